This design comes from an exercise in tuning for small area on the open sky130 flow, not from production work.
Only simulation tests tie the RTL to the original design; equivalence was not proved.
Runs are listed by start time; runs that overlapped did not see each other's results, and the first one shown may already differ from the original design.
Some runs may be left out. An edit can pass the tests and still lose a function that they never use.
No activity file was given, so power comes from the tool's default toggle rates.

**design/flow/run.sh**
```bash
#!/bin/bash
# synth_recipe.tcl (not shown) runs the flow's synth.tcl, then flattens the netlist and writes it again
# the make line also repeats each setting of config.mk as NAME=value (left out here)
make -C /OpenROAD-flow-scripts/flow DESIGN_CONFIG=/design/flow/config.mk WORK_HOME=/design/flow/orfs CLKGATE_MAP_FILE= SYNTH_SCRIPT=/design/flow/synth_recipe.tcl finish
```
**design/flow/config.mk**
```make
export PLATFORM = sky130hd
export DESIGN_NAME = fdc1772
export DESIGN_NICKNAME = fdc1772
export VERILOG_FILES = /design/flow/design.v
export SDC_FILE = /design/flow/constraint.sdc
export NUM_CORES = 4
export LEC_CHECK = 0
export CAP_MARGIN = 20
export CORE_MARGIN = 2
export CORE_UTILIZATION = 40
export PLACE_DENSITY = 0.6
export SLEW_MARGIN = 20
```
**design/flow/constraint.sdc**
```tcl
create_clock -name core_clock -period 13.0 [get_ports {clkcpu}]
set_input_delay 2.6000 -clock core_clock [delete_from_list [all_inputs] [get_ports {clkcpu}]]
set_output_delay 2.6000 -clock core_clock [all_outputs]
set_load 0.01 [all_outputs]
```
**design/flow/design.v**
```verilog
module floppy (
	input        clk,
	input        clk8m_en,
	input        reset,           
	input        select,
	input        motor_on,
	input        step_in,
	input        step_out,
	input        inserted,
	input  [1:0] sector_size_code,
	input        sector_base,     
	input  [5:0] spt,             
	input  [9:0] sector_gap_len,  
	input        hd,
	input        ed,
	input        fm,
	output 	     dclk_en,       
	output [6:0] track,         
	output [5:0] sector,        
	output       sector_hdr,    
	output       sector_data,   
	output       ready,         
	output reg   index
);
parameter CLK_EN = 8000;
assign sector_hdr = (sec_state == SECTOR_STATE_HDR);
assign sector_data = (sec_state == SECTOR_STATE_DATA);
localparam RATESD          = 125000;
localparam RATEDD          = 250000;
localparam RATEHD          = 500000;
localparam RATEED          = 1000000;
localparam RPM             = 300;
localparam STEPBUSY        = 18;     
localparam SPINUP          = 500;    
localparam SPINDOWN        = 300;    
localparam INDEX_PULSE_LEN = 5;      
localparam SECTOR_HDR_LEN  = 6;      
localparam TRACKS          = 85;     
localparam BPTSD = RATESD*60/(8*RPM);
localparam BPTDD = RATEDD*60/(8*RPM);
localparam BPTHD = RATEHD*60/(8*RPM);
localparam BPTED = RATEED*60/(8*RPM);
wire [31:0] DISK_RATE = fm ? RATESD : ed ? RATEED : hd ? RATEHD : RATEDD;
wire [31:0] DISK_BPT  = fm ? BPTSD : ed ? BPTED : hd ? BPTHD : BPTDD;
assign ready = select && (rate == DISK_RATE);
localparam INDEX_PULSE_CYCLES = INDEX_PULSE_LEN * CLK_EN;
reg [19:0] index_pulse_cnt;
always @(posedge clk) if(clk8m_en) begin
	if(index_pulse_start && (index_pulse_cnt == INDEX_PULSE_CYCLES-1)) begin
		index <= 1'b0;
		index_pulse_cnt <= 19'd0;
	end else if(index_pulse_cnt == INDEX_PULSE_CYCLES-1)
		index <= 1'b1;
	else
		index_pulse_cnt <= index_pulse_cnt + 1'd1;
	if(reset) begin
		index <= 1'b0;
		index_pulse_cnt <= 20'd0;
	end
end
localparam STEP_BUSY_CLKS = CLK_EN*STEPBUSY;   
assign track = current_track;
reg [6:0] current_track;
reg step_inD;
reg step_outD;
reg [19:0] step_busy;
always @(posedge clk) begin
	step_inD <= step_in;
	step_outD <= step_out;
	if(clk8m_en && step_busy != 0)
		step_busy <= step_busy - 18'd1;
	if(select) begin
		if(step_in && !step_inD) begin
			if(current_track != 0) current_track <= current_track - 7'd1;
				step_busy <= STEP_BUSY_CLKS[19:0];
		end
		if(step_out && !step_outD) begin
			if(current_track != TRACKS-1) current_track <= current_track + 7'd1;
				step_busy <= STEP_BUSY_CLKS[19:0];
		end
	end
	if(reset) begin
		step_inD <= 1'b0;
		step_outD <= 1'b0;
		step_busy <= 20'd0;
		current_track <= 7'd0;
	end
end
assign sector = current_sector;
localparam SECTOR_STATE_GAP  = 2'd0;
localparam SECTOR_STATE_HDR  = 2'd1;
localparam SECTOR_STATE_DATA = 2'd2;
wire [5:0] start_sector = 6'd1;
reg [1:0] sec_state;
reg [9:0] sec_byte_cnt;   
reg [5:0] current_sector;
always @(posedge clk) begin
	if (byte_clk_en) begin
		if(index_pulse_start) begin
			sec_byte_cnt <= sector_gap_len-1'd1;
			sec_state <= SECTOR_STATE_GAP;      
			current_sector <= start_sector;     
		end else begin
			if(sec_byte_cnt == 0) begin
				case(sec_state)
				SECTOR_STATE_GAP: begin
					sec_state <= SECTOR_STATE_HDR;
					sec_byte_cnt <= SECTOR_HDR_LEN[9:0]-1'd1;
				end
				SECTOR_STATE_HDR: begin
					sec_state <= SECTOR_STATE_DATA;
					sec_byte_cnt <= (10'd128 << sector_size_code) - 1'd1;
				end
				SECTOR_STATE_DATA: begin
					sec_state <= SECTOR_STATE_GAP;
					sec_byte_cnt <= sector_gap_len-1'd1;
					if(current_sector == sector_base+spt-1) 
						current_sector <= sector_base;
					else
						current_sector <= sector + 1'd1;
					end
				default:
					sec_state <= SECTOR_STATE_GAP;
				endcase
			end else
				sec_byte_cnt <= sec_byte_cnt - 10'd1;
		end
	end
	if(reset) begin
		sec_state <= SECTOR_STATE_GAP;
		sec_byte_cnt <= 10'd0;
		current_sector <= 6'd1;
	end
end
reg [14:0] byte_cnt;
reg 	   index_pulse_start;
always @(posedge clk) begin
	if (byte_clk_en) begin
		index_pulse_start <= 1'b0;
		if(byte_cnt == (DISK_BPT - 1'd1)) begin
			byte_cnt <= 0;
			index_pulse_start <= 1'b1;
		end else
			byte_cnt <= byte_cnt + 1'd1;
	end
	if(reset) begin
		byte_cnt <= 15'd0;
		index_pulse_start <= 1'b0;
	end
end
assign dclk_en = byte_clk_en;
reg byte_clk_en;
reg [2:0] clk_cnt2;
always @(posedge clk) begin
	byte_clk_en <= 0;
	if (data_clk_en) begin
		clk_cnt2 <= clk_cnt2 + 1'd1;
		if (clk_cnt2 == 3'b011) byte_clk_en <= 1;
	end
	if(reset) begin
		byte_clk_en <= 1'b0;
		clk_cnt2 <= 3'd0;
	end
end
localparam SPIN_UP_CLKS = CLK_EN*SPINUP;
localparam SPIN_DOWN_CLKS = CLK_EN*SPINDOWN;
reg [31:0] spin_up_counter;
wire motor_on_sel = motor_on && select;
reg [31:0] rate;
reg motor_onD;
always @(posedge clk) begin
	motor_onD <= motor_on_sel;
	if(motor_onD != motor_on_sel)
		spin_up_counter <= 32'd0;
	else if(clk8m_en) begin
		spin_up_counter <= spin_up_counter + DISK_RATE;
		if(motor_on_sel) begin
			if(spin_up_counter > SPIN_UP_CLKS) begin
				if(rate < DISK_RATE)
					rate <= rate + 32'd1;
				spin_up_counter <= spin_up_counter - (SPIN_UP_CLKS - DISK_RATE);
			end
		end else begin
			if(spin_up_counter > SPIN_DOWN_CLKS) begin
				if(rate > 0)
					rate <= rate - 32'd1;
				spin_up_counter <= spin_up_counter - (SPIN_DOWN_CLKS - DISK_RATE);
			end
		end  
	end  
	if(reset) begin
		motor_onD <= 1'b0;
		spin_up_counter <= 32'd0;
		rate <= 32'd0;
	end
end
reg data_clk;
reg data_clk_en;
reg [31:0] clk_cnt;
always @(posedge clk) begin
	data_clk_en <= 0;
	if(clk8m_en) begin
		if(clk_cnt + rate > CLK_EN*1000/2) begin
			clk_cnt <= clk_cnt - (CLK_EN*1000/2 - rate);
			data_clk <= !data_clk;
			if (~data_clk) data_clk_en <= 1;
		end else
			clk_cnt <= clk_cnt + rate;
	end
	if(reset) begin
		data_clk <= 1'b0;
		data_clk_en <= 1'b0;
		clk_cnt <= 32'd0;
	end
end
endmodule
module fdc1772 #(
	parameter CLK_EN           = 16'd2000,  
	parameter FD_NUM           = 2,     
	parameter MODEL            = 2,     
	parameter EXT_MOTOR        = 1'b0,  
	parameter INVERT_HEAD_RA   = 1'b0   
) (
	input            clkcpu,  
	input            clk8m_en,
	input      [FD_NUM-1:0] floppy_drive,
	input            floppy_side, 
	input            floppy_reset,
	output           floppy_step,
	input            floppy_motor,
	output           floppy_ready,
	output reg       irq,
	output reg       drq,  
	input      [1:0] cpu_addr,
	input            cpu_sel,
	input            cpu_rw,
	input      [7:0] cpu_din,
	output reg [7:0] cpu_dout,
	input      [2:0] img_type,
	input      [FD_NUM-1:0] img_mounted,  
	input      [FD_NUM-1:0] img_wp,       
	input            img_ds,       
	input     [31:0] img_size,     
	output reg[31:0] sd_lba,
	output reg [FD_NUM-1:0] sd_rd,
	output reg [FD_NUM-1:0] sd_wr,
	input            sd_ack,
	input      [8:0] sd_buff_addr,
	input      [7:0] sd_dout,
	output     [7:0] sd_din,
	input            sd_dout_strobe,
	output     [9:0] fifo_a_addr,   
	output           fifo_a_we,
	input      [7:0] fifo_a_q,
	output     [9:0] fifo_b_addr,   
	output     [7:0] fifo_b_data,
	output           fifo_b_we,
	input      [7:0] fifo_b_q
);
localparam IMG_ARCHIE      = 0;
localparam IMG_ST          = 1;
localparam IMG_BBC         = 2;  
localparam IMG_TI99        = 3;  
localparam IMG_BETA        = 4;  
localparam IMG_PLUSD_IMG   = 5;  
localparam IMG_COCO        = 6;  
localparam W    = FD_NUM - 1;
localparam WIDX = $clog2(FD_NUM);
reg   [5:0] fdn_spt[FD_NUM];      
reg   [9:0] fdn_gap_len[FD_NUM];  
reg         fdn_doubleside[FD_NUM];
reg         fdn_hd[FD_NUM];
reg         fdn_ed[FD_NUM];
reg         fdn_fm[FD_NUM];
reg         fdn_present[FD_NUM];
reg   [1:0] fdn_sector_size_code[FD_NUM];  
reg         fdn_sector_base[FD_NUM];
reg   [2:0] fdn_type[FD_NUM];
reg  [12:0] image_sectors;
reg  [12:0] image_sps;  
reg   [5:0] image_spt;  
reg   [9:0] image_gap_len;
reg         image_doubleside;
wire        image_hd = img_size[20];  
wire        image_ed = img_size[21];  
reg         image_fm;
reg   [1:0] image_sector_size_code;  
reg         image_sector_base;  
always @(*) begin
	image_sps = 0;
	case (img_type)
	IMG_ARCHIE: begin
		image_sector_size_code = 2'd3;
		image_sector_base = 0;
		image_fm = 0;
		image_sectors = img_size[22:10];
		image_doubleside = 1'b1;
		image_spt = image_hd ? 6'd10 : 6'd5;
		image_gap_len = 10'd220;
	end
	IMG_ST, IMG_PLUSD_IMG: begin
		image_sector_size_code = 2'd2;
		image_sector_base = 1;
		image_fm = 0;
		image_sectors = img_size[21:9];
		image_doubleside = 1'b0;
		image_sps = image_sectors;
		if (image_sectors > (85*12)) begin
			image_doubleside = 1'b1;
			image_sps = image_sectors >> 1'b1;
		end
		if (image_ed) image_sps = image_sps >> 2'd2; else
		if (image_hd) image_sps = image_sps >> 1'd1;
		case (image_sps)
			711,720,729,738,747,756,765   : image_spt = 6'd9;
			790,800,810,820,830,840,850   : image_spt = 6'd10;
			948,960,972,984,996,1008,1020 : image_spt = 6'd12;
			default : image_spt = 6'd11;
		endcase;
		if (image_ed) image_spt = image_spt << 2'd2; else
		if (image_hd) image_spt = image_spt << 2'd1;
		case (image_spt)
			6'd9, 6'd18, 6'd36: image_gap_len = 10'd176;
			6'd10,6'd20, 6'd40: image_gap_len = 10'd107;
			6'd11,6'd22, 6'd44: image_gap_len = 10'd50;
			default : image_gap_len = 10'd2;
		endcase;
	end
	IMG_BBC, IMG_TI99, IMG_BETA, IMG_COCO: begin
		image_sector_size_code = 2'd1;
		image_sector_base = 0;
		image_fm = 1;
		if (img_type == IMG_COCO) begin
			image_spt = 18;
			image_sector_base = 1;
			image_fm = 0;
		end else if (img_type == IMG_BBC) begin
			image_spt = 10;
		end else if (img_type == IMG_TI99) begin
			image_spt = 9;
		end else begin
			image_sector_base = 1;
			image_spt = 16;
			image_fm = 0;
		end
		image_sectors = img_size[19:8];
		image_doubleside = img_ds;
		image_gap_len = 10'd50;
	end
	default: begin
		image_sector_size_code = 2'd0;
		image_sector_base = 0;
		image_fm = 0;
		image_sectors = 0;
		image_doubleside = 0;
		image_spt = 0;
		image_gap_len = 0;
	end
	endcase
end
always @(*) begin
	case (fd_type)
	IMG_ARCHIE:    sd_lba = {(16'd0 + (fd_spt*track[6:0]) << fd_doubleside) + (floppy_side ? 5'd0 : fd_spt) + sector[5:0], s_odd };
	IMG_ST:        sd_lba = ((fd_spt*track[6:0]) << fd_doubleside) + (floppy_side ? 6'd0 : fd_spt) + sector[5:0] - 1'd1;
	IMG_PLUSD_IMG: sd_lba = (floppy_side ? 16'd0 : 16'd800) + fd_spt*track[6:0] + sector[5:0] - 1'd1;
	IMG_BBC:       sd_lba = (((fd_spt*track[6:0]) << fd_doubleside) + (floppy_side ? 5'd0 : fd_spt) + sector[5:0]) >> 1;
	IMG_TI99:      sd_lba = (fd_spt*(floppy_side ? track[5:0] : 79-track[5:0]) + sector[5:0]) >> 1;
	IMG_BETA,
	IMG_COCO:      sd_lba = (((fd_spt*track[6:0]) << fd_doubleside) + (floppy_side ? 5'd0 : fd_spt) + sector[5:0] - 1'd1) >> 1;
	default:       sd_lba = 0;
	endcase
end
always @(posedge clkcpu) begin
	reg [W:0] img_mountedD;
	integer i;
	img_mountedD <= img_mounted;
	for(i = 0; i < FD_NUM; i = i+1'd1) begin
		if (~img_mountedD[i] && img_mounted[i]) begin
			fdn_present[i] <= |img_size;
			fdn_sector_size_code[i] <= image_sector_size_code;
			fdn_spt[i] <= image_spt;
			fdn_gap_len[i] <= image_gap_len;
			fdn_doubleside[i] <= image_doubleside;
			fdn_hd[i] <= image_hd;
			fdn_ed[i] <= image_ed;
			fdn_fm[i] <= image_fm;
			fdn_sector_base[i] <= image_sector_base;
			fdn_type[i] <= img_type;
		end
	end
end
reg cpu_selD;
reg cpu_rwD;
always @(posedge clkcpu) begin
	cpu_rwD <= cpu_sel & ~cpu_rw;
	cpu_selD <= cpu_sel;
	if(!floppy_reset) begin
		cpu_rwD <= 1'b0;
		cpu_selD <= 1'b0;
	end
end
wire cpu_we = cpu_sel & ~cpu_rw & ~cpu_rwD;
reg irq_set;
reg cpu_rw_cmdstatus;
always @(posedge clkcpu)
  cpu_rw_cmdstatus <= floppy_reset && ~cpu_selD && cpu_sel && cpu_addr == FDC_REG_CMDSTATUS;
wire irq_clr = !floppy_reset || cpu_rw_cmdstatus;
always @(posedge clkcpu) begin
	if(irq_clr) irq <= 1'b0;
	else if(irq_set) irq <= 1'b1;
end
reg drq_set;
reg cpu_rw_data;
always @(posedge clkcpu)
	cpu_rw_data <= floppy_reset && ~cpu_selD && cpu_sel && cpu_addr == FDC_REG_DATA;
wire drq_clr = !floppy_reset || cpu_rw_data;
always @(posedge clkcpu) begin
	if(drq_clr) drq <= 1'b0;
	else if(drq_set) drq <= 1'b1;
end
wire       fdn_index[FD_NUM];
wire       fdn_ready[FD_NUM];
wire [6:0] fdn_track[FD_NUM];
wire [5:0] fdn_sector[FD_NUM];
wire       fdn_sector_hdr[FD_NUM];
wire       fdn_sector_data[FD_NUM];
wire       fdn_dclk[FD_NUM];
generate
	genvar i;
	for(i=0; i < FD_NUM; i = i+1) begin :fdd
		floppy #(.CLK_EN(CLK_EN)) floppy
		(
			.clk         ( clkcpu             ),
			.clk8m_en    ( clk8m_en           ),
			.reset       ( !floppy_reset      ),
			.select      ( fd_any && fdn == i ),
			.motor_on    ( fd_motor           ),
			.step_in     ( step_in            ),
			.step_out    ( step_out           ),
			.inserted    ( fdn_present[i]     ),
			.sector_size_code ( fdn_sector_size_code[i]  ),
			.spt         ( fdn_spt[i]         ),
			.sector_gap_len ( fdn_gap_len[i]  ),
			.sector_base ( fdn_sector_base[i] ),
			.hd          ( fdn_hd[i]          ),
			.ed          ( fdn_ed[i]          ),
			.fm          ( fdn_fm[i]          ),
			.dclk_en     ( fdn_dclk[i]        ),
			.track       ( fdn_track[i]       ),
			.sector      ( fdn_sector[i]      ),
			.sector_hdr  ( fdn_sector_hdr[i]  ),
			.sector_data ( fdn_sector_data[i] ),
			.ready       ( fdn_ready[i]       ),
			.index       ( fdn_index[i]       )
		);
	end
endgenerate
reg [WIDX:0] fdn;
always @(*) begin
	integer i;
	fdn = 0;
	for(i = FD_NUM-1; i >= 0; i = i - 1) if(!floppy_drive[i]) fdn = i[WIDX:0];
end
wire        fd_any         = ~&floppy_drive;
wire        fd_index       = fd_any ? fdn_index[fdn]       : 1'b0;
wire        fd_ready       = fd_any ? fdn_ready[fdn]       : 1'b0;
wire  [6:0] fd_track       = fd_any ? fdn_track[fdn]       : 7'd0;
wire  [5:0] fd_sector      = fd_any ? fdn_sector[fdn]      : 5'd0;
wire        fd_sector_hdr  = fd_any ? fdn_sector_hdr[fdn]  : 1'b0;
wire        fd_dclk_en     = fd_any ? fdn_dclk[fdn]        : 1'b0;
wire        fd_present     = fd_any ? fdn_present[fdn]     : 1'b0;
wire        fd_writeprot   = fd_any ? img_wp[fdn]          : 1'b1;
wire        fd_doubleside  = fdn_doubleside[fdn];
wire  [5:0] fd_spt         = fdn_spt[fdn];
wire  [1:0] fd_sector_size_code = fdn_sector_size_code[fdn];
wire [10:0] fd_sector_size = 11'd128 << fdn_sector_size_code[fdn];
wire        fd_sector_base = fdn_sector_base[fdn];
wire  [2:0] fd_type        = fdn_type[fdn];
assign floppy_ready = fd_ready && fd_present;
localparam MOTOR_IDLE_COUNTER = 4'd10;
reg [3:0] motor_timeout_index;
reg indexD;
reg busy;
reg step_in, step_out;
reg [3:0] motor_spin_up_sequence;
wire fd_motor = EXT_MOTOR ? floppy_motor : motor_on;
wire motor_spin_up_done = (!motor_on) || (motor_on && (motor_spin_up_sequence == 0));
localparam STEP_PULSE_LEN = 16'd1;
localparam STEP_PULSE_CLKS = STEP_PULSE_LEN * CLK_EN;
reg [15:0] step_pulse_cnt;
wire [19:0] step_rate_clk = 
           (cmd[1:0]==2'b00)               ? (16'd6 *CLK_EN-1'd1):    
           (cmd[1:0]==2'b01)               ? (16'd12*CLK_EN-1'd1):    
           (MODEL == 2 && cmd[1:0]==2'b10) ? (16'd2 *CLK_EN-1'd1):    
           (cmd[1:0]==2'b10)               ? (16'd20*CLK_EN-1'd1):    
           (MODEL == 2)                    ? (16'd3 *CLK_EN-1'd1):    
                                             (16'd30*CLK_EN-1'd1);    
reg [19:0] step_rate_cnt;
reg [23:0] delay_cnt;
assign floppy_step = step_in | step_out;
wire step_busy = (step_rate_cnt != 0);
wire delaying = (delay_cnt != 0);
wire fd_track0 = (fd_track == 0);
reg [7:0] step_to;
reg RNF;
reg sector_inc_strobe;
reg track_inc_strobe;
reg track_dec_strobe;
reg track_clear_strobe;
always @(posedge clkcpu) begin
	reg [1:0] seek_state;
	reg notready_wait;
	reg sector_not_found;
	reg irq_at_index;
	reg [1:0] data_transfer_state;
	sector_inc_strobe <= 1'b0;
	track_inc_strobe <= 1'b0;
	track_dec_strobe <= 1'b0;
	track_clear_strobe <= 1'b0;
	irq_set <= 1'b0;
	if(!floppy_reset) begin
		motor_on <= 1'b0;
		busy <= 1'b0;
		step_in <= 1'b0;
		step_out <= 1'b0;
		sd_card_read <= 0;
		sd_card_write <= 0;
		data_transfer_start <= 1'b0;
		seek_state <= 0;
		notready_wait <= 1'b0;
		sector_not_found <= 1'b0;
		irq_at_index <= 1'b0;
		data_transfer_state <= 2'b00;
		RNF <= 1'b0;
		motor_spin_up_sequence <= 4'd0;
		motor_timeout_index <= 4'd0;
		step_pulse_cnt <= 16'd0;
		step_rate_cnt <= 20'd0;
		delay_cnt <= 24'd0;
		step_dir <= 1'b0;
		indexD <= 1'b0;
	end else if (clk8m_en) begin
		sd_card_read <= 0;
		sd_card_write <= 0;
		data_transfer_start <= 1'b0;
		if(step_pulse_cnt != 0) 
			step_pulse_cnt <= step_pulse_cnt - 16'd1;
		else begin
			step_in <= 1'b0;
			step_out <= 1'b0;
		end
		if(step_rate_cnt != 0) 
			step_rate_cnt <= step_rate_cnt - 16'd1;
		if(delay_cnt != 0) 
			delay_cnt <= delay_cnt - 1'd1;
		if(cmd_rx) begin
			busy <= 1'b1;
			notready_wait <= 1'b0;
			sector_not_found <= 1'b0;
			data_transfer_state <= 2'b00;
			if(cmd_type_1 || cmd_type_2 || cmd_type_3) begin
				RNF <= 1'b0;
				motor_on <= 1'b1;
				if (!motor_on && !cmd[3]) motor_spin_up_sequence <= 6;    
			end
			if(cmd_type_4) begin
				busy <= 1'b0;
				if(cmd[3]) irq_set <= 1'b1;
				if(cmd[3:2] == 2'b01) irq_at_index <= 1'b1;
				if (!busy) motor_on <= 1'b1;
			end
		end
		if(busy && motor_spin_up_done && !step_busy && !delaying) begin
			if(cmd_type_1) begin
				if(!fd_present) begin
					if (!notready_wait) begin
						delay_cnt <= 16'd6*CLK_EN;
						notready_wait <= 1'b1;
					end else begin
						RNF <= 1'b1;
						busy <= 1'b0;
						irq_set <= 1'b1;  
					end
				end else
				case (seek_state)
				0: begin
					if(cmd[7:4] == 4'b0000) begin
						if (fd_track0) begin
							track_clear_strobe <= 1'b1;
							seek_state <= 2;
						end else begin
							step_dir <= 1'b1;
							seek_state <= 1;
						end
					end
					if(cmd[7:4] == 4'b0001) begin
						if (track == step_to) seek_state <= 2;
						else begin
							step_dir <= (step_to < track);
							seek_state <= 1;
						end
					end
					if(cmd[7:5] == 3'b001) seek_state <= 1;
					if(cmd[7:5] == 3'b010) begin
						step_dir <= 1'b0;
						seek_state <= 1;
					end
					if(cmd[7:5] == 3'b011) begin
						step_dir <= 1'b1;
						seek_state <= 1;
					end
				   end
				1: begin
					if (step_dir)
						step_in <= 1'b1;
					else
						step_out <= 1'b1;
					if( (!cmd[6] && !cmd[5]) || ((cmd[6] || cmd[5]) && cmd[4]))
						if (step_dir)
							track_dec_strobe <= 1'b1;
						else
							track_inc_strobe <= 1'b1;
					step_pulse_cnt <= STEP_PULSE_CLKS - 1'd1;
					step_rate_cnt <= step_rate_clk;
					seek_state <= (!cmd[6] && !cmd[5]) ? 0 : 2;  
				   end
				2: begin
					if (cmd[2]) begin
						delay_cnt <= 16'd3*CLK_EN;  
					end
					seek_state <= 3;
				   end
				3: begin
					busy <= 1'b0;
					irq_set <= 1'b1;  
					seek_state <= 0;
				   end
				endcase
			end  
			if(cmd_type_2) begin
				if(!fd_present) begin
					if (!notready_wait) begin
						delay_cnt <= 16'd6*CLK_EN;
						notready_wait <= 1'b1;
					end else begin
						RNF <= 1'b1;
						busy <= 1'b0;
						irq_set <= 1'b1;  
					end
				end else if (sector_not_found) begin
					busy <= 1'b0;
					irq_set <= 1'b1;  
					RNF <= 1'b1;
				end else if (cmd[2] && !notready_wait) begin
					delay_cnt <= 16'd15*CLK_EN;
					notready_wait <= 1'b1;
				end else begin
					if(cmd[7:5] == 3'b100) begin
						if ((sector - fd_sector_base) >= fd_spt) begin
							sector_not_found <= 1'b1;
							delay_cnt <= 24'd1000 * CLK_EN;
						end else if (sd_state == SD_IDLE) begin
							case (data_transfer_state)
							2'b00: if (fifo_cpuptr == 0) begin
								sd_card_read <= 1;
								data_transfer_state <= 2'b01;
							end
							2'b01: begin
								if(fd_ready && fd_sector_hdr && (fd_sector == sector)) data_transfer_start <= 1'b1;
								if(data_transfer_done) begin
									data_transfer_state <= 2'b00;
									if (cmd[4]) sector_inc_strobe <= 1'b1;  
									else begin
										busy <= 1'b0;
										irq_set <= 1'b1;  
									end
								end
							end
							default :;
							endcase
						end
					end
					if(cmd[7:5] == 3'b101) begin
						if ((sector - fd_sector_base) >= fd_spt) begin
							sector_not_found <= 1'b1;
							delay_cnt <= 24'd1000 * CLK_EN;
						end else if (sd_state == SD_IDLE) begin
							case (data_transfer_state)
							2'b00: begin
									if (fd_sector_size_code < 2) sd_card_read <= 1;
									data_transfer_state <= 2'b10;
								end
							2'b10: begin
								if (fifo_cpuptr == 0 && fd_ready && fd_sector_hdr && (fd_sector == sector)) data_transfer_start <= 1'b1;
								if (data_transfer_done) begin
									sd_card_write <= 1;
									data_transfer_state <= 2'b11;
								end
							end
							2'b11: begin
								data_transfer_state <= 2'b00;
								if (cmd[4]) sector_inc_strobe <= 1'b1;  
								else begin
									busy <= 1'b0;
									irq_set <= 1'b1;  
								end
							end
							default: ;
							endcase
						end
					end
				end
			end
			if(cmd_type_3) begin
				if(!fd_present) begin
					RNF <= 1'b1;
					busy <= 1'b0; 
					irq_set <= 1'b1;  
				end else begin
					if(cmd[7:4] == 4'b1110) begin
						busy <= 1'b0;
						irq_set <= 1'b1;  
					end
					if(cmd[7:4] == 4'b1111) begin
						busy <= 1'b0;
						irq_set <= 1'b1;  
					end
					if(cmd[7:4] == 4'b1100) begin
						if(fd_ready && fd_sector_hdr)
							data_transfer_start <= 1'b1;
						if(data_transfer_done) begin
							busy <= 1'b0;
							irq_set <= 1'b1;  
						end
					end
				end
			end
		end
		indexD <= fd_index;
		if(indexD && !fd_index) begin
			irq_at_index <= 1'b0;
			if (irq_at_index) irq_set <= 1'b1;
			if(!busy && motor_spin_up_done) begin
				if(motor_timeout_index != 0)
					motor_timeout_index <= motor_timeout_index - 4'd1;
				else if(motor_on)
					motor_timeout_index <= MOTOR_IDLE_COUNTER;
				if(motor_timeout_index == 1)
					motor_on <= 1'b0;
			end
			if(motor_spin_up_sequence != 0)
				motor_spin_up_sequence <= motor_spin_up_sequence - 4'd1;
		end
		if(busy) motor_timeout_index <= 0;
	end
end
reg data_transfer_start;
reg data_transfer_done;
reg  [10:0] fifo_cpuptr;
reg  [9:0] fifo_cpuptr_adj;
wire [7:0] fifo_q;
reg        s_odd;  
reg  [9:0] fifo_sdptr;
always @(*) begin
	if (fd_sector_size_code == 3)
		fifo_sdptr = { s_odd, sd_buff_addr };
	else
		fifo_sdptr = { 1'b0, sd_buff_addr };
	if (fd_sector_size_code == 1)
		fifo_cpuptr_adj = { 1'b0, (fd_spt[0] & (track[0] ^ !floppy_side)) ^ sector[0] ^ fd_sector_base, fifo_cpuptr[7:0] };
	else
		fifo_cpuptr_adj = fifo_cpuptr[9:0];
end
assign fifo_a_addr = fifo_sdptr;
assign fifo_a_we   = sd_dout_strobe & sd_ack;
assign sd_din      = fifo_a_q;
assign fifo_b_addr = fifo_cpuptr_adj;
assign fifo_b_data = data_in;
assign fifo_b_we   = data_in_strobe;
assign fifo_q      = fifo_b_q;
localparam SD_IDLE = 0;
localparam SD_READ = 1;
localparam SD_WRITE = 2;
reg [1:0] sd_state;
reg       sd_card_write;
reg       sd_card_read;
always @(posedge clkcpu) begin
	reg sd_ackD;
	reg sd_card_readD;
	reg sd_card_writeD;
	sd_card_readD <= sd_card_read;
	sd_card_writeD <= sd_card_write;
	sd_ackD <= sd_ack;
	if (sd_ack) {sd_rd, sd_wr} <= 0;
	case (sd_state)
	SD_IDLE:
	begin
		s_odd <= 1'b0;
		if (~sd_card_readD & sd_card_read) begin
			sd_rd[fdn] <= 1;
			sd_state <= SD_READ;
		end
		else if (~sd_card_writeD & sd_card_write) begin
			sd_wr[fdn] <= 1;
			sd_state <= SD_WRITE;
		end
	end
	SD_READ:
	if (sd_ackD & ~sd_ack) begin
		if (s_odd || fd_sector_size_code != 3) begin
			sd_state <= SD_IDLE;
		end else begin
			s_odd <= 1;
			sd_rd[fdn] <= 1;
		end
	end
	SD_WRITE:
	if (sd_ackD & ~sd_ack) begin
		if (s_odd || fd_sector_size_code != 3) begin
			sd_state <= SD_IDLE;
		end else begin
			s_odd <= 1;
			sd_wr[fdn] <= 1;
		end
	end
	default: ;
	endcase
	if(!floppy_reset) begin
		sd_ackD <= 1'b0;
		sd_card_readD <= 1'b0;
		sd_card_writeD <= 1'b0;
		sd_rd <= 0;
		sd_wr <= 0;
		sd_state <= SD_IDLE;
		s_odd <= 1'b0;
	end
end
reg data_in_strobe;
reg data_in_valid;
function [15:0] crc;
	input [15:0] curcrc;
	input  [7:0] val;
	reg    [3:0] i;
	begin
		crc = {curcrc[15:8] ^ val, 8'h00};
		for (i = 0; i < 8; i=i+1'd1) begin
			if(crc[15]) begin
				crc = crc << 1;
				crc = crc ^ 16'h1021;
			end
			else crc = crc << 1;
		end
		crc = {curcrc[7:0] ^ crc[15:8], crc[7:0]};
	end
endfunction
always @(posedge clkcpu) begin
	reg        data_transfer_startD;
	reg [10:0] data_transfer_cnt;
	reg [15:0] crcval;
	reg        crc_en;
	crc_en <= 0;
	if(crc_en) crcval <= crc(crcval, data_out);
	if (cpu_we && cpu_addr == FDC_REG_DATA) begin
		data_out <= data_in;
		data_in_valid <= 1;
	end
	if(cmd_rx || sector_inc_strobe) begin
		data_in_valid <= 0;
		data_transfer_cnt <= 0;
		fifo_cpuptr <= 0;
	end
	drq_set <= 1'b0;
	if (clk8m_en) data_transfer_done <= 0;
	data_transfer_startD <= data_transfer_start;
	if(~data_transfer_startD & data_transfer_start) begin
		if(cmd[7:4] == 4'b1100) begin
			crcval <= 16'hB230;
			data_transfer_cnt <= 11'd6+11'd1;
		end
		if(cmd[7:6] == 2'b10)
			data_transfer_cnt <= fd_sector_size + 1'd1;
		if(cmd[7:5] == 3'b101) drq_set <= !data_in_valid;
	end
	data_in_strobe <= 1'b0;
	if(cmd[7:5] == 3'b101 && data_in_strobe) fifo_cpuptr <= fifo_cpuptr + 1'd1;
	if(fd_dclk_en) begin
		if(data_transfer_cnt != 0) begin
			if(data_transfer_cnt != 1) begin
				data_lost <= 1'b0;
				if (drq) data_lost <= 1'b1;
				if (cmd[7:5] != 3'b101 || data_transfer_cnt != 2) drq_set <= 1'b1;
				if(cmd[7:4] == 4'b1100) begin
					case(data_transfer_cnt)
						7: begin data_out <= fd_track; crc_en <= 1; end
						6: begin data_out <= { 7'b0000000, (INVERT_HEAD_RA != 0) ^ floppy_side }; crc_en <= 1; end
						5: begin data_out <= fd_sector; crc_en <= 1; end
						4: begin data_out <= fd_sector_size_code[1:0]; crc_en <= 1; end  
						3: data_out <= crcval[15:8];
						2: data_out <= crcval[7:0];
					endcase  
				end
				if(cmd[7:5] == 3'b100 && fifo_cpuptr != fd_sector_size) begin
					data_out <= fifo_q;
					fifo_cpuptr <= fifo_cpuptr + 1'd1;
				end
				if(cmd[7:5] == 3'b101 && fifo_cpuptr != fd_sector_size) begin
					data_in_strobe <= 1;
					data_in_valid <= 0;
				end
			end
			data_transfer_cnt <= data_transfer_cnt - 11'd1;
			if(data_transfer_cnt == 1)
				data_transfer_done <= 1'b1;
		end
	end
	if(!floppy_reset) begin
		crc_en <= 1'b0;
		crcval <= 16'd0;
		data_out <= 8'd0;
		data_in_valid <= 1'b0;
		data_transfer_cnt <= 11'd0;
		fifo_cpuptr <= 11'd0;
		drq_set <= 1'b0;
		data_transfer_done <= 1'b0;
		data_transfer_startD <= 1'b0;
		data_in_strobe <= 1'b0;
		data_lost <= 1'b0;
	end
end
wire [7:0] status = { (MODEL == 1 || MODEL == 3) ? !floppy_ready : motor_on,
		      (cmd[7:5] == 3'b101 || cmd[7:4] == 4'b1111 || cmd_type_1) && fd_writeprot,  
		      cmd_type_1?motor_spin_up_done:1'b0,   
		      RNF,                                  
		      1'b0,                                 
		      (cmd_type_1 | cmd_type_4)?fd_track0:data_lost,  
		      (cmd_type_1 | cmd_type_4)?~fd_index:drq,        
		      busy }  ;
reg [7:0] track;
reg [7:0] sector;
reg [7:0] data_in;
reg [7:0] data_out;
reg step_dir;
reg motor_on;
reg data_lost;
reg [7:0] cmd;
wire cmd_type_1 = (cmd[7] == 1'b0);
wire cmd_type_2 = (cmd[7:6] == 2'b10);
wire cmd_type_3 = (cmd[7:5] == 3'b111) || (cmd[7:4] == 4'b1100);
wire cmd_type_4 = (cmd[7:4] == 4'b1101);
localparam FDC_REG_CMDSTATUS    = 0;
localparam FDC_REG_TRACK        = 1;
localparam FDC_REG_SECTOR       = 2;
localparam FDC_REG_DATA         = 3;
always @(*) begin
	cpu_dout = 8'h00;
	if(cpu_sel && cpu_rw) begin
		case(cpu_addr)
			FDC_REG_CMDSTATUS: cpu_dout = status;
			FDC_REG_TRACK:     cpu_dout = track;
			FDC_REG_SECTOR:    cpu_dout = sector;
			FDC_REG_DATA:      cpu_dout = data_out;
		endcase
	end
end
reg cmd_rx;
reg cmd_rx_i;
always @(posedge clkcpu) begin
	if(!floppy_reset) begin
		cmd <= 8'h00;
		track <= 8'h00;
		sector <= 8'h00;
		step_to <= 8'h00;
		data_in <= 8'h00;
		cmd_rx_i <= 1'b0;
		cmd_rx <= 1'b0;
	end else begin
		cmd_rx <= cmd_rx_i;
		if((!cmd_type_4 && busy) || (clk8m_en && cmd_type_4 && !busy)) cmd_rx_i <= 1'b0;
		if(cpu_we) begin
			if(cpu_addr == FDC_REG_CMDSTATUS) begin        
				cmd <= cpu_din;
				cmd_rx_i <= 1'b1;
				if(cpu_din[7:4] == 4'b0000) begin                
					step_to <= 8'd0;
					track <= 8'hff;
				end
				if(cpu_din[7:4] == 4'b0001) begin                
					step_to <= data_in;
				end
				if(cpu_din[7:5] == 3'b001) begin                 
				end
				if(cpu_din[7:5] == 3'b010) begin                 
				end
				if(cpu_din[7:5] == 3'b011) begin                 
				end
				if(cpu_din[7:5] == 3'b100) begin                 
				end
				if(cpu_din[7:5] == 3'b101) begin                 
				end
				if(cpu_din[7:4] == 4'b1100) begin                
				end
				if(cpu_din[7:4] == 4'b1110) begin                
				end
				if(cpu_din[7:4] == 4'b1111) begin                
				end
				if(cpu_din[7:4] == 4'b1101) begin                
				end
			end
			if(cpu_addr == FDC_REG_TRACK)                     
				track <= cpu_din;
			if(cpu_addr == FDC_REG_SECTOR)                    
				sector <= cpu_din;
			if(cpu_addr == FDC_REG_DATA) begin                
				data_in <= cpu_din;
			end
		end
		if (sector_inc_strobe) sector <= sector + 1'd1;
		if (track_inc_strobe) track <= track + 1'd1;
		if (track_dec_strobe) track <= track - 1'd1;
		if (track_clear_strobe) track <= 8'd0;
	end
end
endmodule
```
==> results of run 1 <==
[worst max-delay path: cells and delay by family]
family                     cells  cell delay, ns
AOI/OAI and AO/OA              8            1.21
xor gates and xnor gates       1            0.18
adders and majority gates      6            2.61
buffers and inverters          8            1.87
muxes                          1            0.29
and+or+nand+nor                7            1.29
[placed cells by master (no fill, tap or decap), types with 74 or more instances in the layout]
| cell type | n |
|---|---|
| nand4_1 | 84 |
| inv_1 | 562 |
| buf_4 | 96 |
| nor2b_1 | 74 |
| a31oi_1 | 81 |
| nor3_1 | 162 |
| nand3_1 | 192 |
| a21oi_1 | 537 |
| nand2b_1 | 82 |
| nor2_1 | 787 |
| xor2_1 | 189 |
| a211oi_1 | 99 |
| and3_1 | 83 |
| o21ai_0 | 421 |
| a21o_1 | 119 |
| clkdlybuf4s50_1 | 132 |
| fa_1 | 105 |
| dfxtp_1 | 487 |
| xnor2_1 | 304 |
| mux2i_1 | 111 |
| edfxtp_1 | 90 |
| nand2_1 | 614 |
| ha_1 | 607 |
| clkbuf_16 | 78 |
[state kept, by name, indices dropped and copies added, names as in the netlist, 11 cells and up, named ones only]
name / cells
fdd.floppy.byte_cnt: 30
fdd.floppy.index_pulse_cnt: 40
step_rate_cnt: 20
fdd.floppy.current_track: 14
fifo_cpuptr: 11
fdd.floppy.spin_up_counter: 58
fdd.floppy.current_sector: 12
fdn_spt: 12
fdd.floppy.clk_cnt: 64
step_pulse_cnt: 16
fdd.floppy.rate: 64
delay_cnt: 24
fdd.floppy.sec_byte_cnt: 20
fdn_gap_len: 14
[routing by layer]
metal / part of all wire [%] / global-route usage [%] / vias to the layer above
li1: - / - / 25400
met1: 48 / 33.6 / 24600
met2: 43 / 36.3 / 1571
met3: 6.6 / 3.27 / 255
met4: 2.5 / 6.75 / 2
met5: 0.0047 / 0 / -
[how the worst max path moves through the flow]
stage	slack [ns]	cells after the start	end	startpoint
detailed placement	0.1	30	sd_lba[13]	floppy_drive[1]
global placement	0.19	31	sd_lba[13]	floppy_drive[1]
floorplan	0.94	30	sd_lba[13]	floppy_drive[0]
finish	0.36	31	sd_lba[15]	floppy_drive[1]
global route	-0.02	31	sd_lba[15]	floppy_drive[1]
CTS	0.06	30	sd_lba[13]	floppy_drive[1]
[power by group through the flow]
stage | registers, W | logic [W] | clock network, W
3_3_place_gp | 0.00257 | 0.00749 | 0
2_1_floorplan | 0.00242 | 0.00596 | 0
6_report | 0.00254 | 0.00772 | 0.00227
4_1_cts | 0.00254 | 0.00763 | 0.00233
5_1_grt | 0.00259 | 0.00860 | 0.00239
3_5_place_dp | 0.00257 | 0.00756 | 0
[cell families (layout without fill, tap and decap cells)]
kind of cell / after synthesis / in the layout / synth area share (%)
and+or+nand+nor: 2443 / 2443 / 21.2
AOI/OAI and AO/OA: 1910 / 1910 / 22.3
buffers and inverters: 842 / 942 / 5.96
adders and majority gates: 712 / 712 / 17.7
DFF: 577 / 577 / 22.7
xor gates and xnor gates: 495 / 495 / 7.91
muxes: 122 / 122 / 2.31
other: 0 / 2 / 0
[cell type report]
type	count	area (um2)	share of cell area, %
multi-input cells	5682	39300	64.5
clock buffers	93	2080	3.41
well taps	1781	2230	3.66
flip-flops and latches	577	12500	20.4
inverters	575	2170	3.56
clock inverters	42	588	0.965
repair buffers	232	2090	3.43
diodes	2	5.00	0.00821
[repair_timing]
| item | 4_1_cts | 5_1_grt |
|---|---|---|
| hold buffers | 0 | 0 |
| resized for setup | 0 | 17 |
| endpoints found under the setup margin | 0 | 21 |
| buffers inserted | 0 | 4 |
[through the flow]
stage               hold WS (ns)  instances  TNS [ns]  instance area (um2)  setup slack (ns)
finish                     0.388       8984         0                60900             0.360
global route               0.404       8984   -0.0228                60900           -0.0215
CTS                        0.391       8978         0                60800            0.0609
detailed placement         0.383       8843         0                58200            0.0999
global placement           0.379       8842         0                58200             0.194
floorplan                  0.373       7101         0                54900             0.938
==> out/metrics.yaml, run 1 <==
run_status:
  status: "timing/DRC/antenna clean"
power:
  power_density_nw_per_um2: 206
  intPower_w: 0.00670
  p_clk_share_pct: 18.1
  p_sw_w: 0.00583
  seqPwrFrac_pct: 20.3
  p_leak_nw: 25.6
  peakVddDrop_uv: 105
  p_sw_share_pct: 46.5
  power_frac_comb_pct: 61.6
  total_power_w: 0.0125
synthesis:
  synth_common_cells: "790 x nor2_1, 615 x nand2_1, 607 x ha_1"
  synth_edf_count: 90
  avgSynthCellArea_um2: 7.74
  synth-main-ff-cell: "dfxtp_1"
  ys_types: 102
  yosysMostFrequentCell: "nor2_1"
  async_reset_ff_share_pct: 0
  netlist_instances: 7101
  syn_area_um2: 54900
  synth_seq_cells: 577
  synth.area.top_cells: "dfxtp_1 18%, ha_1 14%, nor2_1 5.4%"
  seq_area_frac_synth_pct: 22.7
  synth_largest_area_cell: "dfxtp_1"
  syn_nets: 7907
  synthDominantCellAreaShare_pct: 17.7
  yosysWarnings: 22
sta:
  fin_crit_sh_pct: 97.2
  worst_slew_pin_slew_ns: 1.11
  maxSlewHeadroom_pct: 26.0
  layout_min_cycle_time_ns: 12.64
  hold_viol: 0
  drv_slew: 0
  setup_viol: 0
  fin_skew_ns: 0.0403
  fmax_mhz: 79.1
worst_hold_path:
  hp-start: "cpu_rw_data"
  hold_depth: 1
  hold_path_class: "flop to flop"
  min_to: "drq"
setup_path:
  worstSetupPathType: "input port to output pin"
  regToRegSetupSlack_ns: 6.80
  critPathRequiredTime_ns: 10.40
  r2r_cells: 17
  cpMaxStageDelayCell: "clkdlybuf4s50_1"
  rr_startpoint: "fdn_fm[0]"
  arrival_ns: 10.04
  cp_max_fo: 7
  crit_path_max_incr_delay_ns: 0.58
  worst_setup_path_end_kind: "output pin"
  worst_path_most_repeated_cell: "fa_1"
  r2r-end: "fdd[0].floppy.spin_up_counter[24]"
  startpoint_type: "input port"
clock_network:
  clk_latency_ns: 0.70
  htreeDepth: 3
  clock_path_buffers: 3
  cts_tree: "yes"
  clk_pin_slew_ns: 0.06
  numCtsBuffers: 76
  clock-sinks: 577
  root_buffer: "clkbuf_16"
grt:
  grt_pass1_wl_um: 269000
  grt_max_degree: 87
  antenna_found_initial: 3
  track_usage_pct: 23.4
  grt_pass1_vias: 48500
  grt_overflow_total: 0
cells_and_area:
  drive_gt1_share_pct: 4.53
  final_nets: 7950
  fill_cells: 13600
  finish.utilization_pct: 44.9
  syn2layout_area_growth_pct: 10.9
place:
  hpwlAfterDp_um: 128000
  portBuffers: 136
  gp_congestion: 0.924
route:
  drt-initial-drc-count: 4731
  drt_wl_total_um: 170000
  avgRoutedWirePerCell_um: 19.0
  dr_total_vias: 51900
  first_pass_iters: 8
  postRouteAntennaNets: 0
  viasPerCell: 5.77
  drc: 0
die:
  die_h_um: 375
  die_area_um2: 140000
  die_w_um: 375
  pin_count: 180
  num_rows: 135
  start_util_pct: 40.4
  core_um2: 136000
flow_run:
  max-cap-violations: 0
==> run 2, diff against run 1 <==
--- a/design/flow/config.mk
+++ b/design/flow/config.mk
@@ -7,2 +7,3 @@
 export LEC_CHECK = 0
+export ABC_AREA = 1
 export CAP_MARGIN = 20
==> run 2 against run 1 <==
Still clean on timing, DRC and antenna. Area after synthesis is 7.6% higher. Hold slack lost 0.0031 ns. Critical path depth rose by 6. Largest power group unchanged. Sequential cell count did not move. Via count rose by 17%. Core utilization down 0.54 points. Sequential share of layout area fell by 1.4 points. Count of clock-buffer cells in the layout up 16. Largest cell class unchanged. Wire length is 19% higher. Die area is 7.5% higher. First-iteration DRC count rose by 7.4%.
==> out/metrics.yaml, run 2 <==
setup_path:
  startpoint_type: "input port"
  critPathRequiredTime_ns: 10.40
  arrival_ns: 9.88
  worst_setup_path_end_kind: "output pin"
  cpMaxStageDelayCell: "fa_1"
  worst_path_most_repeated_cell: "inv_1"
  worstSetupPathType: "input port to output pin"
  regToRegSetupSlack_ns: 6.61
  cp_max_fo: 7
  crit_path_max_incr_delay_ns: 0.56
die:
  core_um2: 147000
  die_w_um: 388
  die_area_um2: 151000
  start_util_pct: 40.1
  die_h_um: 388
  pin_count: 180
  num_rows: 141
sta:
  drv_slew: 0
  layout_min_cycle_time_ns: 12.48
  setup_viol: 0
  setup_tns_ns: 0
  fmax_mhz: 80.1
  setup_slack_ns: 0.523
  fin_skew_ns: 0.0468
  rsz0062_at_grt: "no"
  fin_crit_sh_pct: 96.0
  maxSlewHeadroom_pct: 32.6
  worst_slew_pin_slew_ns: 1.00
  hold_viol: 0
cells_and_area:
  final_nets: 9963
  final_cells: 11200
  layout_common_cells: "1835 x nand2_1, 1403 x inv_1, 899 x nor2_1, 818 x a21oi_1, 607 x ha_1"
  reg.largest.list: "fdd.floppy.clk_cnt x64, fdd.floppy.rate x64, fdd.floppy.spin_up_counter x58"
  syn2layout_area_growth_pct: 10.5
  drive_gt1_share_pct: 3.55
  layout_commonest_cell: "nand2_1"
clock_network:
  cts_hold_buf: 0
  htreeDepth: 3
  numCtsBuffers: 78
  root_buffer: "clkbuf_16"
  clock-sinks: 577
  clk_latency_ns: 0.71
  cts_tree: "yes"
  clock_path_buffers: 3
  clk_pin_slew_ns: 0.05
grt:
  antenna_found_initial: 6
  track_usage_pct: 26.1
  grt_max_degree: 110
  grt_pass1_wl_um: 318000
  grt_pass1_vias: 57300
  grt_overflow_total: 0
synthesis:
  synth.area.top_cells: "dfxtp_1 16%, ha_1 13%, nand2_1 12%"
  ys_types: 79
  synth_edf_count: 90
  yosysMostFrequentCell: "nand2_1"
  syn_area_um2: 59100
  avgSynthCellArea_um2: 6.52
  synth_largest_area_cell: "dfxtp_1"
  netlist_instances: 9071
  synthDominantCellAreaShare_pct: 16.5
  synth_common_cells: "1835 x nand2_1, 1404 x inv_1, 901 x nor2_1"
  seq_area_frac_synth_pct: 21.1
  async_reset_ff_share_pct: 0
  yosysWarnings: 22
  synth-main-ff-cell: "dfxtp_1"
  synth_seq_cells: 577
  syn_nets: 9877
place:
  gp_congestion: 0.990
  post-place-ws_ns: 0.0586
  portBuffers: 136
  place_inst: 11000
  hpwlAfterDp_um: 159000
power:
  p_leak_nw: 30.9
  peakVddDrop_uv: 170
  power_density_nw_per_um2: 209
route:
  postRouteAntennaNets: 0
  viasPerCell: 5.46
  first_pass_iters: 8
  drc: 0
  drt-initial-drc-count: 5080
  avgRoutedWirePerCell_um: 18.2
  drt_wl_total_um: 203000
  dr_total_vias: 60900
run_status:
  status: "timing/DRC/antenna clean"
worst_hold_path:
  hold_path_class: "flop to flop"
flow_run:
  max-cap-violations: 0
[run 2: cell families (layout without fill, tap and decap cells)]
kind of cell / after synthesis / after routing / synth area share, %
buffers and inverters: 1643 / 1792 / 10.7
xor gates and xnor gates: 415 / 415 / 6.15
other: 0 / 1 / 0
and+or+nand+nor: 3845 / 3845 / 27.8
DFF: 577 / 577 / 21.1
muxes: 1 / 1 / 0.0169
AOI/OAI and AO/OA: 1878 / 1878 / 17.8
adders and majority gates: 712 / 712 / 16.4
[run 2: through the flow]
step / instance area (um2) / total power (W) / hold slack, ns / util [%]
after CTS: 65300 / 0.0136 / 0.387 / 44.3
after floorplan: 59100 / 0.00882 / 0.373 / -
after global routing: 65300 / 0.0149 / 0.407 / 44.3
after global placement: 62500 / 0.0111 / 0.379 / 42.4
after detailed placement: 62500 / 0.0112 / 0.380 / 42.4
final: 65300 / 0.0137 / 0.385 / 44.3
[run 2: cell type report]
cell class                      count  area, um2
Inverter                         1444       5430
Sequential cell                   577      12500
Multi-Input combinational cell   6851      40400
Timing Repair Buffer              205       1900
Antenna cell                        1       2.50
Clock inverter                     34        518
Tap cell                         1930       2410
Fill cell                       15500      82000
Clock buffer                      109       2230
[run 2: worst paths after layout]
check              startpoint                           endpoint  depth (start not counted)
max           floppy_drive[1]                         sd_lba[19]                         37
min          cpu_rw_cmdstatus                                irq                          1
max reg2reg         fdn_fm[0]  fdd[0].floppy.spin_up_counter[23]                         21
min reg2reg  cpu_rw_cmdstatus                                irq                          1
[run 2: power by group]
| group | leakage [nW] | switching, W | internal (W) | total [W] |
|---|---|---|---|---|
| Clock | 1.33 | 0.000942 | 0.00140 | 0.00234 |
| Sequential | 4.87 | 0.000417 | 0.00211 | 0.00253 |
| Combinational | 24.7 | 0.00573 | 0.00308 | 0.00880 |
| Total | 30.9 | 0.00708 | 0.00658 | 0.0137 |
[run 2: critical path, delay by kind of cell]
kind                       cells  cell delay, ns
adders and majority gates      6            2.79
buffers and inverters         11            1.78
AOI/OAI and AO/OA              6            0.76
and+or+nand+nor               12            1.46
xor gates and xnor gates       2            0.46
[run 2: timing repair]
action                     in CTS  in global routing
setup endpoints to repair       0                 22
setup buffers                   0                  2
resized for setup               0                  8
[run 2: routing by layer]
metal | global-route usage (%) | share of wire (%)
met1 | 35.7 | 46
met2 | 42.7 | 45
met3 | 3.16 | 6.6
met4 | 7.72 | 2.8
met5 | 0 | 0.017
==> run 3, diff against run 2 <==
--- a/design/flow/design.v
+++ b/design/flow/design.v
@@ -44,5 +44,5 @@
 wire [31:0] DISK_BPT  = fm ? BPTSD : ed ? BPTED : hd ? BPTHD : BPTDD;
-assign ready = select && (rate == DISK_RATE);
+assign ready = select && (rate == DISK_RATE[19:0]);
 localparam INDEX_PULSE_CYCLES = INDEX_PULSE_LEN * CLK_EN;
-reg [19:0] index_pulse_cnt;
+reg [13:0] index_pulse_cnt;
 always @(posedge clk) if(clk8m_en) begin
@@ -50,3 +50,3 @@
 		index <= 1'b0;
-		index_pulse_cnt <= 19'd0;
+		index_pulse_cnt <= 14'd0;
 	end else if(index_pulse_cnt == INDEX_PULSE_CYCLES-1)
@@ -57,3 +57,3 @@
 		index <= 1'b0;
-		index_pulse_cnt <= 20'd0;
+		index_pulse_cnt <= 14'd0;
 	end
@@ -65,3 +65,2 @@
 reg step_outD;
-reg [19:0] step_busy;
 always @(posedge clk) begin
@@ -69,4 +68,2 @@
 	step_outD <= step_out;
-	if(clk8m_en && step_busy != 0)
-		step_busy <= step_busy - 18'd1;
 	if(select) begin
@@ -74,3 +71,2 @@
 			if(current_track != 0) current_track <= current_track - 7'd1;
-				step_busy <= STEP_BUSY_CLKS[19:0];
 		end
@@ -78,3 +74,2 @@
 			if(current_track != TRACKS-1) current_track <= current_track + 7'd1;
-				step_busy <= STEP_BUSY_CLKS[19:0];
 		end
@@ -84,3 +79,2 @@
 		step_outD <= 1'b0;
-		step_busy <= 20'd0;
 		current_track <= 7'd0;
@@ -166,6 +160,16 @@
 localparam SPIN_DOWN_CLKS = CLK_EN*SPINDOWN;
-reg [31:0] spin_up_counter;
+reg [28:0] spin_up_counter;
 wire motor_on_sel = motor_on && select;
-reg [31:0] rate;
+reg [19:0] rate;
 reg motor_onD;
+wire [19:0] DISK_RATE20 = DISK_RATE[19:0];
+wire spin_over = motor_on_sel ? (spin_up_counter > SPIN_UP_CLKS/8) : (spin_up_counter > SPIN_DOWN_CLKS/8);
+reg [28:0] spin_add;
+always @(*) begin
+	case ({spin_over, motor_on_sel})
+	2'b10:   spin_add = (DISK_RATE[28:0] >> 3) - SPIN_DOWN_CLKS/8;
+	2'b11:   spin_add = (DISK_RATE[28:0] >> 3) - SPIN_UP_CLKS/8;
+	default: spin_add = DISK_RATE[28:0] >> 3;
+	endcase
+end
 always @(posedge clk) begin
@@ -173,23 +177,19 @@
 	if(motor_onD != motor_on_sel)
-		spin_up_counter <= 32'd0;
+		spin_up_counter <= 29'd0;
 	else if(clk8m_en) begin
-		spin_up_counter <= spin_up_counter + DISK_RATE;
-		if(motor_on_sel) begin
-			if(spin_up_counter > SPIN_UP_CLKS) begin
-				if(rate < DISK_RATE)
-					rate <= rate + 32'd1;
-				spin_up_counter <= spin_up_counter - (SPIN_UP_CLKS - DISK_RATE);
-			end
-		end else begin
-			if(spin_up_counter > SPIN_DOWN_CLKS) begin
-				if(rate > 0)
-					rate <= rate - 32'd1;
-				spin_up_counter <= spin_up_counter - (SPIN_DOWN_CLKS - DISK_RATE);
+		spin_up_counter <= spin_up_counter + spin_add;
+		if(spin_over) begin
+			if(motor_on_sel) begin
+				if(rate < DISK_RATE20)
+					rate <= rate + 20'd1;
+			end else begin
+				if(rate != 0)
+					rate <= rate - 20'd1;
 			end
-		end  
-	end  
+		end
+	end
 	if(reset) begin
 		motor_onD <= 1'b0;
-		spin_up_counter <= 32'd0;
-		rate <= 32'd0;
+		spin_up_counter <= 29'd0;
+		rate <= 20'd0;
 	end
@@ -198,3 +198,4 @@
 reg data_clk_en;
-reg [31:0] clk_cnt;
+reg [19:0] clk_cnt;
+wire [20:0] clk_sum = clk_cnt + rate;
 always @(posedge clk) begin
@@ -202,4 +203,4 @@
 	if(clk8m_en) begin
-		if(clk_cnt + rate > CLK_EN*1000/2) begin
-			clk_cnt <= clk_cnt - (CLK_EN*1000/2 - rate);
+		if(clk_sum > CLK_EN*1000/2) begin
+			clk_cnt <= clk_sum - CLK_EN*1000/2;
 			data_clk <= !data_clk;
@@ -207,3 +208,3 @@
 		end else
-			clk_cnt <= clk_cnt + rate;
+			clk_cnt <= clk_sum[19:0];
 	end
@@ -212,3 +213,3 @@
 		data_clk_en <= 1'b0;
-		clk_cnt <= 32'd0;
+		clk_cnt <= 20'd0;
 	end
@@ -268,4 +269,2 @@
 localparam WIDX = $clog2(FD_NUM);
-reg   [5:0] fdn_spt[FD_NUM];      
-reg   [9:0] fdn_gap_len[FD_NUM];  
 reg         fdn_doubleside[FD_NUM];
@@ -273,11 +272,51 @@
 reg         fdn_ed[FD_NUM];
-reg         fdn_fm[FD_NUM];
 reg         fdn_present[FD_NUM];
-reg   [1:0] fdn_sector_size_code[FD_NUM];  
-reg         fdn_sector_base[FD_NUM];
+reg   [1:0] fdn_cls[FD_NUM];   
 reg   [2:0] fdn_type[FD_NUM];
+function [5:0] spt_of(input [2:0] t, input hd, input ed, input [1:0] cls);
+	reg [5:0] b;
+	begin
+		b = 6'd9 + {4'd0, cls};
+		case (t)
+		IMG_ARCHIE:              spt_of = hd ? 6'd10 : 6'd5;
+		IMG_ST, IMG_PLUSD_IMG:   spt_of = ed ? (b << 2) : hd ? (b << 1) : b;
+		IMG_BBC:                 spt_of = 6'd10;
+		IMG_TI99:                spt_of = 6'd9;
+		IMG_BETA:                spt_of = 6'd16;
+		IMG_COCO:                spt_of = 6'd18;
+		default:                 spt_of = 6'd0;
+		endcase
+	end
+endfunction
+function [9:0] gap_of(input [2:0] t, input [1:0] cls);
+	begin
+		case (t)
+		IMG_ARCHIE:              gap_of = 10'd220;
+		IMG_ST, IMG_PLUSD_IMG:   gap_of = cls == 0 ? 10'd176 : cls == 1 ? 10'd107 : cls == 2 ? 10'd50 : 10'd2;
+		IMG_BBC, IMG_TI99,
+		IMG_BETA, IMG_COCO:      gap_of = 10'd50;
+		default:                 gap_of = 10'd0;
+		endcase
+	end
+endfunction
+function [1:0] ssc_of(input [2:0] t);
+	begin
+		case (t)
+		IMG_ARCHIE:              ssc_of = 2'd3;
+		IMG_ST, IMG_PLUSD_IMG:   ssc_of = 2'd2;
+		IMG_BBC, IMG_TI99,
+		IMG_BETA, IMG_COCO:      ssc_of = 2'd1;
+		default:                 ssc_of = 2'd0;
+		endcase
+	end
+endfunction
+function base_of(input [2:0] t);
+	base_of = (t == IMG_ST) || (t == IMG_PLUSD_IMG) || (t == IMG_BETA) || (t == IMG_COCO);
+endfunction
+function fm_of(input [2:0] t);
+	fm_of = (t == IMG_BBC) || (t == IMG_TI99);
+endfunction
 reg  [12:0] image_sectors;
 reg  [12:0] image_sps;  
-reg   [5:0] image_spt;  
-reg   [9:0] image_gap_len;
+reg   [1:0] image_cls;  
 reg         image_doubleside;
@@ -285,22 +324,11 @@
 wire        image_ed = img_size[21];  
-reg         image_fm;
-reg   [1:0] image_sector_size_code;  
-reg         image_sector_base;  
 always @(*) begin
 	image_sps = 0;
+	image_cls = 2'd0;
+	image_sectors = img_size[21:9];
 	case (img_type)
 	IMG_ARCHIE: begin
-		image_sector_size_code = 2'd3;
-		image_sector_base = 0;
-		image_fm = 0;
-		image_sectors = img_size[22:10];
 		image_doubleside = 1'b1;
-		image_spt = image_hd ? 6'd10 : 6'd5;
-		image_gap_len = 10'd220;
 	end
 	IMG_ST, IMG_PLUSD_IMG: begin
-		image_sector_size_code = 2'd2;
-		image_sector_base = 1;
-		image_fm = 0;
-		image_sectors = img_size[21:9];
 		image_doubleside = 1'b0;
@@ -314,14 +342,6 @@
 		case (image_sps)
-			711,720,729,738,747,756,765   : image_spt = 6'd9;
-			790,800,810,820,830,840,850   : image_spt = 6'd10;
-			948,960,972,984,996,1008,1020 : image_spt = 6'd12;
-			default : image_spt = 6'd11;
-		endcase;
-		if (image_ed) image_spt = image_spt << 2'd2; else
-		if (image_hd) image_spt = image_spt << 2'd1;
-		case (image_spt)
-			6'd9, 6'd18, 6'd36: image_gap_len = 10'd176;
-			6'd10,6'd20, 6'd40: image_gap_len = 10'd107;
-			6'd11,6'd22, 6'd44: image_gap_len = 10'd50;
-			default : image_gap_len = 10'd2;
+			711,720,729,738,747,756,765   : image_cls = 2'd0;
+			790,800,810,820,830,840,850   : image_cls = 2'd1;
+			948,960,972,984,996,1008,1020 : image_cls = 2'd3;
+			default : image_cls = 2'd2;
 		endcase;
@@ -329,30 +349,6 @@
 	IMG_BBC, IMG_TI99, IMG_BETA, IMG_COCO: begin
-		image_sector_size_code = 2'd1;
-		image_sector_base = 0;
-		image_fm = 1;
-		if (img_type == IMG_COCO) begin
-			image_spt = 18;
-			image_sector_base = 1;
-			image_fm = 0;
-		end else if (img_type == IMG_BBC) begin
-			image_spt = 10;
-		end else if (img_type == IMG_TI99) begin
-			image_spt = 9;
-		end else begin
-			image_sector_base = 1;
-			image_spt = 16;
-			image_fm = 0;
-		end
-		image_sectors = img_size[19:8];
 		image_doubleside = img_ds;
-		image_gap_len = 10'd50;
 	end
 	default: begin
-		image_sector_size_code = 2'd0;
-		image_sector_base = 0;
-		image_fm = 0;
-		image_sectors = 0;
 		image_doubleside = 0;
-		image_spt = 0;
-		image_gap_len = 0;
 	end
@@ -360,11 +356,51 @@
 end
+reg   [3:0] lba_o;
+reg   [2:0] lba_sh;
+wire  [1:0] fd_cls = fdn_cls[fdn];
+wire        fd_hd  = fdn_hd[fdn];
+wire        fd_ed  = fdn_ed[fdn];
+always @(*) begin
+	lba_o = 4'd1;
+	lba_sh = 3'd0;
+	case (fd_type)
+	IMG_ARCHIE: begin lba_o = 4'd5; lba_sh = {2'b00, fd_hd}; end
+	IMG_ST, IMG_PLUSD_IMG: begin
+		case (fd_cls)
+		2'd0: begin lba_o = 4'd9;  lba_sh = 3'd0; end
+		2'd1: begin lba_o = 4'd5;  lba_sh = 3'd1; end
+		2'd2: begin lba_o = 4'd11; lba_sh = 3'd0; end
+		2'd3: begin lba_o = 4'd3;  lba_sh = 3'd2; end
+		endcase
+		if (fd_ed) lba_sh = lba_sh + 3'd2; else
+		if (fd_hd) lba_sh = lba_sh + 3'd1;
+	end
+	IMG_BBC:  begin lba_o = 4'd5; lba_sh = 3'd1; end
+	IMG_TI99: begin lba_o = 4'd9; lba_sh = 3'd0; end
+	IMG_BETA: begin lba_o = 4'd1; lba_sh = 3'd4; end
+	IMG_COCO: begin lba_o = 4'd9; lba_sh = 3'd1; end
+	default:  begin lba_o = 4'd1; lba_sh = 3'd0; end
+	endcase
+end
+wire        lba_plusd = (fd_type == IMG_PLUSD_IMG);
+wire        lba_ti99  = (fd_type == IMG_TI99);
+wire  [6:0] lba_trk   = lba_ti99 ? (floppy_side ? {1'b0, track[5:0]} : 7'd79 - {1'b0, track[5:0]}) : track[6:0];
+wire [10:0] lba_mo    = {4'd0, lba_trk} + (lba_o[1] ? {3'd0, lba_trk, 1'b0} : 11'd0) +
+                        (lba_o[2] ? {2'd0, lba_trk, 2'b00} : lba_o[3] ? {1'd0, lba_trk, 3'b000} : 11'd0);
+wire  [2:0] lba_shift = lba_sh + {2'b00, fd_doubleside & !lba_plusd & !lba_ti99};
+wire [13:0] lba_prod  = {3'd0, lba_mo} << lba_shift;
+wire  [9:0] lba_add   = lba_plusd ? (floppy_side ? 10'd0 : 10'd800) :
+                        (lba_ti99 || floppy_side) ? 10'd0 : {4'd0, fd_spt};
+wire        lba_dec   = (fd_type == IMG_ST) || lba_plusd || (fd_type == IMG_BETA) || (fd_type == IMG_COCO);
+wire [13:0] lba_sum   = lba_prod + {4'd0, lba_add} + {8'd0, sector[5:0]};
+wire [14:0] lba_q     = {1'b0, lba_sum} - {14'd0, lba_dec};
+wire [31:0] lba_q32   = {{17{lba_q[14]}}, lba_q};
 always @(*) begin
 	case (fd_type)
-	IMG_ARCHIE:    sd_lba = {(16'd0 + (fd_spt*track[6:0]) << fd_doubleside) + (floppy_side ? 5'd0 : fd_spt) + sector[5:0], s_odd };
-	IMG_ST:        sd_lba = ((fd_spt*track[6:0]) << fd_doubleside) + (floppy_side ? 6'd0 : fd_spt) + sector[5:0] - 1'd1;
-	IMG_PLUSD_IMG: sd_lba = (floppy_side ? 16'd0 : 16'd800) + fd_spt*track[6:0] + sector[5:0] - 1'd1;
-	IMG_BBC:       sd_lba = (((fd_spt*track[6:0]) << fd_doubleside) + (floppy_side ? 5'd0 : fd_spt) + sector[5:0]) >> 1;
-	IMG_TI99:      sd_lba = (fd_spt*(floppy_side ? track[5:0] : 79-track[5:0]) + sector[5:0]) >> 1;
+	IMG_ARCHIE:    sd_lba = {lba_q32[30:0], s_odd};
+	IMG_ST,
+	IMG_PLUSD_IMG: sd_lba = lba_q32;
+	IMG_BBC,
+	IMG_TI99,
 	IMG_BETA,
-	IMG_COCO:      sd_lba = (((fd_spt*track[6:0]) << fd_doubleside) + (floppy_side ? 5'd0 : fd_spt) + sector[5:0] - 1'd1) >> 1;
+	IMG_COCO:      sd_lba = {1'b0, lba_q32[31:1]};
 	default:       sd_lba = 0;
@@ -379,5 +415,3 @@
 			fdn_present[i] <= |img_size;
-			fdn_sector_size_code[i] <= image_sector_size_code;
-			fdn_spt[i] <= image_spt;
-			fdn_gap_len[i] <= image_gap_len;
+			fdn_cls[i] <= image_cls;
 			fdn_doubleside[i] <= image_doubleside;
@@ -385,4 +419,2 @@
 			fdn_ed[i] <= image_ed;
-			fdn_fm[i] <= image_fm;
-			fdn_sector_base[i] <= image_sector_base;
 			fdn_type[i] <= img_type;
@@ -440,9 +472,9 @@
 			.inserted    ( fdn_present[i]     ),
-			.sector_size_code ( fdn_sector_size_code[i]  ),
-			.spt         ( fdn_spt[i]         ),
-			.sector_gap_len ( fdn_gap_len[i]  ),
-			.sector_base ( fdn_sector_base[i] ),
+			.sector_size_code ( ssc_of(fdn_type[i]) ),
+			.spt         ( spt_of(fdn_type[i], fdn_hd[i], fdn_ed[i], fdn_cls[i]) ),
+			.sector_gap_len ( gap_of(fdn_type[i], fdn_cls[i]) ),
+			.sector_base ( base_of(fdn_type[i]) ),
 			.hd          ( fdn_hd[i]          ),
 			.ed          ( fdn_ed[i]          ),
-			.fm          ( fdn_fm[i]          ),
+			.fm          ( fm_of(fdn_type[i]) ),
 			.dclk_en     ( fdn_dclk[i]        ),
@@ -473,7 +505,7 @@
 wire        fd_doubleside  = fdn_doubleside[fdn];
-wire  [5:0] fd_spt         = fdn_spt[fdn];
-wire  [1:0] fd_sector_size_code = fdn_sector_size_code[fdn];
-wire [10:0] fd_sector_size = 11'd128 << fdn_sector_size_code[fdn];
-wire        fd_sector_base = fdn_sector_base[fdn];
 wire  [2:0] fd_type        = fdn_type[fdn];
+wire  [5:0] fd_spt         = spt_of(fd_type, fdn_hd[fdn], fdn_ed[fdn], fdn_cls[fdn]);
+wire  [1:0] fd_sector_size_code = ssc_of(fd_type);
+wire [10:0] fd_sector_size = 11'd128 << fd_sector_size_code;
+wire        fd_sector_base = base_of(fd_type);
 assign floppy_ready = fd_ready && fd_present;
@@ -484,3 +516,3 @@
 reg step_in, step_out;
-reg [3:0] motor_spin_up_sequence;
+reg [2:0] motor_spin_up_sequence;
 wire fd_motor = EXT_MOTOR ? floppy_motor : motor_on;
@@ -489,15 +521,16 @@
 localparam STEP_PULSE_CLKS = STEP_PULSE_LEN * CLK_EN;
-reg [15:0] step_pulse_cnt;
-wire [19:0] step_rate_clk = 
-           (cmd[1:0]==2'b00)               ? (16'd6 *CLK_EN-1'd1):    
-           (cmd[1:0]==2'b01)               ? (16'd12*CLK_EN-1'd1):    
-           (MODEL == 2 && cmd[1:0]==2'b10) ? (16'd2 *CLK_EN-1'd1):    
-           (cmd[1:0]==2'b10)               ? (16'd20*CLK_EN-1'd1):    
-           (MODEL == 2)                    ? (16'd3 *CLK_EN-1'd1):    
-                                             (16'd30*CLK_EN-1'd1);    
-reg [19:0] step_rate_cnt;
-reg [23:0] delay_cnt;
+reg [20:0] tmr;
+reg        tmr_pulse;
+reg  [1:0] tmr_rs;
+wire [20:0] step_rest_clk =
+           (tmr_rs==2'b00)               ? (16'd6 *CLK_EN-16'd1-STEP_PULSE_CLKS):    
+           (tmr_rs==2'b01)               ? (16'd12*CLK_EN-16'd1-STEP_PULSE_CLKS):    
+           (MODEL == 2 && tmr_rs==2'b10) ? (16'd2 *CLK_EN-16'd1-STEP_PULSE_CLKS):    
+           (tmr_rs==2'b10)               ? (16'd20*CLK_EN-16'd1-STEP_PULSE_CLKS):    
+           (MODEL == 2)                  ? (16'd3 *CLK_EN-16'd1-STEP_PULSE_CLKS):    
+                                           (16'd30*CLK_EN-16'd1-STEP_PULSE_CLKS);    
 assign floppy_step = step_in | step_out;
-wire step_busy = (step_rate_cnt != 0);
-wire delaying = (delay_cnt != 0);
+wire tmr_zero = (tmr == 0);
+wire step_pulse_done = !tmr_pulse || tmr_zero;
+wire tmr_idle = !tmr_pulse && tmr_zero;
 wire fd_track0 = (fd_track == 0);
@@ -534,7 +567,7 @@
 		RNF <= 1'b0;
-		motor_spin_up_sequence <= 4'd0;
+		motor_spin_up_sequence <= 3'd0;
 		motor_timeout_index <= 4'd0;
-		step_pulse_cnt <= 16'd0;
-		step_rate_cnt <= 20'd0;
-		delay_cnt <= 24'd0;
+		tmr <= 21'd0;
+		tmr_pulse <= 1'b0;
+		tmr_rs <= 2'd0;
 		step_dir <= 1'b0;
@@ -545,5 +578,3 @@
 		data_transfer_start <= 1'b0;
-		if(step_pulse_cnt != 0) 
-			step_pulse_cnt <= step_pulse_cnt - 16'd1;
-		else begin
+		if(step_pulse_done) begin
 			step_in <= 1'b0;
@@ -551,6 +582,7 @@
 		end
-		if(step_rate_cnt != 0) 
-			step_rate_cnt <= step_rate_cnt - 16'd1;
-		if(delay_cnt != 0) 
-			delay_cnt <= delay_cnt - 1'd1;
+		if(tmr_pulse && tmr_zero) begin
+			tmr_pulse <= 1'b0;
+			tmr <= step_rest_clk;
+		end else if(!tmr_zero)
+			tmr <= tmr - 21'd1;
 		if(cmd_rx) begin
@@ -572,3 +604,3 @@
 		end
-		if(busy && motor_spin_up_done && !step_busy && !delaying) begin
+		if(busy && motor_spin_up_done && tmr_idle) begin
 			if(cmd_type_1) begin
@@ -576,3 +608,3 @@
 					if (!notready_wait) begin
-						delay_cnt <= 16'd6*CLK_EN;
+						tmr <= 16'd6*CLK_EN;
 						notready_wait <= 1'b1;
@@ -622,4 +654,5 @@
 							track_inc_strobe <= 1'b1;
-					step_pulse_cnt <= STEP_PULSE_CLKS - 1'd1;
-					step_rate_cnt <= step_rate_clk;
+					tmr <= STEP_PULSE_CLKS - 1'd1;
+					tmr_pulse <= 1'b1;
+					tmr_rs <= cmd[1:0];
 					seek_state <= (!cmd[6] && !cmd[5]) ? 0 : 2;  
@@ -628,3 +661,3 @@
 					if (cmd[2]) begin
-						delay_cnt <= 16'd3*CLK_EN;  
+						tmr <= 16'd3*CLK_EN;  
 					end
@@ -642,3 +675,3 @@
 					if (!notready_wait) begin
-						delay_cnt <= 16'd6*CLK_EN;
+						tmr <= 16'd6*CLK_EN;
 						notready_wait <= 1'b1;
@@ -654,3 +687,3 @@
 				end else if (cmd[2] && !notready_wait) begin
-					delay_cnt <= 16'd15*CLK_EN;
+					tmr <= 16'd15*CLK_EN;
 					notready_wait <= 1'b1;
@@ -660,3 +693,3 @@
 							sector_not_found <= 1'b1;
-							delay_cnt <= 24'd1000 * CLK_EN;
+							tmr <= 24'd1000 * CLK_EN;
 						end else if (sd_state == SD_IDLE) begin
@@ -685,3 +718,3 @@
 							sector_not_found <= 1'b1;
-							delay_cnt <= 24'd1000 * CLK_EN;
+							tmr <= 24'd1000 * CLK_EN;
 						end else if (sd_state == SD_IDLE) begin
@@ -751,3 +784,3 @@
 			if(motor_spin_up_sequence != 0)
-				motor_spin_up_sequence <= motor_spin_up_sequence - 4'd1;
+				motor_spin_up_sequence <= motor_spin_up_sequence - 3'd1;
 		end
--- a/design/flow/config.mk
+++ b/design/flow/config.mk
@@ -7,3 +7,2 @@
 export LEC_CHECK = 0
-export ABC_AREA = 1
 export CAP_MARGIN = 20
==> run 3 against run 2 <==
Clock skew shrank 0.0074 ns. Cell count shrank 44%. Sequential cell count shrank 127. Hold slack is essentially flat. Count of clock-buffer cells in the layout shrank 33. Design area shrank 36%. Largest power group unchanged.
==> out/metrics.yaml, run 3 <==
run_status:
  status: "timing/DRC/antenna clean"
synthesis:
  seq_area_frac_synth_pct: 25.6
  netlist_instances: 4864
  synth_edf_count: 48
  async_reset_ff_share_pct: 0
  avgSynthCellArea_um2: 7.63
  synth.area.top_cells: "dfxtp_1 22%, ha_1 10%, nor2_1 6.2%"
  synth_seq_cells: 450
  syn_nets: 5275
  synth_common_cells: "617 x nor2_1, 447 x nand2_1, 415 x a21oi_1"
  synth-main-ff-cell: "dfxtp_1"
  synthDominantCellAreaShare_pct: 21.7
  yosysWarnings: 14
  syn_area_um2: 37100
  synth_largest_area_cell: "dfxtp_1"
  yosysMostFrequentCell: "nor2_1"
  ys_types: 112
clock_network:
  cts_hold_buf: 0
  htreeDepth: 2
  clock-sinks: 450
  cts_tree: "yes"
  clock_path_buffers: 3
  root_buffer: "clkbuf_16"
  clk_latency_ns: 0.64
  clk_pin_slew_ns: 0.06
  numCtsBuffers: 54
setup_path:
  worst_setup_path_end_kind: "output pin"
  crit_path_max_incr_delay_ns: 0.59
  startpoint_type: "input port"
  cpMaxStageDelayCell: "clkdlybuf4s50_1"
  critPathRequiredTime_ns: 10.40
  arrival_ns: 9.78
  worstSetupPathType: "input port to output pin"
  cp_max_fo: 5
sta:
  rsz0062_at_grt: "no"
  hold_viol: 0
  fmax_mhz: 80.8
  worst_slew_pin_slew_ns: 1.13
  drv_slew: 0
  setup_slack_ns: 0.621
  fin_crit_sh_pct: 95.2
  fin_skew_ns: 0.0394
  hold_ws_ns: 0.385
  setup_tns_ns: 0
  setup_viol: 0
  layout_min_cycle_time_ns: 12.38
  maxSlewHeadroom_pct: 24.1
place:
  hpwlAfterDp_um: 81400
  post-place-ws_ns: -0.0827
  portBuffers: 136
  gp_congestion: 0.914
  place_inst: 6095
cells_and_area:
  diodes: 0
  largest_register_ffs: 58
  final_nets: 5321
  final_cells: 6198
  reg.largest.list: "fdd.floppy.spin_up_counter x58, fdd.floppy.clk_cnt x40, fdd.floppy.rate x40"
  fill_cells: 9234
  largest_register: "fdd.floppy.spin_up_counter"
  layout_commonest_cell: "nor2_1"
  syn2layout_area_growth_pct: 12.6
  drive_gt1_share_pct: 6.62
  layout_common_cells: "616 x nor2_1, 446 x nand2_1, 415 x a21oi_1, 402 x dfxtp_1, 294 x ha_1"
worst_hold_path:
  hold_path_class: "flop to flop"
route:
  drt_wl_total_um: 110000
  drt-initial-drc-count: 2630
  drc: 0
  postRouteAntennaNets: 0
  dr_total_vias: 35500
  avgRoutedWirePerCell_um: 17.7
  viasPerCell: 5.72
  first_pass_iters: 6
die:
  die_w_um: 309
  die_area_um2: 95200
  pin_count: 180
  core_um2: 91800
  start_util_pct: 40.4
  die_h_um: 309
  num_rows: 111
grt:
  grt_max_degree: 82
  track_usage_pct: 22.4
  grt_pass1_wl_um: 177000
  grt_overflow_total: 0
  grt_pass1_vias: 33100
  antenna_found_initial: 2
power:
  p_leak_nw: 16.7
  peakVddDrop_uv: 112
  power_density_nw_per_um2: 154
flow_run:
  max-cap-violations: 0
==> run 3: cell count changes after synthesis, moves of 168 or more <==
| cell | before | now |
|---|---|---|
| ha_1 | 607 | 296 |
| xor2_1 | 289 | 121 |
| nand3_1 | 535 | 134 |
| inv_1 | 1404 | 202 |
| nand2_1 | 1835 | 447 |
| o21ai_0 | 606 | 287 |
| nor2_1 | 901 | 617 |
| a21oi_1 | 818 | 415 |
==> run 3: layer usage <==
layer,global-route usage (%),routed length (um)
met5,0,26
met1,30.2,51300
met2,37.5,50400
met4,7.07,3310
met3,2.44,4880
==> run 3: kinds of logic after synthesis <==
kind of cell	after synthesis	share of synthesized area, %
AO/OA/AOI/OAI	1333	22.8
XOR/XNOR	296	7.08
adder cells (fa/ha/maj)	317	11.1
buffers and inverters	458	5.14
flip-flops	450	25.6
multiplexers	143	4.11
AND/OR/NAND/NOR	1867	24.2
==> run 3: final timing paths <==
check	startpoint	slack [ns]	cells after the start	end
worst max-delay path	floppy_drive[0]	0.62	33	sd_lba[12]
worst min-delay path	cpu_rw_cmdstatus	0.39	1	irq
worst max register to register	fdn_type[1][1]	6.15	27	fdd[1].floppy.spin_up_counter[27]
worst min register to register	cpu_rw_cmdstatus	0.39	1	irq
==> run 3: report_power, final <==
part	internal [W]	switching (W)	total, W
registers	0.00157	0.000203	0.00178
clock network	0.000937	0.000658	0.00160
logic	0.00136	0.00172	0.00308
total	0.00387	0.00258	0.00645
==> run 3: worst max-delay path: cells and delay by family <==
kind / cells / cell delay, ns
xor gates and xnor gates: 3 / 0.54
adders and majority gates: 5 / 1.60
muxes: 2 / 0.64
buffers and inverters: 6 / 1.15
AOI/OAI and AO/OA: 10 / 2.08
and+or+nand+nor: 7 / 1.17
==> run 3: area by class of cell <==
class                           instances  area, um2  area share, %
Inverter                              207        783           1.88
Clock inverter                         25        280          0.671
Clock buffer                           76       1590           3.82
Tap cell                             1243       1560           3.72
Multi-Input combinational cell       3956      25900           62.0
Sequential cell                       450       9490           22.7
Timing Repair Buffer                  241       2170           5.20
==> run 3: timing repair <==
| item | CTS | global route |
|---|---|---|
| resized for setup | 2 | 33 |
| pin swaps | 0 | 3 |
| setup endpoints to repair | 20 | 25 |
| buffers inserted | 0 | 2 |
==> run 3: stage by stage <==
stage / cell area, um2 / utilization, % / total power, W
4_1_cts: 41600 / 45.3 / 0.00648
3_5_place_dp: 39700 / 43.3 / 0.00485
2_1_floorplan: 37100 / - / 0.00418
5_1_grt: 41800 / 45.5 / 0.00698
6_report: 41800 / 45.5 / 0.00645
3_3_place_gp: 39700 / 43.3 / 0.00481
==> run 4, diff against run 3 <==
--- a/design/flow/design.v
+++ b/design/flow/design.v
@@ -8,7 +8,6 @@
 	input        step_out,
-	input        inserted,
 	input  [1:0] sector_size_code,
 	input        sector_base,     
-	input  [5:0] spt,             
-	input  [9:0] sector_gap_len,  
+	input  [6:0] sector_last,     
+	input  [9:0] sector_gap_m1,   
 	input        hd,
@@ -20,3 +19,2 @@
 	output       sector_hdr,    
-	output       sector_data,   
 	output       ready,         
@@ -25,4 +23,2 @@
 parameter CLK_EN = 8000;
-assign sector_hdr = (sec_state == SECTOR_STATE_HDR);
-assign sector_data = (sec_state == SECTOR_STATE_DATA);
 localparam RATESD          = 125000;
@@ -32,3 +28,2 @@
 localparam RPM             = 300;
-localparam STEPBUSY        = 18;     
 localparam SPINUP          = 500;    
@@ -42,15 +37,16 @@
 localparam BPTED = RATEED*60/(8*RPM);
-wire [31:0] DISK_RATE = fm ? RATESD : ed ? RATEED : hd ? RATEHD : RATEDD;
-wire [31:0] DISK_BPT  = fm ? BPTSD : ed ? BPTED : hd ? BPTHD : BPTDD;
-assign ready = select && (rate == DISK_RATE[19:0]);
+wire [19:0] rate_max = fm ? RATESD : ed ? RATEED : hd ? RATEHD : RATEDD;
+wire [14:0] bpt_m1   = fm ? BPTSD-1 : ed ? BPTED-1 : hd ? BPTHD-1 : BPTDD-1;
+assign ready = select && (rate == rate_max);
 localparam INDEX_PULSE_CYCLES = INDEX_PULSE_LEN * CLK_EN;
-reg [13:0] index_pulse_cnt;
+reg [13:0] index_pulse_cnt;   
+wire index_pulse_end = (index_pulse_cnt == INDEX_PULSE_CYCLES-1);
 always @(posedge clk) if(clk8m_en) begin
-	if(index_pulse_start && (index_pulse_cnt == INDEX_PULSE_CYCLES-1)) begin
+	if(index_pulse_start && index_pulse_end) begin
 		index <= 1'b0;
 		index_pulse_cnt <= 14'd0;
-	end else if(index_pulse_cnt == INDEX_PULSE_CYCLES-1)
+	end else if(index_pulse_end)
 		index <= 1'b1;
 	else
-		index_pulse_cnt <= index_pulse_cnt + 1'd1;
+		index_pulse_cnt <= index_pulse_cnt + 14'd1;
 	if(reset) begin
@@ -60,3 +56,2 @@
 end
-localparam STEP_BUSY_CLKS = CLK_EN*STEPBUSY;   
 assign track = current_track;
@@ -90,2 +85,12 @@
 reg [5:0] current_sector;
+assign sector_hdr = (sec_state == SECTOR_STATE_HDR);
+reg [9:0] sec_len_m1;
+always @(*) begin
+	case (sector_size_code)
+	2'd0: sec_len_m1 = 10'd127;
+	2'd1: sec_len_m1 = 10'd255;
+	2'd2: sec_len_m1 = 10'd511;
+	2'd3: sec_len_m1 = 10'd1023;
+	endcase
+end
 always @(posedge clk) begin
@@ -93,3 +98,3 @@
 		if(index_pulse_start) begin
-			sec_byte_cnt <= sector_gap_len-1'd1;
+			sec_byte_cnt <= sector_gap_m1;
 			sec_state <= SECTOR_STATE_GAP;      
@@ -101,3 +106,3 @@
 					sec_state <= SECTOR_STATE_HDR;
-					sec_byte_cnt <= SECTOR_HDR_LEN[9:0]-1'd1;
+					sec_byte_cnt <= SECTOR_HDR_LEN[9:0]-10'd1;
 				end
@@ -105,3 +110,3 @@
 					sec_state <= SECTOR_STATE_DATA;
-					sec_byte_cnt <= (10'd128 << sector_size_code) - 1'd1;
+					sec_byte_cnt <= sec_len_m1;
 				end
@@ -109,7 +114,7 @@
 					sec_state <= SECTOR_STATE_GAP;
-					sec_byte_cnt <= sector_gap_len-1'd1;
-					if(current_sector == sector_base+spt-1) 
-						current_sector <= sector_base;
+					sec_byte_cnt <= sector_gap_m1;
+					if({1'b0, current_sector} == sector_last)
+						current_sector <= {5'd0, sector_base};
 					else
-						current_sector <= sector + 1'd1;
+						current_sector <= current_sector + 6'd1;
 					end
@@ -133,3 +138,3 @@
 		index_pulse_start <= 1'b0;
-		if(byte_cnt == (DISK_BPT - 1'd1)) begin
+		if(byte_cnt == bpt_m1) begin
 			byte_cnt <= 0;
@@ -137,3 +142,3 @@
 		end else
-			byte_cnt <= byte_cnt + 1'd1;
+			byte_cnt <= byte_cnt + 15'd1;
 	end
@@ -160,3 +165,10 @@
 localparam SPIN_DOWN_CLKS = CLK_EN*SPINDOWN;
-reg [28:0] spin_up_counter;
+localparam SPIN_UNIT = 25000;
+localparam [5:0] SPIN_UP_Q   = SPIN_UP_CLKS/SPIN_UNIT;     
+localparam [5:0] SPIN_DOWN_Q = SPIN_DOWN_CLKS/SPIN_UNIT;   
+localparam [17:0] WRAP_Q = (33'd1 << 32) / SPIN_UNIT;     
+localparam [11:0] WRAP_R = ((33'd1 << 32) % SPIN_UNIT) / 8;  
+localparam [11:0] UNIT_R = SPIN_UNIT / 8;                  
+reg [17:0] spin_q;
+reg [11:0] spin_r;
 wire motor_on_sel = motor_on && select;
@@ -164,27 +176,33 @@
 reg motor_onD;
-wire [19:0] DISK_RATE20 = DISK_RATE[19:0];
-wire spin_over = motor_on_sel ? (spin_up_counter > SPIN_UP_CLKS/8) : (spin_up_counter > SPIN_DOWN_CLKS/8);
-reg [28:0] spin_add;
-always @(*) begin
-	case ({spin_over, motor_on_sel})
-	2'b10:   spin_add = (DISK_RATE[28:0] >> 3) - SPIN_DOWN_CLKS/8;
-	2'b11:   spin_add = (DISK_RATE[28:0] >> 3) - SPIN_UP_CLKS/8;
-	default: spin_add = DISK_RATE[28:0] >> 3;
-	endcase
-end
+wire [5:0] rate_q = fm ? RATESD/SPIN_UNIT : ed ? RATEED/SPIN_UNIT : hd ? RATEHD/SPIN_UNIT : RATEDD/SPIN_UNIT;
+wire [5:0] spin_lim = motor_on_sel ? SPIN_UP_Q : SPIN_DOWN_Q;
+wire spin_q_hi = |spin_q[17:6];
+wire spin_over = spin_q_hi || (spin_q[5:0] > spin_lim) || ((spin_q[5:0] == spin_lim) && (spin_r != 0));
+wire [6:0] spin_step = {1'b0, rate_q} - (spin_over ? {1'b0, spin_lim} : 7'd0);
+wire [17:0] spin_qn;
+floppy_rca #(18) spin_add (.a(spin_q), .b({{11{spin_step[6]}}, spin_step}), .ci(1'b0), .s(spin_qn), .co());
+wire spin_r_hi = (spin_r >= WRAP_R);
+wire spin_wrap = (spin_qn > WRAP_Q) || ((spin_qn == WRAP_Q) && spin_r_hi);
+wire [11:0] spin_rn;
+floppy_rca #(12) spin_radd (.a(spin_r), .b(spin_r_hi ? -WRAP_R : UNIT_R - WRAP_R), .ci(1'b0), .s(spin_rn), .co());
+wire [5:0] spin_qw = spin_qn[5:0] - WRAP_Q[5:0] - {5'd0, !spin_r_hi};
+wire rate_dn = !motor_on_sel;
+wire rate_ge_max;
+floppy_rca #(20) rate_cmp (.a(rate), .b(~rate_max), .ci(1'b1), .s(), .co(rate_ge_max));
+wire rate_step = spin_over && (motor_on_sel ? !rate_ge_max : (rate != 0));
+wire [19:0] rate_next;
+floppy_rca #(20) rate_add (.a(rate), .b({{19{rate_dn}}, 1'b1}), .ci(1'b0), .s(rate_next), .co());
 always @(posedge clk) begin
 	motor_onD <= motor_on_sel;
-	if(motor_onD != motor_on_sel)
-		spin_up_counter <= 29'd0;
-	else if(clk8m_en) begin
-		spin_up_counter <= spin_up_counter + spin_add;
-		if(spin_over) begin
-			if(motor_on_sel) begin
-				if(rate < DISK_RATE20)
-					rate <= rate + 20'd1;
-			end else begin
-				if(rate != 0)
-					rate <= rate - 20'd1;
-			end
-		end
+	if(motor_onD != motor_on_sel) begin
+		spin_q <= 18'd0;
+		spin_r <= 12'd0;
+	end else if(clk8m_en) begin
+		if (spin_wrap) begin
+			spin_q <= {12'd0, spin_qw};
+			spin_r <= spin_rn;
+		end else
+			spin_q <= spin_qn;
+		if(rate_step)
+			rate <= rate_next;
 	end
@@ -192,3 +210,4 @@
 		motor_onD <= 1'b0;
-		spin_up_counter <= 29'd0;
+		spin_q <= 18'd0;
+		spin_r <= 12'd0;
 		rate <= 20'd0;
@@ -196,6 +215,11 @@
 end
+localparam [20:0] CLK_HALF = CLK_EN*1000/2;
+localparam [20:0] CLK_OFS = CLK_HALF + 21'd1;
 reg data_clk;
 reg data_clk_en;
-reg [19:0] clk_cnt;
-wire [20:0] clk_sum = clk_cnt + rate;
+reg [20:0] clk_ofs;
+wire [20:0] clk_sum;
+wire [20:0] clk_sub;
+floppy_rca #(21) clk_add_rate (.a(clk_ofs), .b({1'b0, rate}), .ci(1'b0), .s(clk_sum), .co());
+floppy_rca #(21) clk_add_half (.a(clk_sum), .b(~CLK_HALF), .ci(1'b1), .s(clk_sub), .co());
 always @(posedge clk) begin
@@ -203,4 +227,4 @@
 	if(clk8m_en) begin
-		if(clk_sum > CLK_EN*1000/2) begin
-			clk_cnt <= clk_sum - CLK_EN*1000/2;
+		if(!clk_sum[20]) begin
+			clk_ofs <= clk_sub;
 			data_clk <= !data_clk;
@@ -208,3 +232,3 @@
 		end else
-			clk_cnt <= clk_sum[19:0];
+			clk_ofs <= clk_sum;
 	end
@@ -213,3 +237,3 @@
 		data_clk_en <= 1'b0;
-		clk_cnt <= 20'd0;
+		clk_ofs <= -CLK_OFS;
 	end
@@ -217,2 +241,20 @@
 endmodule
+module floppy_rca #(parameter W = 8) (
+	input  [W-1:0] a,
+	input  [W-1:0] b,
+	input          ci,
+	output [W-1:0] s,
+	output         co
+);
+	wire [W:0] c;
+	assign c[0] = ci;
+	genvar k;
+	generate
+		for (k = 0; k < W; k = k + 1) begin : bits
+			assign s[k] = a[k] ^ b[k] ^ c[k];
+			assign c[k+1] = (a[k] & b[k]) | (c[k] & (a[k] ^ b[k]));
+		end
+	endgenerate
+	assign co = c[W];
+endmodule
 module fdc1772 #(
@@ -318,2 +360,12 @@
 endfunction
+function [6:0] last_of(input [2:0] t, input hd, input ed, input [1:0] cls);
+	reg [5:0] n;
+	reg       b;
+	begin
+		n = spt_of(t, hd, ed, cls);
+		b = base_of(t);
+		if (n == 0 && !b) last_of = 7'h40;
+		else last_of = {1'b0, n + {5'd0, b} - 6'd1};
+	end
+endfunction
 reg  [12:0] image_sectors;
@@ -471,6 +523,5 @@
 			.step_out    ( step_out           ),
-			.inserted    ( fdn_present[i]     ),
 			.sector_size_code ( ssc_of(fdn_type[i]) ),
-			.spt         ( spt_of(fdn_type[i], fdn_hd[i], fdn_ed[i], fdn_cls[i]) ),
-			.sector_gap_len ( gap_of(fdn_type[i], fdn_cls[i]) ),
+			.sector_last ( last_of(fdn_type[i], fdn_hd[i], fdn_ed[i], fdn_cls[i]) ),
+			.sector_gap_m1 ( gap_of(fdn_type[i], fdn_cls[i]) - 10'd1 ),
 			.sector_base ( base_of(fdn_type[i]) ),
@@ -483,3 +534,2 @@
 			.sector_hdr  ( fdn_sector_hdr[i]  ),
-			.sector_data ( fdn_sector_data[i] ),
 			.ready       ( fdn_ready[i]       ),
==> run 4 against run 3 <==
Sequential cell count increased by 4. Via count decreased by 16%. Clock power about the same. Count of clock-buffer cells in the layout decreased by 1. Register-to-register slack got worse by 3.1 ns. Global-route usage decreased by 1.5 points. First-iteration DRC count decreased by 22%. Die area decreased by 9.5%. Hold slack improved by 0.0089 ns. Combinational power decreased by 11%. Design area decreased by 10%. Critical path depth decreased by 4. Critical path type unchanged. Largest cell class unchanged. Largest power group unchanged. Highest routed layer is now met4.
==> out/metrics.yaml, run 4 <==
run_status:
  status: "timing/DRC/antenna clean"
cells_and_area:
  finish.utilization_pct: 45.1
  seq_area_um2: 9570
  multi_input_area_um2: 21700
  syn2layout_area_growth_pct: 12.0
  largest_register: "fdd.floppy.clk_ofs"
  reg.largest.list: "fdd.floppy.clk_ofs x42, fdd.floppy.rate x40, fdd.floppy.spin_q x36"
  fill_cells: 8310
  layout_common_cells: "454 x nor2_1, 406 x dfxtp_1, 395 x nand2_1, 309 x inv_1, 292 x a21oi_1"
  diodes: 0
  largest_register_ffs: 42
  layout_commonest_cell: "nor2_1"
  drive_gt1_share_pct: 5.86
  final_nets: 4594
synthesis:
  yosysMostFrequentCell: "nor2_1"
  syn_area_um2: 33500
  synth_common_cells: "455 x nor2_1, 406 x dfxtp_1, 397 x nand2_1"
  synth-main-ff-cell: "dfxtp_1"
  synth_largest_area_cell: "dfxtp_1"
  synth_edf_count: 48
  synthDominantCellAreaShare_pct: 24.2
  syn_nets: 4591
  synth.area.top_cells: "dfxtp_1 24%, ha_1 8.0%, fa_1 7.0%"
  avgSynthCellArea_um2: 8.05
  yosysWarnings: 14
  seq_area_frac_synth_pct: 28.5
  async_reset_ff_share_pct: 0
  ys_types: 97
  netlist_instances: 4164
  synth_seq_cells: 454
grt:
  grt_pass1_vias: 27700
  track_usage_pct: 20.9
  antenna_found_initial: 0
  grt_overflow_total: 0
  grt_pass1_wl_um: 149000
  grt_max_degree: 86
sta:
  layout_min_cycle_time_ns: 12.58
  setup_viol: 0
  fin_crit_sh_pct: 96.8
  fmax_mhz: 79.5
  hold_viol: 0
  worst_slew_pin_slew_ns: 1.01
  drv_slew: 0
  maxSlewHeadroom_pct: 32.6
  fin_skew_ns: 0.0254
  setup_slack_ns: 0.417
die:
  num_rows: 106
  start_util_pct: 40.3
  die_h_um: 294
  pin_count: 180
  die_area_um2: 86100
  die_w_um: 294
  core_um2: 83300
power:
  intPower_w: 0.00374
  total_power_w: 0.00610
  p_leak_nw: 14.7
  p_clk_share_pct: 26.3
  power_frac_comb_pct: 45.1
  seqPwrFrac_pct: 28.5
  p_sw_share_pct: 38.7
  peakVddDrop_uv: 130
  power_density_nw_per_um2: 162
  p_sw_w: 0.00236
worst_hold_path:
  hold_path_class: "flop to flop"
clock_network:
  clk_pin_slew_ns: 0.06
  cts_tree: "yes"
  htreeDepth: 2
  numCtsBuffers: 54
  cts_hold_buf: 0
  root_buffer: "clkbuf_16"
  clock_path_buffers: 3
  clk_latency_ns: 0.63
  clock-sinks: 454
setup_path:
  startpoint_type: "input port"
  arrival_ns: 9.98
  cp_max_fo: 16
  worstSetupPathType: "input port to output pin"
  critPathRequiredTime_ns: 10.40
  crit_path_max_incr_delay_ns: 0.57
  cpMaxStageDelayCell: "clkdlybuf4s50_1"
  worst_setup_path_end_kind: "output pin"
  worst_path_most_repeated_cell: "fa_1"
place:
  post-place-ws_ns: 0.106
  gp_congestion: 0.919
  hpwlAfterDp_um: 66800
  portBuffers: 136
route:
  postRouteAntennaNets: 0
  viasPerCell: 5.60
  drc: 0
  first_pass_iters: 6
  drt_wl_total_um: 91700
  avgRoutedWirePerCell_um: 17.3
  drt-initial-drc-count: 2046
  dr_total_vias: 29600
flow_run:
  max-cap-violations: 0
[run 4: logic make-up after synthesis]
logic type                 count (synthesis)  synth area share, %
DFF                                      454                 28.5
xor gates and xnor gates                 196                 5.14
buffers and inverters                    563                 6.89
muxes                                    120                 3.89
and+or+nand+nor                         1528                 21.9
AOI/OAI and AO/OA                        970                 18.6
adders and majority gates                333                 15.1
[run 4: stage by stage]
step / area [um2] / setup TNS, ns / hold slack [ns] / std cells
finish: 37600 / 0 / 0.394 / 5293
detailed placement: 35500 / 0 / 0.386 / 5184
floorplan: 33500 / 0 / 0.373 / 4164
global route: 37600 / -0.00398 / 0.416 / 5293
global placement: 35500 / 0 / 0.378 / 5183
CTS: 37400 / 0 / 0.395 / 5286
[run 4: routing by layer]
metal  routed length, um  GRT usage, %
met1               43000          29.0
met2               41300          33.9
met3                4590          2.38
met4                2790          6.63
met5                   0             0
[run 4: final timing paths]
| kind | startpoint | to | slack [ns] | cells past startpoint |
|---|---|---|---|---|
| worst max-delay path | floppy_drive[1] | sd_lba[24] | 0.42 | 29 |
| worst min-delay path | cpu_rw_cmdstatus | irq | 0.39 | 1 |
| worst max register to register | fdd[1].floppy.rate[0] | fdd[1].floppy.clk_ofs[13] | 3.06 | 29 |
| worst min register to register | cpu_rw_cmdstatus | irq | 0.39 | 1 |
[run 4: timing repair]
action | CTS | global route
buffers inserted | 0 | 7
resized for setup | 0 | 8
endpoints found under the hold margin | 0 | 0
setup endpoints to repair | 0 | 23
[run 4: layout make-up]
type	count	area share, %
Multi-Input combinational cell	3147	57.9
Sequential cell	454	25.5
Inverter	312	3.13
Tap cell	1080	3.60
Clock inverter	27	0.866
Clock buffer	75	4.15
Timing Repair Buffer	198	4.91
[run 4: power by group through the flow]
stage                     sequential, W  combinational, W  clock, W
after floorplan                 0.00172           0.00220         0
after global placement          0.00177           0.00269         0
after detailed placement        0.00177           0.00276         0
after CTS                       0.00174           0.00278   0.00164
after global routing            0.00177           0.00322   0.00170
final                           0.00174           0.00275   0.00161
[run 4: critical path, delay by kind of cell]
| kind | cells | cell delay (ns) |
|---|---|---|
| and+or+nand+nor | 5 | 1.49 |
| adders and majority gates | 4 | 1.86 |
| buffers and inverters | 7 | 1.68 |
| xor gates and xnor gates | 2 | 0.38 |
| muxes | 2 | 0.36 |
| AOI/OAI and AO/OA | 9 | 1.57 |
==> run 5, diff against run 4 <==
--- a/design/flow/config.mk
+++ b/design/flow/config.mk
@@ -10,2 +10,5 @@
 export CORE_UTILIZATION = 40
+export CTS_BUF_LIST = sky130_fd_sc_hd__clkbuf_8
+export CTS_CLUSTER_DIAMETER = 60
+export CTS_CLUSTER_SIZE = 16
 export PLACE_DENSITY = 0.6
==> run 5 against run 4 <==
Still clean. Non-clock buffer count did not move. Sequential cell count did not move. Sequential power barely moved. Critical path type unchanged. Largest cell class unchanged. Largest power group unchanged.
==> out/metrics.yaml, run 5 <==
die:
  pin_count: 180
  die_h_um: 294
  die_area_um2: 86100
  num_rows: 106
  core_um2: 83300
  start_util_pct: 40.3
  die_w_um: 294
route:
  drc: 0
  avgRoutedWirePerCell_um: 17.3
  viasPerCell: 5.59
  first_pass_iters: 6
  postRouteAntennaNets: 0
  dr_total_vias: 29500
  drt_wl_total_um: 91600
  drt-initial-drc-count: 2082
grt:
  grt_overflow_total: 0
  grt_pass1_wl_um: 149000
  grt_max_degree: 86
  grt_pass1_vias: 27600
  antenna_found_initial: 1
  track_usage_pct: 20.9
power:
  p_leak_nw: 14.3
  power_density_nw_per_um2: 153
  peakVddDrop_uv: 121
cells_and_area:
  final_nets: 4590
  largest_register: "fdd.floppy.clk_ofs"
  seq_area_um2: 9570
  drive_gt1_share_pct: 5.73
  finish.utilization_pct: 44.2
  final_cells: 5286
  reg.largest.list: "fdd.floppy.clk_ofs x42, fdd.floppy.rate x40, fdd.floppy.spin_q x36"
  layout_common_cells: "454 x nor2_1, 406 x dfxtp_1, 395 x nand2_1, 312 x inv_1, 292 x a21oi_1"
  fill_cells: 8383
  stdcell_area_um2: 36800
  multi_input_area_um2: 21700
  layout_commonest_cell: "nor2_1"
  syn2layout_area_growth_pct: 9.86
  largest_register_ffs: 42
run_status:
  status: "timing/DRC/antenna clean"
setup_path:
  cp_max_fo: 16
  regToRegSetupSlack_ns: 3.07
  arrival_ns: 9.99
  r2r-end: "fdd[1].floppy.clk_ofs[12]"
  rr_startpoint: "fdd[1].floppy.rate[0]"
  r2r_cells: 29
  crit_path_max_incr_delay_ns: 0.57
  critPathRequiredTime_ns: 10.40
  cpMaxStageDelayCell: "clkdlybuf4s50_1"
  worst_setup_path_end_kind: "output pin"
  worstSetupPathType: "input port to output pin"
  worst_path_most_repeated_cell: "fa_1"
  startpoint_type: "input port"
sta:
  maxSlewHeadroom_pct: 31.5
  layout_min_cycle_time_ns: 12.59
  hold_ws_ns: 0.404
  fin_crit_sh_pct: 96.8
  fin_skew_ns: 0.0424
  worst_slew_pin_slew_ns: 1.03
  fmax_mhz: 79.5
  drv_slew: 0
  setup_viol: 0
  hold_viol: 0
  setup_slack_ns: 0.414
synthesis:
  ys_types: 97
  synth.area.top_cells: "dfxtp_1 24%, ha_1 8.0%, fa_1 7.0%"
  avgSynthCellArea_um2: 8.05
  synth_edf_count: 48
  async_reset_ff_share_pct: 0
  synthDominantCellAreaShare_pct: 24.2
  synth_common_cells: "455 x nor2_1, 406 x dfxtp_1, 397 x nand2_1"
  synth_seq_cells: 454
  netlist_instances: 4164
  synth-main-ff-cell: "dfxtp_1"
  seq_area_frac_synth_pct: 28.5
  yosysWarnings: 14
  syn_area_um2: 33500
  synth_largest_area_cell: "dfxtp_1"
  syn_nets: 4591
  yosysMostFrequentCell: "nor2_1"
place:
  post-place-ws_ns: 0.106
  gp_congestion: 0.919
  place_inst: 5184
  place_area_um2: 35500
  portBuffers: 136
  hpwlAfterDp_um: 66800
clock_network:
  cts_tree: "yes"
  htreeDepth: 2
  clock_path_buffers: 3
  clk_latency_ns: 0.71
  numCtsBuffers: 50
  root_buffer: "clkbuf_8"
  clock-sinks: 454
  clk_pin_slew_ns: 0.10
worst_hold_path:
  hold_path_class: "flop to flop"
  hold_depth: 1
  min_to: "irq"
  hp-start: "cpu_rw_cmdstatus"
flow_run:
  max-cap-violations: 0
[run 5: cell count changes in the layout (fill, tap and decap cells not counted), sizes merged]
cell      before  now
inv          318  334
clkbuf        75   52
clkinv        10   12
diode          0    1
clkinvlp       7    4
[run 5: kinds of logic (layout without fill, tap and decap cells)]
logic type / after synthesis / after routing / synth area share [%]
buffers and inverters: 563 / 604 / 6.89
AND/OR/NAND/NOR: 1528 / 1528 / 21.9
flip-flops: 454 / 454 / 28.5
AO/OA/AOI/OAI: 970 / 970 / 18.6
multiplexers: 120 / 120 / 3.89
adder cells (fa/ha/maj): 333 / 333 / 15.1
XOR/XNOR: 196 / 196 / 5.14
other: 0 / 1 / 0
[run 5: metal layers]
| layer | up-vias | track usage (%) | wire length [um] |
|---|---|---|---|
| li1 | 14700 | - | - |
| met1 | 14000 | 29.0 | 42900 |
| met2 | 728 | 33.9 | 41300 |
| met3 | 153 | 2.24 | 4800 |
| met4 | 0 | 6.65 | 2610 |
| met5 | - | 0 | 0 |
[run 5: repair_timing]
item	CTS	global route
buffers inserted	0	7
setup endpoints to repair	0	23
hold buffers	0	0
gates resized for setup	0	8
[run 5: layout make-up]
cell class	count	share of cell area, %
antenna	1	0.00679
clock buffer	52	1.94
clock inverter	42	1.19
inverter	312	3.19
multi-input combinational	3147	59.0
sequential	454	26.0
tap	1080	3.67
timing repair buffer	198	5.01
[run 5: worst max-delay path, delay by kind of cell]
kind / cells / cell delay, ns
AOI/OAI and AO/OA: 9 / 1.57
xor gates and xnor gates: 2 / 0.38
adders and majority gates: 4 / 1.86
buffers and inverters: 7 / 1.70
muxes: 2 / 0.36
and+or+nand+nor: 5 / 1.49
[run 5: power breakdown]
group          leakage [nW]  internal, W  switching (W)
combinational          9.98      0.00122        0.00153
clock                 0.593     0.000491       0.000641
sequential             3.77      0.00159       0.000153
total                  14.3      0.00330        0.00233
[run 5: through the flow]
| stage | setup TNS, ns | power [W] |
|---|---|---|
| after floorplan | 0 | 0.00392 |
| after detailed placement | 0 | 0.00453 |
| final | 0 | 0.00562 |
| after global placement | 0 | 0.00446 |
| after CTS | 0 | 0.00569 |
| after global routing | -0.00402 | 0.00621 |
[run 5: worst max-delay path by stage]
stage | endpoint | from
after global routing | sd_lba[24] | floppy_drive[1]
after detailed placement | sd_lba[24] | floppy_drive[1]
after CTS | sd_lba[24] | floppy_drive[1]
final | sd_lba[24] | floppy_drive[1]
after global placement | sd_lba[20] | floppy_drive[1]
after floorplan | sd_lba[16] | floppy_drive[0]
==> run 6, diff against run 5 <==
--- a/design/flow/config.mk
+++ b/design/flow/config.mk
@@ -10,5 +10,5 @@
 export CORE_UTILIZATION = 40
-export CTS_BUF_LIST = sky130_fd_sc_hd__clkbuf_8
-export CTS_CLUSTER_DIAMETER = 60
-export CTS_CLUSTER_SIZE = 16
+export CTS_BUF_LIST = sky130_fd_sc_hd__clkbuf_16
+export CTS_CLUSTER_DIAMETER = 100
+export CTS_CLUSTER_SIZE = 30
 export PLACE_DENSITY = 0.6
==> run 6 against run 5 <==
Sequential power hardly changed. Sequential share of layout area is 0.16 points higher. First-iteration DRC count is 7.9% higher. Design area is 0.61% lower. Clock skew is 0.0086 ns lower. Sequential cell count stayed put. Global-route usage is 0.27 points lower. Largest cell class unchanged. Largest power group unchanged. Highest routed layer unchanged.
==> out/metrics.yaml, run 6 <==
clock_network:
  cts_tree: "yes"
  clk_pin_slew_ns: 0.11
  numCtsBuffers: 26
  root_buffer: "clkbuf_16"
  cts_hold_buf: 0
  clock_path_buffers: 3
  clk_latency_ns: 0.61
  clock-sinks: 454
  htreeDepth: 1
synthesis:
  seq_area_frac_synth_pct: 28.5
  yosysWarnings: 14
  synth_common_cells: "455 x nor2_1, 406 x dfxtp_1, 397 x nand2_1"
  synth-main-ff-cell: "dfxtp_1"
  synth.area.top_cells: "dfxtp_1 24%, ha_1 8.0%, fa_1 7.0%"
  async_reset_ff_share_pct: 0
  synth_edf_count: 48
  ys_types: 97
  avgSynthCellArea_um2: 8.05
  syn_nets: 4591
  yosysMostFrequentCell: "nor2_1"
  synthDominantCellAreaShare_pct: 24.2
  synth_largest_area_cell: "dfxtp_1"
  synth_seq_cells: 454
  syn_area_um2: 33500
  netlist_instances: 4164
die:
  num_rows: 106
  start_util_pct: 40.3
  die_w_um: 294
  die_area_um2: 86100
  pin_count: 180
  core_um2: 83300
  die_h_um: 294
setup_path:
  worst_path_most_repeated_cell: "fa_1"
  rr_startpoint: "fdd[1].floppy.rate[0]"
  cpMaxStageDelayCell: "clkdlybuf4s50_1"
  startpoint_type: "input port"
  worst_setup_path_end_kind: "output pin"
  r2r-end: "fdd[1].floppy.clk_ofs[13]"
  regToRegSetupSlack_ns: 3.09
  critPathRequiredTime_ns: 10.40
  arrival_ns: 9.98
  cp_max_fo: 16
  worstSetupPathType: "input port to output pin"
  crit_path_max_incr_delay_ns: 0.57
  r2r_cells: 29
power:
  power_density_nw_per_um2: 150
  p_leak_nw: 14.2
  seqPwrFrac_pct: 31.7
  intPower_w: 0.00322
  p_clk_share_pct: 18.2
  peakVddDrop_uv: 121
  p_sw_w: 0.00227
  power_frac_comb_pct: 50.1
  p_sw_share_pct: 41.3
route:
  postRouteAntennaNets: 0
  drt-initial-drc-count: 2247
  dr_total_vias: 29300
  first_pass_iters: 6
  avgRoutedWirePerCell_um: 17.3
  drc: 0
  drt_wl_total_um: 90500
  viasPerCell: 5.60
worst_hold_path:
  hold_depth: 1
  min_to: "irq"
  hold_path_class: "flop to flop"
  hp-start: "cpu_rw_cmdstatus"
run_status:
  status: "timing/DRC/antenna clean"
grt:
  grt_pass1_vias: 27400
  grt_pass1_wl_um: 147000
  grt_overflow_total: 0
  track_usage_pct: 20.6
  grt_max_degree: 86
  antenna_found_initial: 0
cells_and_area:
  syn2layout_area_growth_pct: 9.20
  diodes: 0
  stdcell_area_um2: 36600
  largest_register: "fdd.floppy.clk_ofs"
  final_nets: 4566
  largest_register_ffs: 42
  drive_gt1_share_pct: 4.79
  layout_commonest_cell: "nor2_1"
  reg.largest.list: "fdd.floppy.clk_ofs x42, fdd.floppy.rate x40, fdd.floppy.spin_q x36"
  layout_common_cells: "454 x nor2_1, 406 x dfxtp_1, 395 x nand2_1, 310 x inv_1, 292 x a21oi_1"
sta:
  drv_slew: 0
  fin_crit_sh_pct: 96.8
  maxSlewHeadroom_pct: 31.5
  layout_min_cycle_time_ns: 12.58
  worst_slew_pin_slew_ns: 1.03
  hold_viol: 0
  hold_ws_ns: 0.403
  setup_viol: 0
  fin_skew_ns: 0.0338
  fmax_mhz: 79.5
place:
  gp_congestion: 0.919
  hpwlAfterDp_um: 66800
  portBuffers: 136
  place_area_um2: 35500
flow_run:
  max-cap-violations: 0
## run 6: logic make-up (layout without fill, tap and decap cells)
kind of cell / after synthesis / count (layout) / share of synthesized area (%)
adders and majority gates: 333 / 333 / 15.1
muxes: 120 / 120 / 3.89
buffers and inverters: 563 / 557 / 6.89
DFF: 454 / 454 / 28.5
xor gates and xnor gates: 196 / 196 / 5.14
and+or+nand+nor: 1528 / 1528 / 21.9
AOI/OAI and AO/OA: 970 / 970 / 18.6
## run 6: timing repair
item | CTS | global route
endpoints found under the setup margin | 0 | 23
buffers inserted | 0 | 7
resized for setup | 0 | 8
## run 6: power groups by stage
stage               Clock [W]  Combinational [W]  Sequential [W]
global placement            0            0.00269         0.00177
global route          0.00108            0.00322         0.00177
floorplan                   0            0.00220         0.00172
detailed placement          0            0.00276         0.00177
finish                0.00100            0.00275         0.00174
CTS                   0.00104            0.00278         0.00174
## run 6: stage by stage
step | setup WS [ns] | cells | setup TNS [ns] | total power [W] | utilization (%)
floorplan | 0.847 | 4164 | 0 | 0.00392 | -
global placement | 0.197 | 5183 | 0 | 0.00446 | 42.7
detailed placement | 0.106 | 5184 | 0 | 0.00453 | 42.7
CTS | 0.102 | 5231 | 0 | 0.00556 | 43.8
global route | -0.00343 | 5238 | -0.00402 | 0.00607 | 44.0
finish | 0.419 | 5238 | 0 | 0.00549 | 44.0
## run 6: area by class of cell
class	count	area (um2)
fill	8388	46700
sequential	454	9570
multi-input combinational	3147	21700
tap	1080	1350
timing repair buffer	198	1850
clock buffer	27	676
clock inverter	20	256
inverter	312	1180
## run 6: how the worst max path moves through the flow
stage                          from    endpoint  slack (ns)  depth (start not counted)
finish              floppy_drive[1]  sd_lba[24]        0.42                         29
global route        floppy_drive[1]  sd_lba[24]      -0.003                         32
CTS                 floppy_drive[1]  sd_lba[24]        0.10                         30
detailed placement  floppy_drive[1]  sd_lba[24]        0.11                         30
global placement    floppy_drive[1]  sd_lba[20]        0.20                         30
floorplan           floppy_drive[0]  sd_lba[16]        0.85                         30
## run 6: per-layer routing
metal	global-route usage, %	share of wire, %
met1	29.0	47
met2	33.7	45
met3	1.63	4.5
met4	5.84	3.0
met5	0	0
## run 6: critical path, delay by kind of cell
kind / cells / cell delay (ns)
adder cells (fa/ha/maj): 4 / 1.86
XOR/XNOR: 2 / 0.38
buffers and inverters: 7 / 1.70
multiplexers: 2 / 0.36
AND/OR/NAND/NOR: 5 / 1.49
AO/OA/AOI/OAI: 9 / 1.55
==> run 7, diff against run 6 <==
--- a/design/flow/design.v
+++ b/design/flow/design.v
@@ -370,4 +370,2 @@
 endfunction
-reg  [12:0] image_sectors;
-reg  [12:0] image_sps;  
 reg   [1:0] image_cls;  
@@ -376,32 +374,26 @@
 wire        image_ed = img_size[21];  
+wire [12:0] image_sectors = img_size[21:9];
+wire        image_st_ds = (image_sectors > (85*12));
+wire  [9:0] image_sps = image_ed ? image_sectors[12:3] :
+                        image_hd ? image_sectors[11:2] :
+                        image_st_ds ? image_sectors[10:1] : image_sectors[9:0];
+wire  [3:0] sps_hi = image_sps[9:6];
+wire  [5:0] sps_lo = image_sps[5:0];
+always @(*) begin
+	image_cls = 2'd2;
+	case (sps_hi)
+	4'b1011: if (sps_lo == 7 || sps_lo == 16 || sps_lo == 25 || sps_lo == 34 || sps_lo == 43 || sps_lo == 52 || sps_lo == 61) image_cls = 2'd0;
+	4'b1100: if (sps_lo == 22 || sps_lo == 32 || sps_lo == 42 || sps_lo == 52 || sps_lo == 62) image_cls = 2'd1;
+	4'b1101: if (sps_lo == 8 || sps_lo == 18) image_cls = 2'd1;
+	4'b1110: if (sps_lo == 52) image_cls = 2'd3;
+	4'b1111: if (sps_lo == 0 || sps_lo == 12 || sps_lo == 24 || sps_lo == 36 || sps_lo == 48 || sps_lo == 60) image_cls = 2'd3;
+	default: ;
+	endcase
+end
 always @(*) begin
-	image_sps = 0;
-	image_cls = 2'd0;
-	image_sectors = img_size[21:9];
 	case (img_type)
-	IMG_ARCHIE: begin
-		image_doubleside = 1'b1;
-	end
-	IMG_ST, IMG_PLUSD_IMG: begin
-		image_doubleside = 1'b0;
-		image_sps = image_sectors;
-		if (image_sectors > (85*12)) begin
-			image_doubleside = 1'b1;
-			image_sps = image_sectors >> 1'b1;
-		end
-		if (image_ed) image_sps = image_sps >> 2'd2; else
-		if (image_hd) image_sps = image_sps >> 1'd1;
-		case (image_sps)
-			711,720,729,738,747,756,765   : image_cls = 2'd0;
-			790,800,810,820,830,840,850   : image_cls = 2'd1;
-			948,960,972,984,996,1008,1020 : image_cls = 2'd3;
-			default : image_cls = 2'd2;
-		endcase;
-	end
-	IMG_BBC, IMG_TI99, IMG_BETA, IMG_COCO: begin
-		image_doubleside = img_ds;
-	end
-	default: begin
-		image_doubleside = 0;
-	end
+	IMG_ARCHIE:                            image_doubleside = 1'b1;
+	IMG_ST, IMG_PLUSD_IMG:                 image_doubleside = image_st_ds;
+	IMG_BBC, IMG_TI99, IMG_BETA, IMG_COCO: image_doubleside = img_ds;
+	default:                               image_doubleside = 1'b0;
 	endcase
--- a/design/flow/config.mk
+++ b/design/flow/config.mk
@@ -9,3 +9,3 @@
 export CORE_MARGIN = 2
-export CORE_UTILIZATION = 40
+export CORE_UTILIZATION = 60
 export CTS_BUF_LIST = sky130_fd_sc_hd__clkbuf_16
@@ -13,3 +13,3 @@
 export CTS_CLUSTER_SIZE = 30
-export PLACE_DENSITY = 0.6
+export PLACE_DENSITY = 0.75
 export SLEW_MARGIN = 20
==> run 7 against run 6 <==
Clock power fell by 11%. Highest routed layer is now met5. Largest power group unchanged. Clock skew is 0.0014 ns higher. Maximum frequency decreased by 1.3%. Combinational power grew 13%.
==> out/metrics.yaml, run 7 <==
run_status:
  status: "timing/DRC/antenna clean"
setup_path:
  cp-startpoint: "floppy_drive[0]"
  regToRegSetupSlack_ns: 2.94
  critPathRequiredTime_ns: 10.40
  cp_max_fo: 16
  cp-endpoint: "sd_lba[30]"
  cpMaxStageDelayCell: "clkdlybuf4s50_1"
  arrival_ns: 10.15
  worstSetupPathType: "input port to output pin"
  startpoint_type: "input port"
  crit_path_max_incr_delay_ns: 0.58
  r2r_cells: 29
  worst_setup_path_end_kind: "output pin"
  r2r-end: "fdd[0].floppy.clk_ofs[19]"
  rr_startpoint: "fdd[0].floppy.rate[0]"
place:
  post-place-ws_ns: 0.0794
  portBuffers: 136
  hpwlAfterDp_um: 62700
  gp_congestion: 0.981
die:
  die_area_um2: 57700
  pin_count: 180
  die_w_um: 240
  start_util_pct: 60.7
  num_rows: 86
  die_h_um: 240
  core_um2: 55100
worst_hold_path:
  hold_path_class: "flop to flop"
  hp-start: "cpu_rw_cmdstatus"
route:
  postRouteAntennaNets: 0
  first_pass_iters: 8
  viasPerCell: 6.05
  drc: 0
  drt-initial-drc-count: 2317
  avgRoutedWirePerCell_um: 17.5
  dr_total_vias: 29600
  drt_wl_total_um: 85700
sta:
  hold_viol: 0
  setup_tns_ns: 0
  drv_slew: 0
  fin_crit_sh_pct: 98.0
  setup_slack_ns: 0.254
  fmax_mhz: 78.5
  fin_skew_ns: 0.0353
  setup_viol: 0
  hold_ws_ns: 0.396
  layout_min_cycle_time_ns: 12.75
  worst_slew_pin_slew_ns: 1.07
  maxSlewHeadroom_pct: 28.3
grt:
  grt_pass1_wl_um: 139000
  track_usage_pct: 29.2
  grt_pass1_vias: 27400
  grt_overflow_total: 0
  antenna_found_initial: 1
  grt_max_degree: 86
cells_and_area:
  syn2layout_area_growth_pct: 7.87
  fill_cells: 4876
  diodes: 0
  largest_register: "fdd.floppy.clk_ofs"
  final_nets: 4558
  layout_commonest_cell: "nor2_1"
  drive_gt1_share_pct: 4.56
  seq_area_um2: 9570
  largest_register_ffs: 42
  reg.largest.list: "fdd.floppy.clk_ofs x42, fdd.floppy.rate x40, fdd.floppy.spin_q x36"
  finish.utilization_pct: 65.5
  layout_common_cells: "425 x nor2_1, 412 x nand2_1, 406 x dfxtp_1, 312 x inv_1, 290 x a21oi_1"
  multi_input_area_um2: 21800
power:
  p_leak_nw: 14.0
  total_power_w: 0.00579
  peakVddDrop_uv: 260
  p_clk_share_pct: 15.3
  intPower_w: 0.00336
  power_frac_comb_pct: 53.8
  power_density_nw_per_um2: 160
  p_sw_share_pct: 42.1
  p_sw_w: 0.00244
  seqPwrFrac_pct: 30.8
synthesis:
  synthDominantCellAreaShare_pct: 24.3
  yosysMostFrequentCell: "nor2_1"
  syn_nets: 4582
  synth_edf_count: 48
  avgSynthCellArea_um2: 8.05
  synth_seq_cells: 454
  netlist_instances: 4155
  yosysWarnings: 14
  synth.area.top_cells: "dfxtp_1 24%, ha_1 8.0%, fa_1 7.1%"
  seq_area_frac_synth_pct: 28.6
  async_reset_ff_share_pct: 0
  synth_largest_area_cell: "dfxtp_1"
  ys_types: 98
  synth_common_cells: "429 x nor2_1, 413 x nand2_1, 406 x dfxtp_1"
  synth-main-ff-cell: "dfxtp_1"
  syn_area_um2: 33500
clock_network:
  clock_path_buffers: 3
  cts_tree: "yes"
  clock-sinks: 454
  numCtsBuffers: 23
  root_buffer: "clkbuf_16"
  clk_pin_slew_ns: 0.11
  clk_latency_ns: 0.60
  cts_hold_buf: 0
  htreeDepth: 1
flow_run:
  max-cap-violations: 0
## run 7: cell types whose count changed in the layout (fill, tap and decap cells not counted), sizes merged, moves of 16 or more
cell	before	now
nor2	455	431
nor3b	35	17
nand2	397	413
o21a	21	47
o21ai	202	233
xnor2	104	122
nand3	150	117
## run 7: per-layer routing
metal / track usage, % / vias to the layer above / part of all wire (%)
met2: 47.8 / 823 / 46
met4: 11.3 / 2 / 3.8
li1: - / 14600 / -
met1: 39.7 / 14000 / 45
met3: 2.86 / 171 / 5.6
met5: 0 / - / 0.013
## run 7: how the worst min path moves through the flow
stage / end / slack [ns] / depth (start not counted)
after global placement: irq / 0.37 / 1
after floorplan: drq / 0.37 / 1
after detailed placement: irq / 0.38 / 1
final: irq / 0.40 / 1
after CTS: irq / 0.40 / 1
after global routing: irq / 0.41 / 1
## run 7: layout make-up
type / instances / share of cell area, %
repair buffers: 201 / 5.21
flip-flops and latches: 454 / 26.5
clock buffers: 23 / 1.59
multi-input cells: 3137 / 60.3
well taps: 748 / 2.59
clock inverters: 15 / 0.503
inverters: 314 / 3.28
## run 7: critical path, delay by kind of cell
kind	cells	cell delay [ns]
buf+inv	6	1.57
compound gates	7	1.22
mux	2	0.52
fa+ha+maj	6	2.30
simple gates	9	1.92
## run 7: logic make-up (layout without fill, tap and decap cells)
group / after synthesis / in the layout / share of synthesized area, %
DFF: 454 / 454 / 28.6
adders and majority gates: 333 / 333 / 15.1
and+or+nand+nor: 1478 / 1478 / 21.2
muxes: 112 / 112 / 3.58
xor gates and xnor gates: 201 / 201 / 5.28
AOI/OAI and AO/OA: 1013 / 1013 / 19.3
buffers and inverters: 564 / 553 / 6.85
## run 7: repair_timing
item / CTS / global route
setup endpoints to repair: 0 / 22
buffers inserted: 0 / 1
resized for setup: 0 / 33
## run 7: power groups by stage
| stage | Clock, W | Combinational (W) | Sequential (W) |
|---|---|---|---|
| 2_1_floorplan | 0 | 0.00248 | 0.00176 |
| 4_1_cts | 0.000904 | 0.00313 | 0.00178 |
| 3_5_place_dp | 0 | 0.00311 | 0.00181 |
| 6_report | 0.000887 | 0.00312 | 0.00179 |
| 5_1_grt | 0.000945 | 0.00362 | 0.00181 |
| 3_3_place_gp | 0 | 0.00299 | 0.00181 |
## run 7: metrics by stage
step	instances	cell area, um2
global placement	4851	35100
detailed placement	4851	35100
global route	4892	36100
floorplan	4155	33500
CTS	4889	35900
finish	4892	36100
==> run 8, diff against run 7 <==
--- a/design/flow/design.v
+++ b/design/flow/design.v
@@ -38,3 +38,3 @@
 wire [19:0] rate_max = fm ? RATESD : ed ? RATEED : hd ? RATEHD : RATEDD;
-wire [14:0] bpt_m1   = fm ? BPTSD-1 : ed ? BPTED-1 : hd ? BPTHD-1 : BPTDD-1;
+wire [14:0] bpt_m1   = fm ? 15'd6834 : ed ? 15'd3173 : hd ? 15'd21041 : 15'd2678;
 assign ready = select && (rate == rate_max);
@@ -42,3 +42,3 @@
 reg [13:0] index_pulse_cnt;   
-wire index_pulse_end = (index_pulse_cnt == INDEX_PULSE_CYCLES-1);
+wire index_pulse_end = (index_pulse_cnt == 14'd8202);   
 always @(posedge clk) if(clk8m_en) begin
@@ -50,3 +50,3 @@
 	else
-		index_pulse_cnt <= index_pulse_cnt + 14'd1;
+		index_pulse_cnt <= floppy_up14(index_pulse_cnt);
 	if(reset) begin
@@ -89,6 +89,6 @@
 	case (sector_size_code)
-	2'd0: sec_len_m1 = 10'd127;
-	2'd1: sec_len_m1 = 10'd255;
-	2'd2: sec_len_m1 = 10'd511;
-	2'd3: sec_len_m1 = 10'd1023;
+	2'd0: sec_len_m1 = 10'd663;   
+	2'd1: sec_len_m1 = 10'd67;   
+	2'd2: sec_len_m1 = 10'd528;   
+	2'd3: sec_len_m1 = 10'd1;   
 	endcase
@@ -106,3 +106,3 @@
 					sec_state <= SECTOR_STATE_HDR;
-					sec_byte_cnt <= SECTOR_HDR_LEN[9:0]-10'd1;
+					sec_byte_cnt <= 10'd288;   
 				end
@@ -124,3 +124,3 @@
 			end else
-				sec_byte_cnt <= sec_byte_cnt - 10'd1;
+				sec_byte_cnt <= floppy_dn10(sec_byte_cnt);
 		end
@@ -133,3 +133,3 @@
 end
-reg [14:0] byte_cnt;
+reg [14:0] byte_cnt;   
 reg 	   index_pulse_start;
@@ -142,3 +142,3 @@
 		end else
-			byte_cnt <= byte_cnt + 15'd1;
+			byte_cnt <= floppy_up15(byte_cnt);
 	end
@@ -240,2 +240,11 @@
 end
+function [13:0] floppy_up14(input [13:0] c);
+	floppy_up14 = {c[12:0], c[13] ^ c[4] ^ c[2] ^ c[0] ^ (c[12:0] == 0)};
+endfunction
+function [14:0] floppy_up15(input [14:0] c);
+	floppy_up15 = {c[13:0], c[14] ^ c[13] ^ (c[13:0] == 0)};
+endfunction
+function [9:0] floppy_dn10(input [9:0] c);
+	floppy_dn10 = {c[8:0], c[9] ^ c[6] ^ (c[8:0] == 0)};
+endfunction
 endmodule
@@ -320,3 +329,8 @@
 	begin
-		b = 6'd9 + {4'd0, cls};
+		case (cls)
+		2'd0: b = 6'd9;
+		2'd1: b = 6'd10;
+		2'd2: b = 6'd11;
+		2'd3: b = 6'd12;
+		endcase
 		case (t)
@@ -343,2 +357,13 @@
 endfunction
+function [9:0] gapc_of(input [2:0] t, input [1:0] cls);
+	begin
+		case (t)
+		IMG_ARCHIE:              gapc_of = 10'd339;   
+		IMG_ST, IMG_PLUSD_IMG:   gapc_of = cls == 0 ? 10'd549 : cls == 1 ? 10'd746 : cls == 2 ? 10'd881 : 10'd512;   
+		IMG_BBC, IMG_TI99,
+		IMG_BETA, IMG_COCO:      gapc_of = 10'd881;   
+		default:                 gapc_of = 10'd1;   
+		endcase
+	end
+endfunction
 function [1:0] ssc_of(input [2:0] t);
@@ -517,3 +542,3 @@
 			.sector_last ( last_of(fdn_type[i], fdn_hd[i], fdn_ed[i], fdn_cls[i]) ),
-			.sector_gap_m1 ( gap_of(fdn_type[i], fdn_cls[i]) - 10'd1 ),
+			.sector_gap_m1 ( gapc_of(fdn_type[i], fdn_cls[i]) ),
 			.sector_base ( base_of(fdn_type[i]) ),
@@ -567,8 +592,6 @@
 wire [20:0] step_rest_clk =
-           (tmr_rs==2'b00)               ? (16'd6 *CLK_EN-16'd1-STEP_PULSE_CLKS):    
-           (tmr_rs==2'b01)               ? (16'd12*CLK_EN-16'd1-STEP_PULSE_CLKS):    
-           (MODEL == 2 && tmr_rs==2'b10) ? (16'd2 *CLK_EN-16'd1-STEP_PULSE_CLKS):    
-           (tmr_rs==2'b10)               ? (16'd20*CLK_EN-16'd1-STEP_PULSE_CLKS):    
-           (MODEL == 2)                  ? (16'd3 *CLK_EN-16'd1-STEP_PULSE_CLKS):    
-                                           (16'd30*CLK_EN-16'd1-STEP_PULSE_CLKS);    
+           (tmr_rs==2'b00)               ? 21'd1741002:    
+           (tmr_rs==2'b01)               ? 21'd239943:    
+           (tmr_rs==2'b10)               ? 21'd627764:    
+                                           21'd1905565;    
 assign floppy_step = step_in | step_out;
@@ -628,3 +651,3 @@
 		end else if(!tmr_zero)
-			tmr <= tmr - 21'd1;
+			tmr <= fdc_dn21(tmr);
 		if(cmd_rx) begin
@@ -650,3 +673,3 @@
 					if (!notready_wait) begin
-						tmr <= 16'd6*CLK_EN;
+						tmr <= 21'd519504;   
 						notready_wait <= 1'b1;
@@ -696,3 +719,3 @@
 							track_inc_strobe <= 1'b1;
-					tmr <= STEP_PULSE_CLKS - 1'd1;
+					tmr <= 21'd627764;   
 					tmr_pulse <= 1'b1;
@@ -703,3 +726,3 @@
 					if (cmd[2]) begin
-						tmr <= 16'd3*CLK_EN;  
+						tmr <= 21'd328636;   
 					end
@@ -717,3 +740,3 @@
 					if (!notready_wait) begin
-						tmr <= 16'd6*CLK_EN;
+						tmr <= 21'd519504;   
 						notready_wait <= 1'b1;
@@ -729,3 +752,3 @@
 				end else if (cmd[2] && !notready_wait) begin
-					tmr <= 16'd15*CLK_EN;
+					tmr <= 21'd1509147;   
 					notready_wait <= 1'b1;
@@ -735,3 +758,3 @@
 							sector_not_found <= 1'b1;
-							tmr <= 24'd1000 * CLK_EN;
+							tmr <= 21'd106304;   
 						end else if (sd_state == SD_IDLE) begin
@@ -760,3 +783,3 @@
 							sector_not_found <= 1'b1;
-							tmr <= 24'd1000 * CLK_EN;
+							tmr <= 21'd106304;   
 						end else if (sd_state == SD_IDLE) begin
@@ -952,6 +975,6 @@
 			crcval <= 16'hB230;
-			data_transfer_cnt <= 11'd6+11'd1;
+			data_transfer_cnt <= 11'd1360;   
 		end
 		if(cmd[7:6] == 2'b10)
-			data_transfer_cnt <= fd_sector_size + 1'd1;
+			data_transfer_cnt <= dtc_len;   
 		if(cmd[7:5] == 3'b101) drq_set <= !data_in_valid;
@@ -962,14 +985,14 @@
 		if(data_transfer_cnt != 0) begin
-			if(data_transfer_cnt != 1) begin
+			if(data_transfer_cnt != 11'd1024) begin   
 				data_lost <= 1'b0;
 				if (drq) data_lost <= 1'b1;
-				if (cmd[7:5] != 3'b101 || data_transfer_cnt != 2) drq_set <= 1'b1;
+				if (cmd[7:5] != 3'b101 || data_transfer_cnt != 11'd512) drq_set <= 1'b1;   
 				if(cmd[7:4] == 4'b1100) begin
 					case(data_transfer_cnt)
-						7: begin data_out <= fd_track; crc_en <= 1; end
-						6: begin data_out <= { 7'b0000000, (INVERT_HEAD_RA != 0) ^ floppy_side }; crc_en <= 1; end
-						5: begin data_out <= fd_sector; crc_en <= 1; end
-						4: begin data_out <= fd_sector_size_code[1:0]; crc_en <= 1; end  
-						3: data_out <= crcval[15:8];
-						2: data_out <= crcval[7:0];
+						11'd1360: begin data_out <= fd_track; crc_en <= 1; end
+						11'd672: begin data_out <= { 7'b0000000, (INVERT_HEAD_RA != 0) ^ floppy_side }; crc_en <= 1; end
+						11'd1344: begin data_out <= fd_sector; crc_en <= 1; end
+						11'd640: begin data_out <= fd_sector_size_code[1:0]; crc_en <= 1; end  
+						11'd1280: data_out <= crcval[15:8];
+						11'd512: data_out <= crcval[7:0];
 					endcase  
@@ -985,4 +1008,4 @@
 			end
-			data_transfer_cnt <= data_transfer_cnt - 11'd1;
-			if(data_transfer_cnt == 1)
+			data_transfer_cnt <= fdc_dn11(data_transfer_cnt);
+			if(data_transfer_cnt == 11'd1024)   
 				data_transfer_done <= 1'b1;
@@ -1004,2 +1027,17 @@
 end
+reg [10:0] dtc_len;
+always @(*) begin
+	case (fd_sector_size_code)
+	2'd0: dtc_len = 11'd705;   
+	2'd1: dtc_len = 11'd1350;   
+	2'd2: dtc_len = 11'd1404;   
+	2'd3: dtc_len = 11'd2032;   
+	endcase
+end
+function [20:0] fdc_dn21(input [20:0] c);
+	fdc_dn21 = {c[19:0], c[20] ^ c[18] ^ (c[19:0] == 0)};
+endfunction
+function [10:0] fdc_dn11(input [10:0] c);
+	fdc_dn11 = {c[9:0], c[10] ^ c[8] ^ (c[9:0] == 0)};
+endfunction
 wire [7:0] status = { (MODEL == 1 || MODEL == 3) ? !floppy_ready : motor_on,
==> design/flow/flow/run.sh (new file) <==
#!/bin/bash
# The standard layout (standard.sh, with its standard synthesis),
# except:
#  - the input and output ports are buffered with the smallest buffer
#    (buf_1) instead of the delay buffer buffer_ports picks by default;
#  - clock tree synthesis inserts no dummy loads.
# Each tool's output goes to the logs under orfs/logs; the make output to
# standard.log.
export BUFFER_PORTS_ARGS="-buffer_cell sky130_fd_sc_hd__buf_1"
export CTS_ARGS="-sink_clustering_enable -repair_clock_nets -sink_clustering_size 30 -sink_clustering_max_diameter 100 -buf_list sky130_fd_sc_hd__clkbuf_16 -dont_use_dummy_load"
bash standard.sh > standard.log 2>&1
==> design/flow/standard.sh (new file) <==
#!/bin/bash
# synth_recipe.tcl (not shown) runs the flow's synth.tcl, then flattens the netlist and writes it again
# the make line also repeats each setting of config.mk as NAME=value (left out here)
make -C /OpenROAD-flow-scripts/flow DESIGN_CONFIG=/design/flow/config.mk WORK_HOME=/design/flow/orfs CLKGATE_MAP_FILE= SYNTH_SCRIPT=/design/flow/synth_recipe.tcl "${@:-finish}"
--- a/design/flow/config.mk
+++ b/design/flow/config.mk
@@ -9,3 +9,3 @@
 export CORE_MARGIN = 2
-export CORE_UTILIZATION = 60
+export CORE_UTILIZATION = 40
 export CTS_BUF_LIST = sky130_fd_sc_hd__clkbuf_16
@@ -13,3 +13,3 @@
 export CTS_CLUSTER_SIZE = 30
-export PLACE_DENSITY = 0.75
+export PLACE_DENSITY = 0.6
 export SLEW_MARGIN = 20
removed: design/flow/run.sh
==> run 8 against run 7 <==
Still clean on timing, DRC and antenna. Cell count is 0.63% higher. Clock skew is 0.029 ns higher. Clock power decreased by 7.6%. Sequential cell count unchanged. Via count down 6.7%. Setup slack improved by 0.39 ns. Critical path depth grew 2. Critical path type unchanged. Critical endpoint is now sd_lba[12].
==> out/metrics.yaml, run 8 <==
run_status:
  status: "timing/DRC/antenna clean"
clock_network:
  root_buffer: "clkbuf_16"
  clk_pin_slew_ns: 0.11
  htreeDepth: 1
  numCtsBuffers: 25
  clock_path_buffers: 3
  clock-sinks: 454
  cts_hold_buf: 0
  clk_latency_ns: 0.60
  cts_tree: "yes"
sta:
  setup_viol: 0
  setup_slack_ns: 0.648
  fin_crit_sh_pct: 95.0
  setup_tns_ns: 0
  drv_slew: 0
  fin_skew_ns: 0.0645
  fmax_mhz: 81.0
  worst_slew_pin_slew_ns: 0.986
  layout_min_cycle_time_ns: 12.35
  rsz0062_at_grt: "no"
  hold_viol: 0
  maxSlewHeadroom_pct: 34.3
die:
  pin_count: 180
  die_w_um: 287
  core_um2: 79000
  start_util_pct: 40.4
  die_area_um2: 82100
  num_rows: 103
  die_h_um: 287
cells_and_area:
  syn2layout_area_growth_pct: 5.58
  reg.largest.list: "fdd.floppy.clk_ofs x42, fdd.floppy.rate x40, fdd.floppy.spin_q x36"
  fill_cells: 7987
  multi_input_area_um2: 20300
  largest_register_ffs: 42
  final_nets: 4294
  diodes: 0
  layout_commonest_cell: "dfxtp_1"
  layout_common_cells: "406 x dfxtp_1, 404 x nor2_1, 347 x nand2_1, 296 x a21oi_1, 284 x inv_1"
  seq_area_um2: 9570
  largest_register: "fdd.floppy.clk_ofs"
  finish.utilization_pct: 42.7
  drive_gt1_share_pct: 3.54
  stdcell_area_um2: 33700
power:
  seqPwrFrac_pct: 34.0
  p_leak_nw: 12.9
  p_clk_share_pct: 16.1
  intPower_w: 0.00303
  p_sw_share_pct: 40.6
  p_sw_w: 0.00207
  power_density_nw_per_um2: 151
  power_frac_comb_pct: 50.0
  peakVddDrop_uv: 98.0
worst_hold_path:
  min_to: "drq"
  hold_path_class: "flop to flop"
  hold_depth: 1
  hp-start: "cpu_rw_data"
setup_path:
  regToRegSetupSlack_ns: 3.03
  critPathRequiredTime_ns: 10.40
  startpoint_type: "input port"
  rr_startpoint: "fdn_type[0][1]"
  r2r-end: "fdd[0].floppy.spin_q[3]"
  crit_path_max_incr_delay_ns: 0.51
  worstSetupPathType: "input port to output pin"
  worst_setup_path_end_kind: "output pin"
  cpMaxStageDelayCell: "mux4_2"
  arrival_ns: 9.75
  r2r_cells: 31
  cp_max_fo: 9
place:
  portBuffers: 136
  hpwlAfterDp_um: 61900
  gp_congestion: 0.917
  post-place-ws_ns: 0.604
  place_area_um2: 33000
synthesis:
  synth_largest_area_cell: "dfxtp_1"
  seq_area_frac_synth_pct: 30.0
  syn_area_um2: 31900
  synthDominantCellAreaShare_pct: 25.5
  synth_common_cells: "406 x dfxtp_1, 405 x nor2_1, 349 x nand2_1"
  synth.area.top_cells: "dfxtp_1 25%, ha_1 8.1%, fa_1 7.4%"
  syn_nets: 4329
  synth_seq_cells: 454
  netlist_instances: 3910
  yosysMostFrequentCell: "dfxtp_1"
  synth-main-ff-cell: "dfxtp_1"
  async_reset_ff_share_pct: 0
  ys_types: 98
  synth_edf_count: 48
  yosysWarnings: 14
  avgSynthCellArea_um2: 8.17
flow_run:
  max-cap-violations: 0
grt:
  antenna_found_initial: 0
  grt_pass1_wl_um: 138000
  grt_max_degree: 144
  grt_pass1_vias: 25700
  grt_overflow_total: 0
  track_usage_pct: 20.2
route:
  drt_wl_total_um: 84700
  dr_total_vias: 27600
  avgRoutedWirePerCell_um: 17.2
  postRouteAntennaNets: 0
  viasPerCell: 5.60
  first_pass_iters: 6
  drc: 0
  drt-initial-drc-count: 2248
[run 8: cell types whose count changed after synthesis, sizes merged, moves of 24 or more]
cell    change
xnor2      -31
o21a       -28
inv        -25
a211oi     -27
or3        -24
nor2       -26
nand4      -24
and2       +50
nand2      -64
[run 8: worst max-delay path, delay by kind of cell]
family                     cells  cell delay, ns
and+or+nand+nor               10            1.78
adders and majority gates      5            1.75
AOI/OAI and AO/OA              7            1.50
buffers and inverters          6            0.92
xor gates and xnor gates       3            0.69
muxes                          1            0.51
[run 8: metal layers]
layer,global-route usage [%],share of wire [%]
met1,29.9,49
met2,31.9,44
met3,1.88,5.4
met4,3.94,1.5
met5,0,0
[run 8: cells by family after synthesis]
family          Yosys count  share of synthesized area (%)
buf+inv                 529                           6.74
mux                     117                           3.99
compound gates          963                           19.1
flops                   454                           30.0
fa+ha+maj               325                           15.5
xor+xnor                150                           4.14
simple gates           1372                           20.6
[run 8: area by class of cell]
type	instances	share of cell area (%)
well taps	1050	3.90
repair buffers	176	2.43
multi-input cells	2927	60.2
flip-flops and latches	454	28.4
clock buffers	25	1.86
inverters	291	3.26
[run 8: how the worst max path moves through the flow]
| stage | to | from | depth (start not counted) |
|---|---|---|---|
| floorplan | sd_lba[16] | floppy_drive[0] | 32 |
| global placement | sd_lba[28] | floppy_drive[0] | 31 |
| detailed placement | sd_lba[28] | floppy_drive[1] | 28 |
| CTS | sd_lba[28] | floppy_drive[1] | 28 |
| global route | sd_lba[28] | floppy_drive[0] | 33 |
| finish | sd_lba[12] | floppy_drive[0] | 32 |
[run 8: power groups by stage]
| stage | Sequential, W | Combinational, W | Clock, W |
|---|---|---|---|
| CTS | 0.00173 | 0.00258 | 0.000845 |
| global route | 0.00176 | 0.00302 | 0.000889 |
| floorplan | 0.00171 | 0.00207 | 0 |
| detailed placement | 0.00176 | 0.00256 | 0 |
| finish | 0.00173 | 0.00255 | 0.000820 |
| global placement | 0.00176 | 0.00250 | 0 |
[run 8: stage by stage]
stage / hold WS, ns / cells / total power, W
finish: 0.394 / 4923 / 0.00510
global route: 0.424 / 4923 / 0.00567
CTS: 0.395 / 4922 / 0.00516
detailed placement: 0.378 / 4897 / 0.00433
global placement: 0.377 / 4897 / 0.00426
floorplan: 0.373 / 3910 / 0.00378
[run 8: repair_timing]
action,in CTS,in global routing
gates resized for setup,0,2
setup endpoints to repair,0,18
setup buffers,0,0
==> run 9, diff against run 8 <==
--- a/design/flow/config.mk
+++ b/design/flow/config.mk
@@ -13,2 +13,3 @@
 export CTS_CLUSTER_SIZE = 30
+export GPL_TIMING_DRIVEN = 0
 export PLACE_DENSITY = 0.6
==> run 9 against run 8 <==
Via count grew 5.9%. Die area is the same. Setup slack lost 0.34 ns. Global-route usage grew 3.6 points. Clock skew shrank 0.0036 ns. Sequential cell count is the same. Design area grew 2.7%. Non-clock buffer count grew 216. Maximum frequency shrank 2.7%. Register-to-register slack lost 0.47 ns. Critical path depth grew 2. Area after synthesis is the same.
==> out/metrics.yaml, run 9 <==
cells_and_area:
  largest_register_ffs: 42
  syn2layout_area_growth_pct: 8.40
  largest_register: "fdd.floppy.clk_ofs"
  reg.largest.list: "fdd.floppy.clk_ofs x42, fdd.floppy.rate x40, fdd.floppy.spin_q x36"
  layout_commonest_cell: "dfxtp_1"
  final_cells: 5139
  layout_common_cells: "406 x dfxtp_1, 403 x nor2_1, 349 x nand2_1, 295 x a21oi_1, 283 x inv_1"
  final_nets: 4510
  finish.utilization_pct: 43.8
  diodes: 0
  drive_gt1_share_pct: 3.99
setup_path:
  cp_max_fo: 16
  arrival_ns: 10.09
  crit_family: "adder cells"
  crit_path_max_incr_delay_ns: 0.50
  path_buf_inv: 10
  critPathRequiredTime_ns: 10.40
  worstSetupPathType: "input port to output pin"
  worst_setup_path_end_kind: "output pin"
  cpMaxStageDelayCell: "mux4_2"
  startpoint_type: "input port"
grt:
  track_usage_pct: 23.8
  grt_use_met1_pct: 35.0
  use_met3_pct: 2.50
  grt_pass1_wl_um: 156000
  grt_overflow_total: 0
  antenna_found_initial: 0
  grt_pass1_vias: 26800
  top_usage_layer: "met2"
  gr-usage-met2_pct: 37.6
  grt_max_degree: 31
clock_network:
  clk_latency_ns: 0.62
  clk_pin_slew_ns: 0.11
  htreeDepth: 1
  numCtsBuffers: 25
  clock_path_buffers: 3
  cts_hold_buf: 0
  clock-sinks: 454
  cts_tree: "yes"
  root_buffer: "clkbuf_16"
power:
  power_density_nw_per_um2: 151
  seqPwrFrac_pct: 33.1
  p_leak_nw: 13.3
  p_sw_share_pct: 41.7
  total_power_w: 0.00523
  peakVddDrop_uv: 111
  p_clk_share_pct: 15.8
  intPower_w: 0.00305
  power_frac_comb_pct: 51.0
  p_sw_w: 0.00218
flow_run:
  max-cap-violations: 0
sta:
  fin_crit_sh_pct: 97.6
  setup_slack_ns: 0.308
  fin_skew_ns: 0.0608
  drv_slew: 0
  fmax_mhz: 78.8
  layout_min_cycle_time_ns: 12.69
  setup_viol: 0
  worst_slew_pin_slew_ns: 1.15
  maxSlewHeadroom_pct: 23.4
  hold_viol: 0
synthesis:
  ys_types: 98
  synth_largest_area_cell: "dfxtp_1"
  yosysWarnings: 14
  synthDominantCellAreaShare_pct: 25.5
  netlist_instances: 3910
  synth-main-ff-cell: "dfxtp_1"
  yosysMostFrequentCell: "dfxtp_1"
  syn_nets: 4329
  synth_common_cells: "406 x dfxtp_1, 405 x nor2_1, 349 x nand2_1"
  seq_area_frac_synth_pct: 30.0
  synth_seq_cells: 454
  syn_area_um2: 31900
  async_reset_ff_share_pct: 0
  synth_edf_count: 48
  synth.area.top_cells: "dfxtp_1 25%, ha_1 8.1%, fa_1 7.4%"
  avgSynthCellArea_um2: 8.17
worst_hold_path:
  hold_path_class: "flop to flop"
die:
  die_w_um: 287
  pin_count: 180
  start_util_pct: 40.4
  core_um2: 79000
  die_area_um2: 82100
  die_h_um: 287
  num_rows: 103
route:
  drt-initial-drc-count: 2738
  first_pass_iters: 6
  drc: 0
  viasPerCell: 5.68
  postRouteAntennaNets: 0
  avgRoutedWirePerCell_um: 19.5
  dr_total_vias: 29200
  drt_wl_total_um: 100000
place:
  gp_congestion: 0.938
  place_inst: 5109
  portBuffers: 147
  post-place-ws_ns: -1.38
  hpwlAfterDp_um: 77500
run_status:
  status: "timing/DRC/antenna clean"
==> run 9: cell counts after synthesis <==
No cell type changed its count.
==> run 9: worst reg2reg max path, cell delays in order (launching register included) <==
cell and delay (ns):
dfxtp_1 0.54, nand2_1 0.49, clkinvlp_4 0.53, buf_6 0.32, fa_1 0.40, fa_1 0.46
fa_1 0.46, fa_1 0.48, fa_1 0.48, fa_1 0.46, fa_1 0.47, fa_1 0.46
fa_1 0.46, fa_1 0.46, fa_1 0.46, fa_1 0.47, fa_1 0.46, fa_1 0.47
fa_1 0.46, fa_1 0.48, fa_1 0.46, xnor2_1 0.19, or3_1 0.32, a21oi_1 0.13
==> run 9: power by group through the flow <==
stage / clock network (W) / logic [W] / registers (W)
2_1_floorplan: 0 / 0.00207 / 0.00171
5_1_grt: 0.000886 / 0.00311 / 0.00176
3_5_place_dp: 0 / 0.00265 / 0.00176
4_1_cts: 0.000846 / 0.00267 / 0.00173
6_report: 0.000829 / 0.00267 / 0.00173
3_3_place_gp: 0 / 0.00259 / 0.00176
==> run 9: kinds of logic (layout without fill, tap and decap cells) <==
kind of cell             Yosys count  count (layout)  synth area share, %
flip-flops                       454             454                 30.0
multiplexers                     117             117                 3.99
adder cells (fa/ha/maj)          325             325                 15.5
AND/OR/NAND/NOR                 1372            1372                 20.6
XOR/XNOR                         150             150                 4.14
AO/OA/AOI/OAI                    963             963                 19.1
buffers and inverters            529             708                 6.74
==> run 9: repair_timing <==
item,in CTS,in global routing
pin swaps,2,2
buffers inserted,4,1
cloned,0,0
gates resized for setup,8,28
setup endpoints to repair,27,35
==> run 9: path summary, 6_finish.rpt <==
kind                                 startpoint                      to  slack (ns)  cells past startpoint
worst max-delay path            floppy_drive[0]              sd_lba[22]        0.31                     34
worst min-delay path                cpu_rw_data                     drq        0.40                      1
worst max register to register         motor_on  fdd[1].floppy.rate[19]        2.56                     23
worst min register to register      cpu_rw_data                     drq        0.40                      1
==> run 9: cell type report <==
type,instances,area (um2)
Fill cell,8014,44400
Multi-Input combinational cell,2927,20300
Sequential cell,454,9570
Tap cell,1050,1310
Inverter,291,1100
Buffer,236,1070
Timing Repair Buffer,156,636
Clock buffer,25,626
==> run 9: metal layers <==
metal  share of wire [%]  vias to the layer above
met2                  44                     1090
met3                 7.4                      121
li1                    -                    14100
met4                 1.9                        0
met5                   0                        -
met1                  46                    13900
==> run 9: stage by stage <==
step | instance area [um2] | hold WS [ns] | setup TNS, ns
after floorplan | 31900 | 0.373 | 0
after global placement | 33800 | 0.383 | -30.72
after detailed placement | 33800 | 0.381 | -31.75
after CTS | 34500 | 0.397 | 0
after global routing | 34600 | 0.409 | -0.488
final | 34600 | 0.398 | 0
==> run 10, diff against run 9 <==
--- a/design/flow/flow/run.sh
+++ b/design/flow/flow/run.sh
@@ -9,3 +9,3 @@
 export BUFFER_PORTS_ARGS="-buffer_cell sky130_fd_sc_hd__buf_1"
-export CTS_ARGS="-sink_clustering_enable -repair_clock_nets -sink_clustering_size 30 -sink_clustering_max_diameter 100 -buf_list sky130_fd_sc_hd__clkbuf_16 -dont_use_dummy_load"
+export CTS_ARGS="-sink_clustering_enable -repair_clock_nets -sink_clustering_size 24 -sink_clustering_max_diameter 80 -buf_list {sky130_fd_sc_hd__clkbuf_8 sky130_fd_sc_hd__clkbuf_16} -dont_use_dummy_load"
 bash standard.sh > standard.log 2>&1
--- a/design/flow/config.mk
+++ b/design/flow/config.mk
@@ -13,3 +13,2 @@
 export CTS_CLUSTER_SIZE = 30
-export GPL_TIMING_DRIVEN = 0
 export PLACE_DENSITY = 0.6
==> run 10 against run 9 <==
Cell count decreased by 4.1%. Area after synthesis stayed put. Clock skew grew 0.0022 ns. Power fell by 0.80%. Combinational power fell by 4%. Sequential cell count did not move. Sequential power about the same. Wire length down 16%. Critical endpoint is now sd_lba[12].
==> out/metrics.yaml, run 10 <==
place:
  place_area_um2: 33000
  portBuffers: 136
  gp_congestion: 0.917
  post-place-ws_ns: 0.604
  hpwlAfterDp_um: 61900
sta:
  hold_viol: 0
  fin_skew_ns: 0.0630
  worst_slew_pin_slew_ns: 1.01
  maxSlewHeadroom_pct: 32.9
  setup_tns_ns: 0
  fmax_mhz: 81.1
  setup_slack_ns: 0.669
  drv_slew: 0
  fin_crit_sh_pct: 94.9
  layout_min_cycle_time_ns: 12.33
  rsz0062_at_grt: "no"
  setup_viol: 0
grt:
  track_usage_pct: 20.3
  grt_pass1_vias: 25700
  grt_pass1_wl_um: 138000
  antenna_found_initial: 0
  grt_overflow_total: 0
  grt_max_degree: 144
synthesis:
  synthDominantCellAreaShare_pct: 25.5
  yosysWarnings: 14
  synth-main-ff-cell: "dfxtp_1"
  async_reset_ff_share_pct: 0
  ys_types: 98
  synth_seq_cells: 454
  yosysMostFrequentCell: "dfxtp_1"
  synth_common_cells: "406 x dfxtp_1, 405 x nor2_1, 349 x nand2_1"
  syn_area_um2: 31900
  seq_area_frac_synth_pct: 30.0
  syn_nets: 4329
  synth_edf_count: 48
  netlist_instances: 3910
  avgSynthCellArea_um2: 8.17
  synth.area.top_cells: "dfxtp_1 25%, ha_1 8.1%, fa_1 7.4%"
  synth_largest_area_cell: "dfxtp_1"
clock_network:
  htreeDepth: 1
  root_buffer: "clkbuf_16"
  clk_pin_slew_ns: 0.10
  clock_path_buffers: 3
  clk_latency_ns: 0.63
  clock-sinks: 454
  numCtsBuffers: 31
  cts_tree: "yes"
setup_path:
  r2r-end: "fdd[0].floppy.spin_q[3]"
  critPathRequiredTime_ns: 10.40
  cpMaxStageDelayCell: "mux4_2"
  path_buf_inv: 6
  cp_max_fo: 9
  crit_family: "simple AND/OR/NAND/NOR gates"
  arrival_ns: 9.73
  r2r_cells: 31
  regToRegSetupSlack_ns: 3.06
  startpoint_type: "input port"
  worstSetupPathType: "input port to output pin"
  crit_path_max_incr_delay_ns: 0.51
  rr_startpoint: "fdn_type[0][1]"
  worst_setup_path_end_kind: "output pin"
route:
  dr_total_vias: 27600
  drt_wl_total_um: 84700
  drt-initial-drc-count: 2055
  avgRoutedWirePerCell_um: 17.2
  viasPerCell: 5.60
  drc: 0
  postRouteAntennaNets: 0
  first_pass_iters: 8
cells_and_area:
  finish.utilization_pct: 42.9
  layout_commonest_cell: "dfxtp_1"
  stdcell_area_um2: 33900
  diodes: 0
  largest_register_ffs: 42
  fill_cells: 7983
  layout_common_cells: "406 x dfxtp_1, 404 x nor2_1, 347 x nand2_1, 296 x a21oi_1, 284 x inv_1"
  drive_gt1_share_pct: 3.69
  syn2layout_area_growth_pct: 6.05
  final_nets: 4300
  seq_area_um2: 9570
  largest_register: "fdd.floppy.clk_ofs"
  reg.largest.list: "fdd.floppy.clk_ofs x42, fdd.floppy.rate x40, fdd.floppy.spin_q x36"
  multi_input_area_um2: 20300
die:
  die_h_um: 287
  core_um2: 79000
  die_w_um: 287
  die_area_um2: 82100
  num_rows: 103
  start_util_pct: 40.4
  pin_count: 180
flow_run:
  max-cap-violations: 0
worst_hold_path:
  min_to: "drq"
  hold_path_class: "flop to flop"
  hold_depth: 1
  hp-start: "cpu_rw_data"
power:
  peakVddDrop_uv: 114
  p_leak_nw: 13.0
  power_density_nw_per_um2: 153
  total_power_w: 0.00519
run_status:
  status: "timing/DRC/antenna clean"
[run 10: cell types whose count changed in the layout (fill, tap and decap cells not counted), sizes merged]
cell      delta
clkinvlp     -1
clkbuf     -162
clkinv       -1
inv          +2
buf         -48
[run 10: stage by stage]
stage	hold slack (ns)	instances
after floorplan	0.373	3910
after global placement	0.377	4897
after detailed placement	0.378	4897
after CTS	0.392	4928
after global routing	0.421	4929
final	0.392	4929
[run 10: what timing repair did]
item,in CTS,in global routing
hold buffers,0,0
setup buffers,0,0
setup endpoints to repair,0,18
gates resized for setup,0,2
[run 10: layout make-up]
| class | instances | area share (%) |
|---|---|---|
| well taps | 1050 | 3.88 |
| clock buffers | 31 | 2.29 |
| flip-flops and latches | 454 | 28.3 |
| multi-input cells | 2927 | 59.9 |
| inverters | 291 | 3.25 |
| repair buffers | 176 | 2.42 |
[run 10: layer usage]
layer | track usage (%) | wire length [um] | vias to the layer above
li1 | - | - | 13600
met1 | 29.9 | 41300 | 13200
met2 | 32.1 | 37700 | 663
met3 | 1.92 | 4600 | 68
met4 | 3.99 | 1170 | 0
met5 | 0 | 0 | -
[run 10: worst max-delay path by stage]
stage	to	slack, ns	depth (start not counted)	from
floorplan	sd_lba[16]	0.73	32	floppy_drive[0]
global placement	sd_lba[28]	0.62	31	floppy_drive[0]
detailed placement	sd_lba[28]	0.60	28	floppy_drive[1]
CTS	sd_lba[28]	0.58	28	floppy_drive[1]
global route	sd_lba[28]	0.07	33	floppy_drive[0]
finish	sd_lba[12]	0.67	32	floppy_drive[0]
[run 10: power by group]
group,internal [W],switching (W)
registers,0.00158,0.000148
clock network,0.000418,0.000496
logic,0.00110,0.00144
[run 10: logic make-up after synthesis]
group	count (synthesis)	share of synthesized area, %
AOI/OAI and AO/OA	963	19.1
muxes	117	3.99
and+or+nand+nor	1372	20.6
DFF	454	30.0
xor gates and xnor gates	150	4.14
adders and majority gates	325	15.5
buffers and inverters	529	6.74
==> run 11, diff against run 10 <==
--- a/design/flow/flow/run.sh
+++ b/design/flow/flow/run.sh
@@ -9,3 +9,3 @@
 export BUFFER_PORTS_ARGS="-buffer_cell sky130_fd_sc_hd__buf_1"
-export CTS_ARGS="-sink_clustering_enable -repair_clock_nets -sink_clustering_size 24 -sink_clustering_max_diameter 80 -buf_list {sky130_fd_sc_hd__clkbuf_8 sky130_fd_sc_hd__clkbuf_16} -dont_use_dummy_load"
+export CTS_ARGS="-sink_clustering_enable -repair_clock_nets -sink_clustering_size 16 -sink_clustering_max_diameter 60 -buf_list sky130_fd_sc_hd__clkbuf_8 -dont_use_dummy_load"
 bash standard.sh > standard.log 2>&1
==> run 11 against run 10 <==
Still clean. Power shrank 2.0%. Cell count grew 0.34%. Synthesized cell count is the same. Wire length grew 0.52%. First-iteration DRC count grew 9.0%. Sequential share of layout area grew 0.12 points. Setup slack lost 0.039 ns. Die area is the same. Non-clock buffer count is the same. Design area shrank 0.41%. Sequential power is essentially flat. Combinational power is essentially flat. Largest cell class unchanged.
==> out/metrics.yaml, run 11 <==
grt:
  grt_pass1_vias: 25800
  grt_overflow_total: 0
  antenna_found_initial: 1
  grt_max_degree: 144
  track_usage_pct: 20.5
  grt_pass1_wl_um: 139000
cells_and_area:
  layout_common_cells: "406 x dfxtp_1, 404 x nor2_1, 347 x nand2_1, 296 x a21oi_1, 284 x inv_1"
  stdcell_area_um2: 33700
  finish.utilization_pct: 42.7
  final_nets: 4315
  reg.largest.list: "fdd.floppy.clk_ofs x42, fdd.floppy.rate x40, fdd.floppy.spin_q x36"
  drive_gt1_share_pct: 4.06
  syn2layout_area_growth_pct: 5.62
  layout_commonest_cell: "dfxtp_1"
  largest_register_ffs: 42
  largest_register: "fdd.floppy.clk_ofs"
setup_path:
  worst_setup_path_end_kind: "output pin"
  startpoint_type: "input port"
  path_buf_inv: 6
  arrival_ns: 9.77
  cpMaxStageDelayCell: "mux4_2"
  crit_path_max_incr_delay_ns: 0.51
  worstSetupPathType: "input port to output pin"
  critPathRequiredTime_ns: 10.40
  cp_max_fo: 9
  crit_family: "simple AND/OR/NAND/NOR gates"
clock_network:
  postCtsSetupRepairBufs: 0
  numCtsBuffers: 46
  cts_hold_buf: 0
  ctsResizeCount: 0
  root_buffer: "clkbuf_8"
  htreeDepth: 2
  clk_pin_slew_ns: 0.10
  clk_latency_ns: 0.65
  clock_path_buffers: 3
  cts_tree: "yes"
  clock-sinks: 454
sta:
  rsz0062_at_grt: "no"
  fin_crit_sh_pct: 95.2
  drv_slew: 0
  hold_viol: 0
  maxSlewHeadroom_pct: 33.6
  fin_skew_ns: 0.0594
  setup_viol: 0
  fmax_mhz: 80.8
  layout_min_cycle_time_ns: 12.37
  worst_slew_pin_slew_ns: 0.996
  setup_tns_ns: 0
  hold_ws_ns: 0.393
power:
  p_clk_share_pct: 15.9
  seqPwrFrac_pct: 34.0
  peakVddDrop_uv: 98.0
  power_density_nw_per_um2: 151
  p_sw_w: 0.00209
  p_sw_share_pct: 41.0
  intPower_w: 0.00300
  p_leak_nw: 13.0
  power_frac_comb_pct: 50.0
die:
  start_util_pct: 40.4
  die_h_um: 287
  die_area_um2: 82100
  core_um2: 79000
  num_rows: 103
  pin_count: 180
  die_w_um: 287
synthesis:
  synth_compound_area_share_pct: 19.1
  synth_seq_cells: 454
  seq_area_frac_synth_pct: 30.0
  yosysMostFrequentCell: "dfxtp_1"
  avgSynthCellArea_um2: 8.17
  synth_largest_area_cell: "dfxtp_1"
  yosysWarnings: 14
  async_reset_ff_share_pct: 0
  synthXorXnorAreaFrac_pct: 4.14
  synth_common_cells: "406 x dfxtp_1, 405 x nor2_1, 349 x nand2_1"
  yosys.area_share.simple_pct: 20.6
  synthDominantCellAreaShare_pct: 25.5
  synth_adder_area_share_pct: 15.5
  synth_top_family_by_area: "simple AND/OR/NAND/NOR gates"
  synth-main-ff-cell: "dfxtp_1"
  netlist_instances: 3910
  muxShareOfSynthArea_pct: 3.99
  syn_area_um2: 31900
  synth_edf_count: 48
  ys_types: 98
  synth.area.top_cells: "dfxtp_1 25%, ha_1 8.1%, fa_1 7.4%"
  syn_nets: 4329
place:
  hpwlAfterDp_um: 61900
  portBuffers: 136
  gp_congestion: 0.917
  place_area_um2: 33000
flow_run:
  max-cap-violations: 0
route:
  drt_wl_total_um: 85200
  viasPerCell: 5.57
  dr_total_vias: 27600
  postRouteAntennaNets: 0
  avgRoutedWirePerCell_um: 17.2
  first_pass_iters: 6
  drt-initial-drc-count: 2239
  drc: 0
run_status:
  status: "timing/DRC/antenna clean"
worst_hold_path:
  hold_path_class: "flop to flop"
[run 11: metrics by stage]
stage,cells,setup WS (ns),power (W)
2_1_floorplan,3910,0.730,0.00378
3_3_place_gp,4897,0.623,0.00426
3_5_place_dp,4897,0.604,0.00433
4_1_cts,4943,0.584,0.00516
5_1_grt,4946,0.0651,0.00567
6_report,4946,0.629,0.00509
[run 11: area by class of cell]
cell class              instances  area, um2
multi-input cells            2927      20300
well taps                    1050       1310
repair buffers                176        818
clock buffers                  46        633
flip-flops and latches        454       9570
fillers                      8032      45300
diodes                          2       5.00
inverters                     291       1100
[run 11: worst register-to-register path, delay by kind of cell (launching register included)]
family	cells	cell delay, ns
compound gates	2	0.68
fa+ha+maj	15	5.29
buf+inv	10	1.06
flops	1	0.69
simple gates	4	2.07
[run 11: layer usage]
| metal | GRT usage [%] | vias to the layer above | part of all wire (%) |
|---|---|---|---|
| met5 | 0 | - | 0 |
| met4 | 4.48 | 0 | 1.8 |
| met3 | 2.61 | 99 | 5.8 |
| met2 | 32.2 | 685 | 44 |
| met1 | 29.8 | 13100 | 48 |
| li1 | - | 13700 | - |
[run 11: power groups by stage]
stage | Sequential, W | Clock [W] | Combinational [W]
2_1_floorplan | 0.00171 | 0 | 0.00207
3_3_place_gp | 0.00176 | 0 | 0.00250
3_5_place_dp | 0.00176 | 0 | 0.00256
4_1_cts | 0.00173 | 0.000846 | 0.00258
5_1_grt | 0.00176 | 0.000893 | 0.00302
6_report | 0.00173 | 0.000811 | 0.00255
[run 11: cells by family (layout without fill, tap and decap cells)]
| logic type | after synthesis | count (layout) |
|---|---|---|
| multiplexers | 117 | 117 |
| AND/OR/NAND/NOR | 1372 | 1372 |
| buffers and inverters | 529 | 513 |
| flip-flops | 454 | 454 |
| adder cells (fa/ha/maj) | 325 | 325 |
| AO/OA/AOI/OAI | 963 | 963 |
| other | 0 | 2 |
| XOR/XNOR | 150 | 150 |
[run 11: worst paths after layout]
kind	to	slack, ns	cells after the start	startpoint
worst min register to register	drq	0.39	1	cpu_rw_data
worst min-delay path	drq	0.39	1	cpu_rw_data
worst max-delay path	sd_lba[12]	0.63	32	floppy_drive[0]
worst max register to register	fdd[0].floppy.spin_q[3]	3.08	31	fdn_type[0][1]
==> run 12, diff against run 11 <==
--- a/design/flow/flow/run.sh
+++ b/design/flow/flow/run.sh
@@ -9,3 +9,3 @@
 export BUFFER_PORTS_ARGS="-buffer_cell sky130_fd_sc_hd__buf_1"
-export CTS_ARGS="-sink_clustering_enable -repair_clock_nets -sink_clustering_size 16 -sink_clustering_max_diameter 60 -buf_list sky130_fd_sc_hd__clkbuf_8 -dont_use_dummy_load"
+export CTS_ARGS="-sink_clustering_enable -repair_clock_nets -sink_clustering_size 30 -sink_clustering_max_diameter 100 -buf_list sky130_fd_sc_hd__clkbuf_16 -dont_use_dummy_load"
 bash standard.sh > standard.log 2>&1
--- a/design/flow/config.mk
+++ b/design/flow/config.mk
@@ -13,2 +13,3 @@
 export CTS_CLUSTER_SIZE = 30
+export GPL_ROUTABILITY_DRIVEN = 0
 export PLACE_DENSITY = 0.6
==> run 12 against run 11 <==
Wire length down 0.59%. Non-clock buffer count unchanged. Setup slack better by 0.018 ns. Die area unchanged. Clock skew up 0.0051 ns. Sequential share of layout area about the same. First-iteration DRC count up 0.40%. Hold slack better by 0.0020 ns. Clock power up 1%. Largest power group unchanged.
==> out/metrics.yaml, run 12 <==
die:
  die_area_um2: 82100
  die_w_um: 287
  pin_count: 180
  die_h_um: 287
  start_util_pct: 40.4
  core_um2: 79000
  num_rows: 103
power:
  p_sw_w: 0.00207
  p_leak_nw: 12.9
  peakVddDrop_uv: 98.0
  p_sw_share_pct: 40.6
  seqPwrFrac_pct: 34.0
  intPower_w: 0.00303
  p_clk_share_pct: 16.1
  power_frac_comb_pct: 50.0
  power_density_nw_per_um2: 151
route:
  viasPerCell: 5.60
  first_pass_iters: 6
  drc: 0
  avgRoutedWirePerCell_um: 17.2
  dr_total_vias: 27600
  postRouteAntennaNets: 0
  drt-initial-drc-count: 2248
  drt_wl_total_um: 84700
sta:
  fmax_mhz: 81.0
  setup_slack_ns: 0.648
  rsz0062_at_grt: "no"
  setup_tns_ns: 0
  worst_slew_pin_slew_ns: 0.986
  setup_viol: 0
  hold_viol: 0
  fin_crit_sh_pct: 95.0
  drv_slew: 0
  layout_min_cycle_time_ns: 12.35
  fin_skew_ns: 0.0645
  maxSlewHeadroom_pct: 34.3
setup_path:
  worstSetupPathType: "input port to output pin"
  cp_max_fo: 9
  startpoint_type: "input port"
  arrival_ns: 9.75
  crit_path_max_incr_delay_ns: 0.51
  cpMaxStageDelayCell: "mux4_2"
  critPathRequiredTime_ns: 10.40
  worst_setup_path_end_kind: "output pin"
synthesis:
  synthDominantCellAreaShare_pct: 25.5
  synth_seq_cells: 454
  syn_nets: 4329
  seq_area_frac_synth_pct: 30.0
  async_reset_ff_share_pct: 0
  netlist_instances: 3910
  synth_edf_count: 48
  yosysWarnings: 14
  syn_area_um2: 31900
  ys_types: 98
  synth.area.top_cells: "dfxtp_1 25%, ha_1 8.1%, fa_1 7.4%"
  synth_largest_area_cell: "dfxtp_1"
  synth_common_cells: "406 x dfxtp_1, 405 x nor2_1, 349 x nand2_1"
  yosysMostFrequentCell: "dfxtp_1"
  synth-main-ff-cell: "dfxtp_1"
  avgSynthCellArea_um2: 8.17
clock_network:
  clk_pin_slew_ns: 0.11
  cts_tree: "yes"
  clock-sinks: 454
  numCtsBuffers: 25
  clock_path_buffers: 3
  root_buffer: "clkbuf_16"
  postCtsSetupRepairBufs: 0
  htreeDepth: 1
  clk_latency_ns: 0.60
  cts_hold_buf: 0
cells_and_area:
  diodes: 0
  fill_cells: 7987
  drive_gt1_share_pct: 3.54
  syn2layout_area_growth_pct: 5.58
  finish.utilization_pct: 42.7
  seq_area_um2: 9570
  largest_register_ffs: 42
  multi_input_area_um2: 20300
  largest_register: "fdd.floppy.clk_ofs"
  layout_common_cells: "406 x dfxtp_1, 404 x nor2_1, 347 x nand2_1, 296 x a21oi_1, 284 x inv_1"
  reg.largest.list: "fdd.floppy.clk_ofs x42, fdd.floppy.rate x40, fdd.floppy.spin_q x36"
  layout_commonest_cell: "dfxtp_1"
  final_nets: 4294
place:
  hpwlAfterDp_um: 61900
  post-place-ws_ns: 0.604
  portBuffers: 136
grt:
  grt_pass1_vias: 25700
  grt_pass1_wl_um: 138000
  grt_overflow_total: 0
  grt_max_degree: 144
  track_usage_pct: 20.2
  antenna_found_initial: 0
flow_run:
  max-cap-violations: 0
run_status:
  status: "timing/DRC/antenna clean"
worst_hold_path:
  hold_path_class: "flop to flop"
## run 12: cell counts after synthesis
No cell type changed its count.
## run 12: layer usage
metal  routed length (um)  GRT usage, %
met3                 4540          1.88
met5                    0             0
met1                41200          29.9
met4                 1300          3.94
met2                37600          31.9
## run 12: repair_timing
action,in CTS,in global routing
hold endpoints to repair,0,0
setup endpoints to repair,0,18
gates resized for setup,0,2
## run 12: cells by family (layout without fill, tap and decap cells)
logic type,after synthesis,after routing,synth area share (%)
and+or+nand+nor,1372,1372,20.6
AOI/OAI and AO/OA,963,963,19.1
buffers and inverters,529,492,6.74
DFF,454,454,30.0
adders and majority gates,325,325,15.5
xor gates and xnor gates,150,150,4.14
muxes,117,117,3.99
## run 12: final timing paths
check	cells past startpoint	slack, ns	endpoint	from
min	1	0.39	drq	cpu_rw_data
min reg2reg	1	0.39	drq	cpu_rw_data
max reg2reg	31	3.03	fdd[0].floppy.spin_q[3]	fdn_type[0][1]
max	32	0.65	sd_lba[12]	floppy_drive[0]
## run 12: power groups by stage
stage / Sequential, W / Clock [W] / Combinational [W]
2_1_floorplan: 0.00171 / 0 / 0.00207
3_3_place_gp: 0.00176 / 0 / 0.00250
3_5_place_dp: 0.00176 / 0 / 0.00256
4_1_cts: 0.00173 / 0.000845 / 0.00258
5_1_grt: 0.00176 / 0.000889 / 0.00302
6_report: 0.00173 / 0.000820 / 0.00255
## run 12: per-stage QoR
step	instances	hold WS (ns)	cell area [um2]	power (W)
5_1_grt	4923	0.424	33700	0.00567
4_1_cts	4922	0.395	33700	0.00516
6_report	4923	0.394	33700	0.00510
2_1_floorplan	3910	0.373	31900	0.00378
3_3_place_gp	4897	0.377	33000	0.00426
3_5_place_dp	4897	0.378	33000	0.00433
## run 12: worst max-delay path, delay by kind of cell
| kind | cells | cell delay, ns |
|---|---|---|
| adder cells (fa/ha/maj) | 5 | 1.75 |
| AND/OR/NAND/NOR | 10 | 1.78 |
| multiplexers | 1 | 0.51 |
| buffers and inverters | 6 | 0.92 |
| XOR/XNOR | 3 | 0.69 |
| AO/OA/AOI/OAI | 7 | 1.50 |
## run 12: cell type report
class	instances	share of cell area, %
flip-flops and latches	454	28.4
clock buffers	25	1.86
repair buffers	176	2.43
inverters	291	3.26
multi-input cells	2927	60.2
well taps	1050	3.90
==> run 13, diff against run 12 <==
--- a/design/flow/config.mk
+++ b/design/flow/config.mk
@@ -9,3 +9,3 @@
 export CORE_MARGIN = 2
-export CORE_UTILIZATION = 40
+export CORE_UTILIZATION = 55
 export CTS_BUF_LIST = sky130_fd_sc_hd__clkbuf_16
@@ -13,4 +13,3 @@
 export CTS_CLUSTER_SIZE = 30
-export GPL_ROUTABILITY_DRIVEN = 0
-export PLACE_DENSITY = 0.6
+export PLACE_DENSITY = 0.7
 export SLEW_MARGIN = 20
==> run 13 against run 12 <==
Maximum frequency is 0.22% lower. Count of clock-buffer cells in the layout down 2. Hold slack got worse by 0.011 ns. Clock power fell by 4.8%. Wire length decreased by 5.0%. Via count down 0.41%. Area after synthesis unchanged. Power fell by 0.36%.
==> out/metrics.yaml, run 13 <==
run_status:
  status: "timing/DRC/antenna clean"
cells_and_area:
  largest_register: "fdd.floppy.clk_ofs"
  syn2layout_area_growth_pct: 4.46
  finish.utilization_pct: 57.9
  final_nets: 4298
  diodes: 0
  reg.largest.list: "fdd.floppy.clk_ofs x42, fdd.floppy.rate x40, fdd.floppy.spin_q x36"
  largest_register_ffs: 42
  fill_cells: 5354
  final_cells: 4642
  drive_gt1_share_pct: 3.59
  layout_commonest_cell: "dfxtp_1"
  layout_common_cells: "406 x dfxtp_1, 404 x nor2_1, 349 x nand2_1, 296 x a21oi_1, 284 x inv_1"
sta:
  fmax_mhz: 80.8
  fin_crit_sh_pct: 95.2
  setup_viol: 0
  maxSlewHeadroom_pct: 30.6
  fin_skew_ns: 0.0666
  layout_min_cycle_time_ns: 12.38
  drv_slew: 0
  rsz0062_at_grt: "no"
  hold_viol: 0
  worst_slew_pin_slew_ns: 1.04
  setup_tns_ns: 0
synthesis:
  synth_seq_cells: 454
  synth_edf_count: 48
  synth_common_cells: "406 x dfxtp_1, 405 x nor2_1, 349 x nand2_1"
  synth-main-ff-cell: "dfxtp_1"
  netlist_instances: 3910
  syn_nets: 4329
  yosysMostFrequentCell: "dfxtp_1"
  seq_area_frac_synth_pct: 30.0
  yosysWarnings: 14
  synth.area.top_cells: "dfxtp_1 25%, ha_1 8.1%, fa_1 7.4%"
  avgSynthCellArea_um2: 8.17
  ys_types: 98
  async_reset_ff_share_pct: 0
  syn_area_um2: 31900
  synth_largest_area_cell: "dfxtp_1"
  synthDominantCellAreaShare_pct: 25.5
place:
  hpwlAfterDp_um: 59000
  place_inst: 4616
  portBuffers: 136
  gp_congestion: 0.915
power:
  peakVddDrop_uv: 238
  p_leak_nw: 12.9
  power_density_nw_per_um2: 152
route:
  first_pass_iters: 8
  drt_wl_total_um: 80400
  viasPerCell: 5.92
  drc: 0
  avgRoutedWirePerCell_um: 17.3
  drt-initial-drc-count: 2197
  dr_total_vias: 27500
  postRouteAntennaNets: 0
setup_path:
  arrival_ns: 9.78
  regToRegSetupSlack_ns: 3.12
  rr_startpoint: "fdn_type[0][1]"
  worst_setup_path_end_kind: "output pin"
  worstSetupPathType: "input port to output pin"
  r2r-end: "fdd[0].floppy.spin_q[3]"
  critPathRequiredTime_ns: 10.40
  crit_path_max_incr_delay_ns: 0.50
  startpoint_type: "input port"
  r2r_cells: 31
  cpMaxStageDelayCell: "mux4_2"
  cp_max_fo: 16
clock_network:
  cts_tree: "yes"
  clk_latency_ns: 0.59
  root_buffer: "clkbuf_16"
  clock_path_buffers: 3
  clock-sinks: 454
  postCtsSetupRepairBufs: 0
  htreeDepth: 1
  clk_pin_slew_ns: 0.09
  numCtsBuffers: 23
die:
  core_um2: 57600
  die_h_um: 245
  pin_count: 180
  start_util_pct: 55.5
  die_area_um2: 60000
  die_w_um: 245
  num_rows: 88
worst_hold_path:
  min_to: "drq"
  hold_path_class: "flop to flop"
  hold_depth: 1
  hp-start: "cpu_rw_data"
grt:
  grt_pass1_wl_um: 131000
  grt_overflow_total: 0
  antenna_found_initial: 0
  grt_pass1_vias: 25500
  grt_max_degree: 106
  track_usage_pct: 26.3
flow_run:
  max-cap-violations: 0
[run 13: routing by layer]
metal,up-vias,GRT usage (%),share of wire (%)
li1,13600,-,-
met1,13000,38.2,47
met2,750,41.5,44
met3,117,3.06,6.1
met4,0,6.89,2.6
met5,-,0,0
[run 13: critical path, delay by kind of cell]
| family | cells | cell delay (ns) |
|---|---|---|
| xor gates and xnor gates | 2 | 0.41 |
| and+or+nand+nor | 12 | 2.05 |
| AOI/OAI and AO/OA | 6 | 1.42 |
| buffers and inverters | 7 | 1.06 |
| muxes | 1 | 0.50 |
| adders and majority gates | 5 | 1.71 |
[run 13: what timing repair did]
action / in CTS / in global routing
setup endpoints to repair: 0 / 17
hold buffers: 0 / 0
gates resized for setup: 0 / 2
[run 13: cells by family after synthesis]
group	after synthesis	synth area share, %
buf+inv	529	6.74
mux	117	3.99
simple gates	1372	20.6
fa+ha+maj	325	15.5
compound gates	963	19.1
flops	454	30.0
xor+xnor	150	4.14
[run 13: cell type report]
| cell class | instances | area [um2] | share of cell area, % |
|---|---|---|---|
| Clock buffer | 23 | 576 | 1.73 |
| Tap cell | 765 | 957 | 2.87 |
| Timing Repair Buffer | 182 | 878 | 2.63 |
| Sequential cell | 454 | 9570 | 28.7 |
| Inverter | 291 | 1100 | 3.30 |
| Multi-Input combinational cell | 2927 | 20300 | 60.8 |
[run 13: metrics by stage]
stage | hold slack, ns | setup WS [ns] | total power [W] | instance area, um2
2_1_floorplan | 0.373 | 0.730 | 0.00378 | 31900
3_3_place_gp | 0.378 | 0.594 | 0.00424 | 32700
3_5_place_dp | 0.378 | 0.506 | 0.00433 | 32700
4_1_cts | 0.399 | 0.499 | 0.00511 | 33300
5_1_grt | 0.415 | 0.0727 | 0.00561 | 33400
6_report | 0.384 | 0.620 | 0.00508 | 33400
[run 13: worst max-delay path by stage]
stage	startpoint	endpoint	slack, ns
after floorplan	floppy_drive[0]	sd_lba[16]	0.73
after global routing	floppy_drive[0]	sd_lba[17]	0.07
after detailed placement	floppy_drive[0]	sd_lba[30]	0.51
after global placement	floppy_drive[0]	sd_lba[29]	0.59
final	floppy_drive[0]	sd_lba[30]	0.62
after CTS	floppy_drive[0]	sd_lba[30]	0.50
[run 13: where the power goes]
part / switching (W) / internal, W
sequential: 0.000148 / 0.00158
combinational: 0.00145 / 0.00111
clock: 0.000464 / 0.000317
total: 0.00207 / 0.00301

-- separate check: timing with driven ports --
Ports are ideal in the flow. The routed layouts listed here were re-timed in OpenROAD.
Step 1 sets driving cells, clkbuf_16 on the clock port and buf_2 on the other inputs (assumed; they add their load-dependent delay and slew).
Step 2 moves the port delays by t, midway between the first and last clock arrival at a register: inputs arrive t later, outputs are due t later. That takes back most of the time a late clock gives input paths.
Slacks: ideal / step 1 / step 2; pairs: ideal / step 1.
| run | shift t [ns] | setup slack, ns | latest minus earliest clock arrival (ns) | worst slew at a driven data input, ns | pins driven straight from the clock port |
|---|---|---|---|---|---|
| run 1 | 0.748 | 0.360 / 0.328 / 0.328 | 0.040 / 0.040 | 0.14 | 1 |
| run 2 | 0.764 | 0.523 / 0.497 / 0.497 | 0.049 / 0.049 | 0.12 | 1 |
| run 3 | 0.689 | 0.621 / 0.546 / 0.546 | 0.040 / 0.040 | 0.07 | 1 |
| run 4 | 0.681 | 0.417 / 0.358 / 0.332 | 0.027 / 0.028 | 0.08 | 1 |
| run 5 | 0.745 | 0.414 / 0.350 / 0.310 | 0.042 / 0.042 | 0.08 | 1 |
| run 6 | 0.661 | 0.419 / 0.355 / 0.336 | 0.040 / 0.040 | 0.08 | 1 |
| run 7 | 0.645 | 0.254 / 0.220 / 0.220 | 0.037 / 0.037 | 0.08 | 1 |
| run 8 | 0.637 | 0.648 / 0.617 / 0.617 | 0.066 / 0.065 | 0.09 | 1 |
| run 9 | 0.653 | 0.308 / 0.276 / 0.087 | 0.061 / 0.061 | 0.05 | 1 |
| run 10 | 0.662 | 0.669 / 0.638 / 0.638 | 0.065 / 0.065 | 0.09 | 1 |
| run 11 | 0.696 | 0.629 / 0.599 / 0.599 | 0.064 / 0.064 | 0.09 | 1 |
| run 12 | 0.637 | 0.648 / 0.617 / 0.617 | 0.066 / 0.065 | 0.09 | 1 |
| run 13 | 0.625 | 0.620 / 0.593 / 0.593 | 0.083 / 0.083 | 0.07 | 1 |
After both steps setup and hold are still met in every run listed. The setup slack of run 9, which loses most, moves by -0.032 ns with the drivers and by -0.221 ns with both steps.
